This is an optimization exercise on Yosys and OpenROAD, whose aim is small area, a short achievable clock period and few clock cycles per item, not a production implementation.
Only simulation tests tie the RTL to the original design; equivalence was not proved.
Runs are listed by start time; runs that overlapped did not see each other's results, and the first one shown may already differ from the original design.
Not every run is shown, and edits may drop behaviour that the tests do not exercise.

==> design.v <==
`timescale 1ns / 1ps
`timescale 1ns / 1ps
module matrix_multiply_10x10_pipelined(
    input wire clk,
    input wire reset,
    input wire start,
    input wire [799:0] A,   
    input wire [799:0] B,   
    output reg [799:0] C,  
    output reg done
);
    localparam IDLE = 2'b00;
    localparam MULTIPLY = 2'b01;
    localparam ACCUMULATE = 2'b10;
    reg [1:0] state;
    reg [4:0] i, j, k;   
    reg [15:0] temp_sum;
    wire [7:0] A_matrix [99:0];   
    wire [7:0] B_matrix [99:0];   
    reg [8:0] mult_result;
    generate
        genvar idx;
        for (idx = 0; idx < 100; idx = idx + 1) begin : matrix_unpack
            assign A_matrix[idx] = A[8*idx +: 8];
            assign B_matrix[idx] = B[8*idx +: 8];
        end
    endgenerate
    always @(posedge clk or posedge reset) begin
        if (reset) begin
            state <= IDLE;
            i <= 0;
            j <= 0;
            k <= 0;
            temp_sum <= 0;
            done <= 0;
            C <= 0;
            mult_result <= 0;
        end
        else begin
            case (state)
                IDLE: begin
                    if (start) begin
                        state <= MULTIPLY;
                        i <= 0;
                        j <= 0;
                        k <= 0;
                        temp_sum <= 0;
                        done <= 0;
                    end
                end
                MULTIPLY: begin
                    mult_result <= A_matrix[i*10 + k] * B_matrix[k*10 + j];   
                    state <= ACCUMULATE;
                end
                ACCUMULATE: begin
                    if (k == 0)
                        temp_sum <= mult_result;
                    else
                        temp_sum <= temp_sum + mult_result;
                    if (k == 9) begin   
                        C[8*(i*10 + j) +: 8] <= temp_sum + mult_result;   
                        if (i == 9 && j == 9) begin   
                            state <= IDLE;
                            done <= 1;
                        end
                        else if (j == 9) begin   
                            j <= 0;
                            i <= i + 1;
                            k <= 0;
                            state <= MULTIPLY;
                        end
                        else begin
                            j <= j + 1;
                            k <= 0;
                            state <= MULTIPLY;
                        end
                    end
                    else begin
                        k <= k + 1;
                        state <= MULTIPLY;
                    end
                end
            endcase
        end
    end
endmodule
==> run.sh <==
#!/bin/bash
# synth_recipe.tcl (not shown) runs the flow's synth.tcl, then flattens the netlist and writes it again
# the make line also repeats each setting of config.mk as NAME=value (left out here)
make -C /OpenROAD-flow-scripts/flow DESIGN_CONFIG=/design/flow/config.mk WORK_HOME=/design/flow/orfs CLKGATE_MAP_FILE= SYNTH_SCRIPT=/design/flow/synth_recipe.tcl finish
==> config.mk <==
export PLATFORM = sky130hd
export DESIGN_NAME = matrix_multiply_10x10_pipelined
export DESIGN_NICKNAME = matrix_multiply_10x10_pipelined
export VERILOG_FILES = /design/flow/design.v
export SDC_FILE = /design/flow/constraint.sdc
export NUM_CORES = 4
export LEC_CHECK = 0
export CAP_MARGIN = 20
export CORE_AREA = 10 10 830 830
export DIE_AREA = 0 0 840 840
export SLEW_MARGIN = 20
==> constraint.sdc <==
create_clock -name core_clock -period 12.0 [get_ports {clk}]
set_input_delay 2.4000 -clock core_clock [delete_from_list [all_inputs] [get_ports {clk}]]
set_output_delay 2.4000 -clock core_clock [all_outputs]
set_load 0.01 [all_outputs]
==> results of run 1 <==
==> layout make-up <==
cell class,count,area [um^2],share of cell area [%]
Antenna cell,262,656,0.748
Multi-Input combinational cell,3505,24800,28.3
Timing Repair Buffer,2721,26700,30.4
Inverter,42,161,0.184
Tap cell,8938,11200,12.8
Clock inverter,37,561,0.639
Sequential cell,834,20900,23.8
Clock buffer,137,2790,3.18
==> cells in the mapped netlist (12+ instances only) <==
| master | instances | area, um^2 |
|---|---|---|
| a2111oi_0 | 17 | 149 |
| o21ai_0 | 368 | 1840 |
| a22o_1 | 73 | 639 |
| o2111ai_1 | 13 | 114 |
| mux2i_1 | 84 | 841 |
| nor4_1 | 23 | 144 |
| nand2_1 | 632 | 2370 |
| mux2_2 | 466 | 5250 |
| buf_2 | 76 | 380 |
| inv_1 | 42 | 158 |
| a31oi_1 | 48 | 300 |
| nand2b_1 | 15 | 93.8 |
| ha_1 | 54 | 676 |
| xor2_1 | 18 | 158 |
| o22ai_1 | 36 | 225 |
| a32oi_1 | 23 | 201 |
| a211oi_1 | 25 | 188 |
| a311oi_1 | 15 | 131 |
| nor3_1 | 49 | 245 |
| nor2_1 | 311 | 1170 |
| or2_2 | 12 | 75.1 |
| clkbuf_1 | 271 | 1020 |
| xnor2_1 | 26 | 228 |
| nand3_1 | 172 | 861 |
| fa_1 | 18 | 360 |
| a222oi_1 | 49 | 490 |
| buf_1 | 38 | 143 |
| a22oi_1 | 232 | 1740 |
| o211ai_1 | 21 | 158 |
| and3_1 | 57 | 357 |
| nand4_1 | 62 | 388 |
| dfrtp_1 | 834 | 20900 |
| a221o_1 | 17 | 170 |
| a221oi_1 | 84 | 736 |
| a21oi_1 | 250 | 1250 |
==> worst max-delay path by stage <==
stage,from,endpoint,slack (ps),cells after the start
after floorplan,reset,C[0],-1860,1
after global placement,j[1],mult_result[7],-550,25
after detailed placement,j[1],mult_result[7],1060,28
after CTS,j[1],mult_result[7],990,28
after global routing,j[1],mult_result[7],1010,28
final,j[1],mult_result[7],1080,28
==> state kept, by name, indices dropped and copies added, names as in the netlist <==
| name | flops |
|---|---|
| mult_result | 8 |
| done | 1 |
| temp_sum | 8 |
| state | 2 |
| i | 5 |
| j | 5 |
| C | 800 |
| k | 5 |
==> critical path: cells and delay by family, from the launching register on <==
family          cells  cell delay [ps]
xor+xnor            4              820
fa+ha+maj           7             3490
compound gates      5             1330
simple gates        6             2730
flops               1              490
buf+inv             6             1740
==> kinds of logic after synthesis <==
logic type / synth area share [%]
fa+ha+maj: 2.24
other cells: 0.00809
simple gates: 13.9
buf+inv: 3.74
flops: 45.0
xor+xnor: 1.46
mux: 13.2
compound gates: 20.3
==> metal layers <==
metal	global-route usage, %	routed length [um]	up-vias
met5	0	1590	-
met4	7.29	34800	230
met3	5.88	57300	1318
met2	33.2	343000	4080
met1	20.7	259000	29100
li1	-	-	22900
==> stage by stage <==
step | TNS [ps] | utilization, % | area [um^2] | hold WS, ps
after floorplan | -1548160 | - | 46300 | 456
after global routing | 0 | 13.0 | 87500 | 500
after detailed placement | 0 | 12.5 | 83600 | 470
final | 0 | 13.1 | 87700 | 476
after global placement | -551 | 12.4 | 83300 | 468
after CTS | 0 | 13.0 | 87000 | 481
==> notes.md, run 1 <==
fill count 76400; largest net degree at the start of global routing 166; Critical Path AT 11640 ps; Via Count 57600; Post-Synthesis Cell Area 46300 um^2; EDFF count, synth 0; fin cells 16500; Yosys reg bits 834; top_reg_cell synth dfrtp_1; clock skew 158 ps; commonest non-fill, non-tap cell in the layout clkdlybuf4s50_1; status no timing/DRC/antenna violations; WHS Endpoint C[36]; Port Buf Inserts 2403; final wirelength 695000 um; CTS tree yes; maxcap violations 0; cts bufs inserted 98; layout cells sized above 1 15.9%; CTS Buffer Depth 4; I/O pin total 2404; Area Growth Syn to Fin 89.2%; Pins Over Slew Limit 0; CTS-repair resized insts 0; most frequent cells in the layout 2403 x clkdlybuf4s50_1, 832 x dfrtp_1, 626 x nand2_1; post-synthesis cell type count 105; HP Class flip-flop to flip-flop; Clk Latency, worst-skew pair 870 ps; Peak Freq 0.0916 GHz; synthesis warning total 1; final setup violation count 0; Final min period 10920 ps; worst path required time 12720 ps; Final ANT Viol Nets 0; Starting Density 6.90%; All-Layer GR Usage 18.7%; Worst Setup Slack, final 1080 ps; RR Startpoint j[1]; Fin. Hold Viols 0; startpoint types flip-flop; DRC 0; chip height 840 um; Worst Setup End Kind flip-flop; first-pass GRT wire length 824000 um; Avg Inst Size Synth 9.71 um^2; Die Wd 840 um; Worst R2R End mult_result[7]; num rows 301; drt initial violations 5863; synthesized net count 6445; Max stage delay on crit path 1150 ps; drt pass-1 iters 7; worst reg2reg path depth 28; number of global-route vias before repair 56000; wire per inst 42.2 um; dpl ws 1060 ps; slew at the pin with the worst max-slew slack 1390 ps; max_slew headroom 7.08%; final worst-path cycle share 91.0%; Slowest cell on crit path fa_4; RSZ-0062 raised after global routing no; Inst Count DP 16000; total gr overflow 0; Post-CTS Setup Bufs 0; synthesized instance count 4770; Seq/Total Area, Yosys 45.0%; # clock sinks 834; gpl congestion 0.960; CP max FO 28; cts hold-fix bufs 0; CTS root buf clkbuf_16; # nets final 8877; initial antenna violation count 563; Via density 3.50; Min-Delay Path Depth 2; flop2flop setup slack 1080 ps; Setup CP Type flip-flop to flip-flop; DPL Wire Length 605000 um; CTS H-tree depth 3; Min-Delay Startpoint C[36]; Reg clk slew, reported paths 60 ps; CORE AREA 671000 um^2; asr flop ratio synth 100%; die area 706000 um^2
Testbench counts, summed over its fixed seeds: cycles 96,048, items 48.
Power of run 1 is not shown: the default activity estimate is doubtful for this run.
==> run 2, diff against run 1 <==
==> design.v (replaced) <==
`timescale 1ns / 1ps
module matrix_multiply_10x10_pipelined(
    input wire clk,
    input wire reset,
    input wire start,
    input wire [799:0] A,
    input wire [799:0] B,
    output reg [799:0] C,
    output reg done
);
    reg  [9:0] sel;       
    reg  [9:0] tag_a;     
    reg  [9:0] tag_r;     
    reg  [79:0] arow;     
    wire [79:0] amux;
    wire [9:0] bv [0:79];
    wire [9:0] pw [0:7];
    wire run = start | ~sel[0];
    genvar r, j, k, p;
    generate
        for (k = 0; k < 10; k = k + 1) begin : kk
            for (p = 0; p < 8; p = p + 1) begin : pp
                wire [9:0] acol;
                for (r = 0; r < 10; r = r + 1) begin : rr
                    assign acol[r] = A[8*(10*r + k) + p];
                end
                assign amux[8*k + p] = |(acol & sel);
                for (j = 0; j < 10; j = j + 1) begin : jj
                    assign bv[8*k + p][j] = B[8*(10*k + j) + p];
                end
            end
        end
    endgenerate
    always @(posedge clk or posedge reset) begin
        if (reset) begin
            sel <= 10'b1;
            tag_a <= 10'b0;
            tag_r <= 10'b0;
            done <= 1'b0;
        end else begin
            if (run)
                sel <= {sel[8:0], sel[9]};
            tag_a <= run ? sel : 10'b0;
            tag_r <= tag_a;
            if (start)
                done <= 1'b0;
            else if (tag_r[9])
                done <= 1'b1;
        end
    end
    always @(posedge clk) begin
        arow <= amux;
    end
    wire [9:0] n1, n2, n3, n4, n5, n6, n7, n8, n9, n10, n11, n12, n13, n14, n15, n16;
    wire [9:0] n17, n18, n19, n20, n21, n22, n23, n24, n25, n26, n27, n28, n29, n30, n31, n32;
    wire [9:0] n33, n34, n35, n36, n37, n38, n39, n40, n41, n42, n43, n44, n45, n46, n47, n48;
    wire [9:0] n49, n50, n51, n52, n53, n54, n55, n56, n57, n58, n59, n60, n61, n62, n63, n64;
    wire [9:0] n65, n66, n67, n68, n69, n70, n71, n72, n73, n74, n75, n76, n77, n78, n79, n80;
    wire [9:0] n81, n82, n83, n84, n85, n86, n87, n88, n89, n90, n91, n92, n93, n94, n95, n96;
    wire [9:0] n97, n98, n99, n100, n101, n102, n103, n104, n105, n106, n107, n108, n109, n110, n111, n112;
    wire [9:0] n113, n114, n115, n116, n117, n118, n119, n120, n121, n122, n123, n124, n125, n126, n127, n128;
    wire [9:0] n129, n130, n131, n132, n133, n134, n135, n136, n137, n138, n139, n140, n141, n142, n143, n144;
    wire [9:0] n145, n146, n147, n148, n149, n150, n151, n152, n153, n154, n155, n156, n157, n158, n159, n160;
    wire [9:0] n161, n162, n163, n164, n165, n166, n167, n168, n169, n170, n171, n172, n173, n174, n175, n176;
    wire [9:0] n177, n178, n179, n180, n181, n182, n183, n184, n185, n186, n187, n188, n189, n190, n191, n192;
    wire [9:0] n193, n194, n195, n196, n197, n198, n199, n200, n201, n202, n203, n204, n205, n206, n207, n208;
    wire [9:0] n209, n210, n211, n212, n213, n214, n215, n216, n217, n218, n219, n220, n221, n222, n223, n224;
    wire [9:0] n225, n226, n227, n228, n229, n230, n231, n232, n233, n234, n235, n236, n237, n238, n239, n240;
    wire [9:0] n241, n242, n243, n244, n245, n246, n247, n248, n249, n250, n251, n252, n253, n254, n255, n256;
    wire [9:0] n257, n258, n259, n260, n261, n262, n263, n264, n265, n266, n267, n268, n269, n270, n271, n272;
    wire [9:0] n273, n274, n275, n276, n277, n278, n279, n280, n281, n282, n283, n284, n285, n286, n287, n288;
    wire [9:0] n289, n290, n291, n292, n293, n294, n295, n296, n297, n298, n299, n300, n301, n302, n303, n304;
    wire [9:0] n305, n306, n307, n308, n309, n310, n311, n312, n313, n314, n315, n316, n317, n318, n319, n320;
    wire [9:0] n321, n322, n323, n324, n325, n326, n327, n328, n329, n330, n331, n332, n333, n334, n335, n336;
    wire [9:0] n337, n338, n339, n340, n341, n342, n343, n344, n345, n346, n347, n348, n349, n350, n351, n352;
    wire [9:0] n353, n354, n355, n356, n357, n358, n359, n360, n361, n362, n363, n364, n365, n366, n367, n368;
    wire [9:0] n369, n370, n371, n372, n373, n374, n375, n376, n377, n378, n379, n380, n381, n382, n383, n384;
    wire [9:0] n385, n386, n387, n388, n389, n390, n391, n392, n393, n394, n395, n396, n397, n398, n399, n400;
    wire [9:0] n401, n402, n403, n404, n405, n406, n407, n408, n409, n410, n411, n412, n413, n414, n415, n416;
    wire [9:0] n417, n418, n419, n420, n421, n422, n423, n424, n425, n426, n427, n428, n429, n430, n431, n432;
    wire [9:0] n433, n434, n435, n436, n437, n438, n439, n440, n441, n442, n443, n444, n445, n446, n447, n448;
    wire [9:0] n449, n450, n451, n452, n453, n454, n455, n456, n457, n458, n459, n460, n461, n462, n463, n464;
    wire [9:0] n465, n466, n467, n468, n469, n470, n471, n472, n473, n474, n475, n476, n477, n478, n479, n480;
    wire [9:0] n481, n482, n483, n484, n485, n486, n487, n488, n489, n490, n491, n492, n493, n494, n495, n496;
    wire [9:0] n497, n498, n499, n500, n501, n502, n503, n504, n505, n506, n507, n508, n509, n510, n511, n512;
    wire [9:0] n513, n514, n515, n516, n517, n518, n519, n520, n521, n522, n523, n524, n525, n526, n527, n528;
    wire [9:0] n529, n530, n531, n532, n533, n534, n535, n536, n537, n538, n539, n540, n541, n542, n543, n544;
    wire [9:0] n545, n546, n547, n548, n549, n550, n551, n552, n553, n554, n555, n556, n557, n558, n559, n560;
    wire [9:0] n561, n562, n563, n564, n565, n566, n567, n568, n569, n570, n571, n572, n573, n574, n575, n576;
    wire [9:0] n577, n578, n579, n580, n581, n582, n583, n584, n585, n586, n587, n588, n589, n590, n591, n592;
    wire [9:0] n593, n594, n595, n596, n597, n598, n599, n600, n601, n602, n603, n604, n605, n606, n607, n608;
    wire [9:0] n609, n610, n611, n612, n613, n614, n615, n616, n617, n618, n619, n620, n621, n622, n623, n624;
    wire [9:0] n625, n626, n627, n628, n629, n630, n631, n632, n633, n634, n635, n636, n637, n638, n639, n640;
    wire [9:0] n641, n642, n643, n644, n645, n646, n647, n648, n649, n650, n651, n652, n653, n654, n655, n656;
    wire [9:0] n657, n658, n659, n660, n661, n662, n663, n664, n665, n666, n667, n668, n669, n670, n671, n672;
    wire [9:0] n673, n674, n675, n676, n677, n678, n679, n680, n681, n682, n683, n684, n685, n686, n687, n688;
    wire [9:0] n689, n690, n691, n692, n693, n694, n695, n696, n697, n698, n699, n700, n701, n702, n703, n704;
    wire [9:0] n705, n706, n707, n708, n709, n710, n711, n712, n713, n714, n715, n716, n717, n718, n719, n720;
    wire [9:0] n721, n722, n723, n724, n725, n726, n727, n728, n729, n730, n731, n732, n733, n734, n735, n736;
    wire [9:0] n737, n738, n739, n740, n741, n742, n743, n744, n745, n746, n747, n748, n749, n750, n751, n752;
    wire [9:0] n753, n754, n755, n756, n757, n758, n759, n760, n761, n762, n763, n764, n765, n766, n767, n768;
    wire [9:0] n769, n770, n771, n772, n773, n774, n775, n776, n777, n778, n779, n780, n781, n782, n783, n784;
    wire [9:0] n785, n786, n787, n788, n789, n790, n791, n792, n793, n794, n795, n796, n797, n798, n799, n800;
    wire [9:0] n801, n802, n803, n804, n805, n806, n807, n808, n809, n810, n811, n812, n813, n814, n815, n816;
    wire [9:0] n817, n818, n819, n820, n821, n822, n823, n824, n825, n826, n827, n828, n829, n830, n831, n832;
    wire [9:0] n833, n834, n835, n836, n837, n838, n839, n840, n841, n842, n843, n844, n845, n846, n847, n848;
    wire [9:0] n849, n850, n851, n852, n853, n854, n855, n856, n857, n858, n859, n860, n861, n862, n863, n864;
    wire [9:0] n865, n866, n867, n868, n869, n870, n871, n872, n873, n874, n875, n876, n877, n878, n879, n880;
    wire [9:0] n881, n882, n883, n884, n885, n886, n887, n888, n889, n890, n891, n892, n893, n894, n895, n896;
    wire [9:0] n897, n898, n899, n900, n901, n902, n903, n904, n905, n906, n907, n908, n909, n910, n911, n912;
    wire [9:0] n913, n914, n915, n916, n917, n918, n919, n920, n921, n922, n923, n924, n925, n926, n927, n928;
    wire [9:0] n929, n930, n931, n932, n933, n934, n935, n936, n937, n938, n939;
    reg [9:0] r_n369, r_n394, r_n428, r_n430, r_n395, r_n432, r_n484, r_n486, r_n488, r_n487, r_n554, r_n556, r_n558, r_n489, r_n560, r_n642;
    reg [9:0] r_n644, r_n646, r_n561, r_n648, r_n650, r_n744, r_n746, r_n748, r_n750, r_n752, r_n649, r_n651, r_n754, r_n756, r_n755, r_n885;
    reg [9:0] r_n757, r_n886;
    assign n1 = ~({10{arow[0]}} & bv[0]);
    assign n2 = ~({10{arow[8]}} & bv[8]);
    assign n3 = ~({10{arow[16]}} & bv[16]);
    assign n4 = ~({10{arow[24]}} & bv[24]);
    assign n5 = ~({10{arow[32]}} & bv[32]);
    assign n6 = ~({10{arow[40]}} & bv[40]);
    assign n7 = ~({10{arow[48]}} & bv[48]);
    assign n8 = ~({10{arow[56]}} & bv[56]);
    assign n9 = ~({10{arow[64]}} & bv[64]);
    assign n10 = ~({10{arow[72]}} & bv[72]);
    assign n11 = ~({10{arow[0]}} & bv[1]);
    assign n12 = ~({10{arow[1]}} & bv[0]);
    assign n13 = ~({10{arow[8]}} & bv[9]);
    assign n14 = ~({10{arow[9]}} & bv[8]);
    assign n15 = ~({10{arow[16]}} & bv[17]);
    assign n16 = ~({10{arow[17]}} & bv[16]);
    assign n17 = ~({10{arow[24]}} & bv[25]);
    assign n18 = ~({10{arow[25]}} & bv[24]);
    assign n19 = ~({10{arow[32]}} & bv[33]);
    assign n20 = ~({10{arow[33]}} & bv[32]);
    assign n21 = ~({10{arow[40]}} & bv[41]);
    assign n22 = ~({10{arow[41]}} & bv[40]);
    assign n23 = ~({10{arow[48]}} & bv[49]);
    assign n24 = ~({10{arow[49]}} & bv[48]);
    assign n25 = ~({10{arow[56]}} & bv[57]);
    assign n26 = ~({10{arow[57]}} & bv[56]);
    assign n27 = ~({10{arow[64]}} & bv[65]);
    assign n28 = ~({10{arow[65]}} & bv[64]);
    assign n29 = ~({10{arow[72]}} & bv[73]);
    assign n30 = ~({10{arow[73]}} & bv[72]);
    assign n31 = ~({10{arow[0]}} & bv[2]);
    assign n32 = ~({10{arow[1]}} & bv[1]);
    assign n33 = ~({10{arow[2]}} & bv[0]);
    assign n34 = ~({10{arow[8]}} & bv[10]);
    assign n35 = ~({10{arow[9]}} & bv[9]);
    assign n36 = ~({10{arow[10]}} & bv[8]);
    assign n37 = ~({10{arow[16]}} & bv[18]);
    assign n38 = ~({10{arow[17]}} & bv[17]);
    assign n39 = ~({10{arow[18]}} & bv[16]);
    assign n40 = ~({10{arow[24]}} & bv[26]);
    assign n41 = ~({10{arow[25]}} & bv[25]);
    assign n42 = ~({10{arow[26]}} & bv[24]);
    assign n43 = ~({10{arow[32]}} & bv[34]);
    assign n44 = ~({10{arow[33]}} & bv[33]);
    assign n45 = ~({10{arow[34]}} & bv[32]);
    assign n46 = ~({10{arow[40]}} & bv[42]);
    assign n47 = ~({10{arow[41]}} & bv[41]);
    assign n48 = ~({10{arow[42]}} & bv[40]);
    assign n49 = ~({10{arow[48]}} & bv[50]);
    assign n50 = ~({10{arow[49]}} & bv[49]);
    assign n51 = ~({10{arow[50]}} & bv[48]);
    assign n52 = ~({10{arow[56]}} & bv[58]);
    assign n53 = ~({10{arow[57]}} & bv[57]);
    assign n54 = ~({10{arow[58]}} & bv[56]);
    assign n55 = ~({10{arow[64]}} & bv[66]);
    assign n56 = ~({10{arow[65]}} & bv[65]);
    assign n57 = ~({10{arow[66]}} & bv[64]);
    assign n58 = ~({10{arow[72]}} & bv[74]);
    assign n59 = ~({10{arow[73]}} & bv[73]);
    assign n60 = ~({10{arow[74]}} & bv[72]);
    assign n61 = ~({10{arow[0]}} & bv[3]);
    assign n62 = ~({10{arow[1]}} & bv[2]);
    assign n63 = ~({10{arow[2]}} & bv[1]);
    assign n64 = ~({10{arow[3]}} & bv[0]);
    assign n65 = ~({10{arow[8]}} & bv[11]);
    assign n66 = ~({10{arow[9]}} & bv[10]);
    assign n67 = ~({10{arow[10]}} & bv[9]);
    assign n68 = ~({10{arow[11]}} & bv[8]);
    assign n69 = ~({10{arow[16]}} & bv[19]);
    assign n70 = ~({10{arow[17]}} & bv[18]);
    assign n71 = ~({10{arow[18]}} & bv[17]);
    assign n72 = ~({10{arow[19]}} & bv[16]);
    assign n73 = ~({10{arow[24]}} & bv[27]);
    assign n74 = ~({10{arow[25]}} & bv[26]);
    assign n75 = ~({10{arow[26]}} & bv[25]);
    assign n76 = ~({10{arow[27]}} & bv[24]);
    assign n77 = ~({10{arow[32]}} & bv[35]);
    assign n78 = ~({10{arow[33]}} & bv[34]);
    assign n79 = ~({10{arow[34]}} & bv[33]);
    assign n80 = ~({10{arow[35]}} & bv[32]);
    assign n81 = ~({10{arow[40]}} & bv[43]);
    assign n82 = ~({10{arow[41]}} & bv[42]);
    assign n83 = ~({10{arow[42]}} & bv[41]);
    assign n84 = ~({10{arow[43]}} & bv[40]);
    assign n85 = ~({10{arow[48]}} & bv[51]);
    assign n86 = ~({10{arow[49]}} & bv[50]);
    assign n87 = ~({10{arow[50]}} & bv[49]);
    assign n88 = ~({10{arow[51]}} & bv[48]);
    assign n89 = ~({10{arow[56]}} & bv[59]);
    assign n90 = ~({10{arow[57]}} & bv[58]);
    assign n91 = ~({10{arow[58]}} & bv[57]);
    assign n92 = ~({10{arow[59]}} & bv[56]);
    assign n93 = ~({10{arow[64]}} & bv[67]);
    assign n94 = ~({10{arow[65]}} & bv[66]);
    assign n95 = ~({10{arow[66]}} & bv[65]);
    assign n96 = ~({10{arow[67]}} & bv[64]);
    assign n97 = ~({10{arow[72]}} & bv[75]);
    assign n98 = ~({10{arow[73]}} & bv[74]);
    assign n99 = ~({10{arow[74]}} & bv[73]);
    assign n100 = ~({10{arow[75]}} & bv[72]);
    assign n101 = ~({10{arow[0]}} & bv[4]);
    assign n102 = ~({10{arow[1]}} & bv[3]);
    assign n103 = ~({10{arow[2]}} & bv[2]);
    assign n104 = ~({10{arow[3]}} & bv[1]);
    assign n105 = ~({10{arow[4]}} & bv[0]);
    assign n106 = ~({10{arow[8]}} & bv[12]);
    assign n107 = ~({10{arow[9]}} & bv[11]);
    assign n108 = ~({10{arow[10]}} & bv[10]);
    assign n109 = ~({10{arow[11]}} & bv[9]);
    assign n110 = ~({10{arow[12]}} & bv[8]);
    assign n111 = ~({10{arow[16]}} & bv[20]);
    assign n112 = ~({10{arow[17]}} & bv[19]);
    assign n113 = ~({10{arow[18]}} & bv[18]);
    assign n114 = ~({10{arow[19]}} & bv[17]);
    assign n115 = ~({10{arow[20]}} & bv[16]);
    assign n116 = ~({10{arow[24]}} & bv[28]);
    assign n117 = ~({10{arow[25]}} & bv[27]);
    assign n118 = ~({10{arow[26]}} & bv[26]);
    assign n119 = ~({10{arow[27]}} & bv[25]);
    assign n120 = ~({10{arow[28]}} & bv[24]);
    assign n121 = ~({10{arow[32]}} & bv[36]);
    assign n122 = ~({10{arow[33]}} & bv[35]);
    assign n123 = ~({10{arow[34]}} & bv[34]);
    assign n124 = ~({10{arow[35]}} & bv[33]);
    assign n125 = ~({10{arow[36]}} & bv[32]);
    assign n126 = ~({10{arow[40]}} & bv[44]);
    assign n127 = ~({10{arow[41]}} & bv[43]);
    assign n128 = ~({10{arow[42]}} & bv[42]);
    assign n129 = ~({10{arow[43]}} & bv[41]);
    assign n130 = ~({10{arow[44]}} & bv[40]);
    assign n131 = ~({10{arow[48]}} & bv[52]);
    assign n132 = ~({10{arow[49]}} & bv[51]);
    assign n133 = ~({10{arow[50]}} & bv[50]);
    assign n134 = ~({10{arow[51]}} & bv[49]);
    assign n135 = ~({10{arow[52]}} & bv[48]);
    assign n136 = ~({10{arow[56]}} & bv[60]);
    assign n137 = ~({10{arow[57]}} & bv[59]);
    assign n138 = ~({10{arow[58]}} & bv[58]);
    assign n139 = ~({10{arow[59]}} & bv[57]);
    assign n140 = ~({10{arow[60]}} & bv[56]);
    assign n141 = ~({10{arow[64]}} & bv[68]);
    assign n142 = ~({10{arow[65]}} & bv[67]);
    assign n143 = ~({10{arow[66]}} & bv[66]);
    assign n144 = ~({10{arow[67]}} & bv[65]);
    assign n145 = ~({10{arow[68]}} & bv[64]);
    assign n146 = ~({10{arow[72]}} & bv[76]);
    assign n147 = ~({10{arow[73]}} & bv[75]);
    assign n148 = ~({10{arow[74]}} & bv[74]);
    assign n149 = ~({10{arow[75]}} & bv[73]);
    assign n150 = ~({10{arow[76]}} & bv[72]);
    assign n151 = ~({10{arow[0]}} & bv[5]);
    assign n152 = ~({10{arow[1]}} & bv[4]);
    assign n153 = ~({10{arow[2]}} & bv[3]);
    assign n154 = ~({10{arow[3]}} & bv[2]);
    assign n155 = ~({10{arow[4]}} & bv[1]);
    assign n156 = ~({10{arow[5]}} & bv[0]);
    assign n157 = ~({10{arow[8]}} & bv[13]);
    assign n158 = ~({10{arow[9]}} & bv[12]);
    assign n159 = ~({10{arow[10]}} & bv[11]);
    assign n160 = ~({10{arow[11]}} & bv[10]);
    assign n161 = ~({10{arow[12]}} & bv[9]);
    assign n162 = ~({10{arow[13]}} & bv[8]);
    assign n163 = ~({10{arow[16]}} & bv[21]);
    assign n164 = ~({10{arow[17]}} & bv[20]);
    assign n165 = ~({10{arow[18]}} & bv[19]);
    assign n166 = ~({10{arow[19]}} & bv[18]);
    assign n167 = ~({10{arow[20]}} & bv[17]);
    assign n168 = ~({10{arow[21]}} & bv[16]);
    assign n169 = ~({10{arow[24]}} & bv[29]);
    assign n170 = ~({10{arow[25]}} & bv[28]);
    assign n171 = ~({10{arow[26]}} & bv[27]);
    assign n172 = ~({10{arow[27]}} & bv[26]);
    assign n173 = ~({10{arow[28]}} & bv[25]);
    assign n174 = ~({10{arow[29]}} & bv[24]);
    assign n175 = ~({10{arow[32]}} & bv[37]);
    assign n176 = ~({10{arow[33]}} & bv[36]);
    assign n177 = ~({10{arow[34]}} & bv[35]);
    assign n178 = ~({10{arow[35]}} & bv[34]);
    assign n179 = ~({10{arow[36]}} & bv[33]);
    assign n180 = ~({10{arow[37]}} & bv[32]);
    assign n181 = ~({10{arow[40]}} & bv[45]);
    assign n182 = ~({10{arow[41]}} & bv[44]);
    assign n183 = ~({10{arow[42]}} & bv[43]);
    assign n184 = ~({10{arow[43]}} & bv[42]);
    assign n185 = ~({10{arow[44]}} & bv[41]);
    assign n186 = ~({10{arow[45]}} & bv[40]);
    assign n187 = ~({10{arow[48]}} & bv[53]);
    assign n188 = ~({10{arow[49]}} & bv[52]);
    assign n189 = ~({10{arow[50]}} & bv[51]);
    assign n190 = ~({10{arow[51]}} & bv[50]);
    assign n191 = ~({10{arow[52]}} & bv[49]);
    assign n192 = ~({10{arow[53]}} & bv[48]);
    assign n193 = ~({10{arow[56]}} & bv[61]);
    assign n194 = ~({10{arow[57]}} & bv[60]);
    assign n195 = ~({10{arow[58]}} & bv[59]);
    assign n196 = ~({10{arow[59]}} & bv[58]);
    assign n197 = ~({10{arow[60]}} & bv[57]);
    assign n198 = ~({10{arow[61]}} & bv[56]);
    assign n199 = ~({10{arow[64]}} & bv[69]);
    assign n200 = ~({10{arow[65]}} & bv[68]);
    assign n201 = ~({10{arow[66]}} & bv[67]);
    assign n202 = ~({10{arow[67]}} & bv[66]);
    assign n203 = ~({10{arow[68]}} & bv[65]);
    assign n204 = ~({10{arow[69]}} & bv[64]);
    assign n205 = ~({10{arow[72]}} & bv[77]);
    assign n206 = ~({10{arow[73]}} & bv[76]);
    assign n207 = ~({10{arow[74]}} & bv[75]);
    assign n208 = ~({10{arow[75]}} & bv[74]);
    assign n209 = ~({10{arow[76]}} & bv[73]);
    assign n210 = ~({10{arow[77]}} & bv[72]);
    assign n211 = ~({10{arow[0]}} & bv[6]);
    assign n212 = ~({10{arow[1]}} & bv[5]);
    assign n213 = ~({10{arow[2]}} & bv[4]);
    assign n214 = ~({10{arow[3]}} & bv[3]);
    assign n215 = ~({10{arow[4]}} & bv[2]);
    assign n216 = ~({10{arow[5]}} & bv[1]);
    assign n217 = ~({10{arow[6]}} & bv[0]);
    assign n218 = ~({10{arow[8]}} & bv[14]);
    assign n219 = ~({10{arow[9]}} & bv[13]);
    assign n220 = ~({10{arow[10]}} & bv[12]);
    assign n221 = ~({10{arow[11]}} & bv[11]);
    assign n222 = ~({10{arow[12]}} & bv[10]);
    assign n223 = ~({10{arow[13]}} & bv[9]);
    assign n224 = ~({10{arow[14]}} & bv[8]);
    assign n225 = ~({10{arow[16]}} & bv[22]);
    assign n226 = ~({10{arow[17]}} & bv[21]);
    assign n227 = ~({10{arow[18]}} & bv[20]);
    assign n228 = ~({10{arow[19]}} & bv[19]);
    assign n229 = ~({10{arow[20]}} & bv[18]);
    assign n230 = ~({10{arow[21]}} & bv[17]);
    assign n231 = ~({10{arow[22]}} & bv[16]);
    assign n232 = ~({10{arow[24]}} & bv[30]);
    assign n233 = ~({10{arow[25]}} & bv[29]);
    assign n234 = ~({10{arow[26]}} & bv[28]);
    assign n235 = ~({10{arow[27]}} & bv[27]);
    assign n236 = ~({10{arow[28]}} & bv[26]);
    assign n237 = ~({10{arow[29]}} & bv[25]);
    assign n238 = ~({10{arow[30]}} & bv[24]);
    assign n239 = ~({10{arow[32]}} & bv[38]);
    assign n240 = ~({10{arow[33]}} & bv[37]);
    assign n241 = ~({10{arow[34]}} & bv[36]);
    assign n242 = ~({10{arow[35]}} & bv[35]);
    assign n243 = ~({10{arow[36]}} & bv[34]);
    assign n244 = ~({10{arow[37]}} & bv[33]);
    assign n245 = ~({10{arow[38]}} & bv[32]);
    assign n246 = ~({10{arow[40]}} & bv[46]);
    assign n247 = ~({10{arow[41]}} & bv[45]);
    assign n248 = ~({10{arow[42]}} & bv[44]);
    assign n249 = ~({10{arow[43]}} & bv[43]);
    assign n250 = ~({10{arow[44]}} & bv[42]);
    assign n251 = ~({10{arow[45]}} & bv[41]);
    assign n252 = ~({10{arow[46]}} & bv[40]);
    assign n253 = ~({10{arow[48]}} & bv[54]);
    assign n254 = ~({10{arow[49]}} & bv[53]);
    assign n255 = ~({10{arow[50]}} & bv[52]);
    assign n256 = ~({10{arow[51]}} & bv[51]);
    assign n257 = ~({10{arow[52]}} & bv[50]);
    assign n258 = ~({10{arow[53]}} & bv[49]);
    assign n259 = ~({10{arow[54]}} & bv[48]);
    assign n260 = ~({10{arow[56]}} & bv[62]);
    assign n261 = ~({10{arow[57]}} & bv[61]);
    assign n262 = ~({10{arow[58]}} & bv[60]);
    assign n263 = ~({10{arow[59]}} & bv[59]);
    assign n264 = ~({10{arow[60]}} & bv[58]);
    assign n265 = ~({10{arow[61]}} & bv[57]);
    assign n266 = ~({10{arow[62]}} & bv[56]);
    assign n267 = ~({10{arow[64]}} & bv[70]);
    assign n268 = ~({10{arow[65]}} & bv[69]);
    assign n269 = ~({10{arow[66]}} & bv[68]);
    assign n270 = ~({10{arow[67]}} & bv[67]);
    assign n271 = ~({10{arow[68]}} & bv[66]);
    assign n272 = ~({10{arow[69]}} & bv[65]);
    assign n273 = ~({10{arow[70]}} & bv[64]);
    assign n274 = ~({10{arow[72]}} & bv[78]);
    assign n275 = ~({10{arow[73]}} & bv[77]);
    assign n276 = ~({10{arow[74]}} & bv[76]);
    assign n277 = ~({10{arow[75]}} & bv[75]);
    assign n278 = ~({10{arow[76]}} & bv[74]);
    assign n279 = ~({10{arow[77]}} & bv[73]);
    assign n280 = ~({10{arow[78]}} & bv[72]);
    assign n281 = ~({10{arow[0]}} & bv[7]);
    assign n282 = ~({10{arow[1]}} & bv[6]);
    assign n283 = ~({10{arow[2]}} & bv[5]);
    assign n284 = ~({10{arow[3]}} & bv[4]);
    assign n285 = ~({10{arow[4]}} & bv[3]);
    assign n286 = ~({10{arow[5]}} & bv[2]);
    assign n287 = ~({10{arow[6]}} & bv[1]);
    assign n288 = ~({10{arow[7]}} & bv[0]);
    assign n289 = ~({10{arow[8]}} & bv[15]);
    assign n290 = ~({10{arow[9]}} & bv[14]);
    assign n291 = ~({10{arow[10]}} & bv[13]);
    assign n292 = ~({10{arow[11]}} & bv[12]);
    assign n293 = ~({10{arow[12]}} & bv[11]);
    assign n294 = ~({10{arow[13]}} & bv[10]);
    assign n295 = ~({10{arow[14]}} & bv[9]);
    assign n296 = ~({10{arow[15]}} & bv[8]);
    assign n297 = ~({10{arow[16]}} & bv[23]);
    assign n298 = ~({10{arow[17]}} & bv[22]);
    assign n299 = ~({10{arow[18]}} & bv[21]);
    assign n300 = ~({10{arow[19]}} & bv[20]);
    assign n301 = ~({10{arow[20]}} & bv[19]);
    assign n302 = ~({10{arow[21]}} & bv[18]);
    assign n303 = ~({10{arow[22]}} & bv[17]);
    assign n304 = ~({10{arow[23]}} & bv[16]);
    assign n305 = ~({10{arow[24]}} & bv[31]);
    assign n306 = ~({10{arow[25]}} & bv[30]);
    assign n307 = ~({10{arow[26]}} & bv[29]);
    assign n308 = ~({10{arow[27]}} & bv[28]);
    assign n309 = ~({10{arow[28]}} & bv[27]);
    assign n310 = ~({10{arow[29]}} & bv[26]);
    assign n311 = ~({10{arow[30]}} & bv[25]);
    assign n312 = ~({10{arow[31]}} & bv[24]);
    assign n313 = ~({10{arow[32]}} & bv[39]);
    assign n314 = ~({10{arow[33]}} & bv[38]);
    assign n315 = ~({10{arow[34]}} & bv[37]);
    assign n316 = ~({10{arow[35]}} & bv[36]);
    assign n317 = ~({10{arow[36]}} & bv[35]);
    assign n318 = ~({10{arow[37]}} & bv[34]);
    assign n319 = ~({10{arow[38]}} & bv[33]);
    assign n320 = ~({10{arow[39]}} & bv[32]);
    assign n321 = ~({10{arow[40]}} & bv[47]);
    assign n322 = ~({10{arow[41]}} & bv[46]);
    assign n323 = ~({10{arow[42]}} & bv[45]);
    assign n324 = ~({10{arow[43]}} & bv[44]);
    assign n325 = ~({10{arow[44]}} & bv[43]);
    assign n326 = ~({10{arow[45]}} & bv[42]);
    assign n327 = ~({10{arow[46]}} & bv[41]);
    assign n328 = ~({10{arow[47]}} & bv[40]);
    assign n329 = ~({10{arow[48]}} & bv[55]);
    assign n330 = ~({10{arow[49]}} & bv[54]);
    assign n331 = ~({10{arow[50]}} & bv[53]);
    assign n332 = ~({10{arow[51]}} & bv[52]);
    assign n333 = ~({10{arow[52]}} & bv[51]);
    assign n334 = ~({10{arow[53]}} & bv[50]);
    assign n335 = ~({10{arow[54]}} & bv[49]);
    assign n336 = ~({10{arow[55]}} & bv[48]);
    assign n337 = ~({10{arow[56]}} & bv[63]);
    assign n338 = ~({10{arow[57]}} & bv[62]);
    assign n339 = ~({10{arow[58]}} & bv[61]);
    assign n340 = ~({10{arow[59]}} & bv[60]);
    assign n341 = ~({10{arow[60]}} & bv[59]);
    assign n342 = ~({10{arow[61]}} & bv[58]);
    assign n343 = ~({10{arow[62]}} & bv[57]);
    assign n344 = ~({10{arow[63]}} & bv[56]);
    assign n345 = ~({10{arow[64]}} & bv[71]);
    assign n346 = ~({10{arow[65]}} & bv[70]);
    assign n347 = ~({10{arow[66]}} & bv[69]);
    assign n348 = ~({10{arow[67]}} & bv[68]);
    assign n349 = ~({10{arow[68]}} & bv[67]);
    assign n350 = ~({10{arow[69]}} & bv[66]);
    assign n351 = ~({10{arow[70]}} & bv[65]);
    assign n352 = ~({10{arow[71]}} & bv[64]);
    assign n353 = ~({10{arow[72]}} & bv[79]);
    assign n354 = ~({10{arow[73]}} & bv[78]);
    assign n355 = ~({10{arow[74]}} & bv[77]);
    assign n356 = ~({10{arow[75]}} & bv[76]);
    assign n357 = ~({10{arow[76]}} & bv[75]);
    assign n358 = ~({10{arow[77]}} & bv[74]);
    assign n359 = ~({10{arow[78]}} & bv[73]);
    assign n360 = ~({10{arow[79]}} & bv[72]);
    mm10_fa #(10) f0 (.a(n1), .b(n10), .c(n2), .s(n361), .co(n362));
    mm10_fa #(10) f1 (.a(n3), .b(n4), .c(n5), .s(n363), .co(n364));
    mm10_fa #(10) f2 (.a(n6), .b(n7), .c(n8), .s(n365), .co(n366));
    mm10_fa #(10) f3 (.a(n9), .b(n361), .c(n363), .s(n367), .co(n368));
    mm10_han #(10) h0 (.a(n365), .b(n367), .s(n369), .co(n370));
    mm10_fa #(10) f4 (.a(n11), .b(n12), .c(n13), .s(n371), .co(n372));
    mm10_fa #(10) f5 (.a(n14), .b(n15), .c(n16), .s(n373), .co(n374));
    mm10_fa #(10) f6 (.a(n17), .b(n18), .c(n19), .s(n375), .co(n376));
    mm10_fa #(10) f7 (.a(n20), .b(n21), .c(n22), .s(n377), .co(n378));
    mm10_fa #(10) f8 (.a(n23), .b(n24), .c(n25), .s(n379), .co(n380));
    mm10_fa #(10) f9 (.a(n26), .b(n27), .c(n28), .s(n381), .co(n382));
    mm10_fa #(10) f10 (.a(n29), .b(n30), .c(n362), .s(n383), .co(n384));
    mm10_fa #(10) f11 (.a(n364), .b(n366), .c(n371), .s(n385), .co(n386));
    mm10_fa #(10) f12 (.a(n373), .b(n375), .c(n377), .s(n387), .co(n388));
    mm10_fa #(10) f13 (.a(n379), .b(n381), .c(n368), .s(n389), .co(n390));
    mm10_fa #(10) f14 (.a(n383), .b(n385), .c(n387), .s(n391), .co(n392));
    assign n393 = ~n370;
    mm10_fa #(10) f15 (.a(n393), .b(n389), .c(n391), .s(n394), .co(n395));
    mm10_fa #(10) f16 (.a(n31), .b(n32), .c(n33), .s(n396), .co(n397));
    mm10_fa #(10) f17 (.a(n34), .b(n35), .c(n36), .s(n398), .co(n399));
    mm10_fa #(10) f18 (.a(n37), .b(n38), .c(n39), .s(n400), .co(n401));
    mm10_fa #(10) f19 (.a(n40), .b(n41), .c(n42), .s(n402), .co(n403));
    mm10_fa #(10) f20 (.a(n43), .b(n44), .c(n45), .s(n404), .co(n405));
    mm10_fa #(10) f21 (.a(n46), .b(n47), .c(n48), .s(n406), .co(n407));
    mm10_fa #(10) f22 (.a(n49), .b(n50), .c(n51), .s(n408), .co(n409));
    mm10_fa #(10) f23 (.a(n52), .b(n53), .c(n54), .s(n410), .co(n411));
    mm10_fa #(10) f24 (.a(n55), .b(n56), .c(n57), .s(n412), .co(n413));
    mm10_fa #(10) f25 (.a(n58), .b(n59), .c(n60), .s(n414), .co(n415));
    mm10_fa #(10) f26 (.a(n372), .b(n374), .c(n376), .s(n416), .co(n417));
    mm10_fa #(10) f27 (.a(n378), .b(n380), .c(n382), .s(n418), .co(n419));
    mm10_fa #(10) f28 (.a(n396), .b(n398), .c(n400), .s(n420), .co(n421));
    mm10_fa #(10) f29 (.a(n402), .b(n404), .c(n406), .s(n422), .co(n423));
    mm10_fa #(10) f30 (.a(n408), .b(n410), .c(n412), .s(n424), .co(n425));
    mm10_fa #(10) f31 (.a(n414), .b(n384), .c(n386), .s(n426), .co(n427));
    mm10_fa #(10) f32 (.a(n388), .b(n416), .c(n418), .s(n428), .co(n429));
    mm10_fa #(10) f33 (.a(n420), .b(n422), .c(n424), .s(n430), .co(n431));
    mm10_fa #(10) f34 (.a(n390), .b(n392), .c(n426), .s(n432), .co(n433));
    mm10_fa #(10) f35 (.a(n100), .b(n61), .c(n62), .s(n434), .co(n435));
    mm10_fa #(10) f36 (.a(n63), .b(n64), .c(n65), .s(n436), .co(n437));
    mm10_fa #(10) f37 (.a(n66), .b(n67), .c(n68), .s(n438), .co(n439));
    mm10_fa #(10) f38 (.a(n69), .b(n70), .c(n71), .s(n440), .co(n441));
    mm10_fa #(10) f39 (.a(n72), .b(n73), .c(n74), .s(n442), .co(n443));
    mm10_fa #(10) f40 (.a(n75), .b(n76), .c(n77), .s(n444), .co(n445));
    mm10_fa #(10) f41 (.a(n78), .b(n79), .c(n80), .s(n446), .co(n447));
    mm10_fa #(10) f42 (.a(n81), .b(n82), .c(n83), .s(n448), .co(n449));
    mm10_fa #(10) f43 (.a(n84), .b(n85), .c(n86), .s(n450), .co(n451));
    mm10_fa #(10) f44 (.a(n87), .b(n88), .c(n89), .s(n452), .co(n453));
    mm10_fa #(10) f45 (.a(n90), .b(n91), .c(n92), .s(n454), .co(n455));
    mm10_fa #(10) f46 (.a(n93), .b(n94), .c(n95), .s(n456), .co(n457));
    mm10_fa #(10) f47 (.a(n96), .b(n97), .c(n98), .s(n458), .co(n459));
    mm10_fa #(10) f48 (.a(n99), .b(n397), .c(n399), .s(n460), .co(n461));
    mm10_fa #(10) f49 (.a(n401), .b(n403), .c(n405), .s(n462), .co(n463));
    mm10_fa #(10) f50 (.a(n407), .b(n409), .c(n411), .s(n464), .co(n465));
    mm10_fa #(10) f51 (.a(n413), .b(n415), .c(n434), .s(n466), .co(n467));
    mm10_fa #(10) f52 (.a(n436), .b(n438), .c(n440), .s(n468), .co(n469));
    mm10_fa #(10) f53 (.a(n442), .b(n444), .c(n446), .s(n470), .co(n471));
    mm10_fa #(10) f54 (.a(n448), .b(n450), .c(n452), .s(n472), .co(n473));
    mm10_fa #(10) f55 (.a(n454), .b(n456), .c(n458), .s(n474), .co(n475));
    mm10_fa #(10) f56 (.a(n417), .b(n419), .c(n421), .s(n476), .co(n477));
    mm10_fa #(10) f57 (.a(n423), .b(n425), .c(n460), .s(n478), .co(n479));
    mm10_fa #(10) f58 (.a(n462), .b(n464), .c(n466), .s(n480), .co(n481));
    mm10_fa #(10) f59 (.a(n468), .b(n470), .c(n472), .s(n482), .co(n483));
    mm10_fa #(10) f60 (.a(n474), .b(n427), .c(n429), .s(n484), .co(n485));
    mm10_fa #(10) f61 (.a(n431), .b(n476), .c(n478), .s(n486), .co(n487));
    mm10_fa #(10) f62 (.a(n480), .b(n482), .c(n433), .s(n488), .co(n489));
    mm10_fa #(10) f63 (.a(n101), .b(n102), .c(n103), .s(n490), .co(n491));
    mm10_fa #(10) f64 (.a(n104), .b(n105), .c(n106), .s(n492), .co(n493));
    mm10_fa #(10) f65 (.a(n107), .b(n108), .c(n109), .s(n494), .co(n495));
    mm10_fa #(10) f66 (.a(n110), .b(n111), .c(n112), .s(n496), .co(n497));
    mm10_fa #(10) f67 (.a(n113), .b(n114), .c(n115), .s(n498), .co(n499));
    mm10_fa #(10) f68 (.a(n116), .b(n117), .c(n118), .s(n500), .co(n501));
    mm10_fa #(10) f69 (.a(n119), .b(n120), .c(n121), .s(n502), .co(n503));
    mm10_fa #(10) f70 (.a(n122), .b(n123), .c(n124), .s(n504), .co(n505));
    mm10_fa #(10) f71 (.a(n125), .b(n126), .c(n127), .s(n506), .co(n507));
    mm10_fa #(10) f72 (.a(n128), .b(n129), .c(n130), .s(n508), .co(n509));
    mm10_fa #(10) f73 (.a(n131), .b(n132), .c(n133), .s(n510), .co(n511));
    mm10_fa #(10) f74 (.a(n134), .b(n135), .c(n136), .s(n512), .co(n513));
    mm10_fa #(10) f75 (.a(n137), .b(n138), .c(n139), .s(n514), .co(n515));
    mm10_fa #(10) f76 (.a(n140), .b(n141), .c(n142), .s(n516), .co(n517));
    mm10_fa #(10) f77 (.a(n143), .b(n144), .c(n145), .s(n518), .co(n519));
    mm10_fa #(10) f78 (.a(n146), .b(n147), .c(n148), .s(n520), .co(n521));
    mm10_fa #(10) f79 (.a(n149), .b(n150), .c(n435), .s(n522), .co(n523));
    mm10_fa #(10) f80 (.a(n437), .b(n439), .c(n441), .s(n524), .co(n525));
    mm10_fa #(10) f81 (.a(n443), .b(n445), .c(n447), .s(n526), .co(n527));
    mm10_fa #(10) f82 (.a(n449), .b(n451), .c(n453), .s(n528), .co(n529));
    mm10_fa #(10) f83 (.a(n455), .b(n457), .c(n459), .s(n530), .co(n531));
    mm10_fa #(10) f84 (.a(n490), .b(n492), .c(n494), .s(n532), .co(n533));
    mm10_fa #(10) f85 (.a(n496), .b(n498), .c(n500), .s(n534), .co(n535));
    mm10_fa #(10) f86 (.a(n502), .b(n504), .c(n506), .s(n536), .co(n537));
    mm10_fa #(10) f87 (.a(n508), .b(n510), .c(n512), .s(n538), .co(n539));
    mm10_fa #(10) f88 (.a(n514), .b(n516), .c(n518), .s(n540), .co(n541));
    mm10_fa #(10) f89 (.a(n520), .b(n461), .c(n463), .s(n542), .co(n543));
    mm10_fa #(10) f90 (.a(n465), .b(n467), .c(n469), .s(n544), .co(n545));
    mm10_fa #(10) f91 (.a(n471), .b(n473), .c(n475), .s(n546), .co(n547));
    mm10_fa #(10) f92 (.a(n522), .b(n524), .c(n526), .s(n548), .co(n549));
    mm10_fa #(10) f93 (.a(n528), .b(n530), .c(n532), .s(n550), .co(n551));
    mm10_fa #(10) f94 (.a(n534), .b(n536), .c(n538), .s(n552), .co(n553));
    mm10_fa #(10) f95 (.a(n540), .b(n477), .c(n479), .s(n554), .co(n555));
    mm10_fa #(10) f96 (.a(n542), .b(n481), .c(n483), .s(n556), .co(n557));
    mm10_fa #(10) f97 (.a(n544), .b(n546), .c(n548), .s(n558), .co(n559));
    mm10_fa #(10) f98 (.a(n550), .b(n552), .c(n485), .s(n560), .co(n561));
    mm10_fa #(10) f99 (.a(n151), .b(n152), .c(n153), .s(n562), .co(n563));
    mm10_fa #(10) f100 (.a(n154), .b(n155), .c(n156), .s(n564), .co(n565));
    mm10_fa #(10) f101 (.a(n157), .b(n158), .c(n159), .s(n566), .co(n567));
    mm10_fa #(10) f102 (.a(n160), .b(n161), .c(n162), .s(n568), .co(n569));
    mm10_fa #(10) f103 (.a(n163), .b(n164), .c(n165), .s(n570), .co(n571));
    mm10_fa #(10) f104 (.a(n166), .b(n167), .c(n168), .s(n572), .co(n573));
    mm10_fa #(10) f105 (.a(n169), .b(n170), .c(n171), .s(n574), .co(n575));
    mm10_fa #(10) f106 (.a(n172), .b(n173), .c(n174), .s(n576), .co(n577));
    mm10_fa #(10) f107 (.a(n175), .b(n176), .c(n177), .s(n578), .co(n579));
    mm10_fa #(10) f108 (.a(n178), .b(n179), .c(n180), .s(n580), .co(n581));
    mm10_fa #(10) f109 (.a(n181), .b(n182), .c(n183), .s(n582), .co(n583));
    mm10_fa #(10) f110 (.a(n184), .b(n185), .c(n186), .s(n584), .co(n585));
    mm10_fa #(10) f111 (.a(n187), .b(n188), .c(n189), .s(n586), .co(n587));
    mm10_fa #(10) f112 (.a(n190), .b(n191), .c(n192), .s(n588), .co(n589));
    mm10_fa #(10) f113 (.a(n193), .b(n194), .c(n195), .s(n590), .co(n591));
    mm10_fa #(10) f114 (.a(n196), .b(n197), .c(n198), .s(n592), .co(n593));
    mm10_fa #(10) f115 (.a(n199), .b(n200), .c(n201), .s(n594), .co(n595));
    mm10_fa #(10) f116 (.a(n202), .b(n203), .c(n204), .s(n596), .co(n597));
    mm10_fa #(10) f117 (.a(n205), .b(n206), .c(n207), .s(n598), .co(n599));
    mm10_fa #(10) f118 (.a(n208), .b(n209), .c(n210), .s(n600), .co(n601));
    mm10_fa #(10) f119 (.a(n491), .b(n493), .c(n495), .s(n602), .co(n603));
    mm10_fa #(10) f120 (.a(n497), .b(n499), .c(n501), .s(n604), .co(n605));
    mm10_fa #(10) f121 (.a(n503), .b(n505), .c(n507), .s(n606), .co(n607));
    mm10_fa #(10) f122 (.a(n509), .b(n511), .c(n513), .s(n608), .co(n609));
    mm10_fa #(10) f123 (.a(n515), .b(n517), .c(n519), .s(n610), .co(n611));
    mm10_fa #(10) f124 (.a(n521), .b(n562), .c(n564), .s(n612), .co(n613));
    mm10_fa #(10) f125 (.a(n566), .b(n568), .c(n570), .s(n614), .co(n615));
    mm10_fa #(10) f126 (.a(n572), .b(n574), .c(n576), .s(n616), .co(n617));
    mm10_fa #(10) f127 (.a(n578), .b(n580), .c(n582), .s(n618), .co(n619));
    mm10_fa #(10) f128 (.a(n584), .b(n586), .c(n588), .s(n620), .co(n621));
    mm10_fa #(10) f129 (.a(n590), .b(n592), .c(n594), .s(n622), .co(n623));
    mm10_fa #(10) f130 (.a(n596), .b(n598), .c(n600), .s(n624), .co(n625));
    mm10_fa #(10) f131 (.a(n523), .b(n525), .c(n527), .s(n626), .co(n627));
    mm10_fa #(10) f132 (.a(n529), .b(n531), .c(n533), .s(n628), .co(n629));
    mm10_fa #(10) f133 (.a(n535), .b(n537), .c(n539), .s(n630), .co(n631));
    mm10_fa #(10) f134 (.a(n541), .b(n602), .c(n604), .s(n632), .co(n633));
    mm10_fa #(10) f135 (.a(n606), .b(n608), .c(n610), .s(n634), .co(n635));
    mm10_fa #(10) f136 (.a(n612), .b(n614), .c(n616), .s(n636), .co(n637));
    mm10_fa #(10) f137 (.a(n618), .b(n620), .c(n622), .s(n638), .co(n639));
    mm10_fa #(10) f138 (.a(n624), .b(n543), .c(n545), .s(n640), .co(n641));
    mm10_fa #(10) f139 (.a(n547), .b(n549), .c(n626), .s(n642), .co(n643));
    mm10_fa #(10) f140 (.a(n551), .b(n553), .c(n628), .s(n644), .co(n645));
    mm10_fa #(10) f141 (.a(n630), .b(n632), .c(n634), .s(n646), .co(n647));
    mm10_fa #(10) f142 (.a(n636), .b(n638), .c(n555), .s(n648), .co(n649));
    mm10_fa #(10) f143 (.a(n557), .b(n559), .c(n640), .s(n650), .co(n651));
    mm10_fa #(10) f144 (.a(n211), .b(n212), .c(n213), .s(n652), .co(n653));
    mm10_fa #(10) f145 (.a(n214), .b(n215), .c(n216), .s(n654), .co(n655));
    mm10_fa #(10) f146 (.a(n217), .b(n218), .c(n219), .s(n656), .co(n657));
    mm10_fa #(10) f147 (.a(n220), .b(n221), .c(n222), .s(n658), .co(n659));
    mm10_fa #(10) f148 (.a(n223), .b(n224), .c(n225), .s(n660), .co(n661));
    mm10_fa #(10) f149 (.a(n226), .b(n227), .c(n228), .s(n662), .co(n663));
    mm10_fa #(10) f150 (.a(n229), .b(n230), .c(n231), .s(n664), .co(n665));
    mm10_fa #(10) f151 (.a(n232), .b(n233), .c(n234), .s(n666), .co(n667));
    mm10_fa #(10) f152 (.a(n235), .b(n236), .c(n237), .s(n668), .co(n669));
    mm10_fa #(10) f153 (.a(n238), .b(n239), .c(n240), .s(n670), .co(n671));
    mm10_fa #(10) f154 (.a(n241), .b(n242), .c(n243), .s(n672), .co(n673));
    mm10_fa #(10) f155 (.a(n244), .b(n245), .c(n246), .s(n674), .co(n675));
    mm10_fa #(10) f156 (.a(n247), .b(n248), .c(n249), .s(n676), .co(n677));
    mm10_fa #(10) f157 (.a(n250), .b(n251), .c(n252), .s(n678), .co(n679));
    mm10_fa #(10) f158 (.a(n253), .b(n254), .c(n255), .s(n680), .co(n681));
    mm10_fa #(10) f159 (.a(n256), .b(n257), .c(n258), .s(n682), .co(n683));
    mm10_fa #(10) f160 (.a(n259), .b(n260), .c(n261), .s(n684), .co(n685));
    mm10_fa #(10) f161 (.a(n262), .b(n263), .c(n264), .s(n686), .co(n687));
    mm10_fa #(10) f162 (.a(n265), .b(n266), .c(n267), .s(n688), .co(n689));
    mm10_fa #(10) f163 (.a(n268), .b(n269), .c(n270), .s(n690), .co(n691));
    mm10_fa #(10) f164 (.a(n271), .b(n272), .c(n273), .s(n692), .co(n693));
    mm10_fa #(10) f165 (.a(n274), .b(n275), .c(n276), .s(n694), .co(n695));
    mm10_fa #(10) f166 (.a(n277), .b(n278), .c(n279), .s(n696), .co(n697));
    mm10_fa #(10) f167 (.a(n280), .b(n563), .c(n565), .s(n698), .co(n699));
    mm10_fa #(10) f168 (.a(n567), .b(n569), .c(n571), .s(n700), .co(n701));
    mm10_fa #(10) f169 (.a(n573), .b(n575), .c(n577), .s(n702), .co(n703));
    mm10_fa #(10) f170 (.a(n579), .b(n581), .c(n583), .s(n704), .co(n705));
    mm10_fa #(10) f171 (.a(n585), .b(n587), .c(n589), .s(n706), .co(n707));
    mm10_fa #(10) f172 (.a(n591), .b(n593), .c(n595), .s(n708), .co(n709));
    mm10_fa #(10) f173 (.a(n597), .b(n599), .c(n601), .s(n710), .co(n711));
    mm10_fa #(10) f174 (.a(n652), .b(n654), .c(n656), .s(n712), .co(n713));
    mm10_fa #(10) f175 (.a(n658), .b(n660), .c(n662), .s(n714), .co(n715));
    mm10_fa #(10) f176 (.a(n664), .b(n666), .c(n668), .s(n716), .co(n717));
    mm10_fa #(10) f177 (.a(n670), .b(n672), .c(n674), .s(n718), .co(n719));
    mm10_fa #(10) f178 (.a(n676), .b(n678), .c(n680), .s(n720), .co(n721));
    mm10_fa #(10) f179 (.a(n682), .b(n684), .c(n686), .s(n722), .co(n723));
    mm10_fa #(10) f180 (.a(n688), .b(n690), .c(n692), .s(n724), .co(n725));
    mm10_fa #(10) f181 (.a(n694), .b(n696), .c(n603), .s(n726), .co(n727));
    mm10_fa #(10) f182 (.a(n605), .b(n607), .c(n609), .s(n728), .co(n729));
    mm10_fa #(10) f183 (.a(n611), .b(n613), .c(n615), .s(n730), .co(n731));
    mm10_fa #(10) f184 (.a(n617), .b(n619), .c(n621), .s(n732), .co(n733));
    mm10_fa #(10) f185 (.a(n623), .b(n625), .c(n698), .s(n734), .co(n735));
    mm10_fa #(10) f186 (.a(n700), .b(n702), .c(n704), .s(n736), .co(n737));
    mm10_fa #(10) f187 (.a(n706), .b(n708), .c(n710), .s(n738), .co(n739));
    mm10_fa #(10) f188 (.a(n712), .b(n714), .c(n716), .s(n740), .co(n741));
    mm10_fa #(10) f189 (.a(n718), .b(n720), .c(n722), .s(n742), .co(n743));
    mm10_fa #(10) f190 (.a(n724), .b(n627), .c(n629), .s(n744), .co(n745));
    mm10_fa #(10) f191 (.a(n631), .b(n633), .c(n635), .s(n746), .co(n747));
    mm10_fa #(10) f192 (.a(n726), .b(n728), .c(n637), .s(n748), .co(n749));
    mm10_fa #(10) f193 (.a(n639), .b(n730), .c(n732), .s(n750), .co(n751));
    mm10_fa #(10) f194 (.a(n734), .b(n736), .c(n738), .s(n752), .co(n753));
    mm10_fa #(10) f195 (.a(n740), .b(n742), .c(n641), .s(n754), .co(n755));
    mm10_fa #(10) f196 (.a(n643), .b(n645), .c(n647), .s(n756), .co(n757));
    mm10_xor #(10) x0 (.a(n281), .b(n282), .y(n758));
    mm10_xor #(10) x1 (.a(n283), .b(n284), .y(n759));
    mm10_xor #(10) x2 (.a(n285), .b(n286), .y(n760));
    mm10_xor #(10) x3 (.a(n287), .b(n288), .y(n761));
    mm10_xor #(10) x4 (.a(n289), .b(n290), .y(n762));
    mm10_xor #(10) x5 (.a(n291), .b(n292), .y(n763));
    mm10_xor #(10) x6 (.a(n293), .b(n294), .y(n764));
    mm10_xor #(10) x7 (.a(n295), .b(n296), .y(n765));
    mm10_xor #(10) x8 (.a(n297), .b(n298), .y(n766));
    mm10_xor #(10) x9 (.a(n299), .b(n300), .y(n767));
    mm10_xor #(10) x10 (.a(n301), .b(n302), .y(n768));
    mm10_xor #(10) x11 (.a(n303), .b(n304), .y(n769));
    mm10_xor #(10) x12 (.a(n305), .b(n306), .y(n770));
    mm10_xor #(10) x13 (.a(n307), .b(n308), .y(n771));
    mm10_xor #(10) x14 (.a(n309), .b(n310), .y(n772));
    mm10_xor #(10) x15 (.a(n311), .b(n312), .y(n773));
    mm10_xor #(10) x16 (.a(n313), .b(n314), .y(n774));
    mm10_xor #(10) x17 (.a(n315), .b(n316), .y(n775));
    mm10_xor #(10) x18 (.a(n317), .b(n318), .y(n776));
    mm10_xor #(10) x19 (.a(n319), .b(n320), .y(n777));
    mm10_xor #(10) x20 (.a(n321), .b(n322), .y(n778));
    mm10_xor #(10) x21 (.a(n323), .b(n324), .y(n779));
    mm10_xor #(10) x22 (.a(n325), .b(n326), .y(n780));
    mm10_xor #(10) x23 (.a(n327), .b(n328), .y(n781));
    mm10_xor #(10) x24 (.a(n329), .b(n330), .y(n782));
    mm10_xor #(10) x25 (.a(n331), .b(n332), .y(n783));
    mm10_xor #(10) x26 (.a(n333), .b(n334), .y(n784));
    mm10_xor #(10) x27 (.a(n335), .b(n336), .y(n785));
    mm10_xor #(10) x28 (.a(n337), .b(n338), .y(n786));
    mm10_xor #(10) x29 (.a(n339), .b(n340), .y(n787));
    mm10_xor #(10) x30 (.a(n341), .b(n342), .y(n788));
    mm10_xor #(10) x31 (.a(n343), .b(n344), .y(n789));
    mm10_xor #(10) x32 (.a(n345), .b(n346), .y(n790));
    mm10_xor #(10) x33 (.a(n347), .b(n348), .y(n791));
    mm10_xor #(10) x34 (.a(n349), .b(n350), .y(n792));
    mm10_xor #(10) x35 (.a(n351), .b(n352), .y(n793));
    mm10_xor #(10) x36 (.a(n353), .b(n354), .y(n794));
    mm10_xor #(10) x37 (.a(n355), .b(n356), .y(n795));
    mm10_xor #(10) x38 (.a(n357), .b(n358), .y(n796));
    mm10_xor #(10) x39 (.a(n359), .b(n360), .y(n797));
    mm10_xor #(10) x40 (.a(n758), .b(n759), .y(n798));
    mm10_xor #(10) x41 (.a(n760), .b(n761), .y(n799));
    mm10_xor #(10) x42 (.a(n762), .b(n763), .y(n800));
    mm10_xor #(10) x43 (.a(n764), .b(n765), .y(n801));
    mm10_xor #(10) x44 (.a(n766), .b(n767), .y(n802));
    mm10_xor #(10) x45 (.a(n768), .b(n769), .y(n803));
    mm10_xor #(10) x46 (.a(n770), .b(n771), .y(n804));
    mm10_xor #(10) x47 (.a(n772), .b(n773), .y(n805));
    mm10_xor #(10) x48 (.a(n774), .b(n775), .y(n806));
    mm10_xor #(10) x49 (.a(n776), .b(n777), .y(n807));
    mm10_xor #(10) x50 (.a(n778), .b(n779), .y(n808));
    mm10_xor #(10) x51 (.a(n780), .b(n781), .y(n809));
    mm10_xor #(10) x52 (.a(n782), .b(n783), .y(n810));
    mm10_xor #(10) x53 (.a(n784), .b(n785), .y(n811));
    mm10_xor #(10) x54 (.a(n786), .b(n787), .y(n812));
    mm10_xor #(10) x55 (.a(n788), .b(n789), .y(n813));
    mm10_xor #(10) x56 (.a(n790), .b(n791), .y(n814));
    mm10_xor #(10) x57 (.a(n792), .b(n793), .y(n815));
    mm10_xor #(10) x58 (.a(n794), .b(n795), .y(n816));
    mm10_xor #(10) x59 (.a(n796), .b(n797), .y(n817));
    mm10_xor #(10) x60 (.a(n798), .b(n799), .y(n818));
    mm10_xor #(10) x61 (.a(n800), .b(n801), .y(n819));
    mm10_xor #(10) x62 (.a(n802), .b(n803), .y(n820));
    mm10_xor #(10) x63 (.a(n804), .b(n805), .y(n821));
    mm10_xor #(10) x64 (.a(n806), .b(n807), .y(n822));
    mm10_xor #(10) x65 (.a(n808), .b(n809), .y(n823));
    mm10_xor #(10) x66 (.a(n810), .b(n811), .y(n824));
    mm10_xor #(10) x67 (.a(n812), .b(n813), .y(n825));
    mm10_xor #(10) x68 (.a(n814), .b(n815), .y(n826));
    mm10_xor #(10) x69 (.a(n816), .b(n817), .y(n827));
    mm10_xor #(10) x70 (.a(n653), .b(n655), .y(n828));
    mm10_xor #(10) x71 (.a(n657), .b(n659), .y(n829));
    mm10_xor #(10) x72 (.a(n661), .b(n663), .y(n830));
    mm10_xor #(10) x73 (.a(n665), .b(n667), .y(n831));
    mm10_xor #(10) x74 (.a(n669), .b(n671), .y(n832));
    mm10_xor #(10) x75 (.a(n673), .b(n675), .y(n833));
    mm10_xor #(10) x76 (.a(n677), .b(n679), .y(n834));
    mm10_xor #(10) x77 (.a(n681), .b(n683), .y(n835));
    mm10_xor #(10) x78 (.a(n685), .b(n687), .y(n836));
    mm10_xor #(10) x79 (.a(n689), .b(n691), .y(n837));
    mm10_xor #(10) x80 (.a(n693), .b(n695), .y(n838));
    mm10_xor #(10) x81 (.a(n697), .b(n818), .y(n839));
    mm10_xor #(10) x82 (.a(n819), .b(n820), .y(n840));
    mm10_xor #(10) x83 (.a(n821), .b(n822), .y(n841));
    mm10_xor #(10) x84 (.a(n823), .b(n824), .y(n842));
    mm10_xor #(10) x85 (.a(n825), .b(n826), .y(n843));
    mm10_xor #(10) x86 (.a(n827), .b(n828), .y(n844));
    mm10_xor #(10) x87 (.a(n829), .b(n830), .y(n845));
    mm10_xor #(10) x88 (.a(n831), .b(n832), .y(n846));
    mm10_xor #(10) x89 (.a(n833), .b(n834), .y(n847));
    mm10_xor #(10) x90 (.a(n835), .b(n836), .y(n848));
    mm10_xor #(10) x91 (.a(n837), .b(n838), .y(n849));
    mm10_xor #(10) x92 (.a(n839), .b(n840), .y(n850));
    mm10_xor #(10) x93 (.a(n841), .b(n842), .y(n851));
    mm10_xor #(10) x94 (.a(n843), .b(n844), .y(n852));
    mm10_xor #(10) x95 (.a(n845), .b(n846), .y(n853));
    mm10_xor #(10) x96 (.a(n847), .b(n848), .y(n854));
    mm10_xor #(10) x97 (.a(n849), .b(n699), .y(n855));
    mm10_xor #(10) x98 (.a(n701), .b(n703), .y(n856));
    mm10_xor #(10) x99 (.a(n705), .b(n707), .y(n857));
    mm10_xor #(10) x100 (.a(n709), .b(n711), .y(n858));
    mm10_xor #(10) x101 (.a(n713), .b(n715), .y(n859));
    mm10_xor #(10) x102 (.a(n717), .b(n719), .y(n860));
    mm10_xor #(10) x103 (.a(n721), .b(n723), .y(n861));
    mm10_xor #(10) x104 (.a(n725), .b(n850), .y(n862));
    mm10_xor #(10) x105 (.a(n851), .b(n852), .y(n863));
    mm10_xor #(10) x106 (.a(n853), .b(n854), .y(n864));
    mm10_xor #(10) x107 (.a(n855), .b(n856), .y(n865));
    mm10_xor #(10) x108 (.a(n857), .b(n858), .y(n866));
    mm10_xor #(10) x109 (.a(n859), .b(n860), .y(n867));
    mm10_xor #(10) x110 (.a(n861), .b(n862), .y(n868));
    mm10_xor #(10) x111 (.a(n863), .b(n864), .y(n869));
    mm10_xor #(10) x112 (.a(n865), .b(n866), .y(n870));
    mm10_xor #(10) x113 (.a(n727), .b(n729), .y(n871));
    mm10_xor #(10) x114 (.a(n867), .b(n731), .y(n872));
    mm10_xor #(10) x115 (.a(n733), .b(n735), .y(n873));
    mm10_xor #(10) x116 (.a(n737), .b(n739), .y(n874));
    mm10_xor #(10) x117 (.a(n868), .b(n741), .y(n875));
    mm10_xor #(10) x118 (.a(n743), .b(n869), .y(n876));
    mm10_xor #(10) x119 (.a(n870), .b(n871), .y(n877));
    mm10_xor #(10) x120 (.a(n872), .b(n873), .y(n878));
    mm10_xor #(10) x121 (.a(n874), .b(n875), .y(n879));
    mm10_xor #(10) x122 (.a(n876), .b(n877), .y(n880));
    mm10_xor #(10) x123 (.a(n878), .b(n745), .y(n881));
    mm10_xor #(10) x124 (.a(n747), .b(n879), .y(n882));
    mm10_xor #(10) x125 (.a(n749), .b(n751), .y(n883));
    mm10_xor #(10) x126 (.a(n753), .b(n880), .y(n884));
    mm10_xor #(10) x127 (.a(n881), .b(n882), .y(n885));
    mm10_xor #(10) x128 (.a(n883), .b(n884), .y(n886));
    mm10_fa #(10) f197 (.a(r_n395), .b(r_n428), .c(r_n430), .s(n887), .co(n888));
    mm10_han #(10) h1 (.a(r_n432), .b(n887), .s(n889), .co(n890));
    mm10_fa #(10) f198 (.a(r_n484), .b(r_n486), .c(r_n488), .s(n891), .co(n892));
    assign n893 = ~n890;
    mm10_fa #(10) f199 (.a(n888), .b(n891), .c(n893), .s(n894), .co(n895));
    mm10_fa #(10) f200 (.a(r_n487), .b(r_n489), .c(r_n554), .s(n896), .co(n897));
    mm10_fa #(10) f201 (.a(r_n556), .b(r_n558), .c(r_n560), .s(n898), .co(n899));
    mm10_fa #(10) f202 (.a(n892), .b(n896), .c(n898), .s(n900), .co(n901));
    mm10_han #(10) h2 (.a(n900), .b(n895), .s(n902), .co(n903));
    mm10_fa #(10) f203 (.a(r_n561), .b(r_n642), .c(r_n644), .s(n904), .co(n905));
    mm10_fa #(10) f204 (.a(r_n646), .b(r_n648), .c(r_n650), .s(n906), .co(n907));
    mm10_fa #(10) f205 (.a(n897), .b(n899), .c(n904), .s(n908), .co(n909));
    mm10_fa #(10) f206 (.a(n906), .b(n901), .c(n908), .s(n910), .co(n911));
    assign n914 = ~n910;
    mm10_ha #(10) h3 (.a(n903), .b(n914), .s(n912), .co(n913));
    mm10_fa #(10) f207 (.a(r_n649), .b(r_n651), .c(r_n744), .s(n915), .co(n916));
    mm10_fa #(10) f208 (.a(r_n746), .b(r_n748), .c(r_n750), .s(n917), .co(n918));
    mm10_fa #(10) f209 (.a(r_n752), .b(r_n754), .c(r_n756), .s(n919), .co(n920));
    mm10_fa #(10) f210 (.a(n905), .b(n907), .c(n915), .s(n921), .co(n922));
    mm10_fa #(10) f211 (.a(n917), .b(n919), .c(n909), .s(n923), .co(n924));
    mm10_fa #(10) f212 (.a(n921), .b(n911), .c(n923), .s(n925), .co(n926));
    assign n929 = ~n925;
    mm10_ha #(10) h4 (.a(n913), .b(n929), .s(n927), .co(n928));
    mm10_xor #(10) x129 (.a(r_n755), .b(r_n757), .y(n930));
    mm10_xor #(10) x130 (.a(r_n885), .b(r_n886), .y(n931));
    mm10_xor #(10) x131 (.a(n930), .b(n931), .y(n932));
    mm10_xor #(10) x132 (.a(n932), .b(n916), .y(n933));
    mm10_xor #(10) x133 (.a(n918), .b(n920), .y(n934));
    mm10_xor #(10) x134 (.a(n933), .b(n934), .y(n935));
    mm10_xor #(10) x135 (.a(n935), .b(n922), .y(n936));
    mm10_xor #(10) x136 (.a(n936), .b(n924), .y(n937));
    mm10_xor #(10) x137 (.a(n937), .b(n926), .y(n938));
    mm10_xor #(10) x138 (.a(n938), .b(n928), .y(n939));
    always @(posedge clk) begin
        r_n369 <= n369;
        r_n394 <= n394;
        r_n428 <= n428;
        r_n430 <= n430;
        r_n395 <= n395;
        r_n432 <= n432;
        r_n484 <= n484;
        r_n486 <= n486;
        r_n488 <= n488;
        r_n487 <= n487;
        r_n554 <= n554;
        r_n556 <= n556;
        r_n558 <= n558;
        r_n489 <= n489;
        r_n560 <= n560;
        r_n642 <= n642;
        r_n644 <= n644;
        r_n646 <= n646;
        r_n561 <= n561;
        r_n648 <= n648;
        r_n650 <= n650;
        r_n744 <= n744;
        r_n746 <= n746;
        r_n748 <= n748;
        r_n750 <= n750;
        r_n752 <= n752;
        r_n649 <= n649;
        r_n651 <= n651;
        r_n754 <= n754;
        r_n756 <= n756;
        r_n755 <= n755;
        r_n885 <= n885;
        r_n757 <= n757;
        r_n886 <= n886;
    end
    assign pw[0] = r_n369;
    assign pw[1] = ~r_n394;
    assign pw[2] = n889;
    assign pw[3] = ~n894;
    assign pw[4] = n902;
    assign pw[5] = n912;
    assign pw[6] = n927;
    assign pw[7] = ~n939;
    generate
        for (r = 0; r < 10; r = r + 1) begin : crow
            for (j = 0; j < 10; j = j + 1) begin : ccol
                always @(posedge clk) begin
                    if (tag_r[r])
                        C[8*(10*r + j) +: 8] <= {pw[7][j], pw[6][j], pw[5][j], pw[4][j],
                                                 pw[3][j], pw[2][j], pw[1][j], pw[0][j]};
                end
            end
        end
    endgenerate
endmodule
module mm10_fa #(parameter W = 1) (input wire [W-1:0] a, input wire [W-1:0] b, input wire [W-1:0] c,
                                   output wire [W-1:0] s, output wire [W-1:0] co);
    assign s = a ^ b ^ c;
    assign co = (a & b) | (a & c) | (b & c);
endmodule
module mm10_ha #(parameter W = 1) (input wire [W-1:0] a, input wire [W-1:0] b,
                                   output wire [W-1:0] s, output wire [W-1:0] co);
    assign s = a ^ b;
    assign co = a & b;
endmodule
module mm10_han #(parameter W = 1) (input wire [W-1:0] a, input wire [W-1:0] b,
                                    output wire [W-1:0] s, output wire [W-1:0] co);
    assign s = a ^ b;
    assign co = ~(a | b);
endmodule
module mm10_xor #(parameter W = 1) (input wire [W-1:0] a, input wire [W-1:0] b, output wire [W-1:0] y);
    assign y = a ^ b;
endmodule
--- a/config.mk
+++ b/config.mk
@@ -6,6 +6,7 @@
 export NUM_CORES = 4
 export LEC_CHECK = 0
 export CAP_MARGIN = 20
-export CORE_AREA = 10 10 830 830
-export DIE_AREA = 0 0 840 840
+export CORE_AREA = 10 10 490 490
+export DIE_AREA = 0 0 500 500
 export SLEW_MARGIN = 20
+export SYNTH_HIERARCHICAL = 1
==> notes.md, run 2 <==
status did not finish; stage reached 3_2_place_iop; stop err [ERROR PPL-0024] Number of IO pins (2404) exceeds maximum number of available positions (1812). Increase the die perimeter from 2000.00um to 3269.44um.; synthesized instance count 9647; top_reg_cell synth edfxtp_1; Yosys reg bits 1251; list of most frequent post-synthesis cells 3600 x nand2_1, 2130 x fa_1, 1390 x xor2_1; Seq/Total Area, Yosys 30.4%; synth top area cells fa_1 39%, edfxtp_1 22%, nand2_1 12%, xor2_1 11%, dfxtp_1 7.7%; synthesized net count 13400; area leader, netlist fa_1; Post-Synthesis Cell Area 109000 um^2; Die Wd 500 um; top cell type's share of synthesized area 39.0%; chip height 500 um; count leader, synth nand2_1; num rows 176; synthesis warning total 7; Avg Inst Size Synth 11.3 um^2; EDFF count, synth 800; post-synthesis cell type count 23; asr flop ratio synth 2.48%; Starting Density 47.6%
run 2: changes by cell type after synthesis, sizes merged, moves of 460 or more:
cell	before	now
edfxtp	0	800
xor2	21	1390
fa	18	2130
nand2	634	3600
dfrtp	834	30
mux2	468	8
run 2: kinds of logic after synthesis:
kind of cell    share of synthesized area, %
flops                                   30.4
compound gates                          3.31
fa+ha+maj                               39.6
simple gates                            12.9
buf+inv                                 2.62
mux                                   0.0824
xor+xnor                                11.1
Testbench counts for the RTL of run 2, summed over its fixed seeds: cycles 576, items 48.
==> run 3, diff against run 2 <==
==> flow/run.sh (new file) <==
#!/bin/bash
set -euo pipefail
bash standard.sh SETUP_SLACK_MARGIN=8.5 finish > standard.log 2>&1
==> standard.sh (new file) <==
#!/bin/bash
# synth_recipe.tcl (not shown) runs the flow's synth.tcl, then flattens the netlist and writes it again
# the make line also repeats each setting of config.mk as NAME=value (left out here)
make -C /OpenROAD-flow-scripts/flow DESIGN_CONFIG=/design/flow/config.mk WORK_HOME=/design/flow/orfs CLKGATE_MAP_FILE= SYNTH_SCRIPT=/design/flow/synth_recipe.tcl "${@:-finish}"
removed: run.sh
==> notes.md, run 3 <==
status did not finish; stage reached 3_2_place_iop; stop err [ERROR PPL-0024] Number of IO pins (2404) exceeds maximum number of available positions (1812). Increase the die perimeter from 2000.00um to 3269.44um.; Starting Density 47.6%; top_reg_cell synth edfxtp_1; Avg Inst Size Synth 11.3 um^2; EDFF count, synth 800; Die Wd 500 um; asr flop ratio synth 2.48%; synthesized net count 13400; list of most frequent post-synthesis cells 3600 x nand2_1, 2130 x fa_1, 1390 x xor2_1; num rows 176; Yosys reg bits 1251; count leader, synth nand2_1; top cell type's share of synthesized area 39.0%; synthesized instance count 9647; post-synthesis cell type count 23; synth top area cells fa_1 39%, edfxtp_1 22%, nand2_1 12%, xor2_1 11%, dfxtp_1 7.7%; Seq/Total Area, Yosys 30.4%; area leader, netlist fa_1; Post-Synthesis Cell Area 109000 um^2; synthesis warning total 7; chip height 500 um
[run 3: cell families after synthesis]
kind of cell | after synthesis | synth area share [%]
flip-flops | 1251 | 30.4
AO/OA/AOI/OAI | 401 | 3.31
buffers and inverters | 723 | 2.62
AND/OR/NAND/NOR | 3694 | 12.9
XOR/XNOR | 1390 | 11.1
adder cells (fa/ha/maj) | 2180 | 39.6
multiplexers | 8 | 0.0824
==> run 4, diff against run 3 <==
--- a/design.v
+++ b/design.v
@@ -12,6 +12,7 @@
     reg  [9:0] tag_a;     
     reg  [9:0] tag_r;     
     reg  [79:0] arow;     
+    reg  [799:0] breg;    
     wire [79:0] amux;
     wire [9:0] bv [0:79];
     wire [9:0] pw [0:7];
@@ -26,7 +27,7 @@
                 end
                 assign amux[8*k + p] = |(acol & sel);
                 for (j = 0; j < 10; j = j + 1) begin : jj
-                    assign bv[8*k + p][j] = B[8*(10*k + j) + p];
+                    assign bv[8*k + p][j] = breg[8*(10*k + j) + p];
                 end
             end
         end
@@ -50,6 +51,7 @@
     end
     always @(posedge clk) begin
         arow <= amux;
+        breg <= B;
     end
     wire [9:0] n1, n2, n3, n4, n5, n6, n7, n8, n9, n10, n11, n12, n13, n14, n15, n16;
     wire [9:0] n17, n18, n19, n20, n21, n22, n23, n24, n25, n26, n27, n28, n29, n30, n31, n32;
==> run.sh (new file) <==
#!/bin/bash
# synth_recipe.tcl (not shown) runs the flow's synth.tcl, then flattens the netlist and writes it again
# the make line also repeats each setting of config.mk as NAME=value (left out here)
make -C /OpenROAD-flow-scripts/flow DESIGN_CONFIG=/design/flow/config.mk WORK_HOME=/design/flow/orfs CLKGATE_MAP_FILE= SYNTH_SCRIPT=/design/flow/synth_recipe.tcl finish
--- a/config.mk
+++ b/config.mk
@@ -6,7 +6,7 @@
 export NUM_CORES = 4
 export LEC_CHECK = 0
 export CAP_MARGIN = 20
-export CORE_AREA = 10 10 490 490
-export DIE_AREA = 0 0 500 500
+export CORE_AREA = 10 10 830 830
+export DIE_AREA = 0 0 840 840
 export SLEW_MARGIN = 20
 export SYNTH_HIERARCHICAL = 1
removed: flow/run.sh
removed: standard.sh
==> notes.md, run 4 <==
Multi-input gate area 73300 um^2; asr flop ratio synth 1.51%; synthesis warning total 7; Critical Path AT 5900 ps; slew at the pin with the worst max-slew slack 1210 ps; initial antenna violation count 521; Die Wd 840 um; startpoint types flip-flop; most frequent cells in the layout 3600 x nand2_1, 2403 x clkdlybuf4s50_1, 2130 x fa_1; count leader, synth nand2_1; biggest regs C: 800 flops, breg: 800 flops, arow: 80 flops; Min-Delay Path Depth 0; Reg clk slew, reported paths 50 ps; status complete, but fails checks; wire per inst 39.6 um; # nets final 16500; number of global-route vias before repair 101000; layout check faults antenna rules; die area 706000 um^2; WHS Endpoint tag_r[0]; chip height 840 um; final worst-path cycle share 41.8%; All-Layer GR Usage 23.9%; Area Growth Syn to Fin 35.9%; drt initial violations 12600; Pins Over Slew Limit 0; CTS H-tree depth 5; EDFF count, synth 800; synthesized instance count 10400; synthesized net count 14200; top_reg_cell synth dfxtp_1; RR Startpoint arow[0]; largest net degree at the start of global routing 62; CTS tree yes; worst path required time 12870 ps; Setup CP Type flip-flop to flip-flop; Yosys reg bits 2051; DPL Wire Length 718000 um; Fin. Hold Viols 0; Post-Synthesis Cell Area 125000 um^2; Starting Density 18.7%; Inst Count DP 21400; first-pass GRT wire length 1100000 um; Seq/Total Area, Yosys 39.3%; Avg Inst Size Synth 12.0 um^2; post-synthesis cell type count 23; top cell type's share of synthesized area 34.0%; commonest non-fill, non-tap cell in the layout nand2_1; synth top area cells fa_1 34%, dfxtp_1 19%, edfxtp_1 19%, nand2_1 11%, xor2_1 9.7%; CP max FO 32; Port Buf Inserts 2403; RSZ-0062 raised after global routing no; I/O pin total 2404; area occupied by registers 49500 um^2; Via Count 99700; total gr overflow 0; # clock sinks 2051; DRC 0; cts bufs inserted 262; CTS root buf clkbuf_16; HP Class flip-flop to flip-flop; maxcap violations 0; worst reg2reg path depth 14; final setup violation count 0; cts hold-fix bufs 0; fill count 70500; Fin Setup TNS 0 ps; Final min period 5020 ps; list of most frequent post-synthesis cells 3600 x nand2_1, 2130 x fa_1, 1390 x xor2_1; max_slew headroom 19.2%; clock skew 74.3 ps; final wirelength 881000 um; fin cells 22300; Worst Setup End Kind flip-flop; Peak Freq 0.199 GHz; Final ANT Viol Nets 1; area leader, netlist fa_1; Via density 4.47; num rows 301; gpl congestion 1.00; drt pass-1 iters 6; layout cells sized above 1 6.32%; CTS-repair resized insts 0; Clk Latency, worst-skew pair 980 ps; CTS Buffer Depth 4; CORE AREA 671000 um^2; flop2flop setup slack 6980 ps; Worst R2R End r_n885[7]; Min-Delay Startpoint tag_a[0]; Post-CTS Setup Bufs 0
## run 4: cell types whose count changed after synthesis
cell | before | now
dfxtp_1 | 420 | 1220
## run 4: metrics by stage
| step | util (%) | cell area, um^2 | setup WS (ps) | hold slack [ps] |
|---|---|---|---|---|
| after floorplan | - | 125000 | 8680 | 331 |
| after global placement | 23.9 | 160000 | 6860 | 332 |
| after detailed placement | 23.9 | 160000 | 6860 | 335 |
| after CTS | 25.2 | 169000 | 7020 | 346 |
| after global routing | 25.3 | 170000 | 7000 | 349 |
| final | 25.4 | 170000 | 6980 | 344 |
## run 4: logic make-up (layout without fill, tap and decap cells)
group                    after synthesis  count (layout)  share of synthesized area [%]
AO/OA/AOI/OAI                        401             401                           2.89
XOR/XNOR                            1390            1390                           9.71
adder cells (fa/ha/maj)             2180            2180                           34.5
buffers and inverters                723            3206                           2.29
flip-flops                          2051            2051                           39.3
multiplexers                           8               8                         0.0719
other                                  0             411                              0
AND/OR/NAND/NOR                     3694            3694                           11.2
## run 4: how the worst max path moves through the flow
stage	start	end	slack, ps	cells after the start
final	arow[0]	r_n885[7]	6980	14
after detailed placement	A[105]	arow[25]	6860	3
after floorplan	arow[40]	r_n650[9]	8680	8
after CTS	C[39]	C[39]	7020	1
after global placement	A[105]	arow[25]	6860	3
after global routing	arow[0]	r_n885[7]	7000	14
## run 4: final cells by class
| class | instances | share of cell area [%] |
|---|---|---|
| Antenna cell | 411 | 0.604 |
| Clock buffer | 330 | 4.19 |
| Clock inverter | 137 | 1.11 |
| Inverter | 131 | 0.289 |
| Multi-Input combinational cell | 7673 | 43.1 |
| Sequential cell | 2051 | 29.1 |
| Tap cell | 8938 | 6.57 |
| Timing Repair Buffer | 2608 | 15.1 |
## run 4: routing by layer
metal | wire, um | track usage, %
met1 | 318000 | 27.7
met2 | 373000 | 35.2
met3 | 111000 | 10.2
met4 | 77300 | 17.8
met5 | 1770 | 0
## run 4: critical path: stages, from the launching register on
cell,delay (ps)
dfxtp_4,610
buf_4,610
buf_4,690
nand2_1,140
xor2_1,210
xor2_1,190
xor2_1,340
xor2_1,460
xor2_1,210
xor2_1,200
xor2_1,280
xor2_1,200
xor2_1,210
xor2_1,230
xor2_1,190
Testbench counts for the RTL of run 4, summed over its fixed seeds: cycles 576, items 48.
Power of run 4 is not shown: the default activity estimate is doubtful for this run.
==> run 5, diff against run 4 <==
==> flow/run.sh (new file) <==
#!/bin/bash
set -euo pipefail
bash standard.sh SETUP_SLACK_MARGIN=8.5 finish > standard.log 2>&1
==> standard.sh (new file) <==
#!/bin/bash
# synth_recipe.tcl (not shown) runs the flow's synth.tcl, then flattens the netlist and writes it again
# the make line also repeats each setting of config.mk as NAME=value (left out here)
make -C /OpenROAD-flow-scripts/flow DESIGN_CONFIG=/design/flow/config.mk WORK_HOME=/design/flow/orfs CLKGATE_MAP_FILE= SYNTH_SCRIPT=/design/flow/synth_recipe.tcl "${@:-finish}"
removed: run.sh
==> notes.md, run 5 <==
commonest non-fill, non-tap cell in the layout nand2_1; Critical Path AT 1570 ps; final core utilization 27.2%; Seq/Total Area, Yosys 39.3%; top cell type's share of synthesized area 34.0%; DRC 0; area leader, netlist fa_1; post-synthesis xor/xnor area fraction 9.71%; post-synthesis cell type count 23; post-synthesis adder-cell area fraction 34.5%; synthesized instance count 10400; CTS H-tree depth 5; die area 706000 um^2; total gr overflow 0; maxcap violations 0; status no timing/DRC/antenna violations; fill count 69500; Via Count 109000; drt pass-1 iters 9; DPL Wire Length 718000 um; biggest regs C: 800 flops, breg: 800 flops, arow: 80 flops; Clk Latency, worst-skew pair 1020 ps; clock skew 67.9 ps; Die Wd 840 um; Compound-Gate Fraction of Synth Area 2.89%; # clock sinks 2051; Pins Over Slew Limit 0; CTS Buffer Depth 4; All-Layer GR Usage 27.1%; Setup CP Type flip-flop to output port; Worst Setup End Kind output port; worst path cell trace buf_6; worst path required time 9600 ps; CORE AREA 671000 um^2; initial antenna violation count 561; number of global-route vias before repair 107000; layout cells sized above 1 23.6%; list of most frequent post-synthesis cells 3600 x nand2_1, 2130 x fa_1, 1390 x xor2_1; Peak Freq 0.252 GHz; Worst Setup Slack, final 8030 ps; dpl ws 6860 ps; HP Class flip-flop to flip-flop; synthesized net count 14200; Final ANT Viol Nets 0; largest net degree at the start of global routing 62; Area Growth Syn to Fin 45.7%; startpoint types flip-flop; most frequent cells in the layout 3500 x nand2_1, 1597 x clkdlybuf4s50_1, 1513 x fa_1; mux share of post-synthesis cell area 0.0719%; CP delay by family, top flip-flops; wire per inst 44.0 um; simple-gate share of the synthesized area 11.2%; CTS tree yes; Avg Inst Size Synth 12.0 um^2; gpl congestion 1.00; Starting Density 18.7%; num rows 301; Slowest cell on crit path edfxtp_1; CTS root buf clkbuf_16; count leader, synth nand2_1; CP max FO 1; Post-Synthesis Cell Area 125000 um^2; first-pass GRT wire length 1230000 um; Reg clk slew, reported paths 60 ps; top_reg_cell synth dfxtp_1; RSZ-0062 raised after global routing yes; largest family of logic cells by synthesized area adder cells; Fin. Hold Viols 0; Max stage delay on crit path 430 ps; Port Buf Inserts 2403; Via density 4.74; cts hold-fix bufs 0; final wirelength 1020000 um; Fin Setup TNS 0 ps; asr flop ratio synth 1.51%; synthesis warning total 7; synth top area cells fa_1 34%, dfxtp_1 19%, edfxtp_1 19%, nand2_1 11%, xor2_1 9.7%; final setup violation count 0; Final min period 3970 ps; Yosys reg bits 2051; final worst-path cycle share 33.1%; worst path bufs/invs 1; cts bufs inserted 262; EDFF count, synth 800; chip height 840 um; max_slew headroom 21.1%; I/O pin total 2404; slew at the pin with the worst max-slew slack 1180 ps; drt initial violations 15300; # nets final 17200
[run 5: per-stage QoR]
stage / instance area [um^2] / instances / hold slack (ps)
global placement: 160000 / 21400 / 332
CTS: 176000 / 22400 / 346
finish: 183000 / 23100 / 344
floorplan: 125000 / 10400 / 331
global route: 182000 / 22900 / 349
detailed placement: 160000 / 21400 / 335
[run 5: repair_timing]
item | CTS | global route
gates resized for setup | 4150 | 698
setup buffers | 394 | 173
setup endpoints to repair | 1230 | 981
gates cloned | 89 | 17
pin swaps | 351 | 617
[run 5: final cells by class]
class / count / area (um^2) / share of cell area, %
multi-input cells: 7673 / 76900 / 42.1
flip-flops and latches: 2051 / 49600 / 27.2
repair buffers: 3281 / 34100 / 18.7
well taps: 8938 / 11200 / 6.12
clock buffers: 330 / 7140 / 3.91
clock inverters: 137 / 1880 / 1.03
diodes: 539 / 1350 / 0.738
inverters: 131 / 520 / 0.285
[run 5: final timing paths]
check	cells after the start	slack (ps)	startpoint	end
max	1	8030	C[406]	C[406]
min	0	340	tag_a[0]	tag_r[0]
max reg2reg	12	8230	arow[40]	r_n650[1]
min reg2reg	0	340	tag_a[0]	tag_r[0]
max in group asynchronous	3	9810	reset	tag_r[6]
min in group asynchronous	3	1800	reset	sel[1]
[run 5: cells by family (layout without fill, tap and decap cells)]
logic type	after synthesis	after routing
fa+ha+maj	2180	2180
xor+xnor	1390	1390
flops	2051	2051
other cells	0	539
buf+inv	723	3879
mux	8	8
simple gates	3694	3694
compound gates	401	401
[run 5: routing by layer]
metal,vias to the layer above,GRT usage (%),share of wire [%]
li1,39300,-,-
met1,54300,29.2,33
met2,11500,37.9,40
met3,4006,14.6,15
met4,292,25.0,11
met5,-,0.443,0.32
Power of run 5 is not shown: the default activity estimate is doubtful for this run.
==> run 6, diff against run 5 <==
==> design.v (replaced) <==
`timescale 1ns / 1ps
module matrix_multiply_10x10_pipelined(
    input wire clk,
    input wire reset,
    input wire start,
    input wire [799:0] A,
    input wire [799:0] B,
    output reg [799:0] C,
    output reg done
);
    reg  [9:0] sel;       
    reg  [9:0] tag_a;     
    reg  [9:0] tag_r;     
    reg  [80*1-1:0] arow;   
    wire [9:0] av [0:79];
    wire [9:0] bv [0:79];
    wire [9:0] pw [0:7];
    wire run = start | ~sel[0];
    genvar g, t, j, k, p;
    generate
        for (g = 0; g < 1; g = g + 1) begin : gg
            for (k = 0; k < 10; k = k + 1) begin : kk
                for (p = 0; p < 8; p = p + 1) begin : pp
                    wire [9:0] acol;
                    for (t = 0; t < 10; t = t + 1) begin : tt
                        assign acol[t] = A[8*(10*(10*g + t) + k) + p];
                    end
                    always @(posedge clk) begin
                        arow[80*g + 8*k + p] <= |(acol & sel);
                    end
                    for (j = 0; j < 10; j = j + 1) begin : jj
                        assign av[8*k + p][10*g + j] = arow[80*g + 8*k + p];
                        assign bv[8*k + p][10*g + j] = B[8*(10*k + j) + p];
                    end
                end
            end
        end
    endgenerate
    always @(posedge clk or posedge reset) begin
        if (reset) begin
            sel <= 10'b1;
            tag_a <= 10'b0;
            tag_r <= 10'b0;
            done <= 1'b0;
        end else begin
            if (run)
                sel <= {sel[8:0], sel[9]};
            tag_a <= run ? sel : 10'b0;
            tag_r <= tag_a;
            if (start)
                done <= 1'b0;
            else if (tag_r[9])
                done <= 1'b1;
        end
    end
    wire [9:0] n1, n2, n3, n4, n5, n6, n7, n8, n9, n10, n11, n12, n13, n14, n15, n16;
    wire [9:0] n17, n18, n19, n20, n21, n22, n23, n24, n25, n26, n27, n28, n29, n30, n31, n32;
    wire [9:0] n33, n34, n35, n36, n37, n38, n39, n40, n41, n42, n43, n44, n45, n46, n47, n48;
    wire [9:0] n49, n50, n51, n52, n53, n54, n55, n56, n57, n58, n59, n60, n61, n62, n63, n64;
    wire [9:0] n65, n66, n67, n68, n69, n70, n71, n72, n73, n74, n75, n76, n77, n78, n79, n80;
    wire [9:0] n81, n82, n83, n84, n85, n86, n87, n88, n89, n90, n91, n92, n93, n94, n95, n96;
    wire [9:0] n97, n98, n99, n100, n101, n102, n103, n104, n105, n106, n107, n108, n109, n110, n111, n112;
    wire [9:0] n113, n114, n115, n116, n117, n118, n119, n120, n121, n122, n123, n124, n125, n126, n127, n128;
    wire [9:0] n129, n130, n131, n132, n133, n134, n135, n136, n137, n138, n139, n140, n141, n142, n143, n144;
    wire [9:0] n145, n146, n147, n148, n149, n150, n151, n152, n153, n154, n155, n156, n157, n158, n159, n160;
    wire [9:0] n161, n162, n163, n164, n165, n166, n167, n168, n169, n170, n171, n172, n173, n174, n175, n176;
    wire [9:0] n177, n178, n179, n180, n181, n182, n183, n184, n185, n186, n187, n188, n189, n190, n191, n192;
    wire [9:0] n193, n194, n195, n196, n197, n198, n199, n200, n201, n202, n203, n204, n205, n206, n207, n208;
    wire [9:0] n209, n210, n211, n212, n213, n214, n215, n216, n217, n218, n219, n220, n221, n222, n223, n224;
    wire [9:0] n225, n226, n227, n228, n229, n230, n231, n232, n233, n234, n235, n236, n237, n238, n239, n240;
    wire [9:0] n241, n242, n243, n244, n245, n246, n247, n248, n249, n250, n251, n252, n253, n254, n255, n256;
    wire [9:0] n257, n258, n259, n260, n261, n262, n263, n264, n265, n266, n267, n268, n269, n270, n271, n272;
    wire [9:0] n273, n274, n275, n276, n277, n278, n279, n280, n281, n282, n283, n284, n285, n286, n287, n288;
    wire [9:0] n289, n290, n291, n292, n293, n294, n295, n296, n297, n298, n299, n300, n301, n302, n303, n304;
    wire [9:0] n305, n306, n307, n308, n309, n310, n311, n312, n313, n314, n315, n316, n317, n318, n319, n320;
    wire [9:0] n321, n322, n323, n324, n325, n326, n327, n328, n329, n330, n331, n332, n333, n334, n335, n336;
    wire [9:0] n337, n338, n339, n340, n341, n342, n343, n344, n345, n346, n347, n348, n349, n350, n351, n352;
    wire [9:0] n353, n354, n355, n356, n357, n358, n359, n360, n361, n362, n363, n364, n365, n366, n367, n368;
    wire [9:0] n369, n370, n371, n372, n373, n374, n375, n376, n377, n378, n379, n380, n381, n382, n383, n384;
    wire [9:0] n385, n386, n387, n388, n389, n390, n391, n392, n393, n394, n395, n396, n397, n398, n399, n400;
    wire [9:0] n401, n402, n403, n404, n405, n406, n407, n408, n409, n410, n411, n412, n413, n414, n415, n416;
    wire [9:0] n417, n418, n419, n420, n421, n422, n423, n424, n425, n426, n427, n428, n429, n430, n431, n432;
    wire [9:0] n433, n434, n435, n436, n437, n438, n439, n440, n441, n442, n443, n444, n445, n446, n447, n448;
    wire [9:0] n449, n450, n451, n452, n453, n454, n455, n456, n457, n458, n459, n460, n461, n462, n463, n464;
    wire [9:0] n465, n466, n467, n468, n469, n470, n471, n472, n473, n474, n475, n476, n477, n478, n479, n480;
    wire [9:0] n481, n482, n483, n484, n485, n486, n487, n488, n489, n490, n491, n492, n493, n494, n495, n496;
    wire [9:0] n497, n498, n499, n500, n501, n502, n503, n504, n505, n506, n507, n508, n509, n510, n511, n512;
    wire [9:0] n513, n514, n515, n516, n517, n518, n519, n520, n521, n522, n523, n524, n525, n526, n527, n528;
    wire [9:0] n529, n530, n531, n532, n533, n534, n535, n536, n537, n538, n539, n540, n541, n542, n543, n544;
    wire [9:0] n545, n546, n547, n548, n549, n550, n551, n552, n553, n554, n555, n556, n557, n558, n559, n560;
    wire [9:0] n561, n562, n563, n564, n565, n566, n567, n568, n569, n570, n571, n572, n573, n574, n575, n576;
    wire [9:0] n577, n578, n579, n580, n581, n582, n583, n584, n585, n586, n587, n588, n589, n590, n591, n592;
    wire [9:0] n593, n594, n595, n596, n597, n598, n599, n600, n601, n602, n603, n604, n605, n606, n607, n608;
    wire [9:0] n609, n610, n611, n612, n613, n614, n615, n616, n617, n618, n619, n620, n621, n622, n623, n624;
    wire [9:0] n625, n626, n627, n628, n629, n630, n631, n632, n633, n634, n635, n636, n637, n638, n639, n640;
    wire [9:0] n641, n642, n643, n644, n645, n646, n647, n648, n649, n650, n651, n652, n653, n654, n655, n656;
    wire [9:0] n657, n658, n659, n660, n661, n662, n663, n664, n665, n666, n667, n668, n669, n670, n671, n672;
    wire [9:0] n673, n674, n675, n676, n677, n678, n679, n680, n681, n682, n683, n684, n685, n686, n687, n688;
    wire [9:0] n689, n690, n691, n692, n693, n694, n695, n696, n697, n698, n699, n700, n701, n702, n703, n704;
    wire [9:0] n705, n706, n707, n708, n709, n710, n711, n712, n713, n714, n715, n716, n717, n718, n719, n720;
    wire [9:0] n721, n722, n723, n724, n725, n726, n727, n728, n729, n730, n731, n732, n733, n734, n735, n736;
    wire [9:0] n737, n738, n739, n740, n741, n742, n743, n744, n745, n746, n747, n748, n749, n750, n751, n752;
    wire [9:0] n753, n754, n755, n756, n757, n758, n759, n760, n761, n762, n763, n764, n765, n766, n767, n768;
    wire [9:0] n769, n770, n771, n772, n773, n774, n775, n776, n777, n778, n779, n780, n781, n782, n783, n784;
    wire [9:0] n785, n786, n787, n788, n789, n790, n791, n792, n793, n794, n795, n796, n797, n798, n799, n800;
    wire [9:0] n801, n802, n803, n804, n805, n806, n807, n808, n809, n810, n811, n812, n813, n814, n815, n816;
    wire [9:0] n817, n818, n819, n820, n821, n822, n823, n824, n825, n826, n827, n828, n829, n830, n831, n832;
    wire [9:0] n833, n834, n835, n836, n837, n838, n839, n840, n841, n842, n843, n844, n845, n846, n847, n848;
    wire [9:0] n849, n850, n851, n852, n853, n854, n855, n856, n857, n858, n859, n860, n861, n862, n863, n864;
    wire [9:0] n865, n866, n867, n868, n869, n870, n871, n872, n873, n874, n875, n876, n877, n878, n879, n880;
    wire [9:0] n881, n882, n883, n884, n885, n886, n887, n888, n889, n890, n891, n892, n893, n894, n895, n896;
    wire [9:0] n897, n898, n899, n900, n901, n902, n903, n904, n905, n906, n907, n908, n909, n910, n911, n912;
    wire [9:0] n913, n914, n915, n916, n917, n918, n919, n920, n921, n922, n923, n924, n925, n926, n927, n928;
    wire [9:0] n929, n930, n931, n932, n933, n934, n935, n936, n937, n938, n939;
    reg [9:0] r_n369, r_n394, r_n428, r_n430, r_n395, r_n432, r_n480, r_n482, r_n433, r_n484, r_n486, r_n548, r_n550, r_n485, r_n487, r_n552;
    reg [9:0] r_n554, r_n556, r_n632, r_n634, r_n553, r_n555, r_n557, r_n636, r_n638, r_n640, r_n642, r_n732, r_n734, r_n637, r_n639, r_n641;
    reg [9:0] r_n643, r_n736, r_n738, r_n740, r_n742, r_n744, r_n741, r_n743, r_n745, r_n868, r_n869, r_n870;
    assign n1 = ~(av[0] & bv[0]);
    assign n2 = ~(av[8] & bv[8]);
    assign n3 = ~(av[16] & bv[16]);
    assign n4 = ~(av[24] & bv[24]);
    assign n5 = ~(av[32] & bv[32]);
    assign n6 = ~(av[40] & bv[40]);
    assign n7 = ~(av[48] & bv[48]);
    assign n8 = ~(av[56] & bv[56]);
    assign n9 = ~(av[64] & bv[64]);
    assign n10 = ~(av[72] & bv[72]);
    assign n11 = ~(av[0] & bv[1]);
    assign n12 = ~(av[1] & bv[0]);
    assign n13 = ~(av[8] & bv[9]);
    assign n14 = ~(av[9] & bv[8]);
    assign n15 = ~(av[16] & bv[17]);
    assign n16 = ~(av[17] & bv[16]);
    assign n17 = ~(av[24] & bv[25]);
    assign n18 = ~(av[25] & bv[24]);
    assign n19 = ~(av[32] & bv[33]);
    assign n20 = ~(av[33] & bv[32]);
    assign n21 = ~(av[40] & bv[41]);
    assign n22 = ~(av[41] & bv[40]);
    assign n23 = ~(av[48] & bv[49]);
    assign n24 = ~(av[49] & bv[48]);
    assign n25 = ~(av[56] & bv[57]);
    assign n26 = ~(av[57] & bv[56]);
    assign n27 = ~(av[64] & bv[65]);
    assign n28 = ~(av[65] & bv[64]);
    assign n29 = ~(av[72] & bv[73]);
    assign n30 = ~(av[73] & bv[72]);
    assign n31 = ~(av[0] & bv[2]);
    assign n32 = ~(av[1] & bv[1]);
    assign n33 = ~(av[2] & bv[0]);
    assign n34 = ~(av[8] & bv[10]);
    assign n35 = ~(av[9] & bv[9]);
    assign n36 = ~(av[10] & bv[8]);
    assign n37 = ~(av[16] & bv[18]);
    assign n38 = ~(av[17] & bv[17]);
    assign n39 = ~(av[18] & bv[16]);
    assign n40 = ~(av[24] & bv[26]);
    assign n41 = ~(av[25] & bv[25]);
    assign n42 = ~(av[26] & bv[24]);
    assign n43 = ~(av[32] & bv[34]);
    assign n44 = ~(av[33] & bv[33]);
    assign n45 = ~(av[34] & bv[32]);
    assign n46 = ~(av[40] & bv[42]);
    assign n47 = ~(av[41] & bv[41]);
    assign n48 = ~(av[42] & bv[40]);
    assign n49 = ~(av[48] & bv[50]);
    assign n50 = ~(av[49] & bv[49]);
    assign n51 = ~(av[50] & bv[48]);
    assign n52 = ~(av[56] & bv[58]);
    assign n53 = ~(av[57] & bv[57]);
    assign n54 = ~(av[58] & bv[56]);
    assign n55 = ~(av[64] & bv[66]);
    assign n56 = ~(av[65] & bv[65]);
    assign n57 = ~(av[66] & bv[64]);
    assign n58 = ~(av[72] & bv[74]);
    assign n59 = ~(av[73] & bv[73]);
    assign n60 = ~(av[74] & bv[72]);
    assign n61 = ~(av[0] & bv[3]);
    assign n62 = ~(av[1] & bv[2]);
    assign n63 = ~(av[2] & bv[1]);
    assign n64 = ~(av[3] & bv[0]);
    assign n65 = ~(av[8] & bv[11]);
    assign n66 = ~(av[9] & bv[10]);
    assign n67 = ~(av[10] & bv[9]);
    assign n68 = ~(av[11] & bv[8]);
    assign n69 = ~(av[16] & bv[19]);
    assign n70 = ~(av[17] & bv[18]);
    assign n71 = ~(av[18] & bv[17]);
    assign n72 = ~(av[19] & bv[16]);
    assign n73 = ~(av[24] & bv[27]);
    assign n74 = ~(av[25] & bv[26]);
    assign n75 = ~(av[26] & bv[25]);
    assign n76 = ~(av[27] & bv[24]);
    assign n77 = ~(av[32] & bv[35]);
    assign n78 = ~(av[33] & bv[34]);
    assign n79 = ~(av[34] & bv[33]);
    assign n80 = ~(av[35] & bv[32]);
    assign n81 = ~(av[40] & bv[43]);
    assign n82 = ~(av[41] & bv[42]);
    assign n83 = ~(av[42] & bv[41]);
    assign n84 = ~(av[43] & bv[40]);
    assign n85 = ~(av[48] & bv[51]);
    assign n86 = ~(av[49] & bv[50]);
    assign n87 = ~(av[50] & bv[49]);
    assign n88 = ~(av[51] & bv[48]);
    assign n89 = ~(av[56] & bv[59]);
    assign n90 = ~(av[57] & bv[58]);
    assign n91 = ~(av[58] & bv[57]);
    assign n92 = ~(av[59] & bv[56]);
    assign n93 = ~(av[64] & bv[67]);
    assign n94 = ~(av[65] & bv[66]);
    assign n95 = ~(av[66] & bv[65]);
    assign n96 = ~(av[67] & bv[64]);
    assign n97 = ~(av[72] & bv[75]);
    assign n98 = ~(av[73] & bv[74]);
    assign n99 = ~(av[74] & bv[73]);
    assign n100 = ~(av[75] & bv[72]);
    assign n101 = ~(av[0] & bv[4]);
    assign n102 = ~(av[1] & bv[3]);
    assign n103 = ~(av[2] & bv[2]);
    assign n104 = ~(av[3] & bv[1]);
    assign n105 = ~(av[4] & bv[0]);
    assign n106 = ~(av[8] & bv[12]);
    assign n107 = ~(av[9] & bv[11]);
    assign n108 = ~(av[10] & bv[10]);
    assign n109 = ~(av[11] & bv[9]);
    assign n110 = ~(av[12] & bv[8]);
    assign n111 = ~(av[16] & bv[20]);
    assign n112 = ~(av[17] & bv[19]);
    assign n113 = ~(av[18] & bv[18]);
    assign n114 = ~(av[19] & bv[17]);
    assign n115 = ~(av[20] & bv[16]);
    assign n116 = ~(av[24] & bv[28]);
    assign n117 = ~(av[25] & bv[27]);
    assign n118 = ~(av[26] & bv[26]);
    assign n119 = ~(av[27] & bv[25]);
    assign n120 = ~(av[28] & bv[24]);
    assign n121 = ~(av[32] & bv[36]);
    assign n122 = ~(av[33] & bv[35]);
    assign n123 = ~(av[34] & bv[34]);
    assign n124 = ~(av[35] & bv[33]);
    assign n125 = ~(av[36] & bv[32]);
    assign n126 = ~(av[40] & bv[44]);
    assign n127 = ~(av[41] & bv[43]);
    assign n128 = ~(av[42] & bv[42]);
    assign n129 = ~(av[43] & bv[41]);
    assign n130 = ~(av[44] & bv[40]);
    assign n131 = ~(av[48] & bv[52]);
    assign n132 = ~(av[49] & bv[51]);
    assign n133 = ~(av[50] & bv[50]);
    assign n134 = ~(av[51] & bv[49]);
    assign n135 = ~(av[52] & bv[48]);
    assign n136 = ~(av[56] & bv[60]);
    assign n137 = ~(av[57] & bv[59]);
    assign n138 = ~(av[58] & bv[58]);
    assign n139 = ~(av[59] & bv[57]);
    assign n140 = ~(av[60] & bv[56]);
    assign n141 = ~(av[64] & bv[68]);
    assign n142 = ~(av[65] & bv[67]);
    assign n143 = ~(av[66] & bv[66]);
    assign n144 = ~(av[67] & bv[65]);
    assign n145 = ~(av[68] & bv[64]);
    assign n146 = ~(av[72] & bv[76]);
    assign n147 = ~(av[73] & bv[75]);
    assign n148 = ~(av[74] & bv[74]);
    assign n149 = ~(av[75] & bv[73]);
    assign n150 = ~(av[76] & bv[72]);
    assign n151 = ~(av[0] & bv[5]);
    assign n152 = ~(av[1] & bv[4]);
    assign n153 = ~(av[2] & bv[3]);
    assign n154 = ~(av[3] & bv[2]);
    assign n155 = ~(av[4] & bv[1]);
    assign n156 = ~(av[5] & bv[0]);
    assign n157 = ~(av[8] & bv[13]);
    assign n158 = ~(av[9] & bv[12]);
    assign n159 = ~(av[10] & bv[11]);
    assign n160 = ~(av[11] & bv[10]);
    assign n161 = ~(av[12] & bv[9]);
    assign n162 = ~(av[13] & bv[8]);
    assign n163 = ~(av[16] & bv[21]);
    assign n164 = ~(av[17] & bv[20]);
    assign n165 = ~(av[18] & bv[19]);
    assign n166 = ~(av[19] & bv[18]);
    assign n167 = ~(av[20] & bv[17]);
    assign n168 = ~(av[21] & bv[16]);
    assign n169 = ~(av[24] & bv[29]);
    assign n170 = ~(av[25] & bv[28]);
    assign n171 = ~(av[26] & bv[27]);
    assign n172 = ~(av[27] & bv[26]);
    assign n173 = ~(av[28] & bv[25]);
    assign n174 = ~(av[29] & bv[24]);
    assign n175 = ~(av[32] & bv[37]);
    assign n176 = ~(av[33] & bv[36]);
    assign n177 = ~(av[34] & bv[35]);
    assign n178 = ~(av[35] & bv[34]);
    assign n179 = ~(av[36] & bv[33]);
    assign n180 = ~(av[37] & bv[32]);
    assign n181 = ~(av[40] & bv[45]);
    assign n182 = ~(av[41] & bv[44]);
    assign n183 = ~(av[42] & bv[43]);
    assign n184 = ~(av[43] & bv[42]);
    assign n185 = ~(av[44] & bv[41]);
    assign n186 = ~(av[45] & bv[40]);
    assign n187 = ~(av[48] & bv[53]);
    assign n188 = ~(av[49] & bv[52]);
    assign n189 = ~(av[50] & bv[51]);
    assign n190 = ~(av[51] & bv[50]);
    assign n191 = ~(av[52] & bv[49]);
    assign n192 = ~(av[53] & bv[48]);
    assign n193 = ~(av[56] & bv[61]);
    assign n194 = ~(av[57] & bv[60]);
    assign n195 = ~(av[58] & bv[59]);
    assign n196 = ~(av[59] & bv[58]);
    assign n197 = ~(av[60] & bv[57]);
    assign n198 = ~(av[61] & bv[56]);
    assign n199 = ~(av[64] & bv[69]);
    assign n200 = ~(av[65] & bv[68]);
    assign n201 = ~(av[66] & bv[67]);
    assign n202 = ~(av[67] & bv[66]);
    assign n203 = ~(av[68] & bv[65]);
    assign n204 = ~(av[69] & bv[64]);
    assign n205 = ~(av[72] & bv[77]);
    assign n206 = ~(av[73] & bv[76]);
    assign n207 = ~(av[74] & bv[75]);
    assign n208 = ~(av[75] & bv[74]);
    assign n209 = ~(av[76] & bv[73]);
    assign n210 = ~(av[77] & bv[72]);
    assign n211 = ~(av[0] & bv[6]);
    assign n212 = ~(av[1] & bv[5]);
    assign n213 = ~(av[2] & bv[4]);
    assign n214 = ~(av[3] & bv[3]);
    assign n215 = ~(av[4] & bv[2]);
    assign n216 = ~(av[5] & bv[1]);
    assign n217 = ~(av[6] & bv[0]);
    assign n218 = ~(av[8] & bv[14]);
    assign n219 = ~(av[9] & bv[13]);
    assign n220 = ~(av[10] & bv[12]);
    assign n221 = ~(av[11] & bv[11]);
    assign n222 = ~(av[12] & bv[10]);
    assign n223 = ~(av[13] & bv[9]);
    assign n224 = ~(av[14] & bv[8]);
    assign n225 = ~(av[16] & bv[22]);
    assign n226 = ~(av[17] & bv[21]);
    assign n227 = ~(av[18] & bv[20]);
    assign n228 = ~(av[19] & bv[19]);
    assign n229 = ~(av[20] & bv[18]);
    assign n230 = ~(av[21] & bv[17]);
    assign n231 = ~(av[22] & bv[16]);
    assign n232 = ~(av[24] & bv[30]);
    assign n233 = ~(av[25] & bv[29]);
    assign n234 = ~(av[26] & bv[28]);
    assign n235 = ~(av[27] & bv[27]);
    assign n236 = ~(av[28] & bv[26]);
    assign n237 = ~(av[29] & bv[25]);
    assign n238 = ~(av[30] & bv[24]);
    assign n239 = ~(av[32] & bv[38]);
    assign n240 = ~(av[33] & bv[37]);
    assign n241 = ~(av[34] & bv[36]);
    assign n242 = ~(av[35] & bv[35]);
    assign n243 = ~(av[36] & bv[34]);
    assign n244 = ~(av[37] & bv[33]);
    assign n245 = ~(av[38] & bv[32]);
    assign n246 = ~(av[40] & bv[46]);
    assign n247 = ~(av[41] & bv[45]);
    assign n248 = ~(av[42] & bv[44]);
    assign n249 = ~(av[43] & bv[43]);
    assign n250 = ~(av[44] & bv[42]);
    assign n251 = ~(av[45] & bv[41]);
    assign n252 = ~(av[46] & bv[40]);
    assign n253 = ~(av[48] & bv[54]);
    assign n254 = ~(av[49] & bv[53]);
    assign n255 = ~(av[50] & bv[52]);
    assign n256 = ~(av[51] & bv[51]);
    assign n257 = ~(av[52] & bv[50]);
    assign n258 = ~(av[53] & bv[49]);
    assign n259 = ~(av[54] & bv[48]);
    assign n260 = ~(av[56] & bv[62]);
    assign n261 = ~(av[57] & bv[61]);
    assign n262 = ~(av[58] & bv[60]);
    assign n263 = ~(av[59] & bv[59]);
    assign n264 = ~(av[60] & bv[58]);
    assign n265 = ~(av[61] & bv[57]);
    assign n266 = ~(av[62] & bv[56]);
    assign n267 = ~(av[64] & bv[70]);
    assign n268 = ~(av[65] & bv[69]);
    assign n269 = ~(av[66] & bv[68]);
    assign n270 = ~(av[67] & bv[67]);
    assign n271 = ~(av[68] & bv[66]);
    assign n272 = ~(av[69] & bv[65]);
    assign n273 = ~(av[70] & bv[64]);
    assign n274 = ~(av[72] & bv[78]);
    assign n275 = ~(av[73] & bv[77]);
    assign n276 = ~(av[74] & bv[76]);
    assign n277 = ~(av[75] & bv[75]);
    assign n278 = ~(av[76] & bv[74]);
    assign n279 = ~(av[77] & bv[73]);
    assign n280 = ~(av[78] & bv[72]);
    assign n281 = ~(av[0] & bv[7]);
    assign n282 = ~(av[1] & bv[6]);
    assign n283 = ~(av[2] & bv[5]);
    assign n284 = ~(av[3] & bv[4]);
    assign n285 = ~(av[4] & bv[3]);
    assign n286 = ~(av[5] & bv[2]);
    assign n287 = ~(av[6] & bv[1]);
    assign n288 = ~(av[7] & bv[0]);
    assign n289 = ~(av[8] & bv[15]);
    assign n290 = ~(av[9] & bv[14]);
    assign n291 = ~(av[10] & bv[13]);
    assign n292 = ~(av[11] & bv[12]);
    assign n293 = ~(av[12] & bv[11]);
    assign n294 = ~(av[13] & bv[10]);
    assign n295 = ~(av[14] & bv[9]);
    assign n296 = ~(av[15] & bv[8]);
    assign n297 = ~(av[16] & bv[23]);
    assign n298 = ~(av[17] & bv[22]);
    assign n299 = ~(av[18] & bv[21]);
    assign n300 = ~(av[19] & bv[20]);
    assign n301 = ~(av[20] & bv[19]);
    assign n302 = ~(av[21] & bv[18]);
    assign n303 = ~(av[22] & bv[17]);
    assign n304 = ~(av[23] & bv[16]);
    assign n305 = ~(av[24] & bv[31]);
    assign n306 = ~(av[25] & bv[30]);
    assign n307 = ~(av[26] & bv[29]);
    assign n308 = ~(av[27] & bv[28]);
    assign n309 = ~(av[28] & bv[27]);
    assign n310 = ~(av[29] & bv[26]);
    assign n311 = ~(av[30] & bv[25]);
    assign n312 = ~(av[31] & bv[24]);
    assign n313 = ~(av[32] & bv[39]);
    assign n314 = ~(av[33] & bv[38]);
    assign n315 = ~(av[34] & bv[37]);
    assign n316 = ~(av[35] & bv[36]);
    assign n317 = ~(av[36] & bv[35]);
    assign n318 = ~(av[37] & bv[34]);
    assign n319 = ~(av[38] & bv[33]);
    assign n320 = ~(av[39] & bv[32]);
    assign n321 = ~(av[40] & bv[47]);
    assign n322 = ~(av[41] & bv[46]);
    assign n323 = ~(av[42] & bv[45]);
    assign n324 = ~(av[43] & bv[44]);
    assign n325 = ~(av[44] & bv[43]);
    assign n326 = ~(av[45] & bv[42]);
    assign n327 = ~(av[46] & bv[41]);
    assign n328 = ~(av[47] & bv[40]);
    assign n329 = ~(av[48] & bv[55]);
    assign n330 = ~(av[49] & bv[54]);
    assign n331 = ~(av[50] & bv[53]);
    assign n332 = ~(av[51] & bv[52]);
    assign n333 = ~(av[52] & bv[51]);
    assign n334 = ~(av[53] & bv[50]);
    assign n335 = ~(av[54] & bv[49]);
    assign n336 = ~(av[55] & bv[48]);
    assign n337 = ~(av[56] & bv[63]);
    assign n338 = ~(av[57] & bv[62]);
    assign n339 = ~(av[58] & bv[61]);
    assign n340 = ~(av[59] & bv[60]);
    assign n341 = ~(av[60] & bv[59]);
    assign n342 = ~(av[61] & bv[58]);
    assign n343 = ~(av[62] & bv[57]);
    assign n344 = ~(av[63] & bv[56]);
    assign n345 = ~(av[64] & bv[71]);
    assign n346 = ~(av[65] & bv[70]);
    assign n347 = ~(av[66] & bv[69]);
    assign n348 = ~(av[67] & bv[68]);
    assign n349 = ~(av[68] & bv[67]);
    assign n350 = ~(av[69] & bv[66]);
    assign n351 = ~(av[70] & bv[65]);
    assign n352 = ~(av[71] & bv[64]);
    assign n353 = ~(av[72] & bv[79]);
    assign n354 = ~(av[73] & bv[78]);
    assign n355 = ~(av[74] & bv[77]);
    assign n356 = ~(av[75] & bv[76]);
    assign n357 = ~(av[76] & bv[75]);
    assign n358 = ~(av[77] & bv[74]);
    assign n359 = ~(av[78] & bv[73]);
    assign n360 = ~(av[79] & bv[72]);
    mm10_fa #(10) f0 (.a(n1), .b(n10), .c(n2), .s(n361), .co(n362));
    mm10_fa #(10) f1 (.a(n3), .b(n4), .c(n5), .s(n363), .co(n364));
    mm10_fa #(10) f2 (.a(n6), .b(n7), .c(n8), .s(n365), .co(n366));
    mm10_fa #(10) f3 (.a(n9), .b(n361), .c(n363), .s(n367), .co(n368));
    mm10_han #(10) h0 (.a(n365), .b(n367), .s(n369), .co(n370));
    mm10_fa #(10) f4 (.a(n11), .b(n12), .c(n13), .s(n371), .co(n372));
    mm10_fa #(10) f5 (.a(n14), .b(n15), .c(n16), .s(n373), .co(n374));
    mm10_fa #(10) f6 (.a(n17), .b(n18), .c(n19), .s(n375), .co(n376));
    mm10_fa #(10) f7 (.a(n20), .b(n21), .c(n22), .s(n377), .co(n378));
    mm10_fa #(10) f8 (.a(n23), .b(n24), .c(n25), .s(n379), .co(n380));
    mm10_fa #(10) f9 (.a(n26), .b(n27), .c(n28), .s(n381), .co(n382));
    mm10_fa #(10) f10 (.a(n29), .b(n30), .c(n362), .s(n383), .co(n384));
    mm10_fa #(10) f11 (.a(n364), .b(n366), .c(n371), .s(n385), .co(n386));
    mm10_fa #(10) f12 (.a(n373), .b(n375), .c(n377), .s(n387), .co(n388));
    mm10_fa #(10) f13 (.a(n379), .b(n381), .c(n368), .s(n389), .co(n390));
    mm10_fa #(10) f14 (.a(n383), .b(n385), .c(n387), .s(n391), .co(n392));
    assign n393 = ~n370;
    mm10_fa #(10) f15 (.a(n393), .b(n389), .c(n391), .s(n394), .co(n395));
    mm10_fa #(10) f16 (.a(n31), .b(n32), .c(n33), .s(n396), .co(n397));
    mm10_fa #(10) f17 (.a(n34), .b(n35), .c(n36), .s(n398), .co(n399));
    mm10_fa #(10) f18 (.a(n37), .b(n38), .c(n39), .s(n400), .co(n401));
    mm10_fa #(10) f19 (.a(n40), .b(n41), .c(n42), .s(n402), .co(n403));
    mm10_fa #(10) f20 (.a(n43), .b(n44), .c(n45), .s(n404), .co(n405));
    mm10_fa #(10) f21 (.a(n46), .b(n47), .c(n48), .s(n406), .co(n407));
    mm10_fa #(10) f22 (.a(n49), .b(n50), .c(n51), .s(n408), .co(n409));
    mm10_fa #(10) f23 (.a(n52), .b(n53), .c(n54), .s(n410), .co(n411));
    mm10_fa #(10) f24 (.a(n55), .b(n56), .c(n57), .s(n412), .co(n413));
    mm10_fa #(10) f25 (.a(n58), .b(n59), .c(n60), .s(n414), .co(n415));
    mm10_fa #(10) f26 (.a(n372), .b(n374), .c(n376), .s(n416), .co(n417));
    mm10_fa #(10) f27 (.a(n378), .b(n380), .c(n382), .s(n418), .co(n419));
    mm10_fa #(10) f28 (.a(n396), .b(n398), .c(n400), .s(n420), .co(n421));
    mm10_fa #(10) f29 (.a(n402), .b(n404), .c(n406), .s(n422), .co(n423));
    mm10_fa #(10) f30 (.a(n408), .b(n410), .c(n412), .s(n424), .co(n425));
    mm10_fa #(10) f31 (.a(n414), .b(n384), .c(n386), .s(n426), .co(n427));
    mm10_fa #(10) f32 (.a(n388), .b(n416), .c(n418), .s(n428), .co(n429));
    mm10_fa #(10) f33 (.a(n420), .b(n422), .c(n424), .s(n430), .co(n431));
    mm10_fa #(10) f34 (.a(n390), .b(n392), .c(n426), .s(n432), .co(n433));
    mm10_fa #(10) f35 (.a(n100), .b(n61), .c(n62), .s(n434), .co(n435));
    mm10_fa #(10) f36 (.a(n63), .b(n64), .c(n65), .s(n436), .co(n437));
    mm10_fa #(10) f37 (.a(n66), .b(n67), .c(n68), .s(n438), .co(n439));
    mm10_fa #(10) f38 (.a(n69), .b(n70), .c(n71), .s(n440), .co(n441));
    mm10_fa #(10) f39 (.a(n72), .b(n73), .c(n74), .s(n442), .co(n443));
    mm10_fa #(10) f40 (.a(n75), .b(n76), .c(n77), .s(n444), .co(n445));
    mm10_fa #(10) f41 (.a(n78), .b(n79), .c(n80), .s(n446), .co(n447));
    mm10_fa #(10) f42 (.a(n81), .b(n82), .c(n83), .s(n448), .co(n449));
    mm10_fa #(10) f43 (.a(n84), .b(n85), .c(n86), .s(n450), .co(n451));
    mm10_fa #(10) f44 (.a(n87), .b(n88), .c(n89), .s(n452), .co(n453));
    mm10_fa #(10) f45 (.a(n90), .b(n91), .c(n92), .s(n454), .co(n455));
    mm10_fa #(10) f46 (.a(n93), .b(n94), .c(n95), .s(n456), .co(n457));
    mm10_fa #(10) f47 (.a(n96), .b(n97), .c(n98), .s(n458), .co(n459));
    mm10_fa #(10) f48 (.a(n99), .b(n397), .c(n399), .s(n460), .co(n461));
    mm10_fa #(10) f49 (.a(n401), .b(n403), .c(n405), .s(n462), .co(n463));
    mm10_fa #(10) f50 (.a(n407), .b(n409), .c(n411), .s(n464), .co(n465));
    mm10_fa #(10) f51 (.a(n413), .b(n415), .c(n434), .s(n466), .co(n467));
    mm10_fa #(10) f52 (.a(n436), .b(n438), .c(n440), .s(n468), .co(n469));
    mm10_fa #(10) f53 (.a(n442), .b(n444), .c(n446), .s(n470), .co(n471));
    mm10_fa #(10) f54 (.a(n448), .b(n450), .c(n452), .s(n472), .co(n473));
    mm10_fa #(10) f55 (.a(n454), .b(n456), .c(n458), .s(n474), .co(n475));
    mm10_fa #(10) f56 (.a(n417), .b(n419), .c(n421), .s(n476), .co(n477));
    mm10_fa #(10) f57 (.a(n423), .b(n425), .c(n460), .s(n478), .co(n479));
    mm10_fa #(10) f58 (.a(n462), .b(n464), .c(n466), .s(n480), .co(n481));
    mm10_fa #(10) f59 (.a(n468), .b(n470), .c(n472), .s(n482), .co(n483));
    mm10_fa #(10) f60 (.a(n474), .b(n427), .c(n429), .s(n484), .co(n485));
    mm10_fa #(10) f61 (.a(n431), .b(n476), .c(n478), .s(n486), .co(n487));
    mm10_fa #(10) f62 (.a(n101), .b(n102), .c(n103), .s(n488), .co(n489));
    mm10_fa #(10) f63 (.a(n104), .b(n105), .c(n106), .s(n490), .co(n491));
    mm10_fa #(10) f64 (.a(n107), .b(n108), .c(n109), .s(n492), .co(n493));
    mm10_fa #(10) f65 (.a(n110), .b(n111), .c(n112), .s(n494), .co(n495));
    mm10_fa #(10) f66 (.a(n113), .b(n114), .c(n115), .s(n496), .co(n497));
    mm10_fa #(10) f67 (.a(n116), .b(n117), .c(n118), .s(n498), .co(n499));
    mm10_fa #(10) f68 (.a(n119), .b(n120), .c(n121), .s(n500), .co(n501));
    mm10_fa #(10) f69 (.a(n122), .b(n123), .c(n124), .s(n502), .co(n503));
    mm10_fa #(10) f70 (.a(n125), .b(n126), .c(n127), .s(n504), .co(n505));
    mm10_fa #(10) f71 (.a(n128), .b(n129), .c(n130), .s(n506), .co(n507));
    mm10_fa #(10) f72 (.a(n131), .b(n132), .c(n133), .s(n508), .co(n509));
    mm10_fa #(10) f73 (.a(n134), .b(n135), .c(n136), .s(n510), .co(n511));
    mm10_fa #(10) f74 (.a(n137), .b(n138), .c(n139), .s(n512), .co(n513));
    mm10_fa #(10) f75 (.a(n140), .b(n141), .c(n142), .s(n514), .co(n515));
    mm10_fa #(10) f76 (.a(n143), .b(n144), .c(n145), .s(n516), .co(n517));
    mm10_fa #(10) f77 (.a(n146), .b(n147), .c(n148), .s(n518), .co(n519));
    mm10_fa #(10) f78 (.a(n149), .b(n150), .c(n435), .s(n520), .co(n521));
    mm10_fa #(10) f79 (.a(n437), .b(n439), .c(n441), .s(n522), .co(n523));
    mm10_fa #(10) f80 (.a(n443), .b(n445), .c(n447), .s(n524), .co(n525));
    mm10_fa #(10) f81 (.a(n449), .b(n451), .c(n453), .s(n526), .co(n527));
    mm10_fa #(10) f82 (.a(n455), .b(n457), .c(n459), .s(n528), .co(n529));
    mm10_fa #(10) f83 (.a(n488), .b(n490), .c(n492), .s(n530), .co(n531));
    mm10_fa #(10) f84 (.a(n494), .b(n496), .c(n498), .s(n532), .co(n533));
    mm10_fa #(10) f85 (.a(n500), .b(n502), .c(n504), .s(n534), .co(n535));
    mm10_fa #(10) f86 (.a(n506), .b(n508), .c(n510), .s(n536), .co(n537));
    mm10_fa #(10) f87 (.a(n512), .b(n514), .c(n516), .s(n538), .co(n539));
    mm10_fa #(10) f88 (.a(n518), .b(n461), .c(n463), .s(n540), .co(n541));
    mm10_fa #(10) f89 (.a(n465), .b(n467), .c(n469), .s(n542), .co(n543));
    mm10_fa #(10) f90 (.a(n471), .b(n473), .c(n475), .s(n544), .co(n545));
    mm10_fa #(10) f91 (.a(n520), .b(n522), .c(n524), .s(n546), .co(n547));
    mm10_fa #(10) f92 (.a(n526), .b(n528), .c(n530), .s(n548), .co(n549));
    mm10_fa #(10) f93 (.a(n532), .b(n534), .c(n536), .s(n550), .co(n551));
    mm10_fa #(10) f94 (.a(n538), .b(n477), .c(n479), .s(n552), .co(n553));
    mm10_fa #(10) f95 (.a(n540), .b(n481), .c(n483), .s(n554), .co(n555));
    mm10_fa #(10) f96 (.a(n542), .b(n544), .c(n546), .s(n556), .co(n557));
    mm10_fa #(10) f97 (.a(n151), .b(n152), .c(n153), .s(n558), .co(n559));
    mm10_fa #(10) f98 (.a(n154), .b(n155), .c(n156), .s(n560), .co(n561));
    mm10_fa #(10) f99 (.a(n157), .b(n158), .c(n159), .s(n562), .co(n563));
    mm10_fa #(10) f100 (.a(n160), .b(n161), .c(n162), .s(n564), .co(n565));
    mm10_fa #(10) f101 (.a(n163), .b(n164), .c(n165), .s(n566), .co(n567));
    mm10_fa #(10) f102 (.a(n166), .b(n167), .c(n168), .s(n568), .co(n569));
    mm10_fa #(10) f103 (.a(n169), .b(n170), .c(n171), .s(n570), .co(n571));
    mm10_fa #(10) f104 (.a(n172), .b(n173), .c(n174), .s(n572), .co(n573));
    mm10_fa #(10) f105 (.a(n175), .b(n176), .c(n177), .s(n574), .co(n575));
    mm10_fa #(10) f106 (.a(n178), .b(n179), .c(n180), .s(n576), .co(n577));
    mm10_fa #(10) f107 (.a(n181), .b(n182), .c(n183), .s(n578), .co(n579));
    mm10_fa #(10) f108 (.a(n184), .b(n185), .c(n186), .s(n580), .co(n581));
    mm10_fa #(10) f109 (.a(n187), .b(n188), .c(n189), .s(n582), .co(n583));
    mm10_fa #(10) f110 (.a(n190), .b(n191), .c(n192), .s(n584), .co(n585));
    mm10_fa #(10) f111 (.a(n193), .b(n194), .c(n195), .s(n586), .co(n587));
    mm10_fa #(10) f112 (.a(n196), .b(n197), .c(n198), .s(n588), .co(n589));
    mm10_fa #(10) f113 (.a(n199), .b(n200), .c(n201), .s(n590), .co(n591));
    mm10_fa #(10) f114 (.a(n202), .b(n203), .c(n204), .s(n592), .co(n593));
    mm10_fa #(10) f115 (.a(n205), .b(n206), .c(n207), .s(n594), .co(n595));
    mm10_fa #(10) f116 (.a(n208), .b(n209), .c(n210), .s(n596), .co(n597));
    mm10_fa #(10) f117 (.a(n489), .b(n491), .c(n493), .s(n598), .co(n599));
    mm10_fa #(10) f118 (.a(n495), .b(n497), .c(n499), .s(n600), .co(n601));
    mm10_fa #(10) f119 (.a(n501), .b(n503), .c(n505), .s(n602), .co(n603));
    mm10_fa #(10) f120 (.a(n507), .b(n509), .c(n511), .s(n604), .co(n605));
    mm10_fa #(10) f121 (.a(n513), .b(n515), .c(n517), .s(n606), .co(n607));
    mm10_fa #(10) f122 (.a(n519), .b(n558), .c(n560), .s(n608), .co(n609));
    mm10_fa #(10) f123 (.a(n562), .b(n564), .c(n566), .s(n610), .co(n611));
    mm10_fa #(10) f124 (.a(n568), .b(n570), .c(n572), .s(n612), .co(n613));
    mm10_fa #(10) f125 (.a(n574), .b(n576), .c(n578), .s(n614), .co(n615));
    mm10_fa #(10) f126 (.a(n580), .b(n582), .c(n584), .s(n616), .co(n617));
    mm10_fa #(10) f127 (.a(n586), .b(n588), .c(n590), .s(n618), .co(n619));
    mm10_fa #(10) f128 (.a(n592), .b(n594), .c(n596), .s(n620), .co(n621));
    mm10_fa #(10) f129 (.a(n521), .b(n523), .c(n525), .s(n622), .co(n623));
    mm10_fa #(10) f130 (.a(n527), .b(n529), .c(n531), .s(n624), .co(n625));
    mm10_fa #(10) f131 (.a(n533), .b(n535), .c(n537), .s(n626), .co(n627));
    mm10_fa #(10) f132 (.a(n539), .b(n598), .c(n600), .s(n628), .co(n629));
    mm10_fa #(10) f133 (.a(n602), .b(n604), .c(n606), .s(n630), .co(n631));
    mm10_fa #(10) f134 (.a(n608), .b(n610), .c(n612), .s(n632), .co(n633));
    mm10_fa #(10) f135 (.a(n614), .b(n616), .c(n618), .s(n634), .co(n635));
    mm10_fa #(10) f136 (.a(n620), .b(n541), .c(n543), .s(n636), .co(n637));
    mm10_fa #(10) f137 (.a(n545), .b(n547), .c(n622), .s(n638), .co(n639));
    mm10_fa #(10) f138 (.a(n549), .b(n551), .c(n624), .s(n640), .co(n641));
    mm10_fa #(10) f139 (.a(n626), .b(n628), .c(n630), .s(n642), .co(n643));
    mm10_fa #(10) f140 (.a(n211), .b(n212), .c(n213), .s(n644), .co(n645));
    mm10_fa #(10) f141 (.a(n214), .b(n215), .c(n216), .s(n646), .co(n647));
    mm10_fa #(10) f142 (.a(n217), .b(n218), .c(n219), .s(n648), .co(n649));
    mm10_fa #(10) f143 (.a(n220), .b(n221), .c(n222), .s(n650), .co(n651));
    mm10_fa #(10) f144 (.a(n223), .b(n224), .c(n225), .s(n652), .co(n653));
    mm10_fa #(10) f145 (.a(n226), .b(n227), .c(n228), .s(n654), .co(n655));
    mm10_fa #(10) f146 (.a(n229), .b(n230), .c(n231), .s(n656), .co(n657));
    mm10_fa #(10) f147 (.a(n232), .b(n233), .c(n234), .s(n658), .co(n659));
    mm10_fa #(10) f148 (.a(n235), .b(n236), .c(n237), .s(n660), .co(n661));
    mm10_fa #(10) f149 (.a(n238), .b(n239), .c(n240), .s(n662), .co(n663));
    mm10_fa #(10) f150 (.a(n241), .b(n242), .c(n243), .s(n664), .co(n665));
    mm10_fa #(10) f151 (.a(n244), .b(n245), .c(n246), .s(n666), .co(n667));
    mm10_fa #(10) f152 (.a(n247), .b(n248), .c(n249), .s(n668), .co(n669));
    mm10_fa #(10) f153 (.a(n250), .b(n251), .c(n252), .s(n670), .co(n671));
    mm10_fa #(10) f154 (.a(n253), .b(n254), .c(n255), .s(n672), .co(n673));
    mm10_fa #(10) f155 (.a(n256), .b(n257), .c(n258), .s(n674), .co(n675));
    mm10_fa #(10) f156 (.a(n259), .b(n260), .c(n261), .s(n676), .co(n677));
    mm10_fa #(10) f157 (.a(n262), .b(n263), .c(n264), .s(n678), .co(n679));
    mm10_fa #(10) f158 (.a(n265), .b(n266), .c(n267), .s(n680), .co(n681));
    mm10_fa #(10) f159 (.a(n268), .b(n269), .c(n270), .s(n682), .co(n683));
    mm10_fa #(10) f160 (.a(n271), .b(n272), .c(n273), .s(n684), .co(n685));
    mm10_fa #(10) f161 (.a(n274), .b(n275), .c(n276), .s(n686), .co(n687));
    mm10_fa #(10) f162 (.a(n277), .b(n278), .c(n279), .s(n688), .co(n689));
    mm10_fa #(10) f163 (.a(n280), .b(n559), .c(n561), .s(n690), .co(n691));
    mm10_fa #(10) f164 (.a(n563), .b(n565), .c(n567), .s(n692), .co(n693));
    mm10_fa #(10) f165 (.a(n569), .b(n571), .c(n573), .s(n694), .co(n695));
    mm10_fa #(10) f166 (.a(n575), .b(n577), .c(n579), .s(n696), .co(n697));
    mm10_fa #(10) f167 (.a(n581), .b(n583), .c(n585), .s(n698), .co(n699));
    mm10_fa #(10) f168 (.a(n587), .b(n589), .c(n591), .s(n700), .co(n701));
    mm10_fa #(10) f169 (.a(n593), .b(n595), .c(n597), .s(n702), .co(n703));
    mm10_fa #(10) f170 (.a(n644), .b(n646), .c(n648), .s(n704), .co(n705));
    mm10_fa #(10) f171 (.a(n650), .b(n652), .c(n654), .s(n706), .co(n707));
    mm10_fa #(10) f172 (.a(n656), .b(n658), .c(n660), .s(n708), .co(n709));
    mm10_fa #(10) f173 (.a(n662), .b(n664), .c(n666), .s(n710), .co(n711));
    mm10_fa #(10) f174 (.a(n668), .b(n670), .c(n672), .s(n712), .co(n713));
    mm10_fa #(10) f175 (.a(n674), .b(n676), .c(n678), .s(n714), .co(n715));
    mm10_fa #(10) f176 (.a(n680), .b(n682), .c(n684), .s(n716), .co(n717));
    mm10_fa #(10) f177 (.a(n686), .b(n688), .c(n599), .s(n718), .co(n719));
    mm10_fa #(10) f178 (.a(n601), .b(n603), .c(n605), .s(n720), .co(n721));
    mm10_fa #(10) f179 (.a(n607), .b(n609), .c(n611), .s(n722), .co(n723));
    mm10_fa #(10) f180 (.a(n613), .b(n615), .c(n617), .s(n724), .co(n725));
    mm10_fa #(10) f181 (.a(n619), .b(n621), .c(n690), .s(n726), .co(n727));
    mm10_fa #(10) f182 (.a(n692), .b(n694), .c(n696), .s(n728), .co(n729));
    mm10_fa #(10) f183 (.a(n698), .b(n700), .c(n702), .s(n730), .co(n731));
    mm10_fa #(10) f184 (.a(n704), .b(n706), .c(n708), .s(n732), .co(n733));
    mm10_fa #(10) f185 (.a(n710), .b(n712), .c(n714), .s(n734), .co(n735));
    mm10_fa #(10) f186 (.a(n716), .b(n623), .c(n625), .s(n736), .co(n737));
    mm10_fa #(10) f187 (.a(n627), .b(n629), .c(n631), .s(n738), .co(n739));
    mm10_fa #(10) f188 (.a(n718), .b(n720), .c(n633), .s(n740), .co(n741));
    mm10_fa #(10) f189 (.a(n635), .b(n722), .c(n724), .s(n742), .co(n743));
    mm10_fa #(10) f190 (.a(n726), .b(n728), .c(n730), .s(n744), .co(n745));
    mm10_xor #(10) x0 (.a(n281), .b(n282), .y(n746));
    mm10_xor #(10) x1 (.a(n283), .b(n284), .y(n747));
    mm10_xor #(10) x2 (.a(n285), .b(n286), .y(n748));
    mm10_xor #(10) x3 (.a(n287), .b(n288), .y(n749));
    mm10_xor #(10) x4 (.a(n289), .b(n290), .y(n750));
    mm10_xor #(10) x5 (.a(n291), .b(n292), .y(n751));
    mm10_xor #(10) x6 (.a(n293), .b(n294), .y(n752));
    mm10_xor #(10) x7 (.a(n295), .b(n296), .y(n753));
    mm10_xor #(10) x8 (.a(n297), .b(n298), .y(n754));
    mm10_xor #(10) x9 (.a(n299), .b(n300), .y(n755));
    mm10_xor #(10) x10 (.a(n301), .b(n302), .y(n756));
    mm10_xor #(10) x11 (.a(n303), .b(n304), .y(n757));
    mm10_xor #(10) x12 (.a(n305), .b(n306), .y(n758));
    mm10_xor #(10) x13 (.a(n307), .b(n308), .y(n759));
    mm10_xor #(10) x14 (.a(n309), .b(n310), .y(n760));
    mm10_xor #(10) x15 (.a(n311), .b(n312), .y(n761));
    mm10_xor #(10) x16 (.a(n313), .b(n314), .y(n762));
    mm10_xor #(10) x17 (.a(n315), .b(n316), .y(n763));
    mm10_xor #(10) x18 (.a(n317), .b(n318), .y(n764));
    mm10_xor #(10) x19 (.a(n319), .b(n320), .y(n765));
    mm10_xor #(10) x20 (.a(n321), .b(n322), .y(n766));
    mm10_xor #(10) x21 (.a(n323), .b(n324), .y(n767));
    mm10_xor #(10) x22 (.a(n325), .b(n326), .y(n768));
    mm10_xor #(10) x23 (.a(n327), .b(n328), .y(n769));
    mm10_xor #(10) x24 (.a(n329), .b(n330), .y(n770));
    mm10_xor #(10) x25 (.a(n331), .b(n332), .y(n771));
    mm10_xor #(10) x26 (.a(n333), .b(n334), .y(n772));
    mm10_xor #(10) x27 (.a(n335), .b(n336), .y(n773));
    mm10_xor #(10) x28 (.a(n337), .b(n338), .y(n774));
    mm10_xor #(10) x29 (.a(n339), .b(n340), .y(n775));
    mm10_xor #(10) x30 (.a(n341), .b(n342), .y(n776));
    mm10_xor #(10) x31 (.a(n343), .b(n344), .y(n777));
    mm10_xor #(10) x32 (.a(n345), .b(n346), .y(n778));
    mm10_xor #(10) x33 (.a(n347), .b(n348), .y(n779));
    mm10_xor #(10) x34 (.a(n349), .b(n350), .y(n780));
    mm10_xor #(10) x35 (.a(n351), .b(n352), .y(n781));
    mm10_xor #(10) x36 (.a(n353), .b(n354), .y(n782));
    mm10_xor #(10) x37 (.a(n355), .b(n356), .y(n783));
    mm10_xor #(10) x38 (.a(n357), .b(n358), .y(n784));
    mm10_xor #(10) x39 (.a(n359), .b(n360), .y(n785));
    mm10_xor #(10) x40 (.a(n746), .b(n747), .y(n786));
    mm10_xor #(10) x41 (.a(n748), .b(n749), .y(n787));
    mm10_xor #(10) x42 (.a(n750), .b(n751), .y(n788));
    mm10_xor #(10) x43 (.a(n752), .b(n753), .y(n789));
    mm10_xor #(10) x44 (.a(n754), .b(n755), .y(n790));
    mm10_xor #(10) x45 (.a(n756), .b(n757), .y(n791));
    mm10_xor #(10) x46 (.a(n758), .b(n759), .y(n792));
    mm10_xor #(10) x47 (.a(n760), .b(n761), .y(n793));
    mm10_xor #(10) x48 (.a(n762), .b(n763), .y(n794));
    mm10_xor #(10) x49 (.a(n764), .b(n765), .y(n795));
    mm10_xor #(10) x50 (.a(n766), .b(n767), .y(n796));
    mm10_xor #(10) x51 (.a(n768), .b(n769), .y(n797));
    mm10_xor #(10) x52 (.a(n770), .b(n771), .y(n798));
    mm10_xor #(10) x53 (.a(n772), .b(n773), .y(n799));
    mm10_xor #(10) x54 (.a(n774), .b(n775), .y(n800));
    mm10_xor #(10) x55 (.a(n776), .b(n777), .y(n801));
    mm10_xor #(10) x56 (.a(n778), .b(n779), .y(n802));
    mm10_xor #(10) x57 (.a(n780), .b(n781), .y(n803));
    mm10_xor #(10) x58 (.a(n782), .b(n783), .y(n804));
    mm10_xor #(10) x59 (.a(n784), .b(n785), .y(n805));
    mm10_xor #(10) x60 (.a(n786), .b(n787), .y(n806));
    mm10_xor #(10) x61 (.a(n788), .b(n789), .y(n807));
    mm10_xor #(10) x62 (.a(n790), .b(n791), .y(n808));
    mm10_xor #(10) x63 (.a(n792), .b(n793), .y(n809));
    mm10_xor #(10) x64 (.a(n794), .b(n795), .y(n810));
    mm10_xor #(10) x65 (.a(n796), .b(n797), .y(n811));
    mm10_xor #(10) x66 (.a(n798), .b(n799), .y(n812));
    mm10_xor #(10) x67 (.a(n800), .b(n801), .y(n813));
    mm10_xor #(10) x68 (.a(n802), .b(n803), .y(n814));
    mm10_xor #(10) x69 (.a(n804), .b(n805), .y(n815));
    mm10_xor #(10) x70 (.a(n645), .b(n647), .y(n816));
    mm10_xor #(10) x71 (.a(n649), .b(n651), .y(n817));
    mm10_xor #(10) x72 (.a(n653), .b(n655), .y(n818));
    mm10_xor #(10) x73 (.a(n657), .b(n659), .y(n819));
    mm10_xor #(10) x74 (.a(n661), .b(n663), .y(n820));
    mm10_xor #(10) x75 (.a(n665), .b(n667), .y(n821));
    mm10_xor #(10) x76 (.a(n669), .b(n671), .y(n822));
    mm10_xor #(10) x77 (.a(n673), .b(n675), .y(n823));
    mm10_xor #(10) x78 (.a(n677), .b(n679), .y(n824));
    mm10_xor #(10) x79 (.a(n681), .b(n683), .y(n825));
    mm10_xor #(10) x80 (.a(n685), .b(n687), .y(n826));
    mm10_xor #(10) x81 (.a(n689), .b(n806), .y(n827));
    mm10_xor #(10) x82 (.a(n807), .b(n808), .y(n828));
    mm10_xor #(10) x83 (.a(n809), .b(n810), .y(n829));
    mm10_xor #(10) x84 (.a(n811), .b(n812), .y(n830));
    mm10_xor #(10) x85 (.a(n813), .b(n814), .y(n831));
    mm10_xor #(10) x86 (.a(n815), .b(n816), .y(n832));
    mm10_xor #(10) x87 (.a(n817), .b(n818), .y(n833));
    mm10_xor #(10) x88 (.a(n819), .b(n820), .y(n834));
    mm10_xor #(10) x89 (.a(n821), .b(n822), .y(n835));
    mm10_xor #(10) x90 (.a(n823), .b(n824), .y(n836));
    mm10_xor #(10) x91 (.a(n825), .b(n826), .y(n837));
    mm10_xor #(10) x92 (.a(n827), .b(n828), .y(n838));
    mm10_xor #(10) x93 (.a(n829), .b(n830), .y(n839));
    mm10_xor #(10) x94 (.a(n831), .b(n832), .y(n840));
    mm10_xor #(10) x95 (.a(n833), .b(n834), .y(n841));
    mm10_xor #(10) x96 (.a(n835), .b(n836), .y(n842));
    mm10_xor #(10) x97 (.a(n837), .b(n691), .y(n843));
    mm10_xor #(10) x98 (.a(n693), .b(n695), .y(n844));
    mm10_xor #(10) x99 (.a(n697), .b(n699), .y(n845));
    mm10_xor #(10) x100 (.a(n701), .b(n703), .y(n846));
    mm10_xor #(10) x101 (.a(n705), .b(n707), .y(n847));
    mm10_xor #(10) x102 (.a(n709), .b(n711), .y(n848));
    mm10_xor #(10) x103 (.a(n713), .b(n715), .y(n849));
    mm10_xor #(10) x104 (.a(n717), .b(n838), .y(n850));
    mm10_xor #(10) x105 (.a(n839), .b(n840), .y(n851));
    mm10_xor #(10) x106 (.a(n841), .b(n842), .y(n852));
    mm10_xor #(10) x107 (.a(n843), .b(n844), .y(n853));
    mm10_xor #(10) x108 (.a(n845), .b(n846), .y(n854));
    mm10_xor #(10) x109 (.a(n847), .b(n848), .y(n855));
    mm10_xor #(10) x110 (.a(n849), .b(n850), .y(n856));
    mm10_xor #(10) x111 (.a(n851), .b(n852), .y(n857));
    mm10_xor #(10) x112 (.a(n853), .b(n854), .y(n858));
    mm10_xor #(10) x113 (.a(n719), .b(n721), .y(n859));
    mm10_xor #(10) x114 (.a(n855), .b(n723), .y(n860));
    mm10_xor #(10) x115 (.a(n725), .b(n727), .y(n861));
    mm10_xor #(10) x116 (.a(n729), .b(n731), .y(n862));
    mm10_xor #(10) x117 (.a(n856), .b(n733), .y(n863));
    mm10_xor #(10) x118 (.a(n735), .b(n857), .y(n864));
    mm10_xor #(10) x119 (.a(n858), .b(n859), .y(n865));
    mm10_xor #(10) x120 (.a(n860), .b(n861), .y(n866));
    mm10_xor #(10) x121 (.a(n862), .b(n863), .y(n867));
    mm10_xor #(10) x122 (.a(n864), .b(n865), .y(n868));
    mm10_xor #(10) x123 (.a(n866), .b(n737), .y(n869));
    mm10_xor #(10) x124 (.a(n739), .b(n867), .y(n870));
    mm10_fa #(10) f191 (.a(r_n395), .b(r_n428), .c(r_n430), .s(n871), .co(n872));
    mm10_han #(10) h1 (.a(r_n432), .b(n871), .s(n873), .co(n874));
    mm10_fa #(10) f192 (.a(r_n433), .b(r_n480), .c(r_n482), .s(n875), .co(n876));
    mm10_fa #(10) f193 (.a(r_n484), .b(r_n486), .c(n872), .s(n877), .co(n878));
    assign n879 = ~n874;
    mm10_fa #(10) f194 (.a(n875), .b(n879), .c(n877), .s(n880), .co(n881));
    mm10_fa #(10) f195 (.a(r_n485), .b(r_n487), .c(r_n548), .s(n882), .co(n883));
    mm10_fa #(10) f196 (.a(r_n550), .b(r_n552), .c(r_n554), .s(n884), .co(n885));
    mm10_fa #(10) f197 (.a(r_n556), .b(n876), .c(n882), .s(n886), .co(n887));
    mm10_fa #(10) f198 (.a(n884), .b(n878), .c(n886), .s(n888), .co(n889));
    mm10_han #(10) h2 (.a(n881), .b(n888), .s(n890), .co(n891));
    mm10_fa #(10) f199 (.a(r_n553), .b(r_n555), .c(r_n557), .s(n892), .co(n893));
    mm10_fa #(10) f200 (.a(r_n632), .b(r_n634), .c(r_n636), .s(n894), .co(n895));
    mm10_fa #(10) f201 (.a(r_n638), .b(r_n640), .c(r_n642), .s(n896), .co(n897));
    mm10_fa #(10) f202 (.a(n883), .b(n885), .c(n892), .s(n898), .co(n899));
    mm10_fa #(10) f203 (.a(n894), .b(n896), .c(n887), .s(n900), .co(n901));
    mm10_fa #(10) f204 (.a(n898), .b(n889), .c(n900), .s(n902), .co(n903));
    assign n906 = ~n902;
    mm10_ha #(10) h3 (.a(n891), .b(n906), .s(n904), .co(n905));
    mm10_fa #(10) f205 (.a(r_n637), .b(r_n639), .c(r_n641), .s(n907), .co(n908));
    mm10_fa #(10) f206 (.a(r_n643), .b(r_n732), .c(r_n734), .s(n909), .co(n910));
    mm10_fa #(10) f207 (.a(r_n736), .b(r_n738), .c(r_n740), .s(n911), .co(n912));
    mm10_fa #(10) f208 (.a(r_n742), .b(r_n744), .c(n893), .s(n913), .co(n914));
    mm10_fa #(10) f209 (.a(n895), .b(n897), .c(n907), .s(n915), .co(n916));
    mm10_fa #(10) f210 (.a(n909), .b(n911), .c(n899), .s(n917), .co(n918));
    mm10_fa #(10) f211 (.a(n913), .b(n915), .c(n901), .s(n919), .co(n920));
    mm10_fa #(10) f212 (.a(n917), .b(n903), .c(n919), .s(n921), .co(n922));
    assign n925 = ~n921;
    mm10_ha #(10) h4 (.a(n905), .b(n925), .s(n923), .co(n924));
    mm10_xor #(10) x125 (.a(r_n741), .b(r_n743), .y(n926));
    mm10_xor #(10) x126 (.a(r_n745), .b(r_n868), .y(n927));
    mm10_xor #(10) x127 (.a(r_n869), .b(r_n870), .y(n928));
    mm10_xor #(10) x128 (.a(n926), .b(n927), .y(n929));
    mm10_xor #(10) x129 (.a(n928), .b(n929), .y(n930));
    mm10_xor #(10) x130 (.a(n908), .b(n910), .y(n931));
    mm10_xor #(10) x131 (.a(n912), .b(n930), .y(n932));
    mm10_xor #(10) x132 (.a(n931), .b(n932), .y(n933));
    mm10_xor #(10) x133 (.a(n914), .b(n916), .y(n934));
    mm10_xor #(10) x134 (.a(n933), .b(n934), .y(n935));
    mm10_xor #(10) x135 (.a(n935), .b(n918), .y(n936));
    mm10_xor #(10) x136 (.a(n936), .b(n920), .y(n937));
    mm10_xor #(10) x137 (.a(n937), .b(n922), .y(n938));
    mm10_xor #(10) x138 (.a(n938), .b(n924), .y(n939));
    always @(posedge clk) begin
        r_n369 <= n369;
        r_n394 <= n394;
        r_n428 <= n428;
        r_n430 <= n430;
        r_n395 <= n395;
        r_n432 <= n432;
        r_n480 <= n480;
        r_n482 <= n482;
        r_n433 <= n433;
        r_n484 <= n484;
        r_n486 <= n486;
        r_n548 <= n548;
        r_n550 <= n550;
        r_n485 <= n485;
        r_n487 <= n487;
        r_n552 <= n552;
        r_n554 <= n554;
        r_n556 <= n556;
        r_n632 <= n632;
        r_n634 <= n634;
        r_n553 <= n553;
        r_n555 <= n555;
        r_n557 <= n557;
        r_n636 <= n636;
        r_n638 <= n638;
        r_n640 <= n640;
        r_n642 <= n642;
        r_n732 <= n732;
        r_n734 <= n734;
        r_n637 <= n637;
        r_n639 <= n639;
        r_n641 <= n641;
        r_n643 <= n643;
        r_n736 <= n736;
        r_n738 <= n738;
        r_n740 <= n740;
        r_n742 <= n742;
        r_n744 <= n744;
        r_n741 <= n741;
        r_n743 <= n743;
        r_n745 <= n745;
        r_n868 <= n868;
        r_n869 <= n869;
        r_n870 <= n870;
    end
    assign pw[0] = r_n369;
    assign pw[1] = ~r_n394;
    assign pw[2] = n873;
    assign pw[3] = ~n880;
    assign pw[4] = n890;
    assign pw[5] = n904;
    assign pw[6] = n923;
    assign pw[7] = ~n939;
    generate
        for (g = 0; g < 1; g = g + 1) begin : cg
            for (t = 0; t < 10; t = t + 1) begin : crow
                for (j = 0; j < 10; j = j + 1) begin : ccol
                    always @(posedge clk) begin
                        if (tag_r[t])
                            C[8*(10*(10*g + t) + j) +: 8] <= {pw[7][10*g + j], pw[6][10*g + j], pw[5][10*g + j], pw[4][10*g + j],
                                                             pw[3][10*g + j], pw[2][10*g + j], pw[1][10*g + j], pw[0][10*g + j]};
                    end
                end
            end
        end
    endgenerate
endmodule
module mm10_fa #(parameter W = 1) (input wire [W-1:0] a, input wire [W-1:0] b, input wire [W-1:0] c,
                                   output wire [W-1:0] s, output wire [W-1:0] co);
    assign s = a ^ b ^ c;
    assign co = (a & b) | (a & c) | (b & c);
endmodule
module mm10_ha #(parameter W = 1) (input wire [W-1:0] a, input wire [W-1:0] b,
                                   output wire [W-1:0] s, output wire [W-1:0] co);
    assign s = a ^ b;
    assign co = a & b;
endmodule
module mm10_han #(parameter W = 1) (input wire [W-1:0] a, input wire [W-1:0] b,
                                    output wire [W-1:0] s, output wire [W-1:0] co);
    assign s = a ^ b;
    assign co = ~(a | b);
endmodule
module mm10_xor #(parameter W = 1) (input wire [W-1:0] a, input wire [W-1:0] b, output wire [W-1:0] y);
    assign y = a ^ b;
endmodule
==> flow/run.sh (replaced) <==
#!/bin/bash
# The standard layout (standard.sh, all its steps), with:
#  - the port buffers that every port gets made buf_2 cells.
# make's full output goes to standard.log.
set -euo pipefail
bash standard.sh SETUP_SLACK_MARGIN=7.9 \
  "BUFFER_PORTS_ARGS=-buffer_cell sky130_fd_sc_hd__buf_2" \
  finish > standard.log 2>&1
--- a/config.mk
+++ b/config.mk
@@ -6,7 +6,7 @@
 export NUM_CORES = 4
 export LEC_CHECK = 0
 export CAP_MARGIN = 20
-export CORE_AREA = 10 10 830 830
+export CORE_AREA = 130 130 710 710
 export DIE_AREA = 0 0 840 840
 export SLEW_MARGIN = 20
 export SYNTH_HIERARCHICAL = 1
==> notes.md, run 6 <==
synth top area cells fa_1 38%, edfxtp_1 22%, nand2_1 12%, xor2_1 11%, dfxtp_1 9.4%; Pins Over Slew Limit 0; Avg Inst Size Synth 11.4 um^2; Via density 5.69; worst reg2reg path depth 11; clock skew 109 ps; Reg clk slew, reported paths 60 ps; max_slew headroom 22.8%; largest net degree at the start of global routing 62; Largest register FFs 800; most frequent cells in the layout 3345 x nand2_1, 2335 x buf_2, 1346 x xor2_1; CP max FO 7; Critical Path AT 4900 ps; final setup violation count 0; fin cells 17500; wire per inst 58.4 um; CORE AREA 336000 um^2; final worst-path cycle share 34.4%; synthesized instance count 9747; top cell type's share of synthesized area 38.3%; die area 706000 um^2; Fin. Hold Viols 0; post-synthesis cell type count 23; RSZ-0062 raised after global routing yes; Clk Latency, worst-skew pair 930 ps; cts bufs inserted 163; Die Wd 840 um; status no timing/DRC/antenna violations; top_reg_cell synth edfxtp_1; first-pass GRT wire length 1230000 um; Yosys reg bits 1351; Final min period 4130 ps; Fin Setup TNS 0 ps; area leader, netlist fa_1; count leader, synth nand2_1; CTS tree yes; synthesized net count 13500; I/O pin total 2404; Post-Synthesis Cell Area 111000 um^2; Crit path top cell by count xor2_1; Hold Worst Slack 327 ps; Port Buf Inserts 2403; Worst Setup End Kind flip-flop; num rows 213; number of global-route vias before repair 95100; Slowest cell on crit path fa_1; All-Layer GR Usage 25.4%; Setup CP Type input port to flip-flop; # nets final 15700; total gr overflow 0; final wirelength 1020000 um; cts hold-fix bufs 0; gpl congestion 0.982; worst path cell trace clkbuf_4, nand2_1, fa_1, fa_1, xor2_2, xor2_1, xor2_1, xor2_1, xor2_1; commonest non-fill, non-tap cell in the layout nand2_1; drt pass-1 iters 6; HP Class flip-flop to flip-flop; # clock sinks 1351; final core utilization 41.9%; EDFF count, synth 800; DPL Wire Length 874000 um; chip height 840 um; Peak Freq 0.242 GHz; DRC 0; Via Count 99700; slew at the pin with the worst max-slew slack 1160 ps; startpoint types input port; Starting Density 33.2%; Seq/Total Area, Yosys 31.6%; maxcap violations 0; asr flop ratio synth 2.29%; drt initial violations 11900; CTS H-tree depth 4; CTS root buf clkbuf_16; Area Growth Syn to Fin 26.4%; largest reg by FF count C; synthesis warning total 7; list of most frequent post-synthesis cells 3600 x nand2_1, 2130 x fa_1, 1390 x xor2_1; initial antenna violation count 1560; layout cells sized above 1 35.8%; biggest regs C: 800 flops, arow: 80 flops; CTS Buffer Depth 4; Final ANT Viol Nets 0; worst path required time 12770 ps; Min-Delay Path Depth 0; Max stage delay on crit path 500 ps; Inst Count DP 16100
[run 6: worst max-delay path: cells and delay by family]
kind                       cells  cell delay (ps)
xor gates and xnor gates       5             1170
adders and majority gates      2             1000
buffers and inverters          1              220
and+or+nand+nor                1               90
[run 6: metal layers]
layer  GRT usage (%)  vias to the layer above  routed length (um)
met4            20.1                      582               95000
met2            42.0                     9589              489000
met3            16.2                     4066              152000
met5               0                        -                3660
met1            21.2                    49300              283000
li1                -                    36100                   -
[run 6: repair_timing]
item                       in CTS  in global routing
setup buffers                   9                 11
pin swaps                       0                 95
cloned                          0                  0
setup endpoints to repair     150                 53
resized for setup              30                179
[run 6: logic make-up after synthesis]
kind of cell | share of synthesized area (%)
AOI/OAI and AO/OA | 3.25
xor gates and xnor gates | 10.9
adders and majority gates | 38.9
buffers and inverters | 2.58
DFF | 31.6
muxes | 0.0809
and+or+nand+nor | 12.7
[run 6: cell type report]
cell class	instances	area (um^2)
fill	32600	195000
multi-input combinational	7673	77200
sequential	1351	35600
timing repair buffer	2549	13700
tap	4407	5510
clock buffer	202	4390
antenna	1108	2770
clock inverter	94	1100
inverter	131	499
[run 6: worst paths after layout]
kind	from	to	slack [ps]
setup / recovery	B[289]	r_n869[6]	7870
hold / removal	tag_a[1]	tag_r[1]	330
setup reg to reg	arow[73]	r_n868[7]	7920
hold reg to reg	tag_a[1]	tag_r[1]	330
max in group asynchronous	reset	sel[3]	9970
min in group asynchronous	reset	sel[7]	1660
[run 6: per-stage QoR]
| stage | setup WS, ps | instance area, um^2 |
|---|---|---|
| 2_1_floorplan | 7380 | 116000 |
| 3_3_place_gp | 6830 | 131000 |
| 3_5_place_dp | 6840 | 131000 |
| 4_1_cts | 7860 | 137000 |
| 5_1_grt | 7830 | 140000 |
| 6_report | 7870 | 141000 |
Testbench counts for the RTL of run 6, summed over its fixed seeds: cycles 576, items 48.
Power of run 6 is not shown: the default activity estimate is doubtful for this run.
==> run 7, diff against run 6 <==
==> flow/run.sh (replaced) <==
#!/bin/bash
# The standard layout (standard.sh, all its steps), with:
#  - the port buffers that every port gets made buf_2 cells.
# make's full output goes to standard.log.
set -euo pipefail
bash standard.sh SETUP_SLACK_MARGIN=8.5 \
  "BUFFER_PORTS_ARGS=-buffer_cell sky130_fd_sc_hd__buf_2" \
  finish > standard.log 2>&1
==> notes.md, run 7 <==
status no timing/DRC/antenna violations; slew at the pin with the worst max-slew slack 1170 ps; Crit path top cell by count xor2_1; Port Buf Inserts 2403; number of global-route vias before repair 97200; Worst Setup End Kind flip-flop; HP Class flip-flop to flip-flop; # clock sinks 1351; wl on met1 280000 um; post-synthesis cell type count 23; first-pass GRT wire length 1230000 um; area leader, netlist fa_1; maxcap violations 0; # nets final 15900; most frequent cells in the layout 2191 x nand2_1, 1603 x fa_2, 1170 x xor2_1; synth top area cells fa_1 38%, edfxtp_1 22%, nand2_1 12%, xor2_1 11%, dfxtp_1 9.4%; initial antenna violation count 1115; worst path required time 12780 ps; DRC 0; Seq/Total Area, Yosys 31.6%; synthesized net count 13500; CP delay by family, top XOR/XNOR gates; Slowest cell on crit path xor2_1; Avg Inst Size Synth 11.4 um^2; Min-Delay Path Depth 0; Via Count 99800; worst path cell trace buf_6, nand2_2, xor2_2, xor2_1, xor2_1, xor2_1, xor2_1, xor2_1, xor2_1, xor2_1, xor2_1, xor2_1; metal3 WL 164000 um; Final ANT Viol Nets 0; Starting Density 33.2%; total gr overflow 0; largest net degree at the start of global routing 66; largest reg by FF count C; Fin. Hold Viols 0; CTS root buf clkbuf_16; wire per inst 59.8 um; RSZ-0062 raised after global routing yes; chip height 840 um; list of most frequent post-synthesis cells 3600 x nand2_1, 2130 x fa_1, 1390 x xor2_1; All-Layer GR Usage 25.4%; clock skew 80.2 ps; Final min period 4010 ps; EDFF count, synth 800; CTS Buffer Depth 4; biggest regs C: 800 flops, arow: 80 flops; Reg clk slew, reported paths 60 ps; max_slew headroom 21.7%; Yosys reg bits 1351; cts hold-fix bufs 0; count leader, synth nand2_1; CTS tree yes; worst path bufs/invs 1; metal2 WL 493000 um; DPL Wire Length 864000 um; Via density 5.80; Post-Synthesis Cell Area 111000 um^2; CP max FO 3; Critical Path AT 4790 ps; synthesis warning total 7; drt pass-1 iters 8; CTS H-tree depth 4; Clk Latency, worst-skew pair 910 ps; top_reg_cell synth edfxtp_1; die area 706000 um^2; fill count 29700; I/O pin total 2404; CORE AREA 336000 um^2; Area Growth Syn to Fin 44.3%; WP depth 12; Setup CP Type input port to flip-flop; worst reg2reg path depth 12; final wirelength 1030000 um; Fin Setup TNS 0 ps; final worst-path cycle share 33.4%; num rows 213; Max stage delay on crit path 350 ps; commonest non-fill, non-tap cell in the layout nand2_1; synthesized instance count 9747; cts bufs inserted 163; gpl congestion 0.992; Peak Freq 0.249 GHz; max layer used met5; Die Wd 840 um; startpoint types input port; asr flop ratio synth 2.29%; Pins Over Slew Limit 0; Largest register FFs 800; top cell type's share of synthesized area 38.3%; final setup violation count 0; drt initial violations 12000; layout cells sized above 1 52.8%
## run 7: cell counts after synthesis
No cell type changed its count.
## run 7: cell families after synthesis
| family | share of synthesized area [%] |
|---|---|
| adders and majority gates | 38.9 |
| muxes | 0.0809 |
| xor gates and xnor gates | 10.9 |
| AOI/OAI and AO/OA | 3.25 |
| buffers and inverters | 2.58 |
| DFF | 31.6 |
| and+or+nand+nor | 12.7 |
## run 7: final timing paths
kind	start	end	slack (ps)
max	B[117]	r_n870[4]	7990
min	tag_a[0]	tag_r[0]	350
max reg2reg	arow[10]	r_n870[4]	8000
min reg2reg	tag_a[0]	tag_r[0]	350
max in group asynchronous	reset	tag_r[5]	10010
min in group asynchronous	reset	done	1620
## run 7: layout make-up
| type | instances | area, um^2 | area share (%) |
|---|---|---|---|
| repair buffers | 2743 | 26700 | 16.6 |
| repair inverters | 5 | 37.5 | 0.0234 |
| clock buffers | 202 | 4340 | 2.70 |
| well taps | 4407 | 5510 | 3.43 |
| inverters | 131 | 518 | 0.322 |
| flip-flops and latches | 1351 | 35600 | 22.1 |
| multi-input cells | 7673 | 85300 | 53.1 |
| diodes | 598 | 1500 | 0.931 |
| clock inverters | 91 | 1230 | 0.763 |
## run 7: metal layers
layer / up-vias / track usage [%]
met5: - / 0
met4: 566 / 17.8
met3: 3857 / 17.3
met2: 9658 / 42.4
met1: 49900 / 21.2
li1: 35800 / -
## run 7: stage by stage
step	hold WS, ps	std cells	area [um^2]	utilization [%]	setup slack, ps
global route	351	17100	160000	47.7	7940
floorplan	331	9747	116000	-	7380
detailed placement	335	16100	132000	39.2	6860
global placement	332	16100	132000	39.2	6830
CTS	349	16500	154000	45.8	8010
finish	345	17200	161000	47.8	7990
## run 7: timing repair
item                                    4_1_cts  5_1_grt
pin swaps                                  1759     1084
endpoints found under the setup margin     1429     1276
gates cloned                                  2        4
resized for setup                          4731     1065
setup buffers                                96      106
Power of run 7 is not shown: the default activity estimate is doubtful for this run.
==> run 8, diff against run 7 <==
--- a/design.v
+++ b/design.v
@@ -114,7 +114,7 @@
     wire [9:0] n929, n930, n931, n932, n933, n934, n935, n936, n937, n938, n939;
     reg [9:0] r_n369, r_n394, r_n428, r_n430, r_n395, r_n432, r_n480, r_n482, r_n433, r_n484, r_n486, r_n548, r_n550, r_n485, r_n487, r_n552;
     reg [9:0] r_n554, r_n556, r_n632, r_n634, r_n553, r_n555, r_n557, r_n636, r_n638, r_n640, r_n642, r_n732, r_n734, r_n637, r_n639, r_n641;
-    reg [9:0] r_n643, r_n736, r_n738, r_n740, r_n742, r_n744, r_n741, r_n743, r_n745, r_n868, r_n869, r_n870;
+    reg [9:0] r_n643, r_n736, r_n738, r_n740, r_n742, r_n744, r_n864, r_n865, r_n741, r_n743, r_n745, r_n866, r_n867, r_n868;
     assign n1 = ~(av[0] & bv[0]);
     assign n2 = ~(av[8] & bv[8]);
     assign n3 = ~(av[16] & bv[16]);
@@ -728,28 +728,28 @@
     mm10_xor #(10) x57 (.a(n780), .b(n781), .y(n803));
     mm10_xor #(10) x58 (.a(n782), .b(n783), .y(n804));
     mm10_xor #(10) x59 (.a(n784), .b(n785), .y(n805));
-    mm10_xor #(10) x60 (.a(n786), .b(n787), .y(n806));
-    mm10_xor #(10) x61 (.a(n788), .b(n789), .y(n807));
-    mm10_xor #(10) x62 (.a(n790), .b(n791), .y(n808));
-    mm10_xor #(10) x63 (.a(n792), .b(n793), .y(n809));
-    mm10_xor #(10) x64 (.a(n794), .b(n795), .y(n810));
-    mm10_xor #(10) x65 (.a(n796), .b(n797), .y(n811));
-    mm10_xor #(10) x66 (.a(n798), .b(n799), .y(n812));
-    mm10_xor #(10) x67 (.a(n800), .b(n801), .y(n813));
-    mm10_xor #(10) x68 (.a(n802), .b(n803), .y(n814));
-    mm10_xor #(10) x69 (.a(n804), .b(n805), .y(n815));
-    mm10_xor #(10) x70 (.a(n645), .b(n647), .y(n816));
-    mm10_xor #(10) x71 (.a(n649), .b(n651), .y(n817));
-    mm10_xor #(10) x72 (.a(n653), .b(n655), .y(n818));
-    mm10_xor #(10) x73 (.a(n657), .b(n659), .y(n819));
-    mm10_xor #(10) x74 (.a(n661), .b(n663), .y(n820));
-    mm10_xor #(10) x75 (.a(n665), .b(n667), .y(n821));
-    mm10_xor #(10) x76 (.a(n669), .b(n671), .y(n822));
-    mm10_xor #(10) x77 (.a(n673), .b(n675), .y(n823));
-    mm10_xor #(10) x78 (.a(n677), .b(n679), .y(n824));
-    mm10_xor #(10) x79 (.a(n681), .b(n683), .y(n825));
-    mm10_xor #(10) x80 (.a(n685), .b(n687), .y(n826));
-    mm10_xor #(10) x81 (.a(n689), .b(n806), .y(n827));
+    mm10_xor #(10) x60 (.a(n645), .b(n647), .y(n806));
+    mm10_xor #(10) x61 (.a(n649), .b(n651), .y(n807));
+    mm10_xor #(10) x62 (.a(n653), .b(n655), .y(n808));
+    mm10_xor #(10) x63 (.a(n657), .b(n659), .y(n809));
+    mm10_xor #(10) x64 (.a(n661), .b(n663), .y(n810));
+    mm10_xor #(10) x65 (.a(n665), .b(n667), .y(n811));
+    mm10_xor #(10) x66 (.a(n669), .b(n671), .y(n812));
+    mm10_xor #(10) x67 (.a(n673), .b(n675), .y(n813));
+    mm10_xor #(10) x68 (.a(n677), .b(n679), .y(n814));
+    mm10_xor #(10) x69 (.a(n681), .b(n683), .y(n815));
+    mm10_xor #(10) x70 (.a(n685), .b(n687), .y(n816));
+    mm10_xor #(10) x71 (.a(n689), .b(n786), .y(n817));
+    mm10_xor #(10) x72 (.a(n787), .b(n788), .y(n818));
+    mm10_xor #(10) x73 (.a(n789), .b(n790), .y(n819));
+    mm10_xor #(10) x74 (.a(n791), .b(n792), .y(n820));
+    mm10_xor #(10) x75 (.a(n793), .b(n794), .y(n821));
+    mm10_xor #(10) x76 (.a(n795), .b(n796), .y(n822));
+    mm10_xor #(10) x77 (.a(n797), .b(n798), .y(n823));
+    mm10_xor #(10) x78 (.a(n799), .b(n800), .y(n824));
+    mm10_xor #(10) x79 (.a(n801), .b(n802), .y(n825));
+    mm10_xor #(10) x80 (.a(n803), .b(n804), .y(n826));
+    mm10_xor #(10) x81 (.a(n805), .b(n806), .y(n827));
     mm10_xor #(10) x82 (.a(n807), .b(n808), .y(n828));
     mm10_xor #(10) x83 (.a(n809), .b(n810), .y(n829));
     mm10_xor #(10) x84 (.a(n811), .b(n812), .y(n830));
@@ -760,82 +760,82 @@
     mm10_xor #(10) x89 (.a(n821), .b(n822), .y(n835));
     mm10_xor #(10) x90 (.a(n823), .b(n824), .y(n836));
     mm10_xor #(10) x91 (.a(n825), .b(n826), .y(n837));
-    mm10_xor #(10) x92 (.a(n827), .b(n828), .y(n838));
-    mm10_xor #(10) x93 (.a(n829), .b(n830), .y(n839));
-    mm10_xor #(10) x94 (.a(n831), .b(n832), .y(n840));
-    mm10_xor #(10) x95 (.a(n833), .b(n834), .y(n841));
-    mm10_xor #(10) x96 (.a(n835), .b(n836), .y(n842));
-    mm10_xor #(10) x97 (.a(n837), .b(n691), .y(n843));
-    mm10_xor #(10) x98 (.a(n693), .b(n695), .y(n844));
-    mm10_xor #(10) x99 (.a(n697), .b(n699), .y(n845));
-    mm10_xor #(10) x100 (.a(n701), .b(n703), .y(n846));
-    mm10_xor #(10) x101 (.a(n705), .b(n707), .y(n847));
-    mm10_xor #(10) x102 (.a(n709), .b(n711), .y(n848));
-    mm10_xor #(10) x103 (.a(n713), .b(n715), .y(n849));
-    mm10_xor #(10) x104 (.a(n717), .b(n838), .y(n850));
+    mm10_xor #(10) x92 (.a(n691), .b(n693), .y(n838));
+    mm10_xor #(10) x93 (.a(n695), .b(n697), .y(n839));
+    mm10_xor #(10) x94 (.a(n699), .b(n701), .y(n840));
+    mm10_xor #(10) x95 (.a(n703), .b(n827), .y(n841));
+    mm10_xor #(10) x96 (.a(n828), .b(n829), .y(n842));
+    mm10_xor #(10) x97 (.a(n830), .b(n831), .y(n843));
+    mm10_xor #(10) x98 (.a(n832), .b(n705), .y(n844));
+    mm10_xor #(10) x99 (.a(n707), .b(n709), .y(n845));
+    mm10_xor #(10) x100 (.a(n711), .b(n713), .y(n846));
+    mm10_xor #(10) x101 (.a(n715), .b(n717), .y(n847));
+    mm10_xor #(10) x102 (.a(n833), .b(n834), .y(n848));
+    mm10_xor #(10) x103 (.a(n835), .b(n836), .y(n849));
+    mm10_xor #(10) x104 (.a(n837), .b(n838), .y(n850));
     mm10_xor #(10) x105 (.a(n839), .b(n840), .y(n851));
     mm10_xor #(10) x106 (.a(n841), .b(n842), .y(n852));
     mm10_xor #(10) x107 (.a(n843), .b(n844), .y(n853));
     mm10_xor #(10) x108 (.a(n845), .b(n846), .y(n854));
     mm10_xor #(10) x109 (.a(n847), .b(n848), .y(n855));
-    mm10_xor #(10) x110 (.a(n849), .b(n850), .y(n856));
-    mm10_xor #(10) x111 (.a(n851), .b(n852), .y(n857));
-    mm10_xor #(10) x112 (.a(n853), .b(n854), .y(n858));
-    mm10_xor #(10) x113 (.a(n719), .b(n721), .y(n859));
-    mm10_xor #(10) x114 (.a(n855), .b(n723), .y(n860));
-    mm10_xor #(10) x115 (.a(n725), .b(n727), .y(n861));
-    mm10_xor #(10) x116 (.a(n729), .b(n731), .y(n862));
-    mm10_xor #(10) x117 (.a(n856), .b(n733), .y(n863));
-    mm10_xor #(10) x118 (.a(n735), .b(n857), .y(n864));
+    mm10_xor #(10) x110 (.a(n849), .b(n719), .y(n856));
+    mm10_xor #(10) x111 (.a(n721), .b(n850), .y(n857));
+    mm10_xor #(10) x112 (.a(n851), .b(n723), .y(n858));
+    mm10_xor #(10) x113 (.a(n725), .b(n727), .y(n859));
+    mm10_xor #(10) x114 (.a(n729), .b(n731), .y(n860));
+    mm10_xor #(10) x115 (.a(n852), .b(n853), .y(n861));
+    mm10_xor #(10) x116 (.a(n854), .b(n855), .y(n862));
+    mm10_xor #(10) x117 (.a(n733), .b(n735), .y(n863));
+    mm10_xor #(10) x118 (.a(n856), .b(n857), .y(n864));
     mm10_xor #(10) x119 (.a(n858), .b(n859), .y(n865));
     mm10_xor #(10) x120 (.a(n860), .b(n861), .y(n866));
     mm10_xor #(10) x121 (.a(n862), .b(n863), .y(n867));
-    mm10_xor #(10) x122 (.a(n864), .b(n865), .y(n868));
-    mm10_xor #(10) x123 (.a(n866), .b(n737), .y(n869));
-    mm10_xor #(10) x124 (.a(n739), .b(n867), .y(n870));
-    mm10_fa #(10) f191 (.a(r_n395), .b(r_n428), .c(r_n430), .s(n871), .co(n872));
-    mm10_han #(10) h1 (.a(r_n432), .b(n871), .s(n873), .co(n874));
-    mm10_fa #(10) f192 (.a(r_n433), .b(r_n480), .c(r_n482), .s(n875), .co(n876));
-    mm10_fa #(10) f193 (.a(r_n484), .b(r_n486), .c(n872), .s(n877), .co(n878));
-    assign n879 = ~n874;
-    mm10_fa #(10) f194 (.a(n875), .b(n879), .c(n877), .s(n880), .co(n881));
-    mm10_fa #(10) f195 (.a(r_n485), .b(r_n487), .c(r_n548), .s(n882), .co(n883));
-    mm10_fa #(10) f196 (.a(r_n550), .b(r_n552), .c(r_n554), .s(n884), .co(n885));
-    mm10_fa #(10) f197 (.a(r_n556), .b(n876), .c(n882), .s(n886), .co(n887));
-    mm10_fa #(10) f198 (.a(n884), .b(n878), .c(n886), .s(n888), .co(n889));
-    mm10_han #(10) h2 (.a(n881), .b(n888), .s(n890), .co(n891));
-    mm10_fa #(10) f199 (.a(r_n553), .b(r_n555), .c(r_n557), .s(n892), .co(n893));
-    mm10_fa #(10) f200 (.a(r_n632), .b(r_n634), .c(r_n636), .s(n894), .co(n895));
-    mm10_fa #(10) f201 (.a(r_n638), .b(r_n640), .c(r_n642), .s(n896), .co(n897));
-    mm10_fa #(10) f202 (.a(n883), .b(n885), .c(n892), .s(n898), .co(n899));
-    mm10_fa #(10) f203 (.a(n894), .b(n896), .c(n887), .s(n900), .co(n901));
-    mm10_fa #(10) f204 (.a(n898), .b(n889), .c(n900), .s(n902), .co(n903));
-    assign n906 = ~n902;
-    mm10_ha #(10) h3 (.a(n891), .b(n906), .s(n904), .co(n905));
-    mm10_fa #(10) f205 (.a(r_n637), .b(r_n639), .c(r_n641), .s(n907), .co(n908));
-    mm10_fa #(10) f206 (.a(r_n643), .b(r_n732), .c(r_n734), .s(n909), .co(n910));
-    mm10_fa #(10) f207 (.a(r_n736), .b(r_n738), .c(r_n740), .s(n911), .co(n912));
-    mm10_fa #(10) f208 (.a(r_n742), .b(r_n744), .c(n893), .s(n913), .co(n914));
-    mm10_fa #(10) f209 (.a(n895), .b(n897), .c(n907), .s(n915), .co(n916));
-    mm10_fa #(10) f210 (.a(n909), .b(n911), .c(n899), .s(n917), .co(n918));
-    mm10_fa #(10) f211 (.a(n913), .b(n915), .c(n901), .s(n919), .co(n920));
-    mm10_fa #(10) f212 (.a(n917), .b(n903), .c(n919), .s(n921), .co(n922));
-    assign n925 = ~n921;
-    mm10_ha #(10) h4 (.a(n905), .b(n925), .s(n923), .co(n924));
-    mm10_xor #(10) x125 (.a(r_n741), .b(r_n743), .y(n926));
-    mm10_xor #(10) x126 (.a(r_n745), .b(r_n868), .y(n927));
-    mm10_xor #(10) x127 (.a(r_n869), .b(r_n870), .y(n928));
+    mm10_xor #(10) x122 (.a(n737), .b(n739), .y(n868));
+    mm10_fa #(10) f191 (.a(r_n395), .b(r_n428), .c(r_n430), .s(n869), .co(n870));
+    mm10_han #(10) h1 (.a(r_n432), .b(n869), .s(n871), .co(n872));
+    mm10_fa #(10) f192 (.a(r_n433), .b(r_n480), .c(r_n482), .s(n873), .co(n874));
+    mm10_fa #(10) f193 (.a(r_n484), .b(r_n486), .c(n870), .s(n875), .co(n876));
+    assign n877 = ~n872;
+    mm10_fa #(10) f194 (.a(n873), .b(n877), .c(n875), .s(n878), .co(n879));
+    mm10_fa #(10) f195 (.a(r_n485), .b(r_n487), .c(r_n548), .s(n880), .co(n881));
+    mm10_fa #(10) f196 (.a(r_n550), .b(r_n552), .c(r_n554), .s(n882), .co(n883));
+    mm10_fa #(10) f197 (.a(r_n556), .b(n874), .c(n880), .s(n884), .co(n885));
+    mm10_fa #(10) f198 (.a(n882), .b(n876), .c(n884), .s(n886), .co(n887));
+    mm10_han #(10) h2 (.a(n879), .b(n886), .s(n888), .co(n889));
+    mm10_fa #(10) f199 (.a(r_n553), .b(r_n555), .c(r_n557), .s(n890), .co(n891));
+    mm10_fa #(10) f200 (.a(r_n632), .b(r_n634), .c(r_n636), .s(n892), .co(n893));
+    mm10_fa #(10) f201 (.a(r_n638), .b(r_n640), .c(r_n642), .s(n894), .co(n895));
+    mm10_fa #(10) f202 (.a(n881), .b(n883), .c(n890), .s(n896), .co(n897));
+    mm10_fa #(10) f203 (.a(n892), .b(n894), .c(n885), .s(n898), .co(n899));
+    mm10_fa #(10) f204 (.a(n896), .b(n887), .c(n898), .s(n900), .co(n901));
+    assign n904 = ~n900;
+    mm10_ha #(10) h3 (.a(n889), .b(n904), .s(n902), .co(n903));
+    mm10_fa #(10) f205 (.a(r_n637), .b(r_n639), .c(r_n641), .s(n905), .co(n906));
+    mm10_fa #(10) f206 (.a(r_n643), .b(r_n732), .c(r_n734), .s(n907), .co(n908));
+    mm10_fa #(10) f207 (.a(r_n736), .b(r_n738), .c(r_n740), .s(n909), .co(n910));
+    mm10_fa #(10) f208 (.a(r_n742), .b(r_n744), .c(n891), .s(n911), .co(n912));
+    mm10_fa #(10) f209 (.a(n893), .b(n895), .c(n905), .s(n913), .co(n914));
+    mm10_fa #(10) f210 (.a(n907), .b(n909), .c(n897), .s(n915), .co(n916));
+    mm10_fa #(10) f211 (.a(n911), .b(n913), .c(n899), .s(n917), .co(n918));
+    mm10_fa #(10) f212 (.a(n915), .b(n901), .c(n917), .s(n919), .co(n920));
+    assign n923 = ~n919;
+    mm10_ha #(10) h4 (.a(n903), .b(n923), .s(n921), .co(n922));
+    mm10_xor #(10) x123 (.a(r_n741), .b(r_n743), .y(n924));
+    mm10_xor #(10) x124 (.a(r_n745), .b(r_n864), .y(n925));
+    mm10_xor #(10) x125 (.a(r_n865), .b(r_n866), .y(n926));
+    mm10_xor #(10) x126 (.a(r_n867), .b(r_n868), .y(n927));
+    mm10_xor #(10) x127 (.a(n924), .b(n925), .y(n928));
     mm10_xor #(10) x128 (.a(n926), .b(n927), .y(n929));
-    mm10_xor #(10) x129 (.a(n928), .b(n929), .y(n930));
-    mm10_xor #(10) x130 (.a(n908), .b(n910), .y(n931));
-    mm10_xor #(10) x131 (.a(n912), .b(n930), .y(n932));
-    mm10_xor #(10) x132 (.a(n931), .b(n932), .y(n933));
-    mm10_xor #(10) x133 (.a(n914), .b(n916), .y(n934));
+    mm10_xor #(10) x129 (.a(n906), .b(n908), .y(n930));
+    mm10_xor #(10) x130 (.a(n910), .b(n928), .y(n931));
+    mm10_xor #(10) x131 (.a(n929), .b(n930), .y(n932));
+    mm10_xor #(10) x132 (.a(n931), .b(n912), .y(n933));
+    mm10_xor #(10) x133 (.a(n932), .b(n914), .y(n934));
     mm10_xor #(10) x134 (.a(n933), .b(n934), .y(n935));
-    mm10_xor #(10) x135 (.a(n935), .b(n918), .y(n936));
-    mm10_xor #(10) x136 (.a(n936), .b(n920), .y(n937));
-    mm10_xor #(10) x137 (.a(n937), .b(n922), .y(n938));
-    mm10_xor #(10) x138 (.a(n938), .b(n924), .y(n939));
+    mm10_xor #(10) x135 (.a(n916), .b(n935), .y(n936));
+    mm10_xor #(10) x136 (.a(n936), .b(n918), .y(n937));
+    mm10_xor #(10) x137 (.a(n937), .b(n920), .y(n938));
+    mm10_xor #(10) x138 (.a(n938), .b(n922), .y(n939));
     always @(posedge clk) begin
         r_n369 <= n369;
         r_n394 <= n394;
@@ -875,20 +875,22 @@
         r_n740 <= n740;
         r_n742 <= n742;
         r_n744 <= n744;
+        r_n864 <= n864;
+        r_n865 <= n865;
         r_n741 <= n741;
         r_n743 <= n743;
         r_n745 <= n745;
+        r_n866 <= n866;
+        r_n867 <= n867;
         r_n868 <= n868;
-        r_n869 <= n869;
-        r_n870 <= n870;
     end
     assign pw[0] = r_n369;
     assign pw[1] = ~r_n394;
-    assign pw[2] = n873;
-    assign pw[3] = ~n880;
-    assign pw[4] = n890;
-    assign pw[5] = n904;
-    assign pw[6] = n923;
+    assign pw[2] = n871;
+    assign pw[3] = ~n878;
+    assign pw[4] = n888;
+    assign pw[5] = n902;
+    assign pw[6] = n921;
     assign pw[7] = ~n939;
     generate
         for (g = 0; g < 1; g = g + 1) begin : cg
==> flow/run.sh (replaced) <==
#!/bin/bash
# The standard layout (standard.sh, all its steps), with:
#  - the port buffers that every port gets made buf_2 cells.
# make's full output goes to standard.log.
set -euo pipefail
bash standard.sh SETUP_SLACK_MARGIN=7.9 \
  "BUFFER_PORTS_ARGS=-buffer_cell sky130_fd_sc_hd__buf_2" \
  finish > standard.log 2>&1
==> notes.md, run 8 <==
worst path cell trace buf_4, buf_4, nand2_1, fa_2, fa_1, fa_2, fa_2; synthesized net count 13600; synthesis warning total 7; gpl congestion 0.971; cts hold-fix bufs 0; layout cells sized above 1 35.5%; Fin. Hold Viols 0; slew at the pin with the worst max-slew slack 1210 ps; most frequent cells in the layout 3369 x nand2_1, 2396 x buf_2, 1387 x xor2_1; asr flop ratio synth 2.26%; cts bufs inserted 166; HP Class flip-flop to flip-flop; first-pass GRT wire length 1220000 um; top_reg_cell synth edfxtp_1; Via density 5.67; Avg Inst Size Synth 11.4 um^2; CTS Buffer Depth 4; Fin Setup TNS 0 ps; post-synthesis cell type count 23; Pins Over Slew Limit 0; CP max FO 30; status no timing/DRC/antenna violations; Critical Path AT 4940 ps; DRC 0; WHS Endpoint tag_r[3]; # nets final 15700; total gr overflow 0; Port Buf Inserts 2403; top cell type's share of synthesized area 38.2%; Inst Count DP 16100; # clock sinks 1371; max_slew headroom 19.3%; area leader, netlist fa_1; drt initial violations 12300; final setup violation count 0; die area 706000 um^2; Area Growth Syn to Fin 26.1%; Min-Delay Startpoint tag_a[3]; startpoint types flip-flop; Min-Delay Path Depth 0; num rows 213; drt pass-1 iters 9; biggest regs C: 800 flops, arow: 80 flops; Final ANT Viol Nets 0; worst path required time 12790 ps; commonest non-fill, non-tap cell in the layout nand2_1; Crit path top cell by count fa_2; clock skew 106 ps; Clk Latency, worst-skew pair 920 ps; Post-Synthesis Cell Area 112000 um^2; RSZ-0062 raised after global routing no; final wirelength 1010000 um; Max stage delay on crit path 710 ps; DPL Wire Length 871000 um; Via Count 99900; Worst R2R End r_n642[9]; worst reg2reg path depth 7; final worst-path cycle share 34.6%; flop2flop setup slack 7850 ps; Die Wd 840 um; chip height 840 um; number of global-route vias before repair 95300; Worst Setup End Kind flip-flop; EDFF count, synth 800; Final min period 4150 ps; fin cells 17600; wire per inst 57.3 um; maxcap violations 0; synth top area cells fa_1 38%, edfxtp_1 22%, nand2_1 12%, xor2_1 11%, dfxtp_1 9.7%; largest reg by FF count C; Peak Freq 0.241 GHz; initial antenna violation count 1561; Setup CP Type flip-flop to flip-flop; RR Startpoint arow[2]; CTS tree yes; CTS H-tree depth 4; list of most frequent post-synthesis cells 3600 x nand2_1, 2130 x fa_1, 1390 x xor2_1; fill count 32700; count leader, synth nand2_1; CORE AREA 336000 um^2; Starting Density 33.3%; I/O pin total 2404; CTS root buf clkbuf_16; Slowest cell on crit path buf_4; synthesized instance count 9767; Largest register FFs 800; largest net degree at the start of global routing 60; Yosys reg bits 1371; Seq/Total Area, Yosys 31.9%; Reg clk slew, reported paths 70 ps; All-Layer GR Usage 25.2%
==> run 8: worst max path at each step <==
stage	start	end	slack (ps)	cells past startpoint
after floorplan	B[400]	r_n394[0]	7380	6
after global placement	B[311]	r_n867[8]	7010	10
after detailed placement	B[311]	r_n867[8]	6990	10
after CTS	arow[64]	r_n743[5]	7900	7
after global routing	arow[11]	r_n744[3]	7860	6
final	arow[2]	r_n642[9]	7850	7
==> run 8: per-layer routing <==
metal / track usage [%] / routed length, um / up-vias
met5: 0.00665 / 3890 / -
li1: - / - / 36300
met1: 21.9 / 284000 / 49400
met4: 19.8 / 91300 / 600
met2: 41.1 / 481000 / 9682
met3: 15.4 / 151000 / 3946
==> run 8: critical path, delay by kind of cell, from the launching register on <==
family                   cells  cell delay [ps]
adder cells (fa/ha/maj)      4             2120
buffers and inverters        2             1200
flip-flops                   1              350
AND/OR/NAND/NOR              1              190
==> run 8: through the flow <==
step	setup WS (ps)	util, %	instance area (um^2)	hold slack, ps
2_1_floorplan	7380	-	117000	331
3_3_place_gp	7010	39.3	132000	332
3_5_place_dp	6990	39.3	132000	335
4_1_cts	7900	41.0	138000	329
5_1_grt	7860	41.8	140000	337
6_report	7850	42.0	141000	339
==> run 8: layout make-up <==
cell class | instances | area (um^2) | area share (%)
multi-input combinational | 7673 | 77000 | 54.7
sequential | 1371 | 35900 | 25.5
timing repair buffer | 2537 | 13200 | 9.34
tap | 4407 | 5510 | 3.91
clock buffer | 195 | 4330 | 3.08
antenna | 1213 | 3040 | 2.15
clock inverter | 107 | 1390 | 0.989
inverter | 131 | 495 | 0.352
==> run 8: cells by family after synthesis <==
family / synth area share [%]
muxes: 0.0806
adders and majority gates: 38.7
buffers and inverters: 2.57
and+or+nand+nor: 12.6
DFF: 31.9
AOI/OAI and AO/OA: 3.24
xor gates and xnor gates: 10.9
==> run 8: timing repair <==
action,in CTS,in global routing
setup endpoints to repair,157,31
cloned,0,0
resized for setup,19,18
buffers inserted,1,1
Testbench counts for the RTL of run 8, summed over its fixed seeds: cycles 576, items 48.
Power of run 8 is not shown: the default activity estimate is doubtful for this run.
==> run 9, diff against run 8 <==
==> flow/run.sh (replaced) <==
#!/bin/bash
# The standard layout (standard.sh, all its steps), with:
#  - the port buffers that every port gets made buf_2 cells.
# make's full output goes to standard.log.
set -euo pipefail
bash standard.sh SETUP_SLACK_MARGIN=8.1 \
  "BUFFER_PORTS_ARGS=-buffer_cell sky130_fd_sc_hd__buf_2" \
  finish > standard.log 2>&1
==> notes.md, run 9 <==
Area Growth Syn to Fin 31.4%; num rows 213; Die Wd 840 um; Via Count 100000; total gr overflow 0; CORE AREA 336000 um^2; status no timing/DRC/antenna violations; Worst Setup End Kind flip-flop; clock skew 100 ps; worst path required time 12810 ps; Starting Density 33.3%; final worst-path cycle share 33.2%; Post-Synthesis Cell Area 112000 um^2; max_slew headroom 15.0%; HP Class flip-flop to flip-flop; worst path cell trace buf_6, nand2_1, fa_2, fa_2, fa_2, fa_2; # nets final 15700; Reg clk slew, reported paths 60 ps; synthesis warning total 7; CTS root buf clkbuf_16; RSZ-0062 raised after global routing yes; cts bufs inserted 163; fill count 31900; Yosys reg bits 1371; Setup CP Type flip-flop to flip-flop; drt initial violations 11900; DRC 0; maxcap violations 0; Final ANT Viol Nets 0; final setup violation count 0; I/O pin total 2404; Pins Over Slew Limit 0; largest reg by FF count C; worst path bufs/invs 1; Hold Worst Slack 348 ps; commonest non-fill, non-tap cell in the layout nand2_1; first-pass GRT wire length 1220000 um; largest net degree at the start of global routing 59; synthesized instance count 9767; top cell type's share of synthesized area 38.2%; slew at the pin with the worst max-slew slack 1270 ps; Seq/Total Area, Yosys 31.9%; most frequent cells in the layout 3206 x nand2_1, 1474 x buf_2, 1371 x xor2_1; Avg Inst Size Synth 11.4 um^2; Clk Latency, worst-skew pair 930 ps; startpoint types flip-flop; gpl congestion 0.994; number of global-route vias before repair 95100; Critical Path AT 4790 ps; final wirelength 1020000 um; Largest register FFs 800; post-synthesis cell type count 23; top_reg_cell synth edfxtp_1; biggest regs C: 800 flops, arow: 80 flops; cts hold-fix bufs 0; Peak Freq 0.251 GHz; layout cells sized above 1 38.5%; fin cells 17600; Slowest cell on crit path dfxtp_4; Port Buf Inserts 2403; count leader, synth nand2_1; area leader, netlist fa_1; EDFF count, synth 800; Via density 5.69; Fin Setup TNS 0 ps; Final min period 3980 ps; CTS H-tree depth 4; CP delay by family, top adder cells; synthesized net count 13600; drt pass-1 iters 6; initial antenna violation count 1454; die area 706000 um^2; CP max FO 42; All-Layer GR Usage 25.3%; DPL Wire Length 870000 um; Max stage delay on crit path 840 ps; CTS tree yes; asr flop ratio synth 2.26%; synth top area cells fa_1 38%, edfxtp_1 22%, nand2_1 12%, xor2_1 11%, dfxtp_1 9.7%; Crit path top cell by count fa_2; area occupied by registers 35900 um^2; Multi-input gate area 78100 um^2; Fin. Hold Viols 0; chip height 840 um; Inst Count DP 16100; list of most frequent post-synthesis cells 3600 x nand2_1, 2130 x fa_1, 1390 x xor2_1; CTS Buffer Depth 4; # clock sinks 1371; wire per inst 57.9 um
run 9: cell counts after synthesis:
Identical to the previous run, type by type.
run 9: final cells by class:
cell class / instances / share of cell area [%]
Multi-Input combinational cell: 7673 / 53.2
Sequential cell: 1371 / 24.5
Timing Repair Buffer: 2555 / 12.6
Tap cell: 4407 / 3.75
Clock buffer: 202 / 2.95
Antenna cell: 1154 / 1.97
Clock inverter: 93 / 0.758
Inverter: 131 / 0.339
run 9: per-stage QoR:
stage	worst slack (ps)	utilization (%)	area [um^2]
floorplan	7380	-	117000
global placement	6910	39.3	132000
detailed placement	6920	39.3	132000
CTS	7970	42.3	142000
global route	8000	43.6	146000
finish	8020	43.7	147000
run 9: path summary, 6_finish.rpt:
path | from | to | cells past startpoint | slack, ps
max | arow[0] | r_n740[5] | 6 | 8020
max in group asynchronous | reset | tag_r[2] | 3 | 10010
max reg2reg | arow[0] | r_n740[5] | 6 | 8020
min | tag_a[0] | tag_r[0] | 0 | 350
min reg2reg | tag_a[0] | tag_r[0] | 0 | 350
min in group asynchronous | reset | done | 3 | 1650
run 9: repair_timing:
action,CTS,global route
pin swaps,56,376
setup endpoints to repair,931,396
gates resized for setup,1421,631
buffers inserted,9,13
run 9: layer usage:
| metal | share of wire, % | up-vias | GRT usage [%] |
|---|---|---|---|
| met4 | 9.4 | 582 | 19.6 |
| met2 | 48 | 9698 | 41.8 |
| met1 | 27 | 49500 | 21.3 |
| li1 | - | 36300 | - |
| met3 | 15 | 3936 | 16.3 |
| met5 | 0.37 | - | 0.0399 |
run 9: cells by family after synthesis:
family                   count (synthesis)  share of synthesized area (%)
buffers and inverters                  723                           2.57
adder cells (fa/ha/maj)               2180                           38.7
AND/OR/NAND/NOR                       3694                           12.6
flip-flops                            1371                           31.9
multiplexers                             8                         0.0806
AO/OA/AOI/OAI                          401                           3.24
XOR/XNOR                              1390                           10.9
Power of run 9 is not shown: the default activity estimate is doubtful for this run.

## port drivers added, routing unchanged
The flow's constraints put no driver on any port. The routed layouts listed below were extracted and timed again, unchanged, in two steps. Step 1: set_driving_cell puts a clkbuf_16 on clk and a buf_2 on each other input, an assumption about the parent block. Step 2 times the ports against the registers' clock, not the clock port: input delays grow and output delays shrink by t, the midpoint of the rising clock arrivals with the driver on. Slacks: ideal / step 1 / step 2; pairs: ideal / step 1.
run | t, ns | setup WS [ns] | hold WS [ns] | worst register clock-pin slew, ns
run 1 | 0.897 | 1.082 / 1.082 / 1.082 | 0.476 / 0.476 / 0.476 | 0.07 / 0.07
run 4 | 1.071 | 6.978 / 6.978 / 6.978 | 0.344 / 0.344 / 0.344 | 0.08 / 0.08
run 5 | 1.115 | 8.029 / 7.897 / 7.555 | 0.344 / 0.344 / 0.344 | 0.08 / 0.08
run 6 | 1.006 | 7.872 / 7.623 / 6.617 | 0.327 / 0.327 / 0.327 | 0.08 / 0.08
run 7 | 0.999 | 7.989 / 7.773 / 6.774 | 0.345 / 0.345 / 0.345 | 0.08 / 0.08
run 8 | 0.982 | 7.854 / 7.666 / 6.684 | 0.339 / 0.339 / 0.339 | 0.07 / 0.07
run 9 | 1.004 | 8.018 / 7.786 / 6.781 | 0.348 / 0.348 / 0.348 | 0.08 / 0.08
For run 6, which loses most, drivers alone change the setup slack by -0.249 ns; drivers and shift together by -1.255 ns.
